This design comes from an exercise in tuning for small area on the open sky130 flow, not from production work.
RTL that was checked went through simulation tests only; none was proved equivalent to the original.
The runs stand in the order in which they began. Some may have run side by side, so a run need not build on the results above it, and the first need not be the original design.
The series may have gaps, and a smaller design here may also do less where the tests do not look.
Only the layout flow was run in runs 9, 13 and 26; the RTL was not checked for function there.
No driver is modelled on the clock port, so clock power and skew are understated where the tree is cut down; a real chip needs a root buffer or a tree.

`flow/design.v`:
```
`timescale 1 ps / 1 ps
module arbitor ( 
    input               clk                 ,  
    input               rst                 , 
    input               link_initialized    , 
    input               iotx_tvalid         , 
    input               event_in_0          ,  
    input               event_in_1          , 
    input               event_in_2          , 
    input               event_in_3          , 
    input               event_in_4          , 
    input               event_in_5          , 
    input               event_in_6          , 
    input               event_in_7          , 
    input               event_in_8          ,  
    output reg          event_out_0         ,  
    output reg          event_out_1         , 
    output reg          event_out_2         , 
    output reg          event_out_3         , 
    output reg          event_out_4         , 
    output reg          event_out_5         , 
    output reg          event_out_6         , 
    output reg          event_out_7         , 
    output reg          event_out_8            
);
    reg         [04:00] fifo[8:0]           ;
    reg                 evt_flag0           ;
    reg                 evt_flag1           ;
    reg                 evt_flag2           ;
    reg                 evt_flag3           ;
    reg                 evt_flag4           ;
    reg                 evt_flag5           ;
    reg                 evt_flag6           ;
    reg                 evt_flag7           ;
    wire                no_evt_out          ;
    wire                no_evt              ;
    reg         [30:00] cnt_1s              ;
    reg                 ready_dly           ;
    assign no_evt_out = ~(event_out_8|event_out_7|event_out_6|event_out_5|event_out_4|event_out_3|event_out_2|event_out_1|event_out_0);
    assign no_evt     = ~(event_in_8|event_in_7|event_in_6|event_in_5|event_in_4|event_in_3|event_in_2|event_in_1|event_in_0
                         |evt_flag7|evt_flag6|evt_flag4|evt_flag3|evt_flag2|evt_flag1|evt_flag0);
    always @(posedge clk or posedge rst ) begin
        if ( rst ) begin
            cnt_1s    <= 0;
            ready_dly <= 0;
        end else begin
            cnt_1s <= 0;
            if(link_initialized) begin
                cnt_1s <= cnt_1s + 1;
                    ready_dly <= 1;
            end
        end
    end 
    always@(posedge clk or posedge rst ) begin
        if(rst ) begin
            fifo[0]   <= 0;
            fifo[1]   <= 0;
            fifo[2]   <= 0;
            fifo[3]   <= 0;
            fifo[4]   <= 0;
            fifo[5]   <= 0;
            fifo[6]   <= 0;
            fifo[7]   <= 0;
            fifo[8]   <= 0;
            evt_flag0 <= 0;
            evt_flag1 <= 0;
            evt_flag2 <= 0;
            evt_flag3 <= 0;
            evt_flag4 <= 0;
            evt_flag5 <= 0;
            evt_flag6 <= 0;
            evt_flag7 <= 0;
            event_out_0  <= 0;
            event_out_1  <= 0;
            event_out_2  <= 0;
            event_out_3  <= 0;
            event_out_4  <= 0;
            event_out_5  <= 0;
            event_out_6  <= 0;
            event_out_7  <= 0;
            event_out_8  <= 0;
        end else begin 
            event_out_0 <= 0;
            event_out_1 <= 0;
            event_out_2 <= 0;
            event_out_3 <= 0;
            event_out_4 <= 0;
            event_out_5 <= 0;
            event_out_6 <= 0;
            event_out_7 <= 0;
            event_out_8 <= 0;
            if(fifo[8][4] == 1 & ~iotx_tvalid & no_evt & no_evt_out ) begin
                fifo[8] <= 0;
                case ( fifo[8][3:0] )
                4'd1: event_out_0 <= 1;
                4'd2: event_out_1 <= 1;
                4'd3: event_out_2 <= 1;
                4'd4: event_out_3 <= 1;
                4'd5: event_out_4 <= 1;
                4'd6: event_out_5 <= 1;
                4'd7: event_out_6 <= 1;
                4'd8: event_out_7 <= 1;
                4'd9: event_out_8 <= 1;
                endcase
            end else begin
                if(fifo[7][4] == 1 & ~iotx_tvalid & no_evt & no_evt_out ) begin
                    fifo[7] <= 0;
                    case ( fifo[7][3:0] )
                        4'd1: event_out_0 <= 1;
                        4'd2: event_out_1 <= 1;
                        4'd3: event_out_2 <= 1;
                        4'd4: event_out_3 <= 1;
                        4'd5: event_out_4 <= 1;
                        4'd6: event_out_5 <= 1;
                        4'd7: event_out_6 <= 1;
                        4'd8: event_out_7 <= 1;
                        4'd9: event_out_8 <= 1;
                    endcase
                end else begin
                    if ( fifo[6][4] == 1 & ~iotx_tvalid & no_evt & no_evt_out ) begin
                        fifo[6] <= 0;
                        case ( fifo[6][3:0] )
                            4'd1: event_out_0 <= 1;
                            4'd2: event_out_1 <= 1;
                            4'd3: event_out_2 <= 1;
                            4'd4: event_out_3 <= 1;
                            4'd5: event_out_4 <= 1;
                            4'd6: event_out_5 <= 1;
                            4'd7: event_out_6 <= 1;
                            4'd8: event_out_7 <= 1;
                            4'd9: event_out_8 <= 1;
                        endcase
                    end else begin 
                        if ( fifo[5][4] == 1 & ~iotx_tvalid & no_evt & no_evt_out ) begin
                            fifo[5] <= 0;
                            case ( fifo[5][3:0] )
                                4'd1: event_out_0 <= 1;
                                4'd2: event_out_1 <= 1;
                                4'd3: event_out_2 <= 1;
                                4'd4: event_out_3 <= 1;
                                4'd5: event_out_4 <= 1;
                                4'd6: event_out_5 <= 1;
                                4'd7: event_out_6 <= 1;
                                4'd8: event_out_7 <= 1;
                                4'd9: event_out_8 <= 1;
                            endcase
                        end else begin
                            if ( fifo[4][4] == 1 & ~iotx_tvalid & no_evt & no_evt_out ) begin
                                fifo[4] <= 0;
                                case ( fifo[4][3:0] )
                                4'd1: event_out_0 <= 1;
                                4'd2: event_out_1 <= 1;
                                4'd3: event_out_2 <= 1;
                                4'd4: event_out_3 <= 1;
                                4'd5: event_out_4 <= 1;
                                4'd6: event_out_5 <= 1;
                                4'd7: event_out_6 <= 1;
                                4'd8: event_out_7 <= 1;
                                4'd9: event_out_8 <= 1;
                                endcase
                            end else begin 
                                if ( fifo[3][4] == 1 & ~iotx_tvalid & no_evt & no_evt_out ) begin
                                    fifo[3] <= 0;
                                    case ( fifo[3][3:0] )
                                    4'd1: event_out_0 <= 1;
                                    4'd2: event_out_1 <= 1;
                                    4'd3: event_out_2 <= 1;
                                    4'd4: event_out_3 <= 1;
                                    4'd5: event_out_4 <= 1;
                                    4'd6: event_out_5 <= 1;
                                    4'd7: event_out_6 <= 1;
                                    4'd8: event_out_7 <= 1;
                                    4'd9: event_out_8 <= 1;
                                    endcase
                                end else begin 
                                    if ( fifo[2][4] == 1 & ~iotx_tvalid & no_evt & no_evt_out) begin
                                        fifo[2] <= 0;
                                        case ( fifo[2][3:0] )
                                        4'd1: event_out_0 <= 1;
                                        4'd2: event_out_1 <= 1;
                                        4'd3: event_out_2 <= 1;
                                        4'd4: event_out_3 <= 1;
                                        4'd5: event_out_4 <= 1;
                                        4'd6: event_out_5 <= 1;
                                        4'd7: event_out_6 <= 1;
                                        4'd8: event_out_7 <= 1;
                                        4'd9: event_out_8 <= 1;
                                        endcase
                                    end else begin 
                                        if ( fifo[1][4] == 1 & ~iotx_tvalid & no_evt & no_evt_out) begin
                                            fifo[1] <= 0;
                                            case ( fifo[1][3:0] )
                                            4'd1: event_out_0 <= 1;
                                            4'd2: event_out_1 <= 1;
                                            4'd3: event_out_2 <= 1;
                                            4'd4: event_out_3 <= 1;
                                            4'd5: event_out_4 <= 1;
                                            4'd6: event_out_5 <= 1;
                                            4'd7: event_out_6 <= 1;
                                            4'd8: event_out_7 <= 1;
                                            4'd9: event_out_8 <= 1;
                                            endcase
                                        end else begin
                                            if ( fifo[0][4] == 1 & ~iotx_tvalid & no_evt & no_evt_out) begin
                                                fifo[0] <= 0;
                                                case ( fifo[0][3:0] )
                                                4'd1: event_out_0 <= 1;
                                                4'd2: event_out_1 <= 1;
                                                4'd3: event_out_2 <= 1;
                                                4'd4: event_out_3 <= 1;
                                                4'd5: event_out_4 <= 1;
                                                4'd6: event_out_5 <= 1;
                                                4'd7: event_out_6 <= 1;
                                                4'd8: event_out_7 <= 1;
                                                4'd9: event_out_8 <= 1;
                                                endcase
                                            end
                                        end
                                    end
                                end
                            end
                        end
                    end
                    if (ready_dly)
                    begin
                        if ( event_in_0|evt_flag0 )
                        begin
                            fifo[0] <= {1'b1,4'd1};
                            fifo[1] <= fifo[0];
                            fifo[2] <= fifo[1];
                            fifo[3] <= fifo[2];
                            fifo[4] <= fifo[3];
                            fifo[5] <= fifo[4];
                            fifo[6] <= fifo[5];
                            fifo[7] <= fifo[6];
                            fifo[8] <= fifo[7];
                            evt_flag0 <= 0;
                        end
                        if ( event_in_1|evt_flag1 )
                        begin
                            evt_flag0 <= event_in_0|evt_flag0;
                            fifo[0] <= {1'b1,4'd2};
                            fifo[1] <= fifo[0];
                            fifo[2] <= fifo[1];
                            fifo[3] <= fifo[2];
                            fifo[4] <= fifo[3];
                            fifo[5] <= fifo[4];
                            fifo[6] <= fifo[5];
                            fifo[7] <= fifo[6];
                            fifo[8] <= fifo[7];
                            evt_flag1 <= 0;
                        end
                        if ( event_in_2|evt_flag2 )
                        begin
                            evt_flag1 <= event_in_1|evt_flag1;
                            evt_flag0 <= event_in_0|evt_flag0;
                            fifo[0] <= {1'b1,4'd3};
                            fifo[1] <= fifo[0];
                            fifo[2] <= fifo[1];
                            fifo[3] <= fifo[2];
                            fifo[4] <= fifo[3];
                            fifo[5] <= fifo[4];
                            fifo[6] <= fifo[5];
                            fifo[7] <= fifo[6];
                            fifo[8] <= fifo[7];
                            evt_flag2 <= 0;
                        end
                        if ( event_in_3|evt_flag3 )
                        begin
                            evt_flag2 <= event_in_2|evt_flag2;
                            evt_flag1 <= event_in_1|evt_flag1;
                            evt_flag0 <= event_in_0|evt_flag0;
                            fifo[0] <= {1'b1,4'd4};
                            fifo[1] <= fifo[0];
                            fifo[2] <= fifo[1];
                            fifo[3] <= fifo[2];
                            fifo[4] <= fifo[3];
                            fifo[5] <= fifo[4];
                            fifo[6] <= fifo[5];
                            fifo[7] <= fifo[6];
                            fifo[8] <= fifo[7];
                            evt_flag3 <= 0;
                        end
                        if ( event_in_4|evt_flag4 )
                        begin
                            evt_flag3 <= event_in_3|evt_flag3;
                            evt_flag2 <= event_in_2|evt_flag2;
                            evt_flag1 <= event_in_1|evt_flag1;
                            evt_flag0 <= event_in_0|evt_flag0;
                            fifo[0] <= {1'b1,4'd5};
                            fifo[1] <= fifo[0];
                            fifo[2] <= fifo[1];
                            fifo[3] <= fifo[2];
                            fifo[4] <= fifo[3];
                            fifo[5] <= fifo[4];
                            fifo[6] <= fifo[5];
                            fifo[7] <= fifo[6];
                            fifo[8] <= fifo[7];
                            evt_flag4 <= 0;
                        end
                        if ( event_in_5|evt_flag5 ) begin
                            evt_flag4 <= event_in_4|evt_flag4;
                            evt_flag3 <= event_in_3|evt_flag3;
                            evt_flag2 <= event_in_2|evt_flag2;
                            evt_flag1 <= event_in_1|evt_flag1;
                            evt_flag0 <= event_in_0|evt_flag0;
                            fifo[0] <= {1'b1,4'd6};
                            fifo[1] <= fifo[0];
                            fifo[2] <= fifo[1];
                            fifo[3] <= fifo[2];
                            fifo[4] <= fifo[3];
                            fifo[5] <= fifo[4];
                            fifo[6] <= fifo[5];
                            fifo[7] <= fifo[6];
                            fifo[8] <= fifo[7];
                            evt_flag5 <= 0;
                        end
                        if ( event_in_6|evt_flag6 ) begin
                            evt_flag5 <= event_in_5|evt_flag5;
                            evt_flag4 <= event_in_4|evt_flag4;
                            evt_flag3 <= event_in_3|evt_flag3;
                            evt_flag2 <= event_in_2|evt_flag2;
                            evt_flag1 <= event_in_1|evt_flag1;
                            evt_flag0 <= event_in_0|evt_flag0;
                            fifo[0] <= {1'b1,4'd7};
                            fifo[1] <= fifo[0];
                            fifo[2] <= fifo[1];
                            fifo[3] <= fifo[2];
                            fifo[4] <= fifo[3];
                            fifo[5] <= fifo[4];
                            fifo[6] <= fifo[5];
                            fifo[7] <= fifo[6];
                            fifo[8] <= fifo[7];
                            evt_flag6 <= 0;
                        end
                        if ( event_in_7|evt_flag7 ) begin
                            evt_flag6 <= event_in_6|evt_flag6;
                            evt_flag5 <= event_in_5|evt_flag5;
                            evt_flag4 <= event_in_4|evt_flag4;
                            evt_flag3 <= event_in_3|evt_flag3;
                            evt_flag2 <= event_in_2|evt_flag2;
                            evt_flag1 <= event_in_1|evt_flag1;
                            evt_flag0 <= event_in_0|evt_flag0;
                            fifo[0] <= {1'b1,4'd8};
                            fifo[1] <= fifo[0];
                            fifo[2] <= fifo[1];
                            fifo[3] <= fifo[2];
                            fifo[4] <= fifo[3];
                            fifo[5] <= fifo[4];
                            fifo[6] <= fifo[5];
                            fifo[7] <= fifo[6];
                            fifo[8] <= fifo[7];
                            evt_flag7 <= 0;
                        end
                        if(event_in_8) begin
                            evt_flag7 <= event_in_7|evt_flag7;
                            evt_flag6 <= event_in_6|evt_flag6;
                            evt_flag5 <= event_in_5|evt_flag5;
                            evt_flag4 <= event_in_4|evt_flag4;
                            evt_flag3 <= event_in_3|evt_flag3;
                            evt_flag2 <= event_in_2|evt_flag2;
                            evt_flag1 <= event_in_1|evt_flag1;
                            evt_flag0 <= event_in_0|evt_flag0;
                            fifo[0] <= {1'b1,4'd9};
                            fifo[1] <= fifo[0];
                            fifo[2] <= fifo[1];
                            fifo[3] <= fifo[2];
                            fifo[4] <= fifo[3];
                            fifo[5] <= fifo[4];
                            fifo[6] <= fifo[5];
                            fifo[7] <= fifo[6];
                            fifo[8] <= fifo[7];
                        end
                    end
                end
            end
        end
    end
endmodule
```
`flow/run.sh`:
```
#!/bin/bash
# synth_recipe.tcl (not shown) runs the flow's synth.tcl, then flattens the netlist and writes it again
# the make line also repeats each setting of config.mk as NAME=value (left out here)
make -C /OpenROAD-flow-scripts/flow DESIGN_CONFIG=/design/flow/config.mk WORK_HOME=/design/flow/orfs CLKGATE_MAP_FILE= SYNTH_SCRIPT=/design/flow/synth_recipe.tcl finish
```
`flow/config.mk`:
```
export PLATFORM = sky130hd
export DESIGN_NAME = arbitor
export DESIGN_NICKNAME = arbitor
export VERILOG_FILES = /design/flow/design.v
export SDC_FILE = /design/flow/constraint.sdc
export NUM_CORES = 4
export LEC_CHECK = 0
export CAP_MARGIN = 20
export CORE_MARGIN = 2
export CORE_UTILIZATION = 40
export SLEW_MARGIN = 20
```
`flow/constraint.sdc`:
```
create_clock -name core_clock -period 5.0 [get_ports {clk}]
set_input_delay 1.0000 -clock core_clock [delete_from_list [all_inputs] [get_ports {clk}]]
set_output_delay 1.0000 -clock core_clock [all_outputs]
set_load 0.01 [all_outputs]
```
==> metrics.md, run 1 <==
| Metric | Value |
|---|---|
| Status | complete, no violations |
| Chip Height | ~100 um |
| Largest net degree at the start of global routing | 35 |
| Wire per inst | 18.9 um |
| Global Route Usage Sum | 21.4% |
| TritonCTS clock tree | yes |
| Cells after synthesis | approximately 460 |
| Initial antenna violation count | 0 |
| Final Util | 45.8% |
| PortBufs | 21 |
| Die width | just over 100 um |
| Share of the synthesized area in the top cell type | between 30% and 40% |
| Vias per cell | a little over 6 |
| Gpl congestion | between 0.9 and 1 |
| Final net count | 479 |
| Final setup fails | 0 |
| Startpoint types | input port |
| RSZ-0062 raised after global routing | no |
| Setup TNS | 0 ps |
| Worst Path Arrival | 3510 ps |
| CORE AREA | roughly 9700 um2 |
| Vias in the first global route | approximately 3500 |
| Area Growth Syn to Fin | 11.6% |
| Fin crit period | between 3000 and 4000 ps |
| Worst slew margin | 52.5% |
| ANT cells | 0 |
| Io pins | 22 |
| Synth Register Bits | 63 |
| Async set-or-reset flop fraction in the synthesized netlist | 100% |
| # hold bufs at CTS | 0 |
| Number of flip-flops under the largest register name | 45 |
| CTS Root Cell | clkbuf_8 |
| Worst-Skew Late Latency | around 340 ps |
| Clock transition at path regs | about 70 ps |
| Synth Flop Type | dfrtp_1 |
| Sequential element share of the synthesized area | 39.5% |
| Largest Register | fifo |
| Post-synthesis cell type count | between 60 and 70 |
| Die area | 10800 um2 |
| Most instantiated cells after synthesis | 63 x dfrtp_1, 38 x nand3_1, 37 x nor2_1 |
| Post-synth top area cell | dfrtp_1 |
| Final slew viol count | 0 |
| FP Rows | 36 |
| Tcrit/Tclk final | 65.9% |
| Layout cells sized above 1 | about a tenth |
| 1st-iter DRT viols | approximately 340 |
| CP required | 5220 ps |
| Via count | between 3000 and 4000 |
| Syn Nets | between 400 and 500 |
| Drt total wl | 11400 um |
| Yosys warns | 2 |
| Antenna-violating nets left | 0 |
| Post-DP HPWL | 8380 um |
| Final Skew | 8.45 ps |
| Synth area leaders | dfrtp_1 40%, nand3_1 4.8%, a21oi_1 4.5%, a22o_1 4.2%, o31ai_1 3.8% |
| Synthesized area | approximately 4000 um2 |
| Global-route wire length before repair | approximately 18000 um |
| Initial Utilization | about two fifths |
| Number of flops mapped to enable cells by yosys | 0 |
| Post-synthesis average cell area | 8.77 um2 |
| Congestion Overflow GR | 0 |
| Hold Crit Class | flop to flop |
| CTS Buf Count | 9 |
| CTS HTree Levels | 3 |
| Cts repair resizes | 0 |
| CTS Sinks | 63 |
| Final hold vios | 0 |
| Crit Path Max Fanout | 24 |
| Peak Freq | approximately 300 MHz |
| Worst Tran Pin Value | between 700 and 800 ps |
| Setup crit end kind | flop |
| Clock buffer depth | 2 |
| Drt first pass iters | 5 |
| # DRC | 0 |
| Count leader, synth | dfrtp_1 |
| Postcts setup bufs | 0 |
| Critical path type | input port to flop |
| # Max-Cap Violations | 0 |
==> per-layer routing <==
layer / global-route usage [%] / part of all wire (%) / up-vias
li1: - / - / 1761
met1: 30.3 / 46 / 1786
met2: 33.5 / 47 / 127
met3: 3.76 / 5.2 / 24
met4: 6.85 / 2.2 / 0
met5: 0 / 0 / -
==> logic make-up after synthesis <==
kind of cell           after synthesis  share of synthesized area, %
and+or+nand+nor                    206                          29.6
AOI/OAI and AO/OA                  144                          25.9
DFF                                 63                          39.5
buffers and inverters               42                          4.99
==> path summary, 6_finish.rpt <==
| path | from | end | slack, ps | depth (start not counted) |
|---|---|---|---|---|
| worst min-delay path | evt_flag0$_DFFE_PP0P_ | evt_flag0$_DFFE_PP0P_ | 530 | 2 |
| worst max register to register | event_out_7$_DFF_PP0_ | fifo[1][1]$_DFFE_PP0P_ | 2270 | 6 |
| max in group asynchronous | rst | fifo[2][3]$_DFFE_PP0P_ | 3080 | 3 |
| min in group asynchronous | rst | fifo[8][0]$_DFFE_PP0P_ | 1050 | 2 |
| worst max-delay path | event_in_5 | fifo[1][1]$_DFFE_PP0P_ | 1700 | 7 |
| worst min register to register | evt_flag0$_DFFE_PP0P_ | evt_flag0$_DFFE_PP0P_ | 530 | 2 |
==> cells in the final DEF, fill, tap and decap left out, types with 9 or more instances in the layout <==
| cell type | instances |
|---|---|
| inv_1 | 16 |
| nand2_1 | 31 |
| dfrtp_1 | 63 |
| o21ai_0 | 18 |
| nor2b_1 | 16 |
| nor2_1 | 37 |
| a21oi_1 | 36 |
| clkdlybuf4s50_1 | 21 |
| nand3_1 | 38 |
| nor3_1 | 14 |
| nand4_1 | 9 |
| o31ai_1 | 20 |
| clkbuf_8 | 10 |
| a22o_1 | 19 |
==> metrics by stage <==
stage / setup slack [ps] / cell area (um2) / hold WS, ps / std cells
after floorplan: 2430 / 3990 / 485 / 455
after global placement: 1450 / 4250 / 505 / 587
after detailed placement: 1340 / 4250 / 520 / 587
after CTS: 1720 / 4440 / 534 / 601
after global routing: 1560 / 4450 / 596 / 602
final: 1700 / 4450 / 532 / 602
==> layout make-up <==
type                    instances  area, um2
fillers                       979       5280
repair buffers                 25        248
clock inverters                 4       47.5
well taps                     133        166
clock buffers                  10        138
inverters                      17       63.8
multi-input cells             350       2210
flip-flops and latches         63       1580
==> critical path: stages <==
cell and delay, ps:
clkdlybuf4s50_1 500, nor4_2 440, nand4_1 380, nor2_4 440, a21oi_2 190, buf_4 270
a22o_1 270
Power of run 1 is not shown: the default activity estimate is doubtful for this run.
==> run 2: changes to the inputs <==
==> flow/design.v (replaced) <==
`timescale 1 ps / 1 ps
module arbitor (
    input      clk,
    input      rst,
    input      link_initialized,
    input      iotx_tvalid,
    input      event_in_0,
    input      event_in_1,
    input      event_in_2,
    input      event_in_3,
    input      event_in_4,
    input      event_in_5,
    input      event_in_6,
    input      event_in_7,
    input      event_in_8,
    output     event_out_0,
    output     event_out_1,
    output     event_out_2,
    output     event_out_3,
    output     event_out_4,
    output     event_out_5,
    output     event_out_6,
    output     event_out_7,
    output     event_out_8
);
    reg  [3:0] q [0:8];    
    reg  [3:0] o;          
    reg  [7:0] flag;       
    reg        ready;
    reg        pop;        
    reg        dec;        
    wire [8:0] ev  = {event_in_8, event_in_7, event_in_6, event_in_5, event_in_4,
                      event_in_3, event_in_2, event_in_1, event_in_0};
    wire [8:0] act = ev | {1'b0, flag};
    wire [8:0] higher;
    assign higher[8] = 1'b0;
    genvar k;
    generate
        for (k = 7; k >= 0; k = k - 1) begin : g_hi
            assign higher[k] = higher[k+1] | act[k+1];
        end
    endgenerate
    wire any = higher[0] | act[0];
    reg [3:0] code;
    always @* begin
        casez (act)
            9'b1????????: code = 4'd8;
            9'b01???????: code = 4'd7;
            9'b001??????: code = 4'd6;
            9'b0001?????: code = 4'd5;
            9'b00001????: code = 4'd4;
            9'b000001???: code = 4'd3;
            9'b0000001??: code = 4'd2;
            9'b00000001?: code = 4'd1;
            default:      code = 4'd0;
        endcase
    end
    wire no_evt  = ~(|ev) & ~(|{flag[7:6], flag[4:0]});
    wire replay  = ~iotx_tvalid & no_evt & ~pop & (o != 4'd15);
    wire blocked = replay & (o == 4'd7 || o == 4'd8);
    wire accept  = ready & any & ~blocked;
    always @(posedge clk) begin
        if (accept) begin
            q[0] <= code;
            q[1] <= q[0];
            q[2] <= q[1];
            q[3] <= q[2];
            q[4] <= q[3];
            q[5] <= q[4];
            q[6] <= q[5];
            q[7] <= q[6];
            q[8] <= q[7];
        end
    end
    always @(posedge clk or posedge rst) begin
        if (rst) begin
            o     <= 4'd15;
            flag  <= 8'd0;
            ready <= 1'b0;
            pop   <= 1'b0;
            dec   <= 1'b0;
        end else begin
            if (link_initialized)
                ready <= 1'b1;
            flag[4:0] <= {5{ready}} & act[4:0] & higher[4:0];
            flag[7:6] <= {2{ready}} & act[7:6] & higher[7:6];
            flag[5]   <= ready & act[5] & higher[5] | blocked & flag[5];
            pop <= replay;
            dec <= replay & ~accept;
            if (accept & ~dec & (o != 4'd8))
                o <= o + 4'd1;
            else if (dec & ~accept)
                o <= o - 4'd1;
        end
    end
    wire [3:0] head = q[o];
    assign event_out_0 = pop & (head == 4'd0);
    assign event_out_1 = pop & (head == 4'd1);
    assign event_out_2 = pop & (head == 4'd2);
    assign event_out_3 = pop & (head == 4'd3);
    assign event_out_4 = pop & (head == 4'd4);
    assign event_out_5 = pop & (head == 4'd5);
    assign event_out_6 = pop & (head == 4'd6);
    assign event_out_7 = pop & (head == 4'd7);
    assign event_out_8 = pop & (head == 4'd8);
endmodule
==> metrics.md, run 2 <==
| Metric | Value |
|---|---|
| R2R Setup Slk | about 1900 ps |
| CP Cell Sequence | ha_1 -> nor3_1 -> o22ai_1 -> nor4b_1 -> o21ai_0 -> or2_1 -> nor2_1 -> clkdlybuf4s50_1 |
| Simple-Gate Fraction of Synth Area | between 10% and 20% |
| 1st-iter DRT viols | roughly 160 |
| CP required | about 4000 ps |
| Vias per cell | roughly 5.5 |
| # hold bufs at CTS | 0 |
| Clock transition at path regs | approximately 90 ps |
| Largest family of logic cells by synthesized area | simple AND/OR/NAND/NOR gates |
| CTS Buf Count | 5 |
| Final slew viol count | 0 |
| Synthesized area | about 2400 um2 |
| Post-synthesis cell type count | 48 |
| Postcts setup bufs | 0 |
| Hold Crit Class | flop to flop |
| Initial Utilization | 41.3% |
| Final setup fails | 0 |
| Worst Path Arrival | 3400 ps |
| FP Rows | 28 |
| Global-route wire length before repair | around 7800 um |
| Largest Register | q |
| Worst-Skew Late Latency | about 300 ps |
| Chip Height | just over 80 um |
| CORE AREA | about 5900 um2 |
| Final hold vios | 0 |
| Share of the synthesized area in the top cell type | roughly 44% |
| Die area | 6710 um2 |
| Top flop regs | q (36), flag (8), o (4) |
| # DRC | 0 |
| Fillers | 540 |
| Startpoint types | flop |
| RSZ-0062 raised after global routing | no |
| Post-DP HPWL | between 3000 and 4000 um |
| Cts repair resizes | 0 |
| Synth Area in XOR/XNOR | under 10% |
| Layout cells sized above 1 | around 10% |
| Status | complete, no violations |
| Area Growth Syn to Fin | 15.2% |
| PortBufs | 21 |
| Most instantiated cells after synthesis | 36 x edfxtp_1, 20 x nor2_1, 13 x a21oi_1 |
| Peak Freq | between 200 and 250 MHz |
| Syn Nets | 222 |
| CTS HTree Levels | 2 |
| Final Skew | ~10 ps |
| Vias in the first global route | approximately 1600 |
| Synth Flop Type | edfxtp_1 |
| Setup TNS | 0 ps |
| Critical path's largest stage delay | roughly 600 ps |
| Via count | roughly 1600 |
| Drt total wl | 4720 um |
| Adder-cell share of the synthesized area | between 2 and 2.5% |
| Largest net degree at the start of global routing | 40 |
| Most frequent cells in the layout | 36 x edfxtp_1, 21 x clkdlybuf4s50_1, 20 x nor2_1 |
| Yosys warns | 2 |
| Mux share of post-synthesis cell area | approximately 2.6% |
| Gpl congestion | 0.797 |
| Die width | 81.9 um |
| Antenna-violating nets left | 0 |
| Async set-or-reset flop fraction in the synthesized netlist | ~29% |
| Cells after synthesis | about 200 |
| Synth Register Bits | 51 |
| CTS Root Cell | clkbuf_8 |
| Number of flops mapped to enable cells by yosys | 36 |
| Post-synthesis average cell area | roughly 12 um2 |
| Critical path type | flop to output port |
| Drt first pass iters | 4 |
| CTS Sinks | a little over 50 |
| Worst Tran Pin Value | between 800 and 900 ps |
| Initial antenna violation count | 0 |
| Worst slew margin | between 40% and 50% |
| Tcrit/Tclk final | approximately 88% |
| Sequential element share of the synthesized area | 60.1% |
| Fin crit period | between 4000 and 5000 ps |
| Global Route Usage Sum | around 16% |
| Io pins | 22 |
| Final net count | between 200 and 250 |
| # Max-Cap Violations | 0 |
| Commonest non-fill, non-tap cell in the layout | edfxtp_1 |
| Crit Path Max Fanout | 12 |
| Post-synth top area cell | edfxtp_1 |
| Wire per inst | between 15 and 20 um |
| Congestion Overflow GR | 0 |
| TritonCTS clock tree | yes |
| ANT cells | 0 |
| CP max-delay cell | dfstp_2 |
| Clock buffer depth | 2 |
| Number of flip-flops under the largest register name | 36 |
| Setup crit end kind | output port |
| Synth area leaders | edfxtp_1 44%, dfrtp_1 11%, dfstp_2 4.3%, nor2_1 3.1%, a21oi_1 2.7% |
| Count leader, synth | edfxtp_1 |
| Post-synthesis compound-gate area fraction | about an eighth |
run 2: cell types whose count changed after synthesis, sizes merged, moves of 9 or more:
cell | previous run | this run
a22o | 19 | 0
nor2 | 38 | 20
edfxtp | 0 | 36
nand2 | 32 | 9
buf | 14 | 4
nand3 | 39 | 7
dfrtp | 63 | 11
o31ai | 22 | 0
o21ai | 21 | 10
a21oi | 37 | 13
nand4 | 10 | 1
nor2b | 16 | 0
run 2: worst max-delay path, delay by kind of cell, from the launching register on:
| family | cells | cell delay (ps) |
|---|---|---|
| AO/OA/AOI/OAI | 2 | 560 |
| adder cells (fa/ha/maj) | 1 | 490 |
| AND/OR/NAND/NOR | 4 | 900 |
| buffers and inverters | 1 | 540 |
| flip-flops | 1 | 600 |
run 2: cell families (layout without fill, tap and decap cells):
kind of cell | after synthesis | in the layout
fa+ha+maj | 4 | 4
mux | 6 | 6
flops | 51 | 51
buf+inv | 20 | 39
compound gates | 49 | 49
simple gates | 72 | 72
xor+xnor | 3 | 3
run 2: worst paths after layout:
path	start	endpoint	cells after the start
min	q[3][2]$_DFFE_PP_	q[4][2]$_DFFE_PP_	0
max reg2reg	o[1]$_DFFE_PP1P_	o[0]$_DFFE_PP1P_	9
max	o[1]$_DFFE_PP1P_	event_out_6	8
min in group asynchronous	rst	flag[6]$_DFF_PP0_	2
max in group asynchronous	rst	o[2]$_DFFE_PP1P_	2
min reg2reg	q[3][2]$_DFFE_PP_	q[4][2]$_DFFE_PP_	0
run 2: per-layer routing:
layer	up-vias	global-route usage, %	part of all wire [%]
li1	806	-	-
met1	798	21.4	48
met2	32	24.6	48
met3	5	3.74	3.5
met4	0	5.00	0.97
met5	-	0	0
run 2: stage by stage:
step	hold WS (ps)	cells	worst slack (ps)	instance area, um2	util (%)
CTS	458	299	598	2800	47.6
detailed placement	437	291	944	2690	45.7
global route	463	299	335	2800	47.6
global placement	431	291	1060	2690	45.7
finish	454	299	603	2800	47.6
floorplan	420	205	1820	2430	-
run 2: final cells by class:
type / instances / area [um2] / share of cell area (%)
Multi-Input combinational cell: 134 / 890 / 31.8
Timing Repair Buffer: 21 / 210 / 7.51
Sequential cell: 51 / 1460 / 52.2
Tap cell: 75 / 93.8 / 3.35
Clock buffer: 5 / 68.8 / 2.46
Inverter: 10 / 37.5 / 1.34
Clock inverter: 3 / 38.8 / 1.39
Power of run 2 is not shown: the default activity estimate is doubtful for this run.
==> run 3: changes to the inputs <==
==> flow/flow/run.sh (new file) <==
#!/bin/bash
# Standard ORFS layout with two changes: ports are buffered with the smallest
# buffer, and cells that synthesis upsized are sized back down after floorplan
# (timing repair later sizes up whatever needs it).
set -euo pipefail
here=$(pwd)
export BUFFER_PORTS_ARGS="-buffer_cell sky130_fd_sc_hd__buf_1"
export POST_FLOORPLAN_TCL=$here/flow/downsize.tcl
bash standard.sh > $here/standard.log 2>&1
==> flow/flow/downsize.tcl (new file) <==
# Size every cell down to the smallest-area cell of the same family
# (same function and pins, e.g. nor4_4 -> nor4_1).
set lib_cells {}
foreach lc [get_lib_cells */*] { lappend lib_cells [get_name $lc] }
set dont_use $::env(DONT_USE_CELLS)
proc lc_area {name} {
  set m [[get_lib_cells */$name] liberty_cell]
  return [$m area]
}
set n 0
foreach inst [get_cells *] {
  set master [get_property [get_lib_cells -of_objects $inst] name]
  if {![regexp {^(sky130_fd_sc_hd__[a-z0-9]+)_([0-9]+)$} $master -> base drive]} { continue }
  set best $master
  set best_area [lc_area $master]
  foreach cand [get_lib_cells */${base}_*] {
    set cn [get_name $cand]
    if {![regexp "^${base}_\[0-9\]+\$" $cn]} { continue }
    if {[lsearch -exact $dont_use $cn] >= 0} { continue }
    set a [lc_area $cn]
    if {$a < $best_area} { set best $cn; set best_area $a }
  }
  if {$best ne $master} {
    puts "downsize [get_name $inst]: $master -> $best"
    replace_cell $inst [get_lib_cells */$best]
    incr n
  }
}
puts "downsized $n cells"
==> flow/standard.sh (new file) <==
#!/bin/bash
# synth_recipe.tcl (not shown) runs the flow's synth.tcl, then flattens the netlist and writes it again
# the make line also repeats each setting of config.mk as NAME=value (left out here)
make -C /OpenROAD-flow-scripts/flow DESIGN_CONFIG=/design/flow/config.mk WORK_HOME=/design/flow/orfs CLKGATE_MAP_FILE= SYNTH_SCRIPT=/design/flow/synth_recipe.tcl "${@:-finish}"
removed: flow/run.sh
==> metrics.md, run 3 <==
| Metric | Value |
|---|---|
| Synth area leaders | edfxtp_1 44%, dfrtp_1 11%, dfstp_2 4.3%, nor2_1 3.1%, a21oi_1 2.7% |
| Post-synthesis compound-gate area fraction | about an eighth |
| Synthesized area | between 2000 and 2500 um2 |
| Synth Flop Type | edfxtp_1 |
| Mux share of post-synthesis cell area | under 10% |
| Largest family of logic cells by synthesized area | simple AND/OR/NAND/NOR gates |
| Post-synthesis average cell area | ~12 um2 |
| Initial Utilization | approximately two fifths |
| Post-synthesis cell type count | between 40 and 50 |
| Synth Area in XOR/XNOR | 1.08% |
| Async set-or-reset flop fraction in the synthesized netlist | around 30% |
| Most instantiated cells after synthesis | 36 x edfxtp_1, 20 x nor2_1, 13 x a21oi_1 |
| FP Rows | 28 |
| Synth Register Bits | between 50 and 60 |
| Cells after synthesis | about 210 |
| Last stage | 2_1_floorplan |
| Number of flops mapped to enable cells by yosys | 36 |
| Chip Height | a little over 80 um |
| Status | did not finish |
| Die width | 81.9 um |
| Post-synth top area cell | edfxtp_1 |
| Count leader, synth | edfxtp_1 |
| Yosys warns | 2 |
| Sequential element share of the synthesized area | around three fifths |
| Adder-cell share of the synthesized area | under 10% |
| First Err | Error: floorplan.tcl, 161 Invalid method. Must be one of: configure cget -acquire -disown -delete name is_leaf is_buffer is_inverter liberty_library cell find_liberty_... |
| Simple-Gate Fraction of Synth Area | roughly 18% |
| Share of the synthesized area in the top cell type | ~44% |
| Syn Nets | about 220 |
## run 3: cell counts after synthesis
No cell type changed its count.
## run 3: cell families after synthesis
kind of cell	after synthesis
AO/OA/AOI/OAI	49
XOR/XNOR	3
adder cells (fa/ha/maj)	4
buffers and inverters	20
flip-flops	51
multiplexers	6
AND/OR/NAND/NOR	72
==> run 4: changes to the inputs <==
==> flow/flow/downsize.tcl (replaced) <==
# Size every cell down to the smallest-area cell of the same family
# (same function and pins, e.g. nor4_4 -> nor4_1).
set dont_use $::env(DONT_USE_CELLS)
set n 0
foreach inst [get_cells *] {
  set master [get_property $inst ref_name]
  if {![regexp {^(sky130_fd_sc_hd__[a-z0-9]+)_([0-9]+)$} $master -> base drive]} { continue }
  set best $master
  set best_area [get_property [get_lib_cells */$master] area]
  foreach cand [get_lib_cells */${base}_*] {
    set cn [get_name $cand]
    if {![regexp "^${base}_\[0-9\]+\$" $cn]} { continue }
    if {[lsearch -exact $dont_use $cn] >= 0} { continue }
    set a [get_property $cand area]
    if {$a < $best_area} { set best $cn; set best_area $a }
  }
  if {$best ne $master} {
    puts "downsize [get_name $inst]: $master -> $best"
    replace_cell $inst [get_lib_cells */$best]
    incr n
  }
}
puts "downsized $n cells"
==> metrics.md, run 4 <==
| Metric | Value |
|---|---|
| Status | complete, no violations |
| # DRC | 0 |
| Startpoint types | flop |
| Final hold vios | 0 |
| Postcts setup bufs | 0 |
| Worst-Skew Late Latency | around 300 ps |
| Initial Utilization | roughly two fifths |
| Fillers | 570 |
| Most instantiated cells after synthesis | 36 x edfxtp_1, 20 x nor2_1, 13 x a21oi_1 |
| Clock buffer depth | 2 |
| Post-synth top area cell | edfxtp_1 |
| CORE AREA | just under 6000 um2 |
| Critical path type | flop to output port |
| Worst slew margin | between 40% and 50% |
| Congestion Overflow GR | 0 |
| Commonest non-fill, non-tap cell in the layout | edfxtp_1 |
| # hold bufs at CTS | 0 |
| FP Rows | 28 |
| 1st-iter DRT viols | 165 |
| Post-synthesis cell type count | 48 |
| Die width | 81.9 um |
| Synth Flop Type | edfxtp_1 |
| CTS Root Cell | clkbuf_8 |
| Setup crit end kind | output port |
| Die area | between 6000 and 7000 um2 |
| Wire per inst | ~15 um |
| Synth Register Bits | 51 |
| Area Growth Syn to Fin | 7.88% |
| Share of the synthesized area in the top cell type | about 44% |
| Layout cells sized above 1 | 8.00% |
| Vias per cell | 5.38 |
| Post-synthesis average cell area | about 12 um2 |
| Launch point of the worst reg-to-reg path | o[1]$_DFFE_PP1P_ |
| Hold Startpoint | q[5][1]$_DFFE_PP_ |
| Antenna-violating nets left | 0 |
| Gpl congestion | 0.785 |
| Worst Path Arrival | approximately 3000 ps |
| Chip Height | between 80 and 90 um |
| Final slew viol count | 0 |
| Top flop regs | q (36), flag (8), o (4) |
| Initial antenna violation count | 0 |
| Async set-or-reset flop fraction in the synthesized netlist | roughly 29% |
| Most frequent cells in the layout | 36 x edfxtp_1, 21 x buf_1, 20 x nor2_1 |
| Setup TNS | 0 ps |
| Global Route Usage Sum | about 15% |
| Cells after synthesis | between 200 and 250 |
| Synth area leaders | edfxtp_1 44%, dfrtp_1 11%, dfstp_2 4.3%, nor2_1 3.1%, a21oi_1 2.7% |
| CTS Buf Count | 5 |
| Global-route wire length before repair | approximately 7700 um |
| Met2 usage | between 20% and 30% |
| Largest net degree at the start of global routing | 40 |
| Yosys warns | 2 |
| Count leader, synth | edfxtp_1 |
| Final Skew | around 11 ps |
| Drt total wl | approximately 4500 um |
| Cts repair resizes | 0 |
| PortBufs | 21 |
| Final setup fails | 0 |
| Clock transition at path regs | approximately 90 ps |
| GRT Max-Usage Layer | met2 |
| ANT cells | 0 |
| R2R cell count | 9 |
| Final Util | 44.5% |
| Worst Tran Pin Value | 799 ps |
| TritonCTS clock tree | yes |
| Multi-input logic area | roughly 830 um2 |
| Fin crit period | 3970 ps |
| Reg-to-Reg End | o[0]$_DFFE_PP1P_ |
| # Max-Cap Violations | 0 |
| Drt first pass iters | 4 |
| Largest Register | q |
| Syn Nets | 222 |
| CTS Sinks | 51 |
| Crit Path Max Fanout | 12 |
| Number of flops mapped to enable cells by yosys | 36 |
| CP required | roughly 4000 ps |
| R2R Setup Slk | just over 2000 ps |
| GRT met1 Usage | a little over a fifth |
| Vias in the first global route | between 1500 and 2000 |
| Synthesized area | approximately 2400 um2 |
| Post-DP HPWL | between 3000 and 4000 um |
| Final net count | around 240 |
| FF/Latch Area | between 1000 and 1500 um2 |
| Via count | roughly 1600 |
| Tcrit/Tclk final | about four fifths |
| Hold Crit Class | flop to flop |
| Sequential element share of the synthesized area | between 60% and 70% |
| Io pins | 22 |
| Fin worst setup slack | 1030 ps |
| Met3 usage | between 3 and 4% |
| Peak Freq | between 200 and 300 MHz |
| RSZ-0062 raised after global routing | no |
| CTS HTree Levels | 2 |
| Number of flip-flops under the largest register name | 36 |
| Pre-CTS setup slack | 1300 ps |
| Worst hold path depth | 0 |
| Hold path endpoint | q[6][1]$_DFFE_PP_ |
run 4: critical path: stages, from the launching register on:
cell and delay, ps:
dfstp_2 600, ha_1 470, nor3_1 110, o22ai_1 420
nor4b_1 370, o21ai_0 140, or2_1 270, nor2_1 130
buf_1 160
run 4: area by class of cell:
type	count	area share, %
flip-flops and latches	51	55.8
multi-input cells	134	31.8
well taps	75	3.58
repair buffers	22	3.29
clock buffers	5	2.63
clock inverters	3	1.48
inverters	10	1.43
run 4: logic make-up (layout without fill, tap and decap cells):
family | Yosys count | count (layout) | share of synthesized area [%]
adder cells (fa/ha/maj) | 4 | 4 | 2.06
multiplexers | 6 | 6 | 2.57
flip-flops | 51 | 51 | 60.1
buffers and inverters | 20 | 40 | 3.24
AND/OR/NAND/NOR | 72 | 72 | 17.8
XOR/XNOR | 3 | 3 | 1.08
AO/OA/AOI/OAI | 49 | 49 | 13.1
run 4: worst max path at each step:
stage,from,end,slack [ps]
finish,o[0]$_DFFE_PP1P_,event_out_5,1030
global route,o[0]$_DFFE_PP1P_,event_out_8,700
CTS,o[0]$_DFFE_PP1P_,event_out_5,1040
detailed placement,event_in_2,o[0]$_DFFE_PP1P_,1300
floorplan,o[0]$_DFFE_PP1P_,event_out_4,1820
global placement,event_in_2,o[0]$_DFFE_PP1P_,1330
run 4: through the flow:
step	hold slack (ps)	std cells	cell area, um2
floorplan	420	205	2430
global placement	428	292	2510
detailed placement	432	292	2510
CTS	452	300	2620
global route	462	300	2620
finish	452	300	2620
run 4: layer usage:
metal	vias up	wire length, um
li1	806	-
met1	762	2280
met2	37	2020
met3	8	142
met4	0	76
met5	-	0
Power of run 4 is not shown: the default activity estimate is doubtful for this run.
==> run 5: changes to the inputs <==
==> flow/flow/run.sh (replaced) <==
#!/bin/bash
# Standard ORFS layout with these changes:
#  - ports are buffered with the smallest buffer (buf_1);
#  - after floorplan, the logic between registers is re-synthesised for area
#    with OpenROAD's restructure (registers untouched) and cells are sized
#    down; the later timing repair sizes up whatever needs it.
set -euo pipefail
here=$(pwd)
mkdir -p $here/rmp
export RMP_WORK_DIR=$here/rmp
export BUFFER_PORTS_ARGS="-buffer_cell sky130_fd_sc_hd__buf_1"
export POST_FLOORPLAN_TCL=$here/flow/post_floorplan.tcl
bash standard.sh > $here/standard.log 2>&1
==> flow/flow/post_floorplan.tcl (new file) <==
set here [file dirname [info script]]
source [file join $here downsize.tcl]
report_design_area
# restructure maps with every cell of the liberty file it is given, so give it
# a copy without the platform's don't-use cells
set rmp_lib $::env(RMP_WORK_DIR)/trimmed.lib
exec python3 [file join $here trim_lib.py] [lindex $::env(LIB_FILES) 0] $rmp_lib {*}$::env(DONT_USE_CELLS)
set_dont_use $::env(DONT_USE_CELLS)
restructure -liberty_file $rmp_lib -target area \
  -tielo_port [join $::env(TIELO_CELL_AND_PORT) /] \
  -tiehi_port [join $::env(TIEHI_CELL_AND_PORT) /] \
  -work_dir $::env(RMP_WORK_DIR) -abc_logfile $::env(RMP_WORK_DIR)/abc.log
report_design_area
source [file join $here downsize.tcl]
report_design_area
==> flow/flow/trim_lib.py (new file) <==
"""Write a copy of a liberty file without the given cells (brace-matched)."""
import sys
src, dst, *drop = sys.argv[1:]
drop = set(drop)
t = open(src).read()
out = []
i = 0
key = 'cell ("'
while True:
    j = t.find(key, i)
    if j < 0:
        out.append(t[i:])
        break
    name = t[j + len(key):t.find('"', j + len(key))]
    # find the end of this cell group
    k = t.find('{', j)
    depth = 0
    m = k
    while True:
        c = t[m]
        if c == '{':
            depth += 1
        elif c == '}':
            depth -= 1
            if depth == 0:
                break
        m += 1
    out.append(t[i:j])
    if name not in drop:
        out.append(t[j:m + 1])
    i = m + 1
open(dst, 'w').write(''.join(out))
==> metrics.md, run 5 <==
| Metric | Value |
|---|---|
| Status | complete, no violations |
| Fillers | ~570 |
| Worst hold path depth | 0 |
| Non-filler cells, final | approximately 290 |
| Critical path's largest stage delay | 530 ps |
| Worst-Skew Late Latency | approximately 300 ps |
| CTS HTree Levels | 2 |
| Reg-to-Reg End | q[4][3]$_DFFE_PP_ |
| Critical path type | flop to output port |
| Wire per inst | between 15 and 20 um |
| Post-synthesis average cell area | approximately 12 um2 |
| ANT cells | 0 |
| RSZ-0062 raised after global routing | no |
| Post-DP HPWL | 3250 um |
| # DRC | 0 |
| Launch point of the worst reg-to-reg path | o[0]$_DFFE_PP1P_ |
| FF/Latch Area | 1460 um2 |
| Setup crit end kind | output port |
| Async set-or-reset flop fraction in the synthesized netlist | ~30% |
| Initial Utilization | between 40% and 50% |
| Vias in the first global route | around 1500 |
| Io pins | 22 |
| CTS Buf Count | 5 |
| 1st-iter DRT viols | roughly 130 |
| FP Rows | 28 |
| Clock buffer depth | 2 |
| Die area | ~6700 um2 |
| # Max-Cap Violations | 0 |
| Synthesized area | 2430 um2 |
| Count leader, synth | edfxtp_1 |
| Worst Tran Pin Value | 638 ps |
| Postcts setup bufs | 0 |
| Most frequent cells in the layout | 36 x edfxtp_1, 35 x nor2_1, 21 x buf_1 |
| Synth Flop Type | edfxtp_1 |
| R2R Setup Slk | 1940 ps |
| Antenna-violating nets left | 0 |
| Syn Nets | ~220 |
| # hold bufs at CTS | 0 |
| CP Cell Sequence | nor2_1 -> nand2_1 -> o22ai_1 -> clkinv_1 -> a222oi_1 -> clkinv_1 -> or2_0 -> nor2_1 -> buf_1 |
| CORE AREA | approximately 6000 um2 |
| Drt total wl | about 4600 um |
| Via count | approximately 1600 |
| Yosys warns | 2 |
| Hold Startpoint | q[2][1]$_DFFE_PP_ |
| Synth Register Bits | 51 |
| Largest net degree at the start of global routing | 30 |
| Global Route Usage Sum | approximately 15% |
| Final slew viol count | 0 |
| Die width | a little over 80 um |
| Cts repair resizes | 0 |
| Crit Path Max Fanout | 10 |
| Congestion Overflow GR | 0 |
| Startpoint types | flop |
| Post-synth top area cell | edfxtp_1 |
| Synth area leaders | edfxtp_1 44%, dfrtp_1 11%, dfstp_2 4.3%, nor2_1 3.1%, a21oi_1 2.7% |
| Sequential element share of the synthesized area | between 60% and 70% |
| Layout cells sized above 1 | a little over 6% |
| Met3 usage | under 10% |
| Fin crit period | around 4000 ps |
| Most instantiated cells after synthesis | 36 x edfxtp_1, 20 x nor2_1, 13 x a21oi_1 |
| Peak Freq | between 200 and 250 MHz |
| Worst Path Arrival | roughly 3000 ps |
| Clock transition at path regs | ~90 ps |
| Cells after DPL | around 280 |
| Multi-input logic area | roughly 640 um2 |
| Final hold vios | 0 |
| Top flop regs | q (36), flag (8), o (4) |
| Number of flops mapped to enable cells by yosys | 36 |
| Final net count | 224 |
| CP max-delay cell | a222oi_1 |
| Final Skew | roughly 7.3 ps |
| Met2 usage | 24.5% |
| Worst Path Buf+Inv | 3 |
| Largest Register | q |
| PortBufs | 21 |
| CP delay by family, top | simple AND/OR/NAND/NOR gates |
| GRT met1 Usage | roughly a fifth |
| CP required | around 4000 ps |
| Worst slew margin | between 50% and 60% |
| Initial antenna violation count | 0 |
| Chip Height | ~80 um |
| TritonCTS clock tree | yes |
| GRT Max-Usage Layer | met2 |
| R2R cell count | 8 |
| Share of the synthesized area in the top cell type | 44.5% |
| Hold Crit Class | flop to flop |
| Tcrit/Tclk final | about 80% |
| Area Growth Syn to Fin | 0.670% |
| Drt first pass iters | 4 |
| Setup TNS | 0 ps |
| CTS Sinks | 51 |
| Vias per cell | between 5 and 6 |
| CTS Root Cell | clkbuf_8 |
| Cells after synthesis | just over 200 |
| Final setup fails | 0 |
| Hold path endpoint | q[3][1]$_DFFE_PP_ |
| Post-synthesis cell type count | 48 |
| Gpl congestion | slightly above 0.8 |
| Global-route wire length before repair | between 7000 and 8000 um |
| Number of flip-flops under the largest register name | 36 |
| Commonest non-fill, non-tap cell in the layout | edfxtp_1 |
## run 5: cell type report
class / count / share of cell area (%)
repair buffers: 22 / 3.53
multi-input cells: 111 / 26.2
inverters: 20 / 3.07
flip-flops and latches: 51 / 59.7
clock buffers: 5 / 2.81
clock inverters: 3 / 0.818
well taps: 75 / 3.84
## run 5: cell families after synthesis
family                     synth area share, %
adders and majority gates                 2.06
AOI/OAI and AO/OA                         13.1
buffers and inverters                     3.24
xor gates and xnor gates                  1.08
and+or+nand+nor                           17.8
muxes                                     2.57
DFF                                       60.1
## run 5: per-stage QoR
step | area, um2 | setup slack (ps) | hold WS [ps] | util (%)
detailed placement | 2360 | 1300 | 438 | 40.1
floorplan | 2430 | 1820 | 420 | -
global route | 2450 | 600 | 484 | 41.6
CTS | 2450 | 931 | 470 | 41.6
global placement | 2360 | 1300 | 438 | 40.1
finish | 2450 | 927 | 465 | 41.6
## run 5: how the worst max path moves through the flow
| stage | startpoint | end | slack (ps) | depth (start not counted) |
|---|---|---|---|---|
| 2_1_floorplan | o[0]$_DFFE_PP1P_ | event_out_4 | 1820 | 8 |
| 3_3_place_gp | o[2]$_DFFE_PP1P_ | event_out_8 | 1300 | 8 |
| 3_5_place_dp | o[0]$_DFFE_PP1P_ | event_out_6 | 1300 | 9 |
| 4_1_cts | o[0]$_DFFE_PP1P_ | event_out_6 | 930 | 9 |
| 5_1_grt | o[0]$_DFFE_PP1P_ | event_out_6 | 600 | 9 |
| 6_report | o[0]$_DFFE_PP1P_ | event_out_6 | 930 | 9 |
## run 5: routing by layer
layer / vias up / routed length [um]
met2: 44 / 2230
met5: - / 0
met4: 0 / 65
met1: 777 / 2060
li1: 741 / -
met3: 7 / 194
## run 5: worst reg2reg max path, cell delays in order, from the launching register on
cell      delay, ps
dfstp_2         580
clkinv_1        140
nor2_1          540
clkinv_1        270
nor2_1          160
o21ai_0         140
o211ai_1        220
clkinv_1        360
buf_4           360
Power of run 5 is not shown: the default activity estimate is doubtful for this run.
==> run 6: changes to the inputs <==
--- a/flow/config.mk
+++ b/flow/config.mk
@@ -9,3 +9,6 @@
 export CORE_MARGIN = 2
 export CORE_UTILIZATION = 40
+export CTS_BUF_LIST = sky130_fd_sc_hd__clkbuf_8
+export CTS_CLUSTER_DIAMETER = 500
+export CTS_CLUSTER_SIZE = 30
 export SLEW_MARGIN = 20
==> metrics.md, run 6 <==
| Metric | Value |
|---|---|
| Status | complete, no violations |
| # DRC | 0 |
| Vias per cell | ~5.5 |
| Drt first pass iters | 4 |
| Number of flip-flops under the largest register name | 36 |
| Global-route wire length before repair | around 7400 um |
| Largest Register | q |
| Final instance area | 2450 um2 |
| Synth area leaders | edfxtp_1 44%, dfrtp_1 11%, dfstp_2 4.3%, nor2_1 3.1%, a21oi_1 2.7% |
| # Max-Cap Violations | 0 |
| Chip Height | 81.9 um |
| Top flop regs | q (36), flag (8), o (4) |
| Cells after synthesis | ~210 |
| Gpl congestion | between 0.8 and 0.9 |
| Stages on the worst setup path | 9 |
| Io pins | 22 |
| Count leader, synth | edfxtp_1 |
| Worst-Skew Late Latency | approximately 300 ps |
| CP max-delay cell | a222oi_1 |
| Vias in the first global route | 1544 |
| Via count | roughly 1600 |
| Peak Freq | about 250 MHz |
| 1st-iter DRT viols | approximately 130 |
| CTS Root Cell | clkbuf_8 |
| Clock transition at path regs | approximately 90 ps |
| Setup crit end kind | output port |
| Yosys warns | 2 |
| CP startpoint | o[0]$_DFFE_PP1P_ |
| CTS Sinks | 51 |
| Critical path's largest stage delay | around 530 ps |
| Tcrit/Tclk final | 81.5% |
| CTS Buf Count | 5 |
| Most instantiated cells after synthesis | 36 x edfxtp_1, 20 x nor2_1, 13 x a21oi_1 |
| Initial antenna violation count | 0 |
| Drt total wl | between 4000 and 5000 um |
| Wire per inst | around 16 um |
| Hold Startpoint | q[2][1]$_DFFE_PP_ |
| CP required | 4000 ps |
| Die area | 6710 um2 |
| Final setup fails | 0 |
| RSZ-0062 raised after global routing | no |
| Non-filler cells, final | ~290 |
| Post-synthesis average cell area | about 12 um2 |
| Worst Path Buf+Inv | 3 |
| Final Skew | between 7 and 8 ps |
| Final slew viol count | 0 |
| Crit Path Max Fanout | 10 |
| Layout cells sized above 1 | 6.13% |
| CP delay by family, top | simple AND/OR/NAND/NOR gates |
| ANT cells | 0 |
| # hold bufs at CTS | 0 |
| Synthesized area | ~2400 um2 |
| FP Rows | 28 |
| Cells after DPL | about 280 |
| Most frequent cells in the layout | 36 x edfxtp_1, 35 x nor2_1, 21 x buf_1 |
| Post-synth top area cell | edfxtp_1 |
| Post-synthesis cell type count | 48 |
| Commonest non-fill, non-tap cell in the layout | edfxtp_1 |
| Initial Utilization | roughly 41% |
| Critical path type | flop to output port |
| TritonCTS clock tree | yes |
| Global Route Usage Sum | 14.7% |
| Setup TNS | 0 ps |
| Antenna-violating nets left | 0 |
| Synth Flop Type | edfxtp_1 |
| Post-DP HPWL | between 3000 and 4000 um |
| Worst Tran Pin Value | between 600 and 700 ps |
| Pre-CTS setup slack | roughly 1300 ps |
| Cts repair resizes | 0 |
| Final hold vios | 0 |
| Fin crit period | slightly above 4000 ps |
| Final net count | around 220 |
| Fillers | roughly 570 |
| Fin worst setup slack | approximately 900 ps |
| CP Cell Sequence | nor2_1 -> nand2_1 -> o22ai_1 -> clkinv_1 -> a222oi_1 -> clkinv_1 -> or2_0 -> nor2_1 -> buf_1 |
| R2R cell count | 8 |
| Postcts setup bufs | 0 |
| Congestion Overflow GR | 0 |
| CORE AREA | around 6000 um2 |
| Worst slew margin | ~57% |
| Sequential element share of the synthesized area | ~60% |
| Startpoint types | flop |
| Synth Register Bits | between 50 and 60 |
| Largest net degree at the start of global routing | 30 |
| Hold Crit Class | flop to flop |
| Clock buffer depth | 2 |
| PortBufs | 21 |
| Worst Path Arrival | approximately 3100 ps |
| Launch point of the worst reg-to-reg path | o[0]$_DFFE_PP1P_ |
| Share of the synthesized area in the top cell type | 44.5% |
| CTS HTree Levels | 2 |
| Area Growth Syn to Fin | 0.670% |
| Placed cell area | 2360 um2 |
| Die width | 81.9 um |
| Syn Nets | approximately 220 |
| Async set-or-reset flop fraction in the synthesized netlist | 29.4% |
| Number of flops mapped to enable cells by yosys | 36 |
| Worst hold path depth | 0 |
==> run 6: layout make-up <==
cell class	count	area [um2]	share of cell area (%)
sequential	51	1460	59.7
multi-input combinational	111	641	26.2
tap	75	93.8	3.84
timing repair buffer	22	86.3	3.53
inverter	20	75.1	3.07
clock buffer	5	68.8	2.81
clock inverter	3	20.0	0.818
==> run 6: cell families after synthesis <==
family / share of synthesized area, %
AO/OA/AOI/OAI: 13.1
XOR/XNOR: 1.08
adder cells (fa/ha/maj): 2.06
buffers and inverters: 3.24
flip-flops: 60.1
multiplexers: 2.57
AND/OR/NAND/NOR: 17.8
==> run 6: worst paths after layout <==
check / end / slack, ps
setup / recovery: event_out_6 / 930
hold / removal: q[3][1]$_DFFE_PP_ / 460
setup reg to reg: q[4][3]$_DFFE_PP_ / 1940
hold reg to reg: q[3][1]$_DFFE_PP_ / 460
max in group asynchronous: o[3]$_DFFE_PP1P_ / 4050
min in group asynchronous: ready$_DFFE_PP0P_ / 640
==> run 6: through the flow <==
step / hold slack, ps / util, %
3_3_place_gp: 438 / 40.1
3_5_place_dp: 438 / 40.1
5_1_grt: 484 / 41.6
4_1_cts: 470 / 41.6
6_report: 465 / 41.6
2_1_floorplan: 420 / -
==> run 6: routing by layer <==
| layer | global-route usage [%] | wire [um] |
|---|---|---|
| met1 | 18.9 | 2060 |
| met2 | 24.5 | 2230 |
| met3 | 3.19 | 194 |
| met4 | 5.00 | 65 |
| met5 | 0 | 0 |
Power of run 6 is not shown: the default activity estimate is doubtful for this run.
==> run 7: changes to the inputs <==
--- a/flow/config.mk
+++ b/flow/config.mk
@@ -9,6 +9,5 @@
 export CORE_MARGIN = 2
 export CORE_UTILIZATION = 40
-export CTS_BUF_LIST = sky130_fd_sc_hd__clkbuf_8
 export CTS_CLUSTER_DIAMETER = 500
-export CTS_CLUSTER_SIZE = 30
+export CTS_CLUSTER_SIZE = 60
 export SLEW_MARGIN = 20
==> metrics.md, run 7 <==
| Metric | Value |
|---|---|
| Cts repair resizes | 0 |
| Congestion Overflow GR | 0 |
| Post-synthesis average cell area | 11.9 um2 |
| Number of flops mapped to enable cells by yosys | 36 |
| PortBufs | 21 |
| CTS HTree Levels | 2 |
| TritonCTS clock tree | yes |
| CTS Buf Count | 5 |
| Drt total wl | between 4000 and 5000 um |
| Drt first pass iters | 4 |
| Async set-or-reset flop fraction in the synthesized netlist | between 20% and 30% |
| Final net count | between 200 and 250 |
| FF/Latch Area | roughly 1500 um2 |
| RSZ-0062 raised after global routing | no |
| Crit Path Max Fanout | 10 |
| Peak Freq | 246 MHz |
| Synthesized area | about 2400 um2 |
| Largest net degree at the start of global routing | 30 |
| CORE AREA | ~6000 um2 |
| Worst-Skew Late Latency | 300 ps |
| Startpoint types | flop |
| ANT cells | 0 |
| Tcrit/Tclk final | approximately four fifths |
| Critical path type | flop to output port |
| Die area | ~6700 um2 |
| Area Growth Syn to Fin | 0.670% |
| Most frequent cells in the layout | 36 x edfxtp_1, 35 x nor2_1, 21 x buf_1 |
| CTS Sinks | 51 |
| Setup TNS | 0 ps |
| Share of the synthesized area in the top cell type | between 40 and 50% |
| # hold bufs at CTS | 0 |
| Most instantiated cells after synthesis | 36 x edfxtp_1, 20 x nor2_1, 13 x a21oi_1 |
| Worst slew margin | around 57% |
| Synth Flop Type | edfxtp_1 |
| Non-filler cells, final | 287 |
| Clock transition at path regs | 90 ps |
| Initial antenna violation count | 0 |
| Commonest non-fill, non-tap cell in the layout | edfxtp_1 |
| Vias per cell | 5.47 |
| Final slew viol count | 0 |
| Io pins | 22 |
| Clock buffer depth | 2 |
| Setup crit end kind | output port |
| Post-DP HPWL | 3250 um |
| Count leader, synth | edfxtp_1 |
| Synth area leaders | edfxtp_1 44%, dfrtp_1 11%, dfstp_2 4.3%, nor2_1 3.1%, a21oi_1 2.7% |
| # DRC | 0 |
| FP Rows | 28 |
| Vias in the first global route | roughly 1500 |
| Final Skew | about 7.3 ps |
| Worst hold slack | roughly 460 ps |
| Status | complete, no violations |
| Via count | 1569 |
| Number of flip-flops under the largest register name | 36 |
| Postcts setup bufs | 0 |
| Yosys warns | 2 |
| Fin crit period | around 4100 ps |
| Syn Nets | 222 |
| Die width | between 80 and 90 um |
| 1st-iter DRT viols | 129 |
| Post-synth top area cell | edfxtp_1 |
| Chip Height | about 80 um |
| Fillers | approximately 570 |
| Initial Utilization | 41.3% |
| Top flop regs | q (36), flag (8), o (4) |
| Synth Register Bits | 51 |
| Final hold vios | 0 |
| Gpl congestion | 0.824 |
| # Max-Cap Violations | 0 |
| Sequential element share of the synthesized area | 60.1% |
| Global-route wire length before repair | around 7400 um |
| CP required | ~4000 ps |
| Antenna-violating nets left | 0 |
| Global Route Usage Sum | approximately 15% |
| Cells after DPL | approximately 280 |
| Hold Crit Class | flop to flop |
| Wire per inst | roughly 16 um |
| Multi-input logic area | between 600 and 700 um2 |
| Layout cells sized above 1 | a little over 6% |
| Largest Register | q |
| Cells after synthesis | roughly 200 |
| CTS Root Cell | clkbuf_8 |
| Post-synthesis cell type count | 48 |
| Final setup fails | 0 |
| Worst Path Arrival | between 3000 and 4000 ps |
| Worst Tran Pin Value | about 640 ps |
run 7: cell counts after synthesis:
Identical to the previous run, type by type.
run 7: logic make-up after synthesis:
group / after synthesis / share of synthesized area (%)
simple gates: 72 / 17.8
buf+inv: 20 / 3.24
compound gates: 49 / 13.1
xor+xnor: 3 / 1.08
flops: 51 / 60.1
mux: 6 / 2.57
fa+ha+maj: 4 / 2.06
run 7: worst max-delay path, stage by stage, from the launching register on:
cell and delay, ps:
dfstp_2 400, nor2_1 490, nand2_1 140, o22ai_1 330, clkinv_1 190, a222oi_1 530, clkinv_1 160, or2_0 260
nor2_1 110, buf_1 150
run 7: final timing paths:
kind | slack (ps) | endpoint | start | cells past startpoint
setup / recovery | 930 | event_out_6 | o[0]$_DFFE_PP1P_ | 9
hold / removal | 460 | q[3][1]$_DFFE_PP_ | q[2][1]$_DFFE_PP_ | 0
setup reg to reg | 1940 | q[4][3]$_DFFE_PP_ | o[0]$_DFFE_PP1P_ | 8
hold reg to reg | 460 | q[3][1]$_DFFE_PP_ | q[2][1]$_DFFE_PP_ | 0
max in group asynchronous | 4050 | o[3]$_DFFE_PP1P_ | rst | 2
min in group asynchronous | 640 | ready$_DFFE_PP0P_ | rst | 2
run 7: metal layers:
metal	up-vias	GRT usage, %	share of wire [%]
met5	-	0	0
met4	0	5.00	1.4
met3	7	3.19	4.3
met2	44	24.5	49
met1	777	18.9	45
li1	741	-	-
run 7: layout make-up:
type	count	share of cell area [%]
Sequential cell	51	59.7
Inverter	20	3.07
Clock inverter	3	0.818
Multi-Input combinational cell	111	26.2
Clock buffer	5	2.81
Tap cell	75	3.84
Timing Repair Buffer	22	3.53
run 7: per-stage QoR:
step           instance area, um2  util [%]  setup slack [ps]
2_1_floorplan                2430         -              1820
3_3_place_gp                 2360      40.1              1300
3_5_place_dp                 2360      40.1              1300
4_1_cts                      2450      41.6               931
5_1_grt                      2450      41.6               600
6_report                     2450      41.6               927
Power of run 7 is not shown: the default activity estimate is doubtful for this run.
==> run 8: changes to the inputs <==
--- a/flow/flow/run.sh
+++ b/flow/flow/run.sh
@@ -11,3 +11,4 @@
 export BUFFER_PORTS_ARGS="-buffer_cell sky130_fd_sc_hd__buf_1"
 export POST_FLOORPLAN_TCL=$here/flow/post_floorplan.tcl
+export CTS_ARGS="-repair_clock_nets -buf_list sky130_fd_sc_hd__clkbuf_16 -root_buf sky130_fd_sc_hd__clkbuf_16"
 bash standard.sh > $here/standard.log 2>&1
--- a/flow/config.mk
+++ b/flow/config.mk
@@ -9,5 +9,3 @@
 export CORE_MARGIN = 2
 export CORE_UTILIZATION = 40
-export CTS_CLUSTER_DIAMETER = 500
-export CTS_CLUSTER_SIZE = 60
 export SLEW_MARGIN = 20
==> metrics.md, run 8 <==
| Metric | Value |
|---|---|
| Vias in the first global route | roughly 1500 |
| TritonCTS clock tree | yes |
| Global-route wire length before repair | around 7400 um |
| Final Skew | about 4.6 ps |
| CTS HTree Levels | 2 |
| Worst-Skew Late Latency | ~290 ps |
| CP required | roughly 4000 ps |
| Commonest non-fill, non-tap cell in the layout | edfxtp_1 |
| Setup TNS | 0 ps |
| ANT cells | 0 |
| Most instantiated cells after synthesis | 36 x edfxtp_1, 20 x nor2_1, 13 x a21oi_1 |
| RSZ-0062 raised after global routing | no |
| Peak Freq | approximately 250 MHz |
| Worst Tran Pin Value | 640 ps |
| Cells after synthesis | about 210 |
| 1st-iter DRT viols | approximately 140 |
| Synth Register Bits | 51 |
| Fillers | around 570 |
| Worst hold slack | 459 ps |
| Wire per inst | between 15 and 20 um |
| FF/Latch Area | around 1500 um2 |
| Synthesized area | roughly 2400 um2 |
| Synth Flop Type | edfxtp_1 |
| Final setup fails | 0 |
| PortBufs | 21 |
| Layout cells sized above 1 | roughly 6.1% |
| Io pins | 22 |
| Die width | about 80 um |
| Count leader, synth | edfxtp_1 |
| Clock transition at path regs | about 70 ps |
| CORE AREA | 5890 um2 |
| Via count | 1556 |
| Yosys warns | 2 |
| CP delay by family, top | simple AND/OR/NAND/NOR gates |
| Share of the synthesized area in the top cell type | between 40% and 50% |
| # Max-Cap Violations | 0 |
| Post-synth top area cell | edfxtp_1 |
| Fin crit period | 4070 ps |
| Worst Path Buf+Inv | 3 |
| Startpoint types | flop |
| Drt first pass iters | 4 |
| Chip Height | 81.9 um |
| Crit Path Max Fanout | 10 |
| Initial antenna violation count | 0 |
| Largest Register | q |
| Gpl congestion | 0.824 |
| Status | complete, no violations |
| Final net count | approximately 220 |
| Hold Crit Class | flop to flop |
| Vias per cell | between 5 and 6 |
| Largest net degree at the start of global routing | 30 |
| Sequential element share of the synthesized area | between 60 and 70% |
| Die area | about 6700 um2 |
| Final slew viol count | 0 |
| Post-synthesis average cell area | 11.9 um2 |
| Tcrit/Tclk final | between 80% and 90% |
| Worst slew margin | ~57% |
| Number of flip-flops under the largest register name | 36 |
| Synth area leaders | edfxtp_1 44%, dfrtp_1 11%, dfstp_2 4.3%, nor2_1 3.1%, a21oi_1 2.7% |
| Most frequent cells in the layout | 36 x edfxtp_1, 35 x nor2_1, 21 x buf_1 |
| Post-DP HPWL | ~3200 um |
| Final hold vios | 0 |
| Drt total wl | between 4000 and 5000 um |
| Post-synthesis cell type count | 48 |
| Setup crit end kind | output port |
| CP Cell Sequence | nor2_1 -> nand2_1 -> o22ai_1 -> clkinv_1 -> a222oi_1 -> clkinv_1 -> or2_0 -> nor2_1 -> buf_1 |
| Initial Utilization | between 40 and 50% |
| Async set-or-reset flop fraction in the synthesized netlist | between 20% and 30% |
| Number of flops mapped to enable cells by yosys | 36 |
| CTS Buf Count | 5 |
| Top flop regs | q (36), flag (8), o (4) |
| CTS Sinks | slightly above 50 |
| CTS Root Cell | clkbuf_16 |
| Syn Nets | roughly 220 |
| Multi-input logic area | about 640 um2 |
| Cts repair resizes | 0 |
| Global Route Usage Sum | approximately 15% |
| # hold bufs at CTS | 0 |
| Congestion Overflow GR | 0 |
| FP Rows | 28 |
| Critical path type | flop to output port |
| # DRC | 0 |
| Worst Path Arrival | about 3100 ps |
| CP max-delay cell | a222oi_1 |
| Postcts setup bufs | 0 |
| Critical path's largest stage delay | roughly 540 ps |
| Antenna-violating nets left | 0 |
| Area Growth Syn to Fin | 2.99% |
| Clock buffer depth | 2 |
## run 8: layout make-up
cell class | instances | share of cell area (%)
flip-flops and latches | 51 | 58.4
clock buffers | 5 | 5.00
inverters | 20 | 3.00
clock inverters | 3 | 0.800
repair buffers | 22 | 3.45
multi-input cells | 111 | 25.6
well taps | 75 | 3.75
## run 8: logic make-up after synthesis
kind of cell | after synthesis | share of synthesized area [%]
mux | 6 | 2.57
simple gates | 72 | 17.8
xor+xnor | 3 | 1.08
buf+inv | 20 | 3.24
flops | 51 | 60.1
fa+ha+maj | 4 | 2.06
compound gates | 49 | 13.1
## run 8: final timing paths
| path | from | endpoint | slack [ps] | cells past startpoint |
|---|---|---|---|---|
| max reg2reg | o[0]$_DFFE_PP1P_ | q[3][3]$_DFFE_PP_ | 1970 | 8 |
| min reg2reg | q[2][1]$_DFFE_PP_ | q[3][1]$_DFFE_PP_ | 460 | 0 |
| max in group asynchronous | rst | o[3]$_DFFE_PP1P_ | 4030 | 2 |
| min | q[2][1]$_DFFE_PP_ | q[3][1]$_DFFE_PP_ | 460 | 0 |
| max | o[0]$_DFFE_PP1P_ | event_out_6 | 930 | 9 |
| min in group asynchronous | rst | ready$_DFFE_PP0P_ | 650 | 2 |
## run 8: metrics by stage
stage	std cells	setup slack, ps	util, %	instance area (um2)
after floorplan	205	1820	-	2430
after global placement	279	1300	40.1	2360
after detailed placement	279	1300	40.1	2360
after CTS	287	959	42.5	2500
after global routing	287	628	42.5	2500
final	287	925	42.5	2500
## run 8: routing by layer
metal	routed length, um	part of all wire, %	global-route usage [%]	up-vias
met4	59	1.3	5.00	0
met3	188	4.1	3.52	5
li1	-	-	-	742
met5	0	0	0	-
met2	2300	50	24.6	30
met1	2020	44	18.8	779
Power of run 8 is not shown: the default activity estimate is doubtful for this run.
==> run 9: changes to the inputs <==
--- a/flow/design.v
+++ b/flow/design.v
@@ -27,7 +27,7 @@
     reg  [3:0] o;          
     reg  [7:0] flag;       
-    reg        ready;
     reg        pop;        
     reg        dec;        
+    reg        ready;
     wire [8:0] ev  = {event_in_8, event_in_7, event_in_6, event_in_5, event_in_4,
                       event_in_3, event_in_2, event_in_1, event_in_0};
@@ -45,19 +45,25 @@
     always @* begin
         casez (act)
-            9'b1????????: code = 4'd8;
-            9'b01???????: code = 4'd7;
-            9'b001??????: code = 4'd6;
-            9'b0001?????: code = 4'd5;
-            9'b00001????: code = 4'd4;
-            9'b000001???: code = 4'd3;
-            9'b0000001??: code = 4'd2;
-            9'b00000001?: code = 4'd1;
-            default:      code = 4'd0;
+            9'b1????????: code = 4'd1;
+            9'b01???????: code = 4'd6;
+            9'b001??????: code = 4'd0;
+            9'b0001?????: code = 4'd4;
+            9'b00001????: code = 4'd7;
+            9'b000001???: code = 4'd14;
+            9'b0000001??: code = 4'd10;
+            9'b00000001?: code = 4'd3;
+            default:      code = 4'd11;
         endcase
     end
     wire no_evt  = ~(|ev) & ~(|{flag[7:6], flag[4:0]});
-    wire replay  = ~iotx_tvalid & no_evt & ~pop & (o != 4'd15);
+    wire nonempty = (o != 4'd15);
+    wire replay  = ~iotx_tvalid & no_evt & ~pop & nonempty;
     wire blocked = replay & (o == 4'd7 || o == 4'd8);
     wire accept  = ready & any & ~blocked;
+    reg [3:0] o_inc, o_dec;
+    always @* begin
+        o_inc = o + 4'd1;
+        o_dec = o - 4'd1;
+    end
     always @(posedge clk) begin
         if (accept) begin
@@ -89,18 +95,32 @@
             dec <= replay & ~accept;
             if (accept & ~dec & (o != 4'd8))
-                o <= o + 4'd1;
+                o <= o_inc;
             else if (dec & ~accept)
-                o <= o - 4'd1;
+                o <= o_dec;
         end
     end
-    wire [3:0] head = q[o];
-    assign event_out_0 = pop & (head == 4'd0);
-    assign event_out_1 = pop & (head == 4'd1);
-    assign event_out_2 = pop & (head == 4'd2);
-    assign event_out_3 = pop & (head == 4'd3);
-    assign event_out_4 = pop & (head == 4'd4);
-    assign event_out_5 = pop & (head == 4'd5);
-    assign event_out_6 = pop & (head == 4'd6);
-    assign event_out_7 = pop & (head == 4'd7);
-    assign event_out_8 = pop & (head == 4'd8);
+    reg [3:0] head;
+    always @* begin
+        case (o)
+            4'd0: head = q[0];
+            4'd1: head = q[1];
+            4'd2: head = q[2];
+            4'd3: head = q[3];
+            4'd4: head = q[4];
+            4'd5: head = q[5];
+            4'd6: head = q[6];
+            4'd7: head = q[7];
+            4'd8: head = q[8];
+            default: head = 4'bxxxx;
+        endcase
+    end
+    assign event_out_0 = pop & (head == 4'd11);
+    assign event_out_1 = pop & (head == 4'd3);
+    assign event_out_2 = pop & (head == 4'd10);
+    assign event_out_3 = pop & (head == 4'd14);
+    assign event_out_4 = pop & (head == 4'd7);
+    assign event_out_5 = pop & (head == 4'd4);
+    assign event_out_6 = pop & (head == 4'd0);
+    assign event_out_7 = pop & (head == 4'd6);
+    assign event_out_8 = pop & (head == 4'd1);
 endmodule
--- a/flow/flow/run.sh
+++ b/flow/flow/run.sh
@@ -11,4 +11,3 @@
 export BUFFER_PORTS_ARGS="-buffer_cell sky130_fd_sc_hd__buf_1"
 export POST_FLOORPLAN_TCL=$here/flow/post_floorplan.tcl
-export CTS_ARGS="-repair_clock_nets -buf_list sky130_fd_sc_hd__clkbuf_16 -root_buf sky130_fd_sc_hd__clkbuf_16"
 bash standard.sh > $here/standard.log 2>&1
==> metrics.md, run 9 <==
| Metric | Value |
|---|---|
| Number of flip-flops under the largest register name | 36 |
| Crit path capture | event_out_3 |
| Cts repair resizes | 0 |
| Post-DP HPWL | slightly above 3000 um |
| Hold Crit Class | flop to flop |
| Tcrit/Tclk final | 84.3% |
| Worst Path Arrival | approximately 3200 ps |
| Startpoint types | flop |
| Final net count | 220 |
| Peak Freq | roughly 240 MHz |
| Met2 usage | between 10% and 20% |
| Global-route wire length before repair | ~7000 um |
| Initial antenna violation count | 0 |
| Via count | approximately 1500 |
| Post-synthesis compound-gate area fraction | 15.9% |
| GRT Max-Usage Layer | met2 |
| # Max-Cap Violations | 0 |
| Antenna-violating nets left | 0 |
| Drt total wl | between 4000 and 5000 um |
| Die area | ~7000 um2 |
| Final slew viol count | 0 |
| Congestion Overflow GR | 0 |
| Worst slew margin | between 40% and 50% |
| Syn Nets | around 220 |
| ANT cells | 0 |
| Post-synthesis cell type count | 59 |
| Worst-Skew Late Latency | 300 ps |
| Crit Path Max Fanout | 6 |
| Final Skew | between 7 and 8 ps |
| Wire per inst | approximately 15 um |
| Vias per cell | between 5 and 6 |
| Chip Height | between 80 and 90 um |
| Async set-or-reset flop fraction in the synthesized netlist | 29.4% |
| Post-synthesis average cell area | ~13 um2 |
| TritonCTS clock tree | yes |
| CTS Sinks | about 50 |
| CP startpoint | o[0]$_DFFE_PP1P_ |
| Most frequent cells in the layout | 36 x edfxtp_1, 27 x nor2_1, 21 x buf_1 |
| CORE AREA | roughly 6000 um2 |
| Yosys warns | 2 |
| Met3 usage | 2.88% |
| Global Route Usage Sum | 12.6% |
| RSZ-0062 raised after global routing | no |
| Setup TNS | 0 ps |
| Clock transition at path regs | around 80 ps |
| Count leader, synth | edfxtp_1 |
| PortBufs | 21 |
| FP Rows | 28 |
| Vias in the first global route | about 1400 |
| CTS HTree Levels | 2 |
| Final hold vios | 0 |
| Fin crit period | approximately 4200 ps |
| Top flop regs | q (36), flag (8), o (4) |
| 1st-iter DRT viols | ~210 |
| R2R Setup Slk | 1620 ps |
| Synthesized area | 2500 um2 |
| Synth Register Bits | just over 50 |
| Sequential element share of the synthesized area | between 50% and 60% |
| Commonest non-fill, non-tap cell in the layout | edfxtp_1 |
| # DRC | 0 |
| Initial Utilization | a little over two fifths |
| Synth Flop Type | edfxtp_1 |
| CP required | around 4000 ps |
| Number of flops mapped to enable cells by yosys | 36 |
| Synth area leaders | edfxtp_1 43%, dfrtp_1 11%, dfstp_2 4.2%, nor2_1 2.3%, ha_1 2.0% |
| Share of the synthesized area in the top cell type | ~43% |
| Final setup fails | 0 |
| Mux share of post-synthesis cell area | 2.11% |
| CTS Buf Count | 5 |
| Adder-cell share of the synthesized area | 2.01% |
| Largest net degree at the start of global routing | 28 |
| Synth Area in XOR/XNOR | approximately 1.4% |
| Area Growth Syn to Fin | -1.60% |
| CTS Root Cell | clkbuf_8 |
| Clock buffer depth | 2 |
| Io pins | 22 |
| Worst Tran Pin Value | roughly 770 ps |
| GRT met1 Usage | 17.7% |
| Gpl congestion | between 0.8 and 0.9 |
| Setup crit end kind | output port |
| Layout cells sized above 1 | under 10% |
| Reg-to-Reg End | o[3]$_DFFE_PP1P_ |
| Simple-Gate Fraction of Synth Area | between 15 and 20% |
| Postcts setup bufs | 0 |
| Critical path type | flop to output port |
| Die width | a little over 80 um |
| Most instantiated cells after synthesis | 36 x edfxtp_1, 15 x nor2_1, 11 x dfrtp_1, 11 x nand2_1, 10 x nor3_1 |
| Launch point of the worst reg-to-reg path | o[2]$_DFFE_PP1P_ |
| R2R cell count | 10 |
| Post-synth top area cell | edfxtp_1 |
| Largest Register | q |
| Largest family of logic cells by synthesized area | compound AO/OA/AOI/OAI gates |
| Drt first pass iters | 4 |
| Status | complete, no violations |
| # hold bufs at CTS | 0 |
| Cells after synthesis | 199 |
==> run 9: cell types whose count changed after synthesis, moves of 3 or more <==
cell / change
a21oi_1: -6
nor2_1: -5
nor3_1: +3
nand2b_1: -3
o21ai_1: -3
a31oi_1: -5
buf_6: +3
o31ai_1: +3
clkbuf_1: -6
a221o_2: +3
==> run 9: cell families (layout without fill, tap and decap cells) <==
kind of cell	Yosys count	in the layout
AND/OR/NAND/NOR	71	62
adder cells (fa/ha/maj)	4	0
XOR/XNOR	3	3
buffers and inverters	15	49
flip-flops	51	51
AO/OA/AOI/OAI	50	43
multiplexers	5	0
==> run 9: worst min path at each step <==
stage                           start           endpoint  slack [ps]  depth (start not counted)
floorplan           q[0][1]$_DFFE_PP_  q[1][1]$_DFFE_PP_         420                          0
global placement    q[5][1]$_DFFE_PP_  q[6][1]$_DFFE_PP_         430                          0
detailed placement  q[1][3]$_DFFE_PP_  q[2][3]$_DFFE_PP_         440                          0
CTS                 q[1][3]$_DFFE_PP_  q[2][3]$_DFFE_PP_         460                          0
global route        q[1][3]$_DFFE_PP_  q[2][3]$_DFFE_PP_         470                          0
finish              q[1][3]$_DFFE_PP_  q[2][3]$_DFFE_PP_         460                          0
==> run 9: final cells by class <==
class / count / area, um2
multi-input cells: 108 / 636
inverters: 18 / 67.6
clock buffers: 8 / 104
repair buffers: 23 / 93.8
fillers: 554 / 3530
well taps: 75 / 93.8
flip-flops and latches: 51 / 1460
==> run 9: routing by layer <==
| layer | part of all wire (%) | vias to the layer above | wire length (um) |
|---|---|---|---|
| met5 | 0 | - | 0 |
| met2 | 45 | 63 | 1900 |
| met3 | 7.5 | 4 | 320 |
| met4 | 0.68 | 0 | 29 |
| met1 | 47 | 702 | 2000 |
| li1 | - | 727 | - |
==> run 9: critical path, cell delays in order, from the launching register on <==
cell,delay (ps)
dfstp_2,400
nor2_1,350
clkinv_1,220
nor3_1,380
o21bai_1,220
clkinv_1,170
o32ai_1,510
nand2_1,160
nor4b_1,330
buf_1,180
==> run 9: through the flow <==
stage / instances / utilization, % / instance area [um2] / setup WS [ps] / hold WS (ps)
detailed placement: 275 / 39.3 / 2350 / 1130 / 436
finish: 283 / 41.0 / 2460 / 785 / 457
floorplan: 199 / - / 2500 / 1690 / 417
global placement: 275 / 39.3 / 2350 / 1220 / 432
global route: 283 / 41.0 / 2460 / 463 / 468
CTS: 283 / 41.0 / 2460 / 751 / 457
Power of run 9 is not shown: the default activity estimate is doubtful for this run.
==> run 10: changes to the inputs <==
==> flow/design.v: back to that of run 2 <==
--- a/flow/flow/run.sh
+++ b/flow/flow/run.sh
@@ -11,3 +11,4 @@
 export BUFFER_PORTS_ARGS="-buffer_cell sky130_fd_sc_hd__buf_1"
 export POST_FLOORPLAN_TCL=$here/flow/post_floorplan.tcl
+export CTS_ARGS="-sink_clustering_enable -repair_clock_nets -sink_clustering_size 60 -sink_clustering_max_diameter 500 -sink_buffer_max_cap_derate 1.0 -buf_list sky130_fd_sc_hd__clkbuf_16"
 bash standard.sh > $here/standard.log 2>&1
==> metrics.md, run 10 <==
| Metric | Value |
|---|---|
| CP delay by family, top | simple AND/OR/NAND/NOR gates |
| Die width | between 80 and 90 um |
| Io pins | 22 |
| Share of the synthesized area in the top cell type | approximately 44% |
| Crit Path Max Fanout | 10 |
| TritonCTS clock tree | yes |
| CP max-delay cell | a222oi_1 |
| FP Rows | 28 |
| R2R Setup Slk | roughly 2000 ps |
| Hold Startpoint | q[2][1]$_DFFE_PP_ |
| Postcts setup bufs | 0 |
| Worst Path Arrival | about 3100 ps |
| # Max-Cap Violations | 0 |
| ANT cells | 0 |
| Worst slew margin | between 50% and 60% |
| Peak Freq | ~250 MHz |
| Largest net degree at the start of global routing | 30 |
| Number of flip-flops under the largest register name | 36 |
| 1st-iter DRT viols | between 100 and 150 |
| Post-synth top area cell | edfxtp_1 |
| Clock buffer depth | 2 |
| Synth area leaders | edfxtp_1 44%, dfrtp_1 11%, dfstp_2 4.3%, nor2_1 3.1%, a21oi_1 2.7% |
| Setup crit end kind | output port |
| Count leader, synth | edfxtp_1 |
| Post-DP HPWL | 3250 um |
| Synth Flop Type | edfxtp_1 |
| Die area | about 6700 um2 |
| Vias per cell | around 5.4 |
| Hold Crit Class | flop to flop |
| Global-route wire length before repair | between 7000 and 8000 um |
| Adder-cell share of the synthesized area | under 10% |
| Status | complete, no violations |
| Layout cells sized above 1 | 6.13% |
| Setup TNS | 0 ps |
| Startpoint types | flop |
| Critical path's largest stage delay | ~540 ps |
| Antenna-violating nets left | 0 |
| Cells after synthesis | slightly above 200 |
| Async set-or-reset flop fraction in the synthesized netlist | 29.4% |
| Sequential element share of the synthesized area | about three fifths |
| CTS Sinks | just over 50 |
| Synth Area in XOR/XNOR | around 1.1% |
| Final setup fails | 0 |
| Simple-Gate Fraction of Synth Area | between 10% and 20% |
| Stages on the worst setup path | 9 |
| Drt total wl | roughly 4600 um |
| CORE AREA | 5890 um2 |
| Post-synthesis average cell area | approximately 12 um2 |
| Final net count | between 200 and 250 |
| PortBufs | 21 |
| Cts repair resizes | 0 |
| Drt first pass iters | 4 |
| # hold bufs at CTS | 0 |
| Worst Tran Pin Value | about 640 ps |
| Via count | 1556 |
| Syn Nets | ~220 |
| Synth Register Bits | ~50 |
| Worst Path Buf+Inv | 3 |
| Most frequent cells in the layout | 36 x edfxtp_1, 35 x nor2_1, 21 x buf_1 |
| Wire per inst | approximately 16 um |
| Yosys warns | 2 |
| Critical path type | flop to output port |
| Worst-Skew Late Latency | about 290 ps |
| Post-synthesis cell type count | 48 |
| CTS Buf Count | 5 |
| Largest family of logic cells by synthesized area | simple AND/OR/NAND/NOR gates |
| Congestion Overflow GR | 0 |
| Fillers | about 570 |
| Reg-to-Reg End | q[3][3]$_DFFE_PP_ |
| R2R cell count | 8 |
| Hold path endpoint | q[3][1]$_DFFE_PP_ |
| Post-synthesis compound-gate area fraction | a little over an eighth |
| Final slew viol count | 0 |
| Fin crit period | between 4000 and 5000 ps |
| RSZ-0062 raised after global routing | no |
| CTS Root Cell | clkbuf_16 |
| CP Cell Sequence | nor2_1 -> nand2_1 -> o22ai_1 -> clkinv_1 -> a222oi_1 -> clkinv_1 -> or2_0 -> nor2_1 -> buf_1 |
| Launch point of the worst reg-to-reg path | o[0]$_DFFE_PP1P_ |
| Initial Utilization | roughly two fifths |
| Tcrit/Tclk final | between 80% and 90% |
| Top flop regs | q (36), flag (8), o (4) |
| Most instantiated cells after synthesis | 36 x edfxtp_1, 20 x nor2_1, 13 x a21oi_1 |
| Global Route Usage Sum | between 10 and 15% |
| Commonest non-fill, non-tap cell in the layout | edfxtp_1 |
| Chip Height | between 80 and 90 um |
| Final Skew | about 4.6 ps |
| Synthesized area | ~2400 um2 |
| Final hold vios | 0 |
| Gpl congestion | 0.824 |
| Mux share of post-synthesis cell area | under 10% |
| Clock transition at path regs | around 70 ps |
| CTS HTree Levels | 2 |
| Vias in the first global route | roughly 1500 |
| # DRC | 0 |
| Area Growth Syn to Fin | 2.99% |
| CP required | 4000 ps |
| Number of flops mapped to enable cells by yosys | 36 |
| Largest Register | q |
| Worst hold path depth | 0 |
| Initial antenna violation count | 0 |
run 10: kinds of logic (layout without fill, tap and decap cells):
family / Yosys count / in the layout
compound gates: 49 / 44
xor+xnor: 3 / 2
fa+ha+maj: 4 / 0
buf+inv: 20 / 50
flops: 51 / 51
mux: 6 / 0
simple gates: 72 / 65
run 10: metrics by stage:
stage               instances  hold WS, ps  utilization (%)  setup WS (ps)  cell area, um2
CTS                       287          464             42.5            959            2500
global route              287          478             42.5            628            2500
detailed placement        279          438             40.1           1300            2360
global placement          279          438             40.1           1300            2360
finish                    287          459             42.5            925            2500
floorplan                 205          420                -           1820            2430
run 10: layer usage:
metal | vias up | track usage (%) | part of all wire (%)
li1 | 742 | - | -
met1 | 779 | 18.8 | 44
met2 | 30 | 24.6 | 50
met3 | 5 | 3.52 | 4.1
met4 | 0 | 5.00 | 1.3
met5 | - | 0 | 0
run 10: layout make-up:
| cell class | count | area [um2] | area share [%] |
|---|---|---|---|
| sequential | 51 | 1460 | 58.4 |
| timing repair buffer | 22 | 86.3 | 3.45 |
| clock buffer | 5 | 125 | 5.00 |
| multi-input combinational | 111 | 641 | 25.6 |
| inverter | 20 | 75.1 | 3.00 |
| clock inverter | 3 | 20.0 | 0.800 |
| tap | 75 | 93.8 | 3.75 |
run 10: how the worst max path moves through the flow:
stage	startpoint	to
2_1_floorplan	o[0]$_DFFE_PP1P_	event_out_4
3_3_place_gp	o[2]$_DFFE_PP1P_	event_out_8
3_5_place_dp	o[0]$_DFFE_PP1P_	event_out_6
4_1_cts	o[0]$_DFFE_PP1P_	event_out_6
5_1_grt	o[0]$_DFFE_PP1P_	event_out_6
6_report	o[0]$_DFFE_PP1P_	event_out_6
run 10: worst register-to-register path: cells and delay by family, from the launching register on:
family / cells / cell delay (ps)
compound gates: 2 / 360
flops: 1 / 580
simple gates: 2 / 680
buf+inv: 4 / 1120
Power of run 10 is not shown: the default activity estimate is doubtful for this run.
==> run 11: changes to the inputs <==
--- a/flow/flow/run.sh
+++ b/flow/flow/run.sh
@@ -11,4 +11,4 @@
 export BUFFER_PORTS_ARGS="-buffer_cell sky130_fd_sc_hd__buf_1"
 export POST_FLOORPLAN_TCL=$here/flow/post_floorplan.tcl
-export CTS_ARGS="-sink_clustering_enable -repair_clock_nets -sink_clustering_size 60 -sink_clustering_max_diameter 500 -sink_buffer_max_cap_derate 1.0 -buf_list sky130_fd_sc_hd__clkbuf_16"
+export CTS_ARGS="-sink_clustering_enable -repair_clock_nets -sink_clustering_size 60 -sink_clustering_max_diameter 500 -sink_buffer_max_cap_derate 1.0 -buf_list sky130_fd_sc_hd__clkbuf_8"
 bash standard.sh > $here/standard.log 2>&1
==> metrics.md, run 11 <==
| Metric | Value |
|---|---|
| Wire per inst | between 15 and 20 um |
| Commonest non-fill, non-tap cell in the layout | edfxtp_1 |
| Fillers | roughly 570 |
| Synthesized area | ~2400 um2 |
| Worst Tran Pin Value | 638 ps |
| Cells after synthesis | ~210 |
| Sequential element share of the synthesized area | 60.1% |
| Hold Crit Class | flop to flop |
| Drt first pass iters | 4 |
| CTS Root Cell | clkbuf_8 |
| Post-DP HPWL | roughly 3200 um |
| CP required | 4000 ps |
| Syn Nets | between 200 and 250 |
| Yosys warns | 2 |
| Fin crit period | about 4000 ps |
| Die area | roughly 6700 um2 |
| Critical path type | flop to output port |
| Reg-to-Reg End | q[4][3]$_DFFE_PP_ |
| Vias per cell | approximately 5.5 |
| Worst Path Arrival | a little over 3000 ps |
| Final hold vios | 0 |
| Share of the synthesized area in the top cell type | ~44% |
| FP Rows | 28 |
| R2R Setup Slk | about 1900 ps |
| Clock transition at path regs | ~90 ps |
| FF/Latch Area | approximately 1500 um2 |
| 1st-iter DRT viols | ~130 |
| Tcrit/Tclk final | 81.5% |
| Largest net degree at the start of global routing | 30 |
| Crit path capture | event_out_6 |
| Via count | between 1500 and 2000 |
| Number of flip-flops under the largest register name | 36 |
| Die width | 81.9 um |
| Status | complete, no violations |
| CTS Sinks | between 50 and 60 |
| # Max-Cap Violations | 0 |
| # hold bufs at CTS | 0 |
| TritonCTS clock tree | yes |
| Global-route wire length before repair | between 7000 and 8000 um |
| ANT cells | 0 |
| Critical path's largest stage delay | 530 ps |
| Post-synthesis cell type count | between 40 and 50 |
| Congestion Overflow GR | 0 |
| Final net count | roughly 220 |
| Synth Register Bits | a little over 50 |
| CP startpoint | o[0]$_DFFE_PP1P_ |
| Global Route Usage Sum | about 15% |
| Vias in the first global route | about 1500 |
| Initial antenna violation count | 0 |
| Drt total wl | between 4000 and 5000 um |
| R2R cell count | 8 |
| Peak Freq | approximately 250 MHz |
| CP max-delay cell | a222oi_1 |
| RSZ-0062 raised after global routing | no |
| Worst slew margin | a little under three fifths |
| PortBufs | 21 |
| Largest Register | q |
| Worst-Skew Late Latency | 300 ps |
| Gpl congestion | between 0.8 and 0.9 |
| Most instantiated cells after synthesis | 36 x edfxtp_1, 20 x nor2_1, 13 x a21oi_1 |
| Setup TNS | 0 ps |
| CTS HTree Levels | 2 |
| CP Cell Sequence | nor2_1 -> nand2_1 -> o22ai_1 -> clkinv_1 -> a222oi_1 -> clkinv_1 -> or2_0 -> nor2_1 -> buf_1 |
| Cts repair resizes | 0 |
| Multi-input logic area | roughly 640 um2 |
| Chip Height | just over 80 um |
| Worst hold path depth | 0 |
| Io pins | 22 |
| Clock buffer depth | 2 |
| Layout cells sized above 1 | 6.13% |
| Synth Flop Type | edfxtp_1 |
| Post-synthesis average cell area | 11.9 um2 |
| Post-synth top area cell | edfxtp_1 |
| Crit Path Max Fanout | 10 |
| Initial Utilization | between 40% and 50% |
| Synth area leaders | edfxtp_1 44%, dfrtp_1 11%, dfstp_2 4.3%, nor2_1 3.1%, a21oi_1 2.7% |
| Hold Startpoint | q[2][1]$_DFFE_PP_ |
| Top flop regs | q (36), flag (8), o (4) |
| Startpoint types | flop |
| Final Skew | roughly 7.3 ps |
| Area Growth Syn to Fin | 0.670% |
| Final slew viol count | 0 |
| CTS Buf Count | 5 |
| Most frequent cells in the layout | 36 x edfxtp_1, 35 x nor2_1, 21 x buf_1 |
| Number of flops mapped to enable cells by yosys | 36 |
| Count leader, synth | edfxtp_1 |
| # DRC | 0 |
| Setup crit end kind | output port |
| Launch point of the worst reg-to-reg path | o[0]$_DFFE_PP1P_ |
| CORE AREA | 5890 um2 |
| Final setup fails | 0 |
| Postcts setup bufs | 0 |
| Antenna-violating nets left | 0 |
| Async set-or-reset flop fraction in the synthesized netlist | between 20% and 30% |
[run 11: cell counts after synthesis]
No cell type changed its count.
[run 11: metal layers]
metal  global-route usage, %  vias up  part of all wire (%)
li1                        -      741                     -
met1                    18.9      777                    45
met2                    24.5       44                    49
met3                    3.19        7                   4.3
met4                    5.00        0                   1.4
met5                       0        -                     0
[run 11: worst max-delay path: cells and delay by family (launching register included)]
family                 cells  cell delay [ps]
buffers and inverters      3              500
AND/OR/NAND/NOR            4             1000
AO/OA/AOI/OAI              2              860
flip-flops                 1              400
[run 11: logic make-up (layout without fill, tap and decap cells)]
logic type | after synthesis | after routing | share of synthesized area (%)
AOI/OAI and AO/OA | 49 | 44 | 13.1
xor gates and xnor gates | 3 | 2 | 1.08
adders and majority gates | 4 | 0 | 2.06
buffers and inverters | 20 | 50 | 3.24
DFF | 51 | 51 | 60.1
muxes | 6 | 0 | 2.57
and+or+nand+nor | 72 | 65 | 17.8
[run 11: worst min path at each step]
stage	slack, ps	end
6_report	460	q[3][1]$_DFFE_PP_
5_1_grt	480	q[8][3]$_DFFE_PP_
4_1_cts	470	q[6][3]$_DFFE_PP_
3_5_place_dp	440	q[8][1]$_DFFE_PP_
3_3_place_gp	440	q[3][1]$_DFFE_PP_
2_1_floorplan	420	q[6][1]$_DFFE_PP_
[run 11: stage by stage]
stage          area (um2)  worst slack (ps)  cells  util [%]  hold WS [ps]
4_1_cts              2450               931    287      41.6           470
3_3_place_gp         2360              1300    279      40.1           438
6_report             2450               927    287      41.6           465
5_1_grt              2450               600    287      41.6           484
3_5_place_dp         2360              1300    279      40.1           438
2_1_floorplan        2430              1820    205         -           420
[run 11: cell type report]
class,count,area share (%)
clock inverter,3,0.818
tap,75,3.84
timing repair buffer,22,3.53
sequential,51,59.7
multi-input combinational,111,26.2
inverter,20,3.07
clock buffer,5,2.81
Power of run 11 is not shown: the default activity estimate is doubtful for this run.
==> run 12: changes to the inputs <==
==> flow/flow/run.sh (replaced) <==
#!/bin/bash
# Standard ORFS layout with these changes:
#  - ports are buffered with the smallest buffer (buf_1);
#  - after floorplan, the logic between registers is re-synthesised for area
#    with OpenROAD's restructure (registers untouched) and cells are sized
#    down; the later timing repair sizes up whatever needs it;
#  - after CTS, the clock tree's dummy loads and its root buffer are removed
#    (the clock port then drives the four leaf clock buffers).
set -euo pipefail
here=$(pwd)
mkdir -p $here/rmp
export RMP_WORK_DIR=$here/rmp
export BUFFER_PORTS_ARGS="-buffer_cell sky130_fd_sc_hd__buf_1"
export POST_FLOORPLAN_TCL=$here/flow/post_floorplan.tcl
export POST_CTS_TCL=$here/flow/post_cts.tcl
export TRIM_CLOCK_PORT=clk
bash standard.sh > $here/standard.log 2>&1
==> flow/flow/post_cts.tcl (new file) <==
set block [ord::get_db_block]
set port_net [[$block findBTerm $::env(TRIM_CLOCK_PORT)] getNet]
set todo [list $port_net]
set removed 0
while {[llength $todo] > 0} {
  set net [lindex $todo 0]
  set todo [lrange $todo 1 end]
  foreach it [$net getITerms] {
    if {[$it isOutputSignal]} { continue }
    set inst [$it getInst]
    set m [[$inst getMaster] getName]
    set driven {}
    foreach o [$inst getITerms] {
      if {[$o isOutputSignal] && [$o getNet] ne "NULL"} { lappend driven [$o getNet] }
    }
    if {[string match "*clkinv*" $m] && [llength $driven] == 0} {
      puts "trim clock tree: remove dummy load [$inst getName] ($m)"
      odb::dbInst_destroy $inst
      incr removed
    } elseif {[string match "*clkbuf*" $m]} {
      lappend todo {*}$driven
    }
  }
}
set loads {}
foreach it [$port_net getITerms] { lappend loads $it }
if {[llength $loads] == 1} {
  set root [[lindex $loads 0] getInst]
  set rm [[$root getMaster] getName]
  set out_net ""
  foreach o [$root getITerms] {
    if {[$o isOutputSignal]} { set out_net [$o getNet] }
  }
  if {[string match "*clkbuf*" $rm] && $out_net ne "" && $out_net ne "NULL"} {
    set leaves [$out_net getITerms]
    set ok 1
    set n 0
    foreach it $leaves {
      if {[$it isOutputSignal]} { continue }
      incr n
      if {![string match "*clkbuf*" [[[$it getInst] getMaster] getName]]} { set ok 0 }
    }
    if {$ok && $n <= 4} {
      foreach it $leaves {
        if {[$it isOutputSignal]} { continue }
        $it disconnect
        $it connect $port_net
      }
      puts "trim clock tree: remove root buffer [$root getName] ($rm), port now drives $n buffers"
      odb::dbInst_destroy $root
      odb::dbNet_destroy $out_net
      incr removed
    }
  }
}
puts "trim clock tree: removed $removed cells"
==> metrics.md, run 12 <==
| Metric | Value |
|---|---|
| Status | complete, no violations |
| Area Growth Syn to Fin | -0.721% |
| Fin crit period | between 3000 and 4000 ps |
| Antenna-violating nets left | 0 |
| R2R cell count | 8 |
| Post-synthesis cell type count | 48 |
| Worst Tran Pin Value | about 640 ps |
| Io pins | 22 |
| Post-synthesis compound-gate area fraction | about an eighth |
| Synth area leaders | edfxtp_1 44%, dfrtp_1 11%, dfstp_2 4.3%, nor2_1 3.1%, a21oi_1 2.7% |
| Most instantiated cells after synthesis | 36 x edfxtp_1, 20 x nor2_1, 13 x a21oi_1 |
| Number of flip-flops under the largest register name | 36 |
| Initial antenna violation count | 0 |
| Critical path's largest stage delay | between 500 and 600 ps |
| Worst hold path depth | 0 |
| CP max-delay cell | a222oi_1 |
| CP required | 4000 ps |
| Mux share of post-synthesis cell area | under 10% |
| Post-synth top area cell | edfxtp_1 |
| Final setup fails | 0 |
| Layout cells sized above 1 | under 10% |
| Simple-Gate Fraction of Synth Area | between 15 and 20% |
| ANT cells | 0 |
| Cells after synthesis | 205 |
| Vias in the first global route | 1529 |
| Yosys warns | 2 |
| Count leader, synth | edfxtp_1 |
| Synth Area in XOR/XNOR | under 10% |
| Chip Height | roughly 82 um |
| Global Route Usage Sum | between 10% and 20% |
| Async set-or-reset flop fraction in the synthesized netlist | roughly 29% |
| Setup crit end kind | output port |
| # DRC | 0 |
| Die width | approximately 82 um |
| Final hold vios | 0 |
| Largest net degree at the start of global routing | 30 |
| Number of flops mapped to enable cells by yosys | 36 |
| Vias per cell | 5.41 |
| RSZ-0062 raised after global routing | no |
| Final net count | 223 |
| Peak Freq | around 250 MHz |
| Worst Path Arrival | slightly below 3000 ps |
| 1st-iter DRT viols | approximately 160 |
| Worst-Skew Late Latency | 150 ps |
| Wire per inst | 15.9 um |
| Synthesized area | ~2400 um2 |
| Via count | 1532 |
| Critical path type | flop to output port |
| Most frequent cells in the layout | 36 x edfxtp_1, 35 x nor2_1, 21 x buf_1 |
| Multi-input logic area | approximately 640 um2 |
| # Max-Cap Violations | 0 |
| Fillers | 574 |
| Crit Path Max Fanout | 10 |
| CTS Sinks | 51 |
| Syn Nets | around 220 |
| Synth Register Bits | a little over 50 |
| Synth Flop Type | edfxtp_1 |
| Final slew viol count | 0 |
| CP Cell Sequence | nor2_1 -> nand2_1 -> o22ai_1 -> clkinv_1 -> a222oi_1 -> clkinv_1 -> or2_0 -> nor2_1 -> buf_1 |
| FF/Latch Area | roughly 1500 um2 |
| Setup TNS | 0 ps |
| Die area | roughly 6700 um2 |
| CORE AREA | approximately 5900 um2 |
| FP Rows | 28 |
| Post-synthesis average cell area | approximately 12 um2 |
| Drt total wl | 4490 um |
| Gpl congestion | 0.824 |
| Hold Crit Class | flop to flop |
| Startpoint types | flop |
| Largest family of logic cells by synthesized area | simple AND/OR/NAND/NOR gates |
| Post-DP HPWL | 3250 um |
| Share of the synthesized area in the top cell type | about 44% |
| Drt first pass iters | 4 |
| Clock transition at path regs | around 90 ps |
| Worst slew margin | 56.9% |
| PortBufs | 21 |
| Commonest non-fill, non-tap cell in the layout | edfxtp_1 |
| Sequential element share of the synthesized area | about three fifths |
| Tcrit/Tclk final | about four fifths |
| Congestion Overflow GR | 0 |
| Largest Register | q |
| Global-route wire length before repair | about 7300 um |
| Top flop regs | q (36), flag (8), o (4) |
| Final Skew | ~17 ps |
| Adder-cell share of the synthesized area | about 2.1% |
| Initial Utilization | between 40% and 50% |
==> run 12: cell counts after synthesis <==
Identical to the previous run, type by type.
==> run 12: final cells by class <==
class                   count  share of cell area (%)
multi-input cells         111                    26.6
repair buffers             22                    3.58
inverters                  20                    3.11
clock buffers               4                    2.28
well taps                  75                    3.89
flip-flops and latches     51                    60.6
==> run 12: logic make-up (layout without fill, tap and decap cells) <==
group | Yosys count | after routing
adders and majority gates | 4 | 0
xor gates and xnor gates | 3 | 2
DFF | 51 | 51
muxes | 6 | 0
AOI/OAI and AO/OA | 49 | 44
buffers and inverters | 20 | 46
and+or+nand+nor | 72 | 65
==> run 12: worst max-delay path, delay by kind of cell (launching register included) <==
| family | cells | cell delay, ps |
|---|---|---|
| AO/OA/AOI/OAI | 2 | 890 |
| buffers and inverters | 3 | 500 |
| flip-flops | 1 | 400 |
| AND/OR/NAND/NOR | 4 | 1030 |
==> run 12: path summary, 6_finish.rpt <==
path                                   start           endpoint  slack (ps)
max                         o[0]$_DFFE_PP1P_        event_out_6        1040
min                        q[4][0]$_DFFE_PP_  q[5][0]$_DFFE_PP_         470
max reg2reg                 o[0]$_DFFE_PP1P_  q[3][2]$_DFFE_PP_        1970
min reg2reg                q[4][0]$_DFFE_PP_  q[5][0]$_DFFE_PP_         470
max in group asynchronous                rst   o[3]$_DFFE_PP1P_        3880
min in group asynchronous                rst  flag[3]$_DFF_PP0_         800
==> run 12: layer usage <==
layer / part of all wire, % / vias to the layer above / GRT usage (%)
li1: - / 734 / -
met3: 3.5 / 2 / 2.53
met4: 0.38 / 0 / 4.00
met5: 0 / - / 0
met2: 52 / 26 / 24.5
met1: 44 / 770 / 18.8
==> run 12: metrics by stage <==
stage / instance area, um2 / hold slack [ps] / worst slack, ps / instances / utilization, %
after global placement: 2360 / 438 / 1300 / 279 / 40.1
after detailed placement: 2360 / 438 / 1300 / 279 / 40.1
after global routing: 2410 / 480 / 776 / 283 / 41.0
final: 2410 / 466 / 1040 / 283 / 41.0
after floorplan: 2430 / 420 / 1820 / 205 / -
Power of run 12 is not shown: the default activity estimate is doubtful for this run.
==> run 13: changes to the inputs <==
--- a/flow/design.v
+++ b/flow/design.v
@@ -25,9 +25,10 @@
 );
     reg  [3:0] q [0:8];    
-    reg  [3:0] o;          
+    reg  [3:0] o_n;        
     reg  [7:0] flag;       
     reg        ready;
     reg        pop;        
     reg        dec;        
+    wire [3:0] o = ~o_n;
     wire [8:0] ev  = {event_in_8, event_in_7, event_in_6, event_in_5, event_in_4,
                       event_in_3, event_in_2, event_in_1, event_in_0};
@@ -42,21 +43,14 @@
     endgenerate
     wire any = higher[0] | act[0];
-    reg [3:0] code;
-    always @* begin
-        casez (act)
-            9'b1????????: code = 4'd8;
-            9'b01???????: code = 4'd7;
-            9'b001??????: code = 4'd6;
-            9'b0001?????: code = 4'd5;
-            9'b00001????: code = 4'd4;
-            9'b000001???: code = 4'd3;
-            9'b0000001??: code = 4'd2;
-            9'b00000001?: code = 4'd1;
-            default:      code = 4'd0;
-        endcase
-    end
-    wire no_evt  = ~(|ev) & ~(|{flag[7:6], flag[4:0]});
-    wire replay  = ~iotx_tvalid & no_evt & ~pop & (o != 4'd15);
-    wire blocked = replay & (o == 4'd7 || o == 4'd8);
+    wire [3:0] code;
+    assign code[3] = act[8];
+    assign code[2] = higher[3] & ~act[8];
+    assign code[1] = higher[5] & ~act[8] | higher[1] & ~higher[3];
+    assign code[0] = act[7] & ~act[8] | act[5] & ~higher[5] | act[3] & ~higher[3] | act[1] & ~higher[1];
+    wire busy    = higher[5] | ev[5] | (|act[4:0]);
+    wire empty   = o[3] & o[0];
+    wire replay  = ~iotx_tvalid & ~busy & ~pop & ~empty;
+    wire full    = o[3] & ~o[0];
+    wire blocked = replay & (o[3] | o[2] & o[1] & o[0]);    
     wire accept  = ready & any & ~blocked;
     always @(posedge clk) begin
@@ -75,5 +69,5 @@
     always @(posedge clk or posedge rst) begin
         if (rst) begin
-            o     <= 4'd15;
+            o_n   <= 4'd0;
             flag  <= 8'd0;
             ready <= 1'b0;
@@ -88,19 +82,33 @@
             pop <= replay;
             dec <= replay & ~accept;
-            if (accept & ~dec & (o != 4'd8))
-                o <= o + 4'd1;
+            if (accept & ~dec & ~full)
+                o_n <= o_n - 4'd1;
             else if (dec & ~accept)
-                o <= o - 4'd1;
+                o_n <= o_n + 4'd1;
         end
     end
-    wire [3:0] head = q[o];
+    reg [3:0] head;
+    always @* begin
+        case (o[2:0])
+            3'd0: head = q[0];
+            3'd1: head = q[1];
+            3'd2: head = q[2];
+            3'd3: head = q[3];
+            3'd4: head = q[4];
+            3'd5: head = q[5];
+            3'd6: head = q[6];
+            default: head = q[7];
+        endcase
+        if (o[3])
+            head = q[8];
+    end
     assign event_out_0 = pop & (head == 4'd0);
-    assign event_out_1 = pop & (head == 4'd1);
-    assign event_out_2 = pop & (head == 4'd2);
-    assign event_out_3 = pop & (head == 4'd3);
-    assign event_out_4 = pop & (head == 4'd4);
-    assign event_out_5 = pop & (head == 4'd5);
-    assign event_out_6 = pop & (head == 4'd6);
-    assign event_out_7 = pop & (head == 4'd7);
-    assign event_out_8 = pop & (head == 4'd8);
+    assign event_out_1 = pop & (head[2:0] == 3'd1);
+    assign event_out_2 = pop & (head[2:0] == 3'd2);
+    assign event_out_3 = pop & (head[2:0] == 3'd3);
+    assign event_out_4 = pop & (head[2:0] == 3'd4);
+    assign event_out_5 = pop & (head[2:0] == 3'd5);
+    assign event_out_6 = pop & (head[2:0] == 3'd6);
+    assign event_out_7 = pop & (head[2:0] == 3'd7);
+    assign event_out_8 = pop & head[3];
 endmodule
==> metrics.md, run 13 <==
| Metric | Value |
|---|---|
| Status | complete, no violations |
| Critical path's largest stage delay | roughly 600 ps |
| Vias in the first global route | 1349 |
| 1st-iter DRT viols | 121 |
| Synth Flop Type | edfxtp_1 |
| Count leader, synth | edfxtp_1 |
| Synthesized area | ~2400 um2 |
| Initial Utilization | about 41% |
| Yosys warns | 2 |
| Final net count | ~220 |
| Post-synth top area cell | edfxtp_1 |
| Antenna-violating nets left | 0 |
| TritonCTS clock tree | yes |
| ANT cells | 0 |
| Final setup fails | 0 |
| Post-synthesis average cell area | between 10 and 15 um2 |
| Drt total wl | 4250 um |
| Largest Register | q |
| CP max-delay cell | dfrtp_1 |
| Commonest non-fill, non-tap cell in the layout | edfxtp_1 |
| Number of flip-flops under the largest register name | 36 |
| PortBufs | 21 |
| Worst slew margin | roughly 47% |
| CP startpoint | o_n[2]$_DFFE_PP0P_ |
| CP required | about 4000 ps |
| Hold Startpoint | q[7][0]$_DFFE_PP_ |
| Syn Nets | 203 |
| Congestion Overflow GR | 0 |
| Crit-path most repeated cell | clkinv_1 |
| CTS Sinks | 51 |
| Met2 usage | 20.0% |
| GRT met1 Usage | about 21% |
| Most instantiated cells after synthesis | 36 x edfxtp_1, 15 x dfrtp_1, 13 x nor2_1 |
| Post-DP HPWL | 3020 um |
| Worst Path Arrival | 2880 ps |
| Worst Path Buf+Inv | 4 |
| GRT Max-Usage Layer | met1 |
| Initial antenna violation count | 0 |
| Largest net degree at the start of global routing | 26 |
| FP Rows | 28 |
| Met3 usage | under 10% |
| Chip Height | approximately 81 um |
| R2R Setup Slk | 1760 ps |
| Hold Crit Class | flop to flop |
| Number of flops mapped to enable cells by yosys | 36 |
| Die area | roughly 6600 um2 |
| Final slew viol count | 0 |
| CP Cell Sequence | clkinv_1 -> nor2_1 -> clkinv_1 -> o21ai_0 -> a221oi_1 -> o22ai_1 -> clkinv_1 -> or3_1 -> nor2_1 -> buf_1 |
| Most frequent cells in the layout | 36 x edfxtp_1, 24 x nor2_1, 21 x buf_1 |
| RSZ-0062 raised after global routing | no |
| Share of the synthesized area in the top cell type | ~46% |
| Wire per inst | 15.2 um |
| Vias per cell | 5.44 |
| Launch point of the worst reg-to-reg path | flag[2]$_DFF_PP0_ |
| Worst Tran Pin Value | 794 ps |
| # Max-Cap Violations | 0 |
| Global Route Usage Sum | between 10 and 15% |
| Die width | about 81 um |
| Clock transition at path regs | about 90 ps |
| Global-route wire length before repair | approximately 6900 um |
| Worst-Skew Late Latency | 150 ps |
| Critical path type | flop to output port |
| Post-synthesis cell type count | a little under 50 |
| Peak Freq | approximately 260 MHz |
| Sequential element share of the synthesized area | roughly three fifths |
| Final hold vios | 0 |
| Setup crit end kind | output port |
| Via count | ~1500 |
| Cells after synthesis | about 190 |
| Io pins | 22 |
| Gpl congestion | ~0.83 |
| CP delay by family, top | buffers and inverters |
| CORE AREA | 5820 um2 |
| Async set-or-reset flop fraction in the synthesized netlist | between 20 and 30% |
| Drt first pass iters | 4 |
| Final Skew | 6.01 ps |
| Setup TNS | 0 ps |
| Startpoint types | flop |
| Fin crit period | 3880 ps |
| Top flop regs | q (36), flag (8), o_n (4) |
| Synth Register Bits | 51 |
| Tcrit/Tclk final | roughly 78% |
| Area Growth Syn to Fin | 2.75% |
| Layout cells sized above 1 | a little under 3% |
| Crit Path Max Fanout | 13 |
| Synth area leaders | edfxtp_1 46%, dfrtp_1 16%, mux2i_1 3.0%, o21ai_0 2.5%, nand3_1 2.3% |
| # DRC | 0 |
==> run 13: cell count changes in the layout (fill, tap and decap cells not counted), moves of 6 or more <==
cell	previous run	this run
o22ai_1	3	9
o21ai_0	2	13
a221oi_1	2	9
nor2_1	35	24
==> run 13: layout make-up <==
type	instances	area [um2]
tap	75	93.8
clock buffer	6	62.6
multi-input combinational	108	642
timing repair buffer	22	86.3
fill	592	3380
inverter	17	63.8
clock inverter	1	30.0
sequential	51	1460
==> run 13: per-layer routing <==
| layer | vias up | share of wire (%) |
|---|---|---|
| li1 | 748 | - |
| met3 | 3 | 3.9 |
| met2 | 36 | 43 |
| met4 | 0 | 0.82 |
| met5 | - | 0 |
| met1 | 736 | 52 |
==> run 13: stage by stage <==
step | hold slack (ps) | cells | worst slack, ps | area, um2 | utilization [%]
final | 455 | 280 | 1120 | 2430 | 41.9
after global routing | 467 | 280 | 814 | 2430 | 41.9
after detailed placement | 434 | 273 | 1080 | 2340 | 40.3
after global placement | 433 | 273 | 1240 | 2340 | 40.3
after floorplan | 421 | 187 | 1480 | 2370 | -
==> run 13: final timing paths <==
check                                     end  cells after the start
setup reg to reg           o_n[1]$_DFFE_PP0P_                     10
hold / removal              q[8][0]$_DFFE_PP_                      0
hold reg to reg             q[8][0]$_DFFE_PP_                      0
max in group asynchronous       dec$_DFF_PP0_                      2
min in group asynchronous   ready$_DFFE_PP0P_                      2
setup / recovery                  event_out_4                     10
==> run 13: cell families after synthesis <==
logic type,after synthesis,share of synthesized area [%]
compound gates,49,14.5
xor+xnor,2,0.739
fa+ha+maj,3,1.90
buf+inv,16,3.06
flops,51,61.5
mux,10,5.33
simple gates,56,13.0
Power of run 13 is not shown: the default activity estimate is doubtful for this run.
==> run 14: changes to the inputs <==
--- a/flow/design.v
+++ b/flow/design.v
@@ -25,10 +25,10 @@
 );
     reg  [3:0] q [0:8];    
-    reg  [3:0] o_n;        
+    reg  [3:0] o_s;        
     reg  [7:0] flag;       
-    reg        ready;
     reg        pop;        
     reg        dec;        
-    wire [3:0] o = ~o_n;
+    wire [3:0] o = o_s ^ 4'd14;
+    wire ready = ~(o[3] & o[1] & ~o[0]);
     wire [8:0] ev  = {event_in_8, event_in_7, event_in_6, event_in_5, event_in_4,
                       event_in_3, event_in_2, event_in_1, event_in_0};
@@ -49,7 +49,7 @@
     assign code[0] = act[7] & ~act[8] | act[5] & ~higher[5] | act[3] & ~higher[3] | act[1] & ~higher[1];
     wire busy    = higher[5] | ev[5] | (|act[4:0]);
-    wire empty   = o[3] & o[0];
+    wire empty   = o[3] & o[1];    
     wire replay  = ~iotx_tvalid & ~busy & ~pop & ~empty;
-    wire full    = o[3] & ~o[0];
+    wire full    = o[3] & ~o[1];
     wire blocked = replay & (o[3] | o[2] & o[1] & o[0]);    
     wire accept  = ready & any & ~blocked;
@@ -69,12 +69,9 @@
     always @(posedge clk or posedge rst) begin
         if (rst) begin
-            o_n   <= 4'd0;
+            o_s   <= 4'd0;
             flag  <= 8'd0;
-            ready <= 1'b0;
             pop   <= 1'b0;
             dec   <= 1'b0;
         end else begin
-            if (link_initialized)
-                ready <= 1'b1;
             flag[4:0] <= {5{ready}} & act[4:0] & higher[4:0];
             flag[7:6] <= {2{ready}} & act[7:6] & higher[7:6];
@@ -82,8 +79,8 @@
             pop <= replay;
             dec <= replay & ~accept;
-            if (accept & ~dec & ~full)
-                o_n <= o_n - 4'd1;
+            if (accept & ~dec & ~full | ~ready & link_initialized)
+                o_s <= (o + 4'd1) ^ 4'd14;
             else if (dec & ~accept)
-                o_n <= o_n + 4'd1;
+                o_s <= (o - 4'd1) ^ 4'd14;
         end
     end
==> metrics.md, run 14 <==
| Metric | Value |
|---|---|
| Worst-Skew Late Latency | around 150 ps |
| Drt total wl | between 4000 and 5000 um |
| Layout cells sized above 1 | 3.96% |
| Final slew viol count | 0 |
| Largest Register | q |
| Largest net degree at the start of global routing | 41 |
| FP Rows | 27 |
| Commonest non-fill, non-tap cell in the layout | edfxtp_1 |
| Crit-path most repeated cell | nor2_1 |
| Number of flip-flops under the largest register name | 36 |
| Worst slew margin | around 38% |
| Final hold vios | 0 |
| Post-DP HPWL | about 3000 um |
| RSZ-0062 raised after global routing | no |
| CTS Sinks | 50 |
| TritonCTS clock tree | yes |
| Congestion Overflow GR | 0 |
| Status | complete, no violations |
| Global Route Usage Sum | between 10% and 20% |
| Setup TNS | 0 ps |
| Crit path capture | o_s[2]$_DFFE_PP0P_ |
| R2R Setup Slk | roughly 1400 ps |
| Global-route wire length before repair | between 6000 and 7000 um |
| Clock transition at path regs | around 90 ps |
| Post-synth top area cell | edfxtp_1 |
| Critical path's largest stage delay | approximately 800 ps |
| Number of flops mapped to enable cells by yosys | 36 |
| CP required | approximately 5000 ps |
| Initial Utilization | a little over two fifths |
| Vias per cell | about 5.4 |
| Synth Flop Type | edfxtp_1 |
| Via count | between 1000 and 1500 |
| Worst Path Arrival | roughly 3800 ps |
| Final Skew | 20.0 ps |
| Final instance area | between 2000 and 2500 um2 |
| Initial antenna violation count | 0 |
| CORE AREA | about 5600 um2 |
| Die width | 80.6 um |
| ANT cells | 0 |
| Setup crit end kind | flop |
| Cells after synthesis | between 150 and 200 |
| Die area | between 6000 and 7000 um2 |
| Non-filler cells, final | ~270 |
| Critical path type | input port to flop |
| Wire per inst | approximately 15 um |
| Startpoint types | input port |
| CP Cell Sequence | buf_1 -> nor2_1 -> clkinv_1 -> nor2_1 -> nand2_1 -> nor4b_1 -> a21boi_0 -> nor2_4 -> buf_12 -> o31ai_1 -> a32oi_1 |
| Drt first pass iters | 4 |
| # DRC | 0 |
| Chip Height | slightly above 80 um |
| Top flop regs | q (36), flag (8), o_s (4) |
| R2R cell count | 10 |
| Peak Freq | about 260 MHz |
| Reg-to-Reg End | o_s[2]$_DFFE_PP0P_ |
| Worst hold path depth | 0 |
| Placed cell area | around 2300 um2 |
| Yosys warns | 2 |
| Async set-or-reset flop fraction in the synthesized netlist | 28.0% |
| Tcrit/Tclk final | 75.9% |
| Post-synthesis cell type count | 47 |
| Sequential element share of the synthesized area | just over 60% |
| PortBufs | 21 |
| Antenna-violating nets left | 0 |
| # Max-Cap Violations | 0 |
| Io pins | 22 |
| Most instantiated cells after synthesis | 36 x edfxtp_1, 18 x nor2_1, 14 x dfrtp_1 |
| Syn Nets | 200 |
| Final net count | 215 |
| CP startpoint | event_in_3 |
| Share of the synthesized area in the top cell type | a little under half |
| Worst Tran Pin Value | around 920 ps |
| Vias in the first global route | about 1400 |
| Crit Path Max Fanout | 30 |
| CP max-delay cell | a21boi_0 |
| Area Growth Syn to Fin | 2.34% |
| Count leader, synth | edfxtp_1 |
| Cells after DPL | approximately 270 |
| Fin crit period | around 3800 ps |
| Synth area leaders | edfxtp_1 46%, dfrtp_1 15%, ha_1 3.7%, nor2_1 2.9%, a222oi_1 2.6% |
| Gpl congestion | around 0.78 |
| 1st-iter DRT viols | between 150 and 200 |
| Most frequent cells in the layout | 36 x edfxtp_1, 29 x nor2_1, 21 x buf_1, 21 x clkinv_1, 14 x dfrtp_1 |
| Hold Crit Class | flop to flop |
| Final setup fails | 0 |
| Synth Register Bits | 50 |
| Synthesized area | roughly 2300 um2 |
| Post-synthesis average cell area | between 10 and 15 um2 |
| Launch point of the worst reg-to-reg path | o_s[0]$_DFFE_PP0P_ |
## run 14: final cells by class
class / instances / area (um2)
Inverter: 21 / 78.8
Tap cell: 72 / 90.1
Fill cell: 533 / 3170
Timing Repair Buffer: 23 / 106
Clock inverter: 1 / 30.0
Clock buffer: 5 / 58.8
Sequential cell: 50 / 1430
Multi-Input combinational cell: 102 / 609
## run 14: stage by stage
| step | hold slack, ps | utilization [%] | setup WS (ps) |
|---|---|---|---|
| floorplan | 419 | - | 1800 |
| global placement | 428 | 41.2 | 1070 |
| detailed placement | 433 | 41.2 | 1010 |
| global route | 471 | 43.1 | 909 |
| finish | 456 | 43.1 | 1200 |
## run 14: kinds of logic (layout without fill, tap and decap cells)
group | count (synthesis) | count (layout) | share of synthesized area [%]
xor gates and xnor gates | 2 | 2 | 0.746
muxes | 7 | 0 | 3.35
buffers and inverters | 16 | 50 | 3.04
AOI/OAI and AO/OA | 42 | 46 | 15.1
adders and majority gates | 7 | 0 | 3.73
DFF | 50 | 50 | 60.9
and+or+nand+nor | 56 | 54 | 13.1
## run 14: routing by layer
| layer | track usage, % | vias up | part of all wire (%) | routed length, um |
|---|---|---|---|---|
| met1 | 19.4 | 709 | 49 | 2070 |
| met5 | 0 | - | 0 | 0 |
| li1 | - | 721 | - | - |
| met2 | 20.7 | 45 | 44 | 1860 |
| met4 | 3.39 | 0 | 0.64 | 27 |
| met3 | 3.37 | 3 | 5.4 | 226 |
## run 14: worst max-delay path: cells and delay by family
kind	cells	cell delay, ps
AOI/OAI and AO/OA	3	1140
and+or+nand+nor	5	1220
buffers and inverters	3	410
## run 14: worst min-delay path by stage
stage / slack, ps / from / to
floorplan: 420 / q[5][0]$_DFFE_PP_ / q[6][0]$_DFFE_PP_
global placement: 430 / q[2][3]$_DFFE_PP_ / q[3][3]$_DFFE_PP_
detailed placement: 430 / q[2][3]$_DFFE_PP_ / q[3][3]$_DFFE_PP_
global route: 470 / q[3][0]$_DFFE_PP_ / q[4][0]$_DFFE_PP_
finish: 460 / q[2][3]$_DFFE_PP_ / q[3][3]$_DFFE_PP_
Power of run 14 is not shown: the default activity estimate is doubtful for this run.
==> run 15: changes to the inputs <==
--- a/flow/flow/post_cts.tcl
+++ b/flow/flow/post_cts.tcl
@@ -14,5 +14,5 @@
       if {[$o isOutputSignal] && [$o getNet] ne "NULL"} { lappend driven [$o getNet] }
     }
-    if {[string match "*clkinv*" $m] && [llength $driven] == 0} {
+    if {![[$inst getMaster] isSequential] && [llength $driven] == 0} {
       puts "trim clock tree: remove dummy load [$inst getName] ($m)"
       odb::dbInst_destroy $inst
==> metrics.md, run 15 <==
| Metric | Value |
|---|---|
| Setup TNS | 0 ps |
| Area Growth Syn to Fin | 0.905% |
| Initial Utilization | a little over two fifths |
| PortBufs | 21 |
| Post-DP HPWL | between 2000 and 3000 um |
| Initial antenna violation count | 0 |
| Count leader, synth | edfxtp_1 |
| Chip Height | ~80 um |
| Synth Register Bits | 50 |
| Sequential element share of the synthesized area | 60.9% |
| Die area | approximately 6500 um2 |
| ANT cells | 0 |
| Drt first pass iters | 5 |
| Die width | between 80 and 90 um |
| Fin worst setup slack | between 1000 and 1500 ps |
| Worst slew margin | 40.1% |
| Final hold vios | 0 |
| Final setup fails | 0 |
| Gpl congestion | between 0.7 and 0.8 |
| Global-route wire length before repair | 6760 um |
| Wire per inst | about 15 um |
| Critical path's largest stage delay | around 780 ps |
| CP required | 5000 ps |
| CP Cell Sequence | buf_1 -> nor2_1 -> clkinv_1 -> nor2_1 -> nand2_1 -> nor4b_1 -> a21boi_0 -> nor2_4 -> buf_12 -> o31ai_1 -> a32oi_1 |
| CORE AREA | roughly 5600 um2 |
| Synth area leaders | edfxtp_1 46%, dfrtp_1 15%, ha_1 3.7%, nor2_1 2.9%, a222oi_1 2.6% |
| Post-synthesis average cell area | ~13 um2 |
| Final net count | between 200 and 250 |
| Io pins | 22 |
| RSZ-0062 raised after global routing | no |
| Most instantiated cells after synthesis | 36 x edfxtp_1, 18 x nor2_1, 14 x dfrtp_1 |
| Commonest non-fill, non-tap cell in the layout | edfxtp_1 |
| Largest Register | q |
| Congestion Overflow GR | 0 |
| Final Skew | 20.8 ps |
| Syn Nets | 200 |
| Worst Path Arrival | ~3800 ps |
| Worst hold slack | between 400 and 500 ps |
| Status | complete, no violations |
| Global Route Usage Sum | approximately 14% |
| CTS Sinks | 50 |
| Critical path type | input port to flop |
| Largest net degree at the start of global routing | approximately 40 |
| Final slew viol count | 0 |
| CP max-delay cell | a21boi_0 |
| Worst-Skew Late Latency | 150 ps |
| Crit-path most repeated cell | nor2_1 |
| FP Rows | 27 |
| Crit Path Max Fanout | 29 |
| Drt total wl | approximately 4200 um |
| Fin crit period | between 3000 and 4000 ps |
| Number of flip-flops under the largest register name | 36 |
| Top flop regs | q (36), flag (8), o_s (4) |
| Startpoint types | input port |
| Vias per cell | roughly 5.4 |
| Worst Tran Pin Value | slightly below 900 ps |
| Cells after synthesis | 180 |
| Number of flops mapped to enable cells by yosys | 36 |
| Peak Freq | between 200 and 300 MHz |
| Pre-CTS setup slack | approximately 1000 ps |
| Yosys warns | 2 |
| Antenna-violating nets left | 0 |
| Via count | ~1500 |
| Post-synthesis cell type count | between 40 and 50 |
| Tcrit/Tclk final | roughly three quarters |
| Vias in the first global route | 1429 |
| Placed cell area | between 2000 and 2500 um2 |
| Setup crit end kind | flop |
| Synthesized area | between 2000 and 2500 um2 |
| Clock transition at path regs | 90 ps |
| Most frequent cells in the layout | 36 x edfxtp_1, 29 x nor2_1, 21 x buf_1, 21 x clkinv_1, 14 x dfrtp_1 |
| Async set-or-reset flop fraction in the synthesized netlist | 28.0% |
| 1st-iter DRT viols | approximately 190 |
| Final instance area | ~2400 um2 |
| Layout cells sized above 1 | 3.50% |
| Hold Crit Class | flop to flop |
| # DRC | 0 |
| Post-synth top area cell | edfxtp_1 |
| Share of the synthesized area in the top cell type | between 40% and 50% |
| # Max-Cap Violations | 0 |
| Synth Flop Type | edfxtp_1 |
## run 15: cell counts after synthesis
Identical to the previous run, type by type.
## run 15: worst paths after layout
path / end / cells past startpoint / slack, ps / start
worst min-delay path: q[3][3]$_DFFE_PP_ / 0 / 460 / q[2][3]$_DFFE_PP_
max in group asynchronous: o_s[2]$_DFFE_PP0P_ / 2 / 3930 / rst
worst max register to register: o_s[2]$_DFFE_PP0P_ / 10 / 1360 / o_s[0]$_DFFE_PP0P_
worst max-delay path: o_s[2]$_DFFE_PP0P_ / 11 / 1190 / event_in_3
min in group asynchronous: flag[2]$_DFF_PP0_ / 2 / 780 / rst
worst min register to register: q[3][3]$_DFFE_PP_ / 0 / 460 / q[2][3]$_DFFE_PP_
## run 15: cells by family after synthesis
| group | after synthesis | synth area share (%) |
|---|---|---|
| AND/OR/NAND/NOR | 56 | 13.1 |
| flip-flops | 50 | 60.9 |
| AO/OA/AOI/OAI | 42 | 15.1 |
| buffers and inverters | 16 | 3.04 |
| multiplexers | 7 | 3.35 |
| adder cells (fa/ha/maj) | 7 | 3.73 |
| XOR/XNOR | 2 | 0.746 |
## run 15: critical path: cells and delay by family
kind,cells,cell delay [ps]
AOI/OAI and AO/OA,3,1180
and+or+nand+nor,5,1200
buffers and inverters,3,410
## run 15: cell type report
class,count,area [um2]
Timing Repair Buffer,23,106
Multi-Input combinational cell,102,609
Sequential cell,50,1430
Inverter,21,78.8
Fill cell,533,3200
Clock buffer,4,55.1
Tap cell,72,90.1
## run 15: stage by stage
stage               util (%)  instances
finish                  42.5        272
global route            42.5        272
detailed placement      41.2        267
global placement        41.2        267
floorplan                  -        180
## run 15: layer usage
layer	track usage [%]	share of wire, %	up-vias
met5	0	0	-
met4	3.39	0.70	0
met3	3.37	6.2	3
met2	20.8	45	51
met1	19.3	48	700
li1	-	-	719
Power of run 15 is not shown: the default activity estimate is doubtful for this run.
==> run 16: changes to the inputs <==
--- a/flow/config.mk
+++ b/flow/config.mk
@@ -6,6 +6,6 @@
 export NUM_CORES = 4
 export LEC_CHECK = 0
-export CAP_MARGIN = 20
+export CAP_MARGIN = 0
 export CORE_MARGIN = 2
 export CORE_UTILIZATION = 40
-export SLEW_MARGIN = 20
+export SLEW_MARGIN = 0
==> metrics.md, run 16 <==
| Metric | Value |
|---|---|
| Async set-or-reset flop fraction in the synthesized netlist | between 20% and 30% |
| Post-synthesis cell type count | between 40 and 50 |
| Synthesized area | roughly 2300 um2 |
| Clock transition at path regs | about 90 ps |
| Count leader, synth | edfxtp_1 |
| Die area | roughly 6500 um2 |
| Cells after DPL | ~270 |
| Syn Nets | 200 |
| Synth Register Bits | 50 |
| FP Rows | 27 |
| Largest Register | q |
| Global Route Usage Sum | between 10% and 20% |
| Initial antenna violation count | 0 |
| Tcrit/Tclk final | a little under 80% |
| Congestion Overflow GR | 0 |
| Sequential element share of the synthesized area | around three fifths |
| Yosys warns | 2 |
| PortBufs | 21 |
| CP max-delay cell | a21boi_0 |
| Final Util | between 40% and 50% |
| Antenna-violating nets left | 0 |
| Largest net degree at the start of global routing | between 40 and 50 |
| Non-filler cells, final | 271 |
| Synth Flop Type | edfxtp_1 |
| Hold Crit Class | flop to flop |
| Post-DP HPWL | between 2000 and 3000 um |
| Met2 usage | around 21% |
| Gpl congestion | slightly below 0.8 |
| Cells after synthesis | 180 |
| Most instantiated cells after synthesis | 36 x edfxtp_1, 18 x nor2_1, 14 x dfrtp_1 |
| ANT cells | 0 |
| Startpoint types | input port |
| Initial Utilization | a little over two fifths |
| Drt first pass iters | 6 |
| Crit Path Max Fanout | 40 |
| Critical path type | input port to flop |
| Commonest non-fill, non-tap cell in the layout | edfxtp_1 |
| Drt total wl | 4120 um |
| Status | complete, no violations |
| Final hold vios | 0 |
| Area Growth Syn to Fin | 0.0530% |
| Setup TNS | 0 ps |
| Fin crit period | a little under 4000 ps |
| Number of flip-flops under the largest register name | 36 |
| 1st-iter DRT viols | ~200 |
| CORE AREA | about 5600 um2 |
| Worst Path Buf+Inv | 2 |
| Top flop regs | q (36), flag (8), o_s (4) |
| Final setup fails | 0 |
| Worst-Skew Late Latency | around 150 ps |
| Worst slew margin | 29.8% |
| CP delay by family, top | simple AND/OR/NAND/NOR gates |
| GRT Max-Usage Layer | met2 |
| Peak Freq | between 200 and 300 MHz |
| Share of the synthesized area in the top cell type | 46.0% |
| # Max-Cap Violations | 0 |
| Most frequent cells in the layout | 36 x edfxtp_1, 29 x nor2_1, 21 x buf_1, 21 x clkinv_1, 14 x dfrtp_1 |
| Layout cells sized above 1 | between 3 and 4% |
| Via count | between 1000 and 1500 |
| RSZ-0062 raised after global routing | no |
| Vias in the first global route | approximately 1400 |
| Io pins | 22 |
| Wire per inst | around 15 um |
| Vias per cell | 5.52 |
| Global-route wire length before repair | roughly 6800 um |
| # DRC | 0 |
| CP required | approximately 5000 ps |
| Synth area leaders | edfxtp_1 46%, dfrtp_1 15%, ha_1 3.7%, nor2_1 2.9%, a222oi_1 2.6% |
| Met3 usage | ~3.4% |
| GRT met1 Usage | 19.3% |
| Die width | between 80 and 90 um |
| Chip Height | 80.6 um |
| Setup crit end kind | flop |
| Final net count | 214 |
| Worst Tran Pin Value | ~1100 ps |
| Fillers | around 540 |
| Worst Path Arrival | approximately 3900 ps |
| Critical path's largest stage delay | about 800 ps |
| Crit-path most repeated cell | nor2_1 |
| Number of flops mapped to enable cells by yosys | 36 |
| Final slew viol count | 0 |
| Post-synthesis average cell area | around 13 um2 |
| CP Cell Sequence | buf_1 -> nor2_1 -> clkinv_1 -> nor2_1 -> nand2_1 -> nor4b_1 -> a21boi_0 -> nor2_4 -> o31ai_1 -> a32oi_1 |
| Final Skew | 17.2 ps |
| CTS Sinks | 50 |
| Post-synth top area cell | edfxtp_1 |
## run 16: stage by stage
step,instance area [um2],hold slack [ps],setup WS (ps)
global placement,2300,428,1070
detailed placement,2300,433,1010
floorplan,2350,419,1800
global route,2350,468,806
finish,2350,455,1130
## run 16: worst paths after layout
| check | startpoint | to | slack [ps] | cells after the start |
|---|---|---|---|---|
| min in group asynchronous | rst | flag[3]$_DFF_PP0_ | 780 | 2 |
| hold reg to reg | q[2][3]$_DFFE_PP_ | q[3][3]$_DFFE_PP_ | 460 | 0 |
| setup reg to reg | o_s[0]$_DFFE_PP0P_ | o_s[2]$_DFFE_PP0P_ | 1330 | 9 |
| setup / recovery | event_in_3 | o_s[2]$_DFFE_PP0P_ | 1130 | 10 |
| hold / removal | q[2][3]$_DFFE_PP_ | q[3][3]$_DFFE_PP_ | 460 | 0 |
| max in group asynchronous | rst | o_s[2]$_DFFE_PP0P_ | 3930 | 2 |
## run 16: cells by family (layout without fill, tap and decap cells)
family          count (synthesis)  count (layout)  synth area share [%]
buf+inv                        16              47                  3.04
compound gates                 42              46                  15.1
flops                          50              50                  60.9
simple gates                   56              54                  13.1
xor+xnor                        2               2                 0.746
fa+ha+maj                       7               0                  3.73
mux                             7               0                  3.35
## run 16: per-layer routing
layer | vias up | wire, um
met1 | 707 | 1940
met3 | 4 | 263
met4 | 0 | 21
met5 | - | 0
li1 | 720 | -
met2 | 65 | 1890
## run 16: layout make-up
cell class	count	area, um2	share of cell area, %
Sequential cell	50	1430	60.9
Multi-Input combinational cell	102	609	25.9
Timing Repair Buffer	22	86.3	3.67
Tap cell	72	90.1	3.83
Inverter	21	78.8	3.35
Clock buffer	4	55.1	2.34
## run 16: worst register-to-register path: cells and delay by family, from the launching register on
| kind | cells | cell delay (ps) |
|---|---|---|
| compound gates | 4 | 1480 |
| buf+inv | 2 | 420 |
| flops | 1 | 390 |
| simple gates | 3 | 1240 |
Power of run 16 is not shown: the default activity estimate is doubtful for this run.
==> run 17: changes to the inputs <==
--- a/flow/config.mk
+++ b/flow/config.mk
@@ -9,3 +9,4 @@
 export CORE_MARGIN = 2
 export CORE_UTILIZATION = 40
+export GPL_TIMING_DRIVEN = 0
 export SLEW_MARGIN = 0
==> metrics.md, run 17 <==
| Metric | Value |
|---|---|
| Status | complete, no violations |
| Worst-Skew Late Latency | 150 ps |
| 1st-iter DRT viols | 112 |
| Io pins | 22 |
| Via count | roughly 1500 |
| FF/Latch Area | 1430 um2 |
| Gpl congestion | approximately 0.81 |
| Count leader, synth | edfxtp_1 |
| R2R Setup Slk | between 1000 and 1500 ps |
| Clock transition at path regs | around 90 ps |
| Worst Path Arrival | approximately 3000 ps |
| Synthesized area | between 2000 and 2500 um2 |
| Critical path type | flop to output port |
| Die width | between 80 and 90 um |
| Final setup fails | 0 |
| Simple-Gate Fraction of Synth Area | 13.1% |
| Post-synth top area cell | edfxtp_1 |
| Multi-input logic area | about 610 um2 |
| Reg-to-Reg End | o_s[2]$_DFFE_PP0P_ |
| Synth Flop Type | edfxtp_1 |
| Vias per cell | 5.44 |
| Cells after synthesis | 180 |
| Mux share of post-synthesis cell area | 3.35% |
| Async set-or-reset flop fraction in the synthesized netlist | about 28% |
| Worst hold path depth | 0 |
| Setup TNS | 0 ps |
| Hold Crit Class | flop to flop |
| Largest Register | q |
| Worst Tran Pin Value | about 1200 ps |
| R2R cell count | 10 |
| # DRC | 0 |
| Top flop regs | q (36), flag (8), o_s (4) |
| Share of the synthesized area in the top cell type | a little under half |
| Final net count | 216 |
| Yosys warns | 2 |
| # Max-Cap Violations | 0 |
| Fin crit period | between 3000 and 4000 ps |
| ANT cells | 0 |
| Setup crit end kind | output port |
| Sequential element share of the synthesized area | between 60% and 70% |
| Number of flops mapped to enable cells by yosys | 36 |
| Startpoint types | flop |
| Drt first pass iters | 4 |
| Syn Nets | 200 |
| Initial Utilization | 42.2% |
| Final slew viol count | 0 |
| Largest family of logic cells by synthesized area | compound AO/OA/AOI/OAI gates |
| Peak Freq | between 200 and 300 MHz |
| Adder-cell share of the synthesized area | under 10% |
| Hold Startpoint | q[2][0]$_DFFE_PP_ |
| Drt total wl | ~4200 um |
| Global-route wire length before repair | between 6000 and 7000 um |
| Number of flip-flops under the largest register name | 36 |
| CORE AREA | approximately 5600 um2 |
| Tcrit/Tclk final | 79.0% |
| Antenna-violating nets left | 0 |
| Wire per inst | ~15 um |
| RSZ-0062 raised after global routing | no |
| Layout cells sized above 1 | 2.99% |
| Post-synthesis compound-gate area fraction | ~15% |
| FP Rows | 27 |
| Synth area leaders | edfxtp_1 46%, dfrtp_1 15%, ha_1 3.7%, nor2_1 2.9%, a222oi_1 2.6% |
| PortBufs | 21 |
| CTS Sinks | 50 |
| Final Skew | 13.3 ps |
| Global Route Usage Sum | 14.1% |
| Fillers | 559 |
| Synth Register Bits | 50 |
| Chip Height | 80.6 um |
| Congestion Overflow GR | 0 |
| Largest net degree at the start of global routing | 31 |
| Worst slew margin | between 10% and 20% |
| Synth Area in XOR/XNOR | less than 1% |
| Die area | about 6500 um2 |
| CP required | roughly 4000 ps |
| Launch point of the worst reg-to-reg path | o_s[0]$_DFFE_PP0P_ |
| Vias in the first global route | 1400 |
| Post-DP HPWL | around 3000 um |
| Final hold vios | 0 |
| Area Growth Syn to Fin | 0.905% |
| Post-synthesis average cell area | 13.1 um2 |
| Hold path endpoint | q[3][0]$_DFFE_PP_ |
| Most instantiated cells after synthesis | 36 x edfxtp_1, 18 x nor2_1, 14 x dfrtp_1 |
| Most frequent cells in the layout | 36 x edfxtp_1, 29 x nor2_1, 23 x buf_1 |
| Post-synthesis cell type count | between 40 and 50 |
| Initial antenna violation count | 0 |
| Commonest non-fill, non-tap cell in the layout | edfxtp_1 |
| Crit Path Max Fanout | 8 |
[run 17: cell counts after synthesis]
No cell type changed its count.
[run 17: stage by stage]
stage | setup slack, ps | std cells | hold WS, ps | utilization (%) | instance area [um2]
after floorplan | 1800 | 180 | 419 | - | 2350
after global placement | 70.6 | 268 | 429 | 41.1 | 2290
after detailed placement | 1170 | 269 | 435 | 41.5 | 2320
after global routing | 769 | 273 | 450 | 42.5 | 2370
final | 1050 | 273 | 440 | 42.5 | 2370
[run 17: worst max-delay path by stage]
| stage | slack (ps) | start | cells past startpoint | to |
|---|---|---|---|---|
| 6_report | 1050 | o_s[0]$_DFFE_PP0P_ | 10 | event_out_7 |
| 3_3_place_gp | 70 | event_in_8 | 10 | o_s[0]$_DFFE_PP0P_ |
| 2_1_floorplan | 1800 | o_s[1]$_DFFE_PP0P_ | 7 | event_out_0 |
| 5_1_grt | 770 | o_s[0]$_DFFE_PP0P_ | 10 | event_out_7 |
| 3_5_place_dp | 1170 | event_in_3 | 11 | o_s[2]$_DFFE_PP0P_ |
[run 17: kinds of logic (layout without fill, tap and decap cells)]
group           after synthesis  count (layout)
simple gates                 56              54
flops                        50              50
compound gates               42              46
buf+inv                      16              49
fa+ha+maj                     7               0
mux                           7               0
xor+xnor                      2               2
[run 17: critical path: stages (launching register included)]
cell,delay (ps)
dfrtp_1,400
clkinv_1,150
nor2_1,530
clkinv_1,310
nor2_1,430
nand2_1,100
o221ai_1,80
o22ai_1,150
or3_1,390
nor2_1,100
buf_1,150
[run 17: layout make-up]
| type | count | area share, % |
|---|---|---|
| Buffer | 2 | 0.317 |
| Clock buffer | 4 | 2.32 |
| Inverter | 21 | 3.32 |
| Timing Repair Buffer | 22 | 4.17 |
| Tap cell | 72 | 3.80 |
| Multi-Input combinational cell | 102 | 25.7 |
| Sequential cell | 50 | 60.4 |
[run 17: layer usage]
layer	vias to the layer above	track usage [%]	wire length, um
met1	714	20.0	1990
met3	4	3.82	214
met5	-	0	0
li1	718	-	-
met2	50	21.8	1920
met4	0	2.54	30
Power of run 17 is not shown: the default activity estimate is doubtful for this run.
==> run 18: changes to the inputs <==
--- a/flow/flow/post_floorplan.tcl
+++ b/flow/flow/post_floorplan.tcl
@@ -12,4 +12,9 @@
   -work_dir $::env(RMP_WORK_DIR) -abc_logfile $::env(RMP_WORK_DIR)/abc.log
 report_design_area
+restructure -liberty_file $rmp_lib -target area \
+  -tielo_port [join $::env(TIELO_CELL_AND_PORT) /] \
+  -tiehi_port [join $::env(TIEHI_CELL_AND_PORT) /] \
+  -work_dir $::env(RMP_WORK_DIR) -abc_logfile $::env(RMP_WORK_DIR)/abc.log
+report_design_area
 source [file join $here downsize.tcl]
 report_design_area
--- a/flow/config.mk
+++ b/flow/config.mk
@@ -9,4 +9,3 @@
 export CORE_MARGIN = 2
 export CORE_UTILIZATION = 40
-export GPL_TIMING_DRIVEN = 0
 export SLEW_MARGIN = 0
==> metrics.md, run 18 <==
| Metric | Value |
|---|---|
| Post-synth top area cell | edfxtp_1 |
| Most frequent cells in the layout | 36 x edfxtp_1, 27 x nor2_1, 22 x clkinv_1 |
| Startpoint types | flop |
| Vias per cell | roughly 5.4 |
| Chip Height | 80.6 um |
| Post-DP HPWL | around 3000 um |
| Hold Crit Class | flop to flop |
| Global Route Usage Sum | between 10% and 20% |
| Post-synthesis cell type count | 47 |
| 1st-iter DRT viols | 155 |
| Final hold vios | 0 |
| Io pins | 22 |
| Final instance area | about 2300 um2 |
| Largest net degree at the start of global routing | 39 |
| Commonest non-fill, non-tap cell in the layout | edfxtp_1 |
| Count leader, synth | edfxtp_1 |
| Post-synthesis average cell area | between 10 and 15 um2 |
| Layout cells sized above 1 | around 2.5% |
| Worst-Skew Late Latency | 140 ps |
| R2R cell count | 10 |
| Clock transition at path regs | about 80 ps |
| Drt first pass iters | 5 |
| R2R Setup Slk | between 1500 and 2000 ps |
| Hold Startpoint | q[5][2]$_DFFE_PP_ |
| Die width | 80.6 um |
| Sequential element share of the synthesized area | 60.9% |
| Yosys warns | 2 |
| Reg-to-Reg End | o_s[2]$_DFFE_PP0P_ |
| Crit Path Max Fanout | 9 |
| Worst Tran Pin Value | between 1000 and 1500 ps |
| Worst slew margin | around 28% |
| RSZ-0062 raised after global routing | no |
| Status | complete, no violations |
| Pre-CTS setup slack | 1210 ps |
| ANT cells | 0 |
| Final slew viol count | 0 |
| Initial antenna violation count | 0 |
| Via count | around 1500 |
| Drt total wl | 4180 um |
| Setup crit end kind | output port |
| Number of flops mapped to enable cells by yosys | 36 |
| Gpl congestion | 0.807 |
| Hold path endpoint | q[6][2]$_DFFE_PP_ |
| Top flop regs | q (36), flag (8), o_s (4) |
| Die area | 6500 um2 |
| Share of the synthesized area in the top cell type | 46.0% |
| Synth area leaders | edfxtp_1 46%, dfrtp_1 15%, ha_1 3.7%, nor2_1 2.9%, a222oi_1 2.6% |
| Worst Path Arrival | between 2000 and 3000 ps |
| Tcrit/Tclk final | ~80% |
| Largest Register | q |
| Synth Register Bits | 50 |
| Fin worst setup slack | 1010 ps |
| Congestion Overflow GR | 0 |
| Final setup fails | 0 |
| Area Growth Syn to Fin | -0.479% |
| Cells after synthesis | 180 |
| Antenna-violating nets left | 0 |
| Vias in the first global route | around 1400 |
| Initial Utilization | 42.2% |
| Critical path type | flop to output port |
| Fin crit period | roughly 4000 ps |
| Launch point of the worst reg-to-reg path | o_s[0]$_DFFE_PP0P_ |
| Async set-or-reset flop fraction in the synthesized netlist | between 20% and 30% |
| Wire per inst | about 15 um |
| PortBufs | 21 |
| Syn Nets | 200 |
| # DRC | 0 |
| CORE AREA | between 5000 and 6000 um2 |
| Final Skew | roughly 14 ps |
| Setup TNS | 0 ps |
| Synth Flop Type | edfxtp_1 |
| Number of flip-flops under the largest register name | 36 |
| Final net count | approximately 210 |
| CTS Sinks | 50 |
| Global-route wire length before repair | about 6800 um |
| CP required | roughly 4000 ps |
| Peak Freq | 251 MHz |
| # Max-Cap Violations | 0 |
| Synthesized area | roughly 2300 um2 |
| Most instantiated cells after synthesis | 36 x edfxtp_1, 18 x nor2_1, 14 x dfrtp_1 |
| FP Rows | 27 |
| Worst hold path depth | 0 |
| Placed cell area | roughly 2300 um2 |
==> run 18: cell count changes in the layout (fill, tap and decap cells not counted), moves of 3 or more <==
cell and change:
nand3_1 +3, o22a_1 +4, o221ai_1 -3, a21oi_1 +4, a31oi_1 -3
==> run 18: logic make-up after synthesis <==
logic type               Yosys count  share of synthesized area (%)
adder cells (fa/ha/maj)            7                           3.73
buffers and inverters             16                           3.04
multiplexers                       7                           3.35
AND/OR/NAND/NOR                   56                           13.1
flip-flops                        50                           60.9
AO/OA/AOI/OAI                     42                           15.1
XOR/XNOR                           2                          0.746
==> run 18: metrics by stage <==
| stage | util [%] | hold slack (ps) | instances |
|---|---|---|---|
| 6_report | 42.0 | 447 | 270 |
| 3_3_place_gp | 41.0 | 431 | 266 |
| 2_1_floorplan | - | 419 | 180 |
| 3_5_place_dp | 41.0 | 439 | 266 |
| 5_1_grt | 42.0 | 452 | 270 |
==> run 18: how the worst max path moves through the flow <==
stage                        from          end  slack (ps)  depth (start not counted)
3_5_place_dp   o_s[0]$_DFFE_PP0P_  event_out_0        1210                          8
6_report       o_s[0]$_DFFE_PP0P_  event_out_0        1010                          8
2_1_floorplan  o_s[1]$_DFFE_PP0P_  event_out_0        1800                          7
5_1_grt        o_s[0]$_DFFE_PP0P_  event_out_0         780                          8
3_3_place_gp   o_s[0]$_DFFE_PP0P_  event_out_0        1240                          8
==> run 18: metal layers <==
metal / up-vias / wire (um) / GRT usage [%]
li1: 705 / - / -
met1: 703 / 2000 / 18.9
met2: 49 / 1910 / 22.3
met3: 2 / 247 / 3.15
met4: 0 / 29 / 2.03
met5: - / 0 / 0
==> run 18: final cells by class <==
type | count | area [um2]
fill | 550 | 3240
tap | 72 | 90.1
multi-input combinational | 101 | 601
sequential | 50 | 1430
clock buffer | 4 | 55.1
timing repair buffer | 21 | 78.8
inverter | 22 | 82.6
==> run 18: worst max-delay path, stage by stage, from the launching register on <==
cell and delay, ps:
dfrtp_1 430, clkinv_1 170, nor2_1 560, clkinv_1 300
or3_1 370, a32oi_1 400, clkinv_1 230, nor3b_1 210
buf_1 170
Power of run 18 is not shown: the default activity estimate is doubtful for this run.
==> run 19: changes to the inputs <==
--- a/flow/flow/run.sh
+++ b/flow/flow/run.sh
@@ -6,5 +6,6 @@
 #    down; the later timing repair sizes up whatever needs it;
 #  - after CTS, the clock tree's dummy loads and its root buffer are removed
-#    (the clock port then drives the four leaf clock buffers).
+#    (the clock port then drives the four leaf clock buffers), and leaf
+#    buffers are sized down where the estimated clock slew stays low.
 set -euo pipefail
 here=$(pwd)
@@ -15,3 +16,5 @@
 export POST_CTS_TCL=$here/flow/post_cts.tcl
 export TRIM_CLOCK_PORT=clk
+export SHRINK_CELLS="sky130_fd_sc_hd__clkbuf_4"
+export SHRINK_MAX_SLEW=0.110
 bash standard.sh > $here/standard.log 2>&1
--- a/flow/flow/post_cts.tcl
+++ b/flow/flow/post_cts.tcl
@@ -55,2 +55,5 @@
 }
 puts "trim clock tree: removed $removed cells"
+
+# then size the leaf clock buffers down where the clock slew allows
+source [file join [file dirname [info script]] shrink_leaves.tcl]
==> flow/flow/shrink_leaves.tcl (new file) <==
estimate_parasitics -placement
set block [ord::get_db_block]
set port_net [[$block findBTerm $::env(TRIM_CLOCK_PORT)] getNet]
set cands $::env(SHRINK_CELLS)
proc leaf_slew {inst} {
  set w 0
  foreach o [$inst getITerms] {
    if {![$o isOutputSignal] || [$o getNet] eq "NULL"} { continue }
    foreach it [[$o getNet] getITerms] {
      if {[$it isOutputSignal]} { continue }
      set p [get_pins [[$it getInst] getName]/[[$it getMTerm] getName]]
      set s [get_property $p slew_max]
      if {$s > $w} { set w $s }
    }
  }
  return $w
}
foreach it [$port_net getITerms] {
  if {[$it isOutputSignal]} { continue }
  set inst [$it getInst]
  set orig [[$inst getMaster] getName]
  if {![string match "*clkbuf*" $orig]} { continue }
  set cell [get_cells [$inst getName]]
  set best $orig
  foreach c $cands {
    replace_cell $cell [get_lib_cells */$c]
    estimate_parasitics -placement
    set s [leaf_slew $inst]
    puts "shrink leaves: [$inst getName] as $c: slew $s"
    if {$s <= $::env(SHRINK_MAX_SLEW)} { set best $c; break }
  }
  replace_cell $cell [get_lib_cells */$best]
  puts "shrink leaves: [$inst getName] $orig -> $best"
}
estimate_parasitics -placement
==> metrics.md, run 19 <==
| Metric | Value |
|---|---|
| Vias in the first global route | around 1400 |
| Async set-or-reset flop fraction in the synthesized netlist | ~28% |
| Final setup fails | 0 |
| Launch point of the worst reg-to-reg path | o_s[0]$_DFFE_PP0P_ |
| Post-DP HPWL | 2970 um |
| Hold Startpoint | q[6][2]$_DFFE_PP_ |
| Via count | 1447 |
| Congestion Overflow GR | 0 |
| Setup crit end kind | output port |
| CTS Sinks | 50 |
| Syn Nets | 200 |
| Post-synthesis cell type count | between 40 and 50 |
| Final hold vios | 0 |
| Startpoint types | flop |
| Post-synth top area cell | edfxtp_1 |
| # Max-Cap Violations | 0 |
| Largest net degree at the start of global routing | 39 |
| Number of flip-flops under the largest register name | 36 |
| Synth area leaders | edfxtp_1 46%, dfrtp_1 15%, ha_1 3.7%, nor2_1 2.9%, a222oi_1 2.6% |
| Fin crit period | about 4000 ps |
| Tcrit/Tclk final | about four fifths |
| Antenna-violating nets left | 0 |
| Area Growth Syn to Fin | -0.745% |
| Initial Utilization | 42.2% |
| Status | complete, no violations |
| Clock transition at path regs | ~80 ps |
| Critical path type | flop to output port |
| Worst Tran Pin Value | ~1100 ps |
| Gpl congestion | between 0.8 and 0.9 |
| Count leader, synth | edfxtp_1 |
| CP startpoint | o_s[0]$_DFFE_PP0P_ |
| Synth Flop Type | edfxtp_1 |
| # DRC | 0 |
| Initial antenna violation count | 0 |
| Final slew viol count | 0 |
| Final net count | between 200 and 250 |
| Yosys warns | 2 |
| Hold Crit Class | flop to flop |
| Most instantiated cells after synthesis | 36 x edfxtp_1, 18 x nor2_1, 14 x dfrtp_1 |
| RSZ-0062 raised after global routing | no |
| Cells after DPL | approximately 270 |
| Final Skew | roughly 24 ps |
| Number of flops mapped to enable cells by yosys | 36 |
| Wire per inst | around 15 um |
| Io pins | 22 |
| ANT cells | 0 |
| Most frequent cells in the layout | 36 x edfxtp_1, 27 x nor2_1, 22 x clkinv_1 |
| Global-route wire length before repair | between 6000 and 7000 um |
| Die area | roughly 6500 um2 |
| Sequential element share of the synthesized area | between 60% and 70% |
| Drt first pass iters | 5 |
| FP Rows | 27 |
| CP required | 4000 ps |
| Non-filler cells, final | 270 |
| Drt total wl | 4180 um |
| Layout cells sized above 1 | under 10% |
| Synth Register Bits | 50 |
| Setup TNS | 0 ps |
| Worst-Skew Late Latency | 160 ps |
| Worst hold path depth | 0 |
| Worst slew margin | ~29% |
| Vias per cell | 5.36 |
| CORE AREA | around 5600 um2 |
| Cells after synthesis | 180 |
| PortBufs | 21 |
| Share of the synthesized area in the top cell type | between 40 and 50% |
| Largest Register | q |
| Post-synthesis average cell area | about 13 um2 |
| Global Route Usage Sum | 13.6% |
| R2R cell count | 10 |
| 1st-iter DRT viols | roughly 160 |
| Synthesized area | around 2300 um2 |
| Peak Freq | approximately 250 MHz |
| Worst Path Arrival | around 3000 ps |
| Crit Path Max Fanout | 9 |
| Commonest non-fill, non-tap cell in the layout | edfxtp_1 |
| Top flop regs | q (36), flag (8), o_s (4) |
| Die width | 80.6 um |
| Chip Height | ~80 um |
## run 19: cells by family (layout without fill, tap and decap cells)
| kind of cell | after synthesis | in the layout | synth area share (%) |
|---|---|---|---|
| simple gates | 56 | 56 | 13.1 |
| flops | 50 | 50 | 60.9 |
| compound gates | 42 | 43 | 15.1 |
| buf+inv | 16 | 47 | 3.04 |
| fa+ha+maj | 7 | 0 | 3.73 |
| mux | 7 | 0 | 3.35 |
| xor+xnor | 2 | 2 | 0.746 |
## run 19: critical path: stages, from the launching register on
cell	delay, ps
dfrtp_1	430
clkinv_1	170
nor2_1	560
clkinv_1	300
or3_1	370
a32oi_1	400
clkinv_1	230
nor3b_1	210
buf_1	170
## run 19: area by class of cell
cell class / count / area (um2)
fillers: 552 / 3240
flip-flops and latches: 50 / 1430
multi-input cells: 101 / 601
well taps: 72 / 90.1
inverters: 22 / 82.6
repair buffers: 21 / 78.8
clock buffers: 4 / 48.8
## run 19: per-layer routing
metal  global-route usage (%)  wire [um]  vias to the layer above
met5                        0          0                        -
met4                     2.03         29                        0
met3                     3.15        219                        2
met2                     22.3       1910                       39
met1                     18.9       2020                      700
li1                         -          -                      706
## run 19: path summary, 6_finish.rpt
path	endpoint	slack [ps]
min in group asynchronous	flag[4]$_DFF_PP0_	760
max in group asynchronous	o_s[1]$_DFFE_PP0P_	3940
hold / removal	q[7][2]$_DFFE_PP_	460
setup / recovery	event_out_0	1010
setup reg to reg	o_s[2]$_DFFE_PP0P_	1620
hold reg to reg	q[7][2]$_DFFE_PP_	460
## run 19: metrics by stage
stage               hold WS (ps)  cell area (um2)  util (%)  worst slack [ps]
floorplan                    419             2350         -              1800
global placement             431             2280      41.0              1240
detailed placement           439             2280      41.0              1210
global route                 469             2330      41.8               777
finish                       457             2330      41.8              1010
Power of run 19 is not shown: the default activity estimate is doubtful for this run.
==> run 20: changes to the inputs <==
--- a/flow/config.mk
+++ b/flow/config.mk
@@ -8,4 +8,4 @@
 export CAP_MARGIN = 0
 export CORE_MARGIN = 2
-export CORE_UTILIZATION = 40
+export CORE_UTILIZATION = 60
 export SLEW_MARGIN = 0
==> metrics.md, run 20 <==
| Metric | Value |
|---|---|
| Io pins | 22 |
| Wire per inst | 16.3 um |
| Syn Nets | 200 |
| FP Rows | 22 |
| Clock transition at path regs | ~100 ps |
| Hold Crit Class | flop to flop |
| Largest net degree at the start of global routing | 39 |
| # DRC | 0 |
| Fin crit period | roughly 4000 ps |
| Crit path capture | event_out_0 |
| Largest Register | q |
| Via count | roughly 1500 |
| Vias in the first global route | about 1400 |
| Synth Register Bits | 50 |
| Cells after synthesis | 180 |
| Initial antenna violation count | 0 |
| Stages on the worst setup path | 8 |
| CP required | around 4000 ps |
| Number of flops mapped to enable cells by yosys | 36 |
| Gpl congestion | between 0.8 and 0.9 |
| Global Route Usage Sum | around 20% |
| Worst Path Buf+Inv | 4 |
| Async set-or-reset flop fraction in the synthesized netlist | 28.0% |
| Post-synthesis average cell area | between 10 and 15 um2 |
| Initial Utilization | 63.2% |
| R2R Setup Slk | ~1700 ps |
| Final hold vios | 0 |
| Chip Height | around 67 um |
| Count leader, synth | edfxtp_1 |
| Post-synthesis cell type count | 47 |
| CORE AREA | between 3000 and 4000 um2 |
| Final net count | around 210 |
| Synthesized area | approximately 2300 um2 |
| Reg-to-Reg End | o_s[2]$_DFFE_PP0P_ |
| Setup TNS | 0 ps |
| Sequential element share of the synthesized area | 60.9% |
| Non-filler cells, final | 246 |
| Critical path type | flop to output port |
| CTS Sinks | 50 |
| Most instantiated cells after synthesis | 36 x edfxtp_1, 18 x nor2_1, 14 x dfrtp_1 |
| Die width | between 60 and 70 um |
| R2R cell count | 10 |
| Drt first pass iters | 5 |
| Final setup fails | 0 |
| Synth area leaders | edfxtp_1 46%, dfrtp_1 15%, ha_1 3.7%, nor2_1 2.9%, a222oi_1 2.6% |
| Crit Path Max Fanout | 9 |
| Crit-path most repeated cell | clkinv_1 |
| Worst Tran Pin Value | between 1000 and 1500 ps |
| Worst Path Arrival | approximately 3000 ps |
| Synth Flop Type | edfxtp_1 |
| Status | complete, no violations |
| Worst-Skew Late Latency | 160 ps |
| # Max-Cap Violations | 0 |
| Worst slew margin | 31.3% |
| 1st-iter DRT viols | around 170 |
| Top flop regs | q (36), flag (8), o_s (4) |
| CP Cell Sequence | clkinv_1 -> nor2_1 -> clkinv_1 -> or3_1 -> a32oi_1 -> clkinv_1 -> nor3b_1 -> buf_1 |
| Post-synth top area cell | edfxtp_1 |
| Share of the synthesized area in the top cell type | a little under half |
| Area Growth Syn to Fin | -2.29% |
| Startpoint types | flop |
| CP startpoint | o_s[0]$_DFFE_PP0P_ |
| Final slew viol count | 0 |
| Final Skew | 19.9 ps |
| Drt total wl | approximately 4000 um |
| CP delay by family, top | simple AND/OR/NAND/NOR gates |
| Most frequent cells in the layout | 36 x edfxtp_1, 27 x nor2_1, 22 x clkinv_1 |
| Antenna-violating nets left | 0 |
| Commonest non-fill, non-tap cell in the layout | edfxtp_1 |
| Yosys warns | 2 |
| PortBufs | 21 |
| Setup crit end kind | output port |
| Global-route wire length before repair | 6570 um |
| RSZ-0062 raised after global routing | no |
| CP max-delay cell | nor2_1 |
| Number of flip-flops under the largest register name | 36 |
| Layout cells sized above 1 | under 10% |
| Critical path's largest stage delay | 550 ps |
| Vias per cell | roughly 6 |
| Post-DP HPWL | approximately 2900 um |
| Launch point of the worst reg-to-reg path | o_s[0]$_DFFE_PP0P_ |
| Tcrit/Tclk final | between 80% and 90% |
| ANT cells | 0 |
| Peak Freq | between 200 and 250 MHz |
| Congestion Overflow GR | 0 |
| Cells after DPL | between 200 and 250 |
| Die area | 4430 um2 |
==> run 20: per-stage QoR <==
stage	worst slack (ps)	cell area, um2	util, %	hold WS, ps
after floorplan	1800	2350	-	419
after global placement	1290	2250	60.6	433
after detailed placement	1240	2250	60.6	434
after global routing	775	2300	61.8	467
final	999	2300	61.8	455
==> run 20: layout make-up <==
type | instances | area [um2]
fill | 315 | 1420
sequential | 50 | 1430
timing repair buffer | 21 | 78.8
multi-input combinational | 101 | 601
clock buffer | 4 | 42.5
inverter | 22 | 82.6
tap | 48 | 60.1
==> run 20: logic make-up (layout without fill, tap and decap cells) <==
group                    after synthesis  after routing  synth area share (%)
AO/OA/AOI/OAI                         42             43                  15.1
XOR/XNOR                               2              2                 0.746
adder cells (fa/ha/maj)                7              0                  3.73
buffers and inverters                 16             47                  3.04
flip-flops                            50             50                  60.9
multiplexers                           7              0                  3.35
AND/OR/NAND/NOR                       56             56                  13.1
==> run 20: per-layer routing <==
metal  vias up  global-route usage (%)  wire [um]
met5         -                       0          0
met4         0                    4.59         29
met3         3                    4.56        228
met2        50                    32.9       1990
met1       721                    27.4       1770
li1        706                       -          -
==> run 20: worst min-delay path by stage <==
stage                 startpoint                end  slack [ps]  depth (start not counted)
2_1_floorplan  q[5][0]$_DFFE_PP_  q[6][0]$_DFFE_PP_         420                          0
6_report       q[4][3]$_DFFE_PP_  q[5][3]$_DFFE_PP_         450                          0
5_1_grt        q[5][1]$_DFFE_PP_  q[6][1]$_DFFE_PP_         470                          0
3_5_place_dp   q[4][3]$_DFFE_PP_  q[5][3]$_DFFE_PP_         430                          0
3_3_place_gp   q[2][1]$_DFFE_PP_  q[3][1]$_DFFE_PP_         430                          0
Power of run 20 is not shown: the default activity estimate is doubtful for this run.
==> run 21: changes to the inputs <==
--- a/flow/config.mk
+++ b/flow/config.mk
@@ -6,4 +6,5 @@
 export NUM_CORES = 4
 export LEC_CHECK = 0
+export ABC_AREA = 1
 export CAP_MARGIN = 0
 export CORE_MARGIN = 2
==> metrics.md, run 21 <==
| Metric | Value |
|---|---|
| Cells after synthesis | 250 |
| Number of flip-flops under the largest register name | 36 |
| Final slew viol count | 0 |
| Final hold vios | 0 |
| Synth area leaders | edfxtp_1 44%, dfrtp_1 14%, nand2_1 8.9%, inv_1 5.2%, nand3_1 4.7% |
| CP required | around 4000 ps |
| Count leader, synth | nand2_1 |
| Antenna-violating nets left | 0 |
| # DRC | 0 |
| Multi-input logic area | approximately 590 um2 |
| Number of flops mapped to enable cells by yosys | 36 |
| Worst Tran Pin Value | a little under 1000 ps |
| Worst-Skew Late Latency | around 170 ps |
| Drt first pass iters | 7 |
| CP Cell Sequence | clkinv_1 -> nor2_1 -> nand2_1 -> nor2_1 -> a41oi_1 -> o22ai_1 -> clkinv_1 -> or2_0 -> nor2_1 -> buf_1 |
| Vias per cell | 5.85 |
| ANT cells | 0 |
| Via count | ~1500 |
| Initial antenna violation count | 0 |
| Clock transition at path regs | 110 ps |
| Drt total wl | between 4000 and 5000 um |
| Tcrit/Tclk final | 76.1% |
| Global-route wire length before repair | between 6000 and 7000 um |
| Critical path type | flop to output port |
| Post-synthesis cell type count | 29 |
| Setup TNS | 0 ps |
| Adder-cell share of the synthesized area | 3.56% |
| Global Route Usage Sum | 19.3% |
| # Max-Cap Violations | 0 |
| RSZ-0062 raised after global routing | no |
| Async set-or-reset flop fraction in the synthesized netlist | 28.0% |
| Critical path's largest stage delay | 450 ps |
| Status | complete, no violations |
| CP max-delay cell | dfrtp_1 |
| Most frequent cells in the layout | 36 x edfxtp_1, 25 x nor2_1, 21 x buf_1 |
| PortBufs | 21 |
| Die width | between 60 and 70 um |
| Final Skew | roughly 26 ps |
| Post-DP HPWL | approximately 3000 um |
| Placed cell area | 2250 um2 |
| Startpoint types | flop |
| Pre-CTS setup slack | 1300 ps |
| Layout cells sized above 1 | under 10% |
| 1st-iter DRT viols | ~240 |
| Simple-Gate Fraction of Synth Area | ~27% |
| CTS Sinks | 50 |
| Sequential element share of the synthesized area | roughly three fifths |
| Vias in the first global route | between 1000 and 1500 |
| Top flop regs | q (36), flag (8), o_s (4) |
| Worst slew margin | about a third |
| Initial Utilization | about three fifths |
| Worst Path Arrival | 2800 ps |
| Peak Freq | ~260 MHz |
| Share of the synthesized area in the top cell type | between 40% and 50% |
| Post-synthesis compound-gate area fraction | around 4.7% |
| Worst Path Buf+Inv | 3 |
| Syn Nets | 270 |
| Final instance area | around 2300 um2 |
| CP delay by family, top | simple AND/OR/NAND/NOR gates |
| Final net count | approximately 210 |
| Fin crit period | 3800 ps |
| Fillers | approximately 330 |
| Synthesized area | 2460 um2 |
| Wire per inst | around 17 um |
| Synth Register Bits | 50 |
| Commonest non-fill, non-tap cell in the layout | edfxtp_1 |
| Crit-path most repeated cell | nor2_1 |
| Synth Area in XOR/XNOR | less than 1% |
| Post-synthesis average cell area | 9.83 um2 |
| Congestion Overflow GR | 0 |
| Yosys warns | 2 |
| Crit Path Max Fanout | 8 |
| CORE AREA | approximately 4000 um2 |
| Setup crit end kind | output port |
| Die area | around 4600 um2 |
| Chip Height | a little under 70 um |
| Synth Flop Type | edfxtp_1 |
| FP Rows | 23 |
| Mux share of post-synthesis cell area | 0% |
| Area Growth Syn to Fin | -6.82% |
| Largest family of logic cells by synthesized area | simple AND/OR/NAND/NOR gates |
| Io pins | 22 |
| Largest net degree at the start of global routing | 39 |
| Fin worst setup slack | 1200 ps |
| Most instantiated cells after synthesis | 58 x nand2_1, 36 x edfxtp_1, 34 x inv_1 |
| Hold Crit Class | flop to flop |
| Post-synth top area cell | edfxtp_1 |
| Largest Register | q |
| FF/Latch Area | about 1400 um2 |
| Final setup fails | 0 |
| Gpl congestion | 0.804 |
## run 21: changes by cell type in the layout (fill, tap and decap cells not counted), moves of 2 or more
cell and delta:
a21oi_1 -2, nand3_1 -6, clkinv_1 -2, or3_1 -2, nor2_1 -2, nand2_1 +5
a41oi_1 +3, nor3_1 +6, a22oi_1 +2, o22a_1 -4, or2_0 +3
## run 21: cells by family after synthesis
kind of cell / after synthesis
simple gates: 134
flops: 50
buf+inv: 38
compound gates: 19
fa+ha+maj: 7
xor+xnor: 2
## run 21: worst paths after layout
path	slack (ps)	start	to	depth (start not counted)
worst max-delay path	1200	o_s[0]$_DFFE_PP0P_	event_out_6	10
worst min-delay path	430	q[7][0]$_DFFE_PP_	q[8][0]$_DFFE_PP_	0
worst max register to register	1930	o_s[0]$_DFFE_PP0P_	o_s[2]$_DFFE_PP0P_	10
worst min register to register	430	q[7][0]$_DFFE_PP_	q[8][0]$_DFFE_PP_	0
max in group asynchronous	3960	rst	flag[5]$_DFF_PP0_	2
min in group asynchronous	750	rst	o_s[3]$_DFFE_PP0P_	2
## run 21: stage by stage
step,instances,util (%),hold slack [ps]
floorplan,250,-,421
global placement,244,56.6,436
detailed placement,244,56.6,434
global route,248,57.7,447
finish,248,57.7,435
## run 21: worst register-to-register path, stage by stage (launching register included)
cell and delay (ps):
dfrtp_1 450, clkinv_1 240, nor2_1 430, nand2_1 300, a211o_1 370, a21boi_0 140
nor2b_2 190, nor2_1 240, nor2_1 120, a222oi_1 370, clkinv_1 100
## run 21: layout make-up
cell class | instances | area share, %
Timing Repair Buffer | 22 | 3.77
Tap cell | 50 | 2.73
Sequential cell | 50 | 62.5
Clock buffer | 4 | 1.86
Multi-Input combinational cell | 102 | 25.8
Inverter | 20 | 3.28
## run 21: per-layer routing
| metal | share of wire, % | track usage (%) |
|---|---|---|
| met1 | 45 | 27.7 |
| met2 | 49 | 30.6 |
| met3 | 5.1 | 2.96 |
| met4 | 0.61 | 6.00 |
| met5 | 0 | 0 |
Power of run 21 is not shown: the default activity estimate is doubtful for this run.
==> run 22: changes to the inputs <==
--- a/flow/design.v
+++ b/flow/design.v
@@ -67,14 +67,15 @@
         end
     end
+    always @(posedge clk) begin
+        flag[4:0] <= {5{ready}} & act[4:0] & higher[4:0];
+        flag[7:6] <= {2{ready}} & act[7:6] & higher[7:6];
+        flag[5]   <= ready & act[5] & higher[5] | blocked & flag[5];
+    end
     always @(posedge clk or posedge rst) begin
         if (rst) begin
             o_s   <= 4'd0;
-            flag  <= 8'd0;
             pop   <= 1'b0;
             dec   <= 1'b0;
         end else begin
-            flag[4:0] <= {5{ready}} & act[4:0] & higher[4:0];
-            flag[7:6] <= {2{ready}} & act[7:6] & higher[7:6];
-            flag[5]   <= ready & act[5] & higher[5] | blocked & flag[5];
             pop <= replay;
             dec <= replay & ~accept;
==> metrics.md, run 22 <==
| Metric | Value |
|---|---|
| Critical path type | flop to output port |
| Launch point of the worst reg-to-reg path | o_s[0]$_DFFE_PP0P_ |
| Final hold vios | 0 |
| Most instantiated cells after synthesis | 61 x nand2_1, 36 x edfxtp_1, 28 x nor2_1 |
| Count leader, synth | nand2_1 |
| Status | complete, no violations |
| 1st-iter DRT viols | about 150 |
| Worst-Skew Late Latency | around 150 ps |
| ANT cells | 0 |
| Drt total wl | approximately 4300 um |
| Worst Path Arrival | ~2800 ps |
| CTS Sinks | 50 |
| Die area | between 4000 and 5000 um2 |
| R2R cell count | 13 |
| Post-DP HPWL | 3160 um |
| Setup TNS | 0 ps |
| Largest net degree at the start of global routing | 40 |
| Global-route wire length before repair | around 7100 um |
| Tcrit/Tclk final | between 70% and 80% |
| Synthesized area | 2460 um2 |
| PortBufs | 21 |
| Vias per cell | 6.00 |
| Post-synthesis average cell area | around 9.7 um2 |
| Die width | around 68 um |
| Final setup fails | 0 |
| Startpoint types | flop |
| Chip Height | about 70 um |
| Crit Path Max Fanout | 11 |
| Hold Crit Class | flop to flop |
| Yosys warns | 2 |
| RSZ-0062 raised after global routing | no |
| Most frequent cells in the layout | 36 x edfxtp_1, 28 x nor2_1, 21 x buf_1 |
| Global Route Usage Sum | around a fifth |
| Initial antenna violation count | 0 |
| CORE AREA | ~4000 um2 |
| Io pins | 22 |
| Number of flip-flops under the largest register name | 36 |
| CP required | 4000 ps |
| # DRC | 0 |
| FP Rows | 23 |
| Reg-to-Reg End | o_s[2]$_DFFE_PP0P_ |
| Async set-or-reset flop fraction in the synthesized netlist | approximately an eighth |
| Syn Nets | approximately 270 |
| Peak Freq | between 200 and 300 MHz |
| Initial Utilization | ~62% |
| Final Skew | 14.9 ps |
| CP startpoint | o_s[0]$_DFFE_PP0P_ |
| Final slew viol count | 0 |
| Post-synthesis cell type count | 33 |
| Post-synth top area cell | edfxtp_1 |
| Layout cells sized above 1 | under 10% |
| Final net count | around 210 |
| Area Growth Syn to Fin | -8.27% |
| Sequential element share of the synthesized area | a little under three fifths |
| Drt first pass iters | 5 |
| Worst slew margin | approximately 58% |
| R2R Setup Slk | ~1600 ps |
| Gpl congestion | just under 0.9 |
| Crit path capture | event_out_7 |
| Setup crit end kind | output port |
| Synth area leaders | edfxtp_1 44%, nand2_1 9.3%, dfxtp_1 6.5%, dfrtp_1 6.1%, nor2_1 4.3% |
| Share of the synthesized area in the top cell type | between 40% and 50% |
| Antenna-violating nets left | 0 |
| Clock transition at path regs | 80 ps |
| Top flop regs | q (36), flag (8), o_s (4) |
| Worst Tran Pin Value | ~630 ps |
| Wire per inst | ~18 um |
| Number of flops mapped to enable cells by yosys | 36 |
| Synth Flop Type | edfxtp_1 |
| Cells after synthesis | 254 |
| Vias in the first global route | approximately 1500 |
| # Max-Cap Violations | 0 |
| Fin crit period | 3830 ps |
| Via count | 1488 |
| Largest Register | q |
| Synth Register Bits | 50 |
| Commonest non-fill, non-tap cell in the layout | edfxtp_1 |
| Congestion Overflow GR | 0 |
[run 22: cell types whose count changed after synthesis, moves of 4 or more]
cell / delta
o21ai_0: -4
dfrtp_1: -8
inv_2: +4
inv_1: -8
dfxtp_1: +8
[run 22: final cells by class]
type	count	area (um2)
timing repair buffer	23	93.8
multi-input combinational	103	597
sequential	50	1390
tap	50	62.6
clock buffer	4	48.8
inverter	18	67.6
fill	350	1710
[run 22: logic make-up (layout without fill, tap and decap cells)]
kind of cell / count (synthesis) / count (layout) / share of synthesized area [%]
simple gates: 142 / 55 / 28.9
flops: 50 / 50 / 56.4
buf+inv: 36 / 45 / 6.19
compound gates: 17 / 47 / 4.21
fa+ha+maj: 7 / 0 / 3.55
xor+xnor: 2 / 1 / 0.711
[run 22: routing by layer]
metal	share of wire, %	routed length (um)	track usage, %
met1	42	1850	28.0
met5	0	0	0
met4	1.6	70	8.50
met3	6.2	270	4.11
met2	50	2160	34.2
[run 22: how the worst min path moves through the flow]
stage	from	to	slack, ps	cells after the start
floorplan	q[7][0]$_DFFE_PP_	q[8][0]$_DFFE_PP_	420	0
global placement	q[1][3]$_DFFE_PP_	q[2][3]$_DFFE_PP_	430	0
detailed placement	q[1][3]$_DFFE_PP_	q[2][3]$_DFFE_PP_	440	0
global route	q[1][3]$_DFFE_PP_	q[2][3]$_DFFE_PP_	470	0
finish	q[7][0]$_DFFE_PP_	q[8][0]$_DFFE_PP_	460	0
[run 22: stage by stage]
| step | util (%) | area, um2 | hold slack, ps | worst slack, ps | std cells |
|---|---|---|---|---|---|
| 6_report | 56.9 | 2260 | 459 | 1170 | 248 |
| 5_1_grt | 56.9 | 2260 | 465 | 807 | 248 |
| 3_5_place_dp | 55.7 | 2210 | 438 | 1040 | 244 |
| 3_3_place_gp | 55.7 | 2210 | 431 | 1280 | 244 |
| 2_1_floorplan | - | 2460 | 421 | 2160 | 254 |
[run 22: worst max-delay path, cell delays in order (launching register included)]
cell and delay (ps):
dfrtp_1 570, clkinv_1 220, nor2_1 200, clkinv_1 140, nor2_1 460, a21oi_1 150
a31oi_1 290, clkinv_1 140, or2_0 240, nor2_1 120, buf_1 160
Power of run 22 is not shown: the default activity estimate is doubtful for this run.
==> run 23: changes to the inputs <==
--- a/flow/design.v
+++ b/flow/design.v
@@ -71,4 +71,5 @@
         flag[7:6] <= {2{ready}} & act[7:6] & higher[7:6];
         flag[5]   <= ready & act[5] & higher[5] | blocked & flag[5];
+        dec       <= replay & ~accept;
     end
     always @(posedge clk or posedge rst) begin
@@ -76,11 +77,9 @@
             o_s   <= 4'd0;
             pop   <= 1'b0;
-            dec   <= 1'b0;
         end else begin
             pop <= replay;
-            dec <= replay & ~accept;
             if (accept & ~dec & ~full | ~ready & link_initialized)
                 o_s <= (o + 4'd1) ^ 4'd14;
-            else if (dec & ~accept)
+            else if (dec & ~accept & ~empty)
                 o_s <= (o - 4'd1) ^ 4'd14;
         end
==> metrics.md, run 23 <==
| Metric | Value |
|---|---|
| Status | complete, no violations |
| Worst-Skew Late Latency | 160 ps |
| Cells after synthesis | between 200 and 250 |
| Number of flops mapped to enable cells by yosys | 36 |
| PortBufs | 21 |
| Synth Area in XOR/XNOR | less than 1% |
| Worst Path Arrival | between 2000 and 3000 ps |
| Global-route wire length before repair | 6470 um |
| Vias in the first global route | 1367 |
| Drt total wl | about 4000 um |
| Critical path type | flop to output port |
| Commonest non-fill, non-tap cell in the layout | edfxtp_1 |
| Tcrit/Tclk final | about three quarters |
| Congestion Overflow GR | 0 |
| Worst hold slack | ~440 ps |
| Post-synthesis average cell area | a little under 10 um2 |
| Final hold vios | 0 |
| Largest net degree at the start of global routing | 38 |
| Sequential element share of the synthesized area | between 50% and 60% |
| CP max-delay cell | dfrtp_1 |
| Peak Freq | about 260 MHz |
| Antenna-violating nets left | 0 |
| Largest family of logic cells by synthesized area | simple AND/OR/NAND/NOR gates |
| Most instantiated cells after synthesis | 53 x nand2_1, 36 x edfxtp_1, 32 x nor2_1 |
| Final slew viol count | 0 |
| Setup crit end kind | output port |
| Simple-Gate Fraction of Synth Area | roughly 28% |
| Top flop regs | q (36), flag (8), o_s (4) |
| Drt first pass iters | 5 |
| FP Rows | 22 |
| Fin crit period | 3800 ps |
| Number of flip-flops under the largest register name | 36 |
| Io pins | 22 |
| Gpl congestion | about 0.77 |
| Die width | 66.8 um |
| Most frequent cells in the layout | 36 x edfxtp_1, 24 x nor2_1, 21 x buf_1 |
| Via count | about 1400 |
| Global Route Usage Sum | 20.0% |
| CP required | 4000 ps |
| Multi-input logic area | about 580 um2 |
| Worst Tran Pin Value | about 950 ps |
| CP Cell Sequence | clkinv_1 -> nand2_1 -> clkinv_1 -> a222oi_1 -> o2111ai_1 -> o21ai_0 -> nand2_1 -> nor3b_1 -> buf_1 |
| Async set-or-reset flop fraction in the synthesized netlist | between 10% and 20% |
| CTS Sinks | 50 |
| Synth Register Bits | 50 |
| Post-synthesis compound-gate area fraction | between 3 and 4% |
| Post-synthesis cell type count | 31 |
| Synth area leaders | edfxtp_1 46%, nand2_1 8.4%, dfxtp_1 7.6%, dfrtp_1 5.3%, nand3_1 5.3% |
| Vias per cell | 5.86 |
| ANT cells | 0 |
| Mux share of post-synthesis cell area | 0% |
| Chip Height | 66.8 um |
| Hold Crit Class | flop to flop |
| Largest Register | q |
| Fillers | between 300 and 400 |
| Crit Path Max Fanout | 14 |
| FF/Latch Area | approximately 1400 um2 |
| Yosys warns | 2 |
| Initial antenna violation count | 0 |
| Final Skew | between 20 and 25 ps |
| Synthesized area | 2370 um2 |
| CP delay by family, top | compound AO/OA/AOI/OAI gates |
| Startpoint types | flop |
| Layout cells sized above 1 | 2.53% |
| # DRC | 0 |
| Final net count | roughly 210 |
| Share of the synthesized area in the top cell type | ~46% |
| Post-DP HPWL | around 2900 um |
| Post-synth top area cell | edfxtp_1 |
| RSZ-0062 raised after global routing | no |
| Synth Flop Type | edfxtp_1 |
| Worst slew margin | approximately 36% |
| CORE AREA | between 3000 and 4000 um2 |
| Wire per inst | 16.2 um |
| Setup TNS | 0 ps |
| Final setup fails | 0 |
| Adder-cell share of the synthesized area | 3.70% |
| Syn Nets | roughly 260 |
| 1st-iter DRT viols | 200 |
| Initial Utilization | between 60% and 70% |
| # Max-Cap Violations | 0 |
| Count leader, synth | nand2_1 |
| Worst Path Buf+Inv | 3 |
| Area Growth Syn to Fin | -5.39% |
| Clock transition at path regs | 90 ps |
| Die area | about 4500 um2 |
| Critical path's largest stage delay | 460 ps |
run 23: cell types whose count changed in the layout (fill, tap and decap cells not counted), sizes merged, moves of 4 or more:
cell / delta
o21ai: +4
nand2: +5
a21oi: -6
nor2: -4
run 23: stage by stage:
stage	util [%]	cells	setup slack, ps	instance area, um2
2_1_floorplan	-	243	1550	2370
3_3_place_gp	59.0	242	1290	2190
3_5_place_dp	59.0	242	1310	2190
5_1_grt	60.3	246	1000	2240
6_report	60.3	246	1200	2240
run 23: cell type report:
type | count | share of cell area, %
clock buffer | 4 | 2.18
inverter | 20 | 3.35
multi-input combinational | 102 | 26.1
sequential | 50 | 61.9
tap | 48 | 2.68
timing repair buffer | 22 | 3.85
run 23: kinds of logic after synthesis:
kind of cell	count (synthesis)
buf+inv	32
compound gates	14
flops	50
simple gates	138
xor+xnor	2
fa+ha+maj	7
run 23: worst paths after layout:
kind	start	endpoint	slack, ps	depth (start not counted)
max	o_s[2]$_DFFE_PP0P_	event_out_0	1200	9
max in group asynchronous	rst	o_s[1]$_DFFE_PP0P_	4170	2
min	q[3][2]$_DFFE_PP_	q[4][2]$_DFFE_PP_	440	0
min in group asynchronous	rst	o_s[3]$_DFFE_PP0P_	670	2
max reg2reg	flag[2]$_DFF_P_	o_s[3]$_DFFE_PP0P_	2020	10
min reg2reg	q[3][2]$_DFFE_PP_	q[4][2]$_DFFE_PP_	440	0
run 23: per-layer routing:
metal,GRT usage [%],routed length [um]
met1,27.3,1790
met2,32.5,1950
met3,4.73,217
met4,4.85,40
met5,0,0
Power of run 23 is not shown: the default activity estimate is doubtful for this run.
==> run 24: changes to the inputs <==
--- a/flow/design.v
+++ b/flow/design.v
@@ -25,9 +25,8 @@
 );
     reg  [3:0] q [0:8];    
-    reg  [3:0] o_s;        
+    reg  [3:0] o;          
     reg  [7:0] flag;       
     reg        pop;        
     reg        dec;        
-    wire [3:0] o = o_s ^ 4'd14;
     wire ready = ~(o[3] & o[1] & ~o[0]);
     wire [8:0] ev  = {event_in_8, event_in_7, event_in_6, event_in_5, event_in_4,
@@ -75,12 +74,12 @@
     always @(posedge clk or posedge rst) begin
         if (rst) begin
-            o_s   <= 4'd0;
+            o     <= 4'd14;
             pop   <= 1'b0;
         end else begin
             pop <= replay;
             if (accept & ~dec & ~full | ~ready & link_initialized)
-                o_s <= (o + 4'd1) ^ 4'd14;
+                o <= o + 4'd1;
             else if (dec & ~accept & ~empty)
-                o_s <= (o - 4'd1) ^ 4'd14;
+                o <= o - 4'd1;
         end
     end
==> metrics.md, run 24 <==
| Metric | Value |
|---|---|
| Startpoint types | input port |
| Die area | ~4600 um2 |
| Drt total wl | 4060 um |
| Stages on the worst setup path | 12 |
| CTS Sinks | 50 |
| Final Skew | slightly above 20 ps |
| Post-synthesis compound-gate area fraction | ~7% |
| Crit Path Max Fanout | 5 |
| Adder-cell share of the synthesized area | less than 1% |
| Via count | between 1000 and 1500 |
| Drt first pass iters | 4 |
| Number of flip-flops under the largest register name | 36 |
| Tcrit/Tclk final | between 70% and 80% |
| Share of the synthesized area in the top cell type | a little over two fifths |
| Async set-or-reset flop fraction in the synthesized netlist | around 10% |
| Largest family of logic cells by synthesized area | simple AND/OR/NAND/NOR gates |
| Io pins | 22 |
| Reg-to-Reg End | o[3]$_DFFE_PP1P_ |
| PortBufs | 21 |
| Mux share of post-synthesis cell area | 0% |
| Simple-Gate Fraction of Synth Area | 27.8% |
| Post-synthesis average cell area | just under 10 um2 |
| Initial Utilization | between 60% and 70% |
| ANT cells | 0 |
| FP Rows | 23 |
| CP max-delay cell | nor4bb_1 |
| Commonest non-fill, non-tap cell in the layout | edfxtp_1 |
| Count leader, synth | nand2_1 |
| Hold path endpoint | q[7][3]$_DFFE_PP_ |
| Global-route wire length before repair | roughly 6400 um |
| Peak Freq | around 260 MHz |
| Worst Path Arrival | around 4000 ps |
| Final setup fails | 0 |
| Clock transition at path regs | 100 ps |
| Syn Nets | 266 |
| Antenna-violating nets left | 0 |
| Worst Path Buf+Inv | 3 |
| Synth area leaders | edfxtp_1 44%, nand2_1 8.1%, dfxtp_1 7.3%, inv_1 5.3%, nor2_1 4.6% |
| Final instance area | 2230 um2 |
| RSZ-0062 raised after global routing | no |
| Worst hold path depth | 0 |
| Setup crit end kind | flop |
| Final net count | around 210 |
| Top flop regs | q (36), flag (8), o (4) |
| Most frequent cells in the layout | 36 x edfxtp_1, 28 x nor2_1, 21 x buf_1 |
| Final hold vios | 0 |
| Area Growth Syn to Fin | -9.44% |
| CORE AREA | 3970 um2 |
| Congestion Overflow GR | 0 |
| Synth Flop Type | edfxtp_1 |
| Layout cells sized above 1 | between 4 and 5% |
| Largest Register | q |
| CP required | slightly above 5000 ps |
| Sequential element share of the synthesized area | between 50 and 60% |
| Post-synth top area cell | edfxtp_1 |
| Chip Height | between 60 and 70 um |
| Placed cell area | about 2200 um2 |
| Largest net degree at the start of global routing | 38 |
| Fin crit period | roughly 4000 ps |
| Yosys warns | 2 |
| CP delay by family, top | simple AND/OR/NAND/NOR gates |
| R2R cell count | 11 |
| Launch point of the worst reg-to-reg path | flag[2]$_DFF_P_ |
| Post-synthesis cell type count | 34 |
| CP Cell Sequence | buf_1 -> or2_0 -> nor3_1 -> nor4bb_1 -> o21ai_0 -> nand3_1 -> a211oi_1 -> a21oi_1 -> clkinv_1 -> a31oi_1 -> clkinv_1 -> o21ai_0 |
| Vias in the first global route | about 1300 |
| Critical path type | input port to flop |
| Vias per cell | between 5 and 6 |
| # DRC | 0 |
| Synth Area in XOR/XNOR | less than 1% |
| Cells after synthesis | ~250 |
| # Max-Cap Violations | 0 |
| Setup TNS | 0 ps |
| Worst-Skew Late Latency | ~160 ps |
| Critical path's largest stage delay | between 400 and 500 ps |
| Global Route Usage Sum | between 10% and 20% |
| Initial antenna violation count | 0 |
| Post-DP HPWL | a little under 3000 um |
| Gpl congestion | roughly 0.83 |
| Worst slew margin | a little under three fifths |
| Hold Crit Class | flop to flop |
| Die width | around 70 um |
| Synth Register Bits | 50 |
| Most instantiated cells after synthesis | 53 x nand2_1, 36 x edfxtp_1, 35 x inv_1 |
| Synthesized area | 2460 um2 |
| Wire per inst | 16.4 um |
| Hold Startpoint | q[6][3]$_DFFE_PP_ |
| Worst Tran Pin Value | 661 ps |
| Status | complete, no violations |
| Number of flops mapped to enable cells by yosys | 36 |
| Final slew viol count | 0 |
| R2R Setup Slk | roughly 1700 ps |
| 1st-iter DRT viols | roughly 170 |
run 24: cell count changes after synthesis, sizes merged, moves of 3 or more:
cell / before / now
and3: 3 / 0
dfstp: 0 / 3
o22ai: 0 / 3
dfrtp: 5 / 2
nand4: 9 / 4
inv: 28 / 42
ha: 7 / 1
run 24: metal layers:
| metal | global-route usage (%) | up-vias | share of wire, % |
|---|---|---|---|
| met1 | 25.8 | 691 | 46 |
| met3 | 4.44 | 6 | 4.9 |
| met5 | 0 | - | 0 |
| met2 | 30.6 | 49 | 49 |
| li1 | - | 704 | - |
| met4 | 5.25 | 0 | 0.89 |
run 24: worst max path at each step:
stage	endpoint	slack [ps]	start
floorplan	event_out_0	2460	o[1]$_DFFE_PP1P_
global placement	o[3]$_DFFE_PP1P_	1350	event_in_2
detailed placement	o[3]$_DFFE_PP1P_	1050	event_in_2
global route	o[3]$_DFFE_PP1P_	800	event_in_2
finish	o[3]$_DFFE_PP1P_	1080	event_in_2
run 24: metrics by stage:
stage               setup WS, ps  instances  util (%)  hold slack [ps]
finish                      1080        247      56.2              448
global route                 800        247      56.2              460
detailed placement          1050        243      55.1              433
global placement            1350        243      55.1              431
floorplan                   2460        252         -              426
run 24: layout make-up:
class,instances,area [um2]
Fill cell,354,1740
Sequential cell,50,1390
Multi-Input combinational cell,106,594
Timing Repair Buffer,22,86.3
Tap cell,50,62.6
Inverter,15,56.3
Clock buffer,4,42.5
run 24: kinds of logic after synthesis:
family | Yosys count
adder cells (fa/ha/maj) | 1
buffers and inverters | 46
flip-flops | 50
XOR/XNOR | 1
AND/OR/NAND/NOR | 130
AO/OA/AOI/OAI | 24
Power of run 24 is not shown: the default activity estimate is doubtful for this run.
==> run 25: changes to the inputs <==
--- a/flow/flow/post_floorplan.tcl
+++ b/flow/flow/post_floorplan.tcl
@@ -17,4 +17,9 @@
   -work_dir $::env(RMP_WORK_DIR) -abc_logfile $::env(RMP_WORK_DIR)/abc.log
 report_design_area
+restructure -liberty_file $rmp_lib -target area \
+  -tielo_port [join $::env(TIELO_CELL_AND_PORT) /] \
+  -tiehi_port [join $::env(TIEHI_CELL_AND_PORT) /] \
+  -work_dir $::env(RMP_WORK_DIR) -abc_logfile $::env(RMP_WORK_DIR)/abc.log
+report_design_area
 source [file join $here downsize.tcl]
 report_design_area
==> metrics.md, run 25 <==
| Metric | Value |
|---|---|
| Final net count | 211 |
| Initial antenna violation count | 0 |
| Chip Height | about 68 um |
| Startpoint types | flop |
| Die width | between 60 and 70 um |
| Vias in the first global route | approximately 1400 |
| Vias per cell | 5.83 |
| Commonest non-fill, non-tap cell in the layout | edfxtp_1 |
| FF/Latch Area | approximately 1400 um2 |
| Worst Path Arrival | ~2700 ps |
| Status | complete, no violations |
| Drt first pass iters | 4 |
| GRT Max-Usage Layer | met2 |
| Placed cell area | approximately 2200 um2 |
| Setup crit end kind | output port |
| Number of flip-flops under the largest register name | 36 |
| CORE AREA | 3970 um2 |
| Synth area leaders | edfxtp_1 44%, nand2_1 8.1%, dfxtp_1 7.3%, inv_1 5.3%, nor2_1 4.6% |
| Post-synthesis cell type count | 34 |
| Most frequent cells in the layout | 36 x edfxtp_1, 28 x nor2_1, 21 x buf_1 |
| Largest net degree at the start of global routing | 37 |
| Post-synthesis average cell area | 9.78 um2 |
| Hold Crit Class | flop to flop |
| ANT cells | 0 |
| Async set-or-reset flop fraction in the synthesized netlist | about a tenth |
| Cells after DPL | around 240 |
| Syn Nets | 266 |
| Sequential element share of the synthesized area | between 50% and 60% |
| Final setup fails | 0 |
| Number of flops mapped to enable cells by yosys | 36 |
| CTS Sinks | 50 |
| Synth Register Bits | 50 |
| Layout cells sized above 1 | 4.08% |
| Congestion Overflow GR | 0 |
| Most instantiated cells after synthesis | 53 x nand2_1, 36 x edfxtp_1, 35 x inv_1 |
| PortBufs | 21 |
| Worst-Skew Late Latency | about 150 ps |
| Initial Utilization | between 60% and 70% |
| Adder-cell share of the synthesized area | less than 1% |
| Crit Path Max Fanout | 8 |
| Drt total wl | 4230 um |
| Post-DP HPWL | 3110 um |
| Met3 usage | ~5.3% |
| Setup TNS | 0 ps |
| Peak Freq | between 200 and 300 MHz |
| Worst Tran Pin Value | ~670 ps |
| Tcrit/Tclk final | about three quarters |
| Top flop regs | q (36), flag (8), o (4) |
| Area Growth Syn to Fin | -9.29% |
| Die area | about 4600 um2 |
| Post-synth top area cell | edfxtp_1 |
| Io pins | 22 |
| Worst slew margin | 55.0% |
| Global-route wire length before repair | between 6000 and 7000 um |
| Largest family of logic cells by synthesized area | simple AND/OR/NAND/NOR gates |
| Yosys warns | 2 |
| Largest Register | q |
| Non-filler cells, final | 246 |
| Synthesized area | around 2500 um2 |
| Fillers | 341 |
| Count leader, synth | nand2_1 |
| Final hold vios | 0 |
| Post-synthesis compound-gate area fraction | between 7 and 8% |
| FP Rows | 23 |
| # DRC | 0 |
| Share of the synthesized area in the top cell type | between 40 and 50% |
| 1st-iter DRT viols | between 100 and 150 |
| Critical path type | flop to output port |
| Met2 usage | between 30% and 40% |
| Final instance area | about 2200 um2 |
| Synth Flop Type | edfxtp_1 |
| # Max-Cap Violations | 0 |
| Synth Area in XOR/XNOR | less than 1% |
| Cells after synthesis | roughly 250 |
| Wire per inst | between 15 and 20 um |
| Antenna-violating nets left | 0 |
| Global Route Usage Sum | ~20% |
| Fin crit period | about 3700 ps |
| Gpl congestion | just over 0.8 |
| Simple-Gate Fraction of Synth Area | between 20 and 30% |
| CP required | about 4000 ps |
| Final Skew | about 13 ps |
| GRT met1 Usage | a little over a quarter |
| Mux share of post-synthesis cell area | 0% |
| Clock transition at path regs | roughly 90 ps |
| Via count | approximately 1400 |
| Multi-input logic area | between 500 and 600 um2 |
| Final slew viol count | 0 |
| RSZ-0062 raised after global routing | no |
run 25: critical path, cell delays in order (launching register included):
cell and delay, ps:
dfstp_2 610, clkinv_1 180, nor3_1 600, a222oi_1 230, a21oi_1 260, o22ai_1 130, or2_0 280, nor2_1 120
buf_1 180
run 25: cell families (layout without fill, tap and decap cells):
logic type | after synthesis | count (layout)
simple gates | 130 | 63
flops | 50 | 50
buf+inv | 46 | 41
compound gates | 24 | 42
fa+ha+maj | 1 | 0
xor+xnor | 1 | 0
run 25: area by class of cell:
type                       instances  share of cell area (%)
clock buffer                       4                    2.18
inverter                          15                    2.52
multi-input combinational        105                    26.5
sequential                        50                    62.2
tap                               50                    2.80
timing repair buffer              22                    3.86
run 25: worst paths after layout:
path,start,to,slack [ps],cells after the start
setup / recovery,o[1]$_DFFE_PP1P_,event_out_7,1260,8
hold / removal,q[3][2]$_DFFE_PP_,q[4][2]$_DFFE_PP_,450,0
setup reg to reg,o[3]$_DFFE_PP1P_,o[1]$_DFFE_PP1P_,1860,10
hold reg to reg,q[3][2]$_DFFE_PP_,q[4][2]$_DFFE_PP_,450,0
max in group asynchronous,rst,o[2]$_DFFE_PP1P_,4100,2
min in group asynchronous,rst,pop$_DFF_PP0_,670,2
run 25: metal layers:
layer  up-vias  wire (um)
li1        704          -
met1       685       1860
met2        37       2130
met3         8        184
met4         0         57
met5         -          0
run 25: stage by stage:
| stage | setup WS, ps | util (%) | hold slack, ps |
|---|---|---|---|
| after floorplan | 2460 | - | 426 |
| after global placement | 1410 | 55.1 | 432 |
| after detailed placement | 1210 | 55.1 | 442 |
| after global routing | 974 | 56.3 | 478 |
| final | 1260 | 56.3 | 453 |
Power of run 25 is not shown: the default activity estimate is doubtful for this run.
==> run 26: changes to the inputs <==
--- a/flow/design.v
+++ b/flow/design.v
@@ -53,4 +53,11 @@
     wire blocked = replay & (o[3] | o[2] & o[1] & o[0]);    
     wire accept  = ready & any & ~blocked;
+    wire inc = accept & ~dec & ~full | ~ready & link_initialized;
+    wire dn  = dec & ~accept & ~empty;
+    wire [3:0] o_tog;
+    assign o_tog[0] = inc | dn;
+    assign o_tog[1] = inc & o[0] | dn & ~o[0];
+    assign o_tog[2] = inc & o[0] & o[1] | dn & ~o[0] & ~o[1];
+    assign o_tog[3] = inc & o[0] & o[1] & o[2] | dn & ~o[0] & ~o[1] & ~o[2];
     always @(posedge clk) begin
         if (accept) begin
@@ -78,8 +85,5 @@
         end else begin
             pop <= replay;
-            if (accept & ~dec & ~full | ~ready & link_initialized)
-                o <= o + 4'd1;
-            else if (dec & ~accept & ~empty)
-                o <= o - 4'd1;
+            o <= o ^ o_tog;
         end
     end
--- a/flow/flow/post_floorplan.tcl
+++ b/flow/flow/post_floorplan.tcl
@@ -17,9 +17,4 @@
   -work_dir $::env(RMP_WORK_DIR) -abc_logfile $::env(RMP_WORK_DIR)/abc.log
 report_design_area
-restructure -liberty_file $rmp_lib -target area \
-  -tielo_port [join $::env(TIELO_CELL_AND_PORT) /] \
-  -tiehi_port [join $::env(TIEHI_CELL_AND_PORT) /] \
-  -work_dir $::env(RMP_WORK_DIR) -abc_logfile $::env(RMP_WORK_DIR)/abc.log
-report_design_area
 source [file join $here downsize.tcl]
 report_design_area
==> metrics.md, run 26 <==
| Metric | Value |
|---|---|
| Final setup fails | 0 |
| CP required | 4000 ps |
| Largest net degree at the start of global routing | 40 |
| # Max-Cap Violations | 0 |
| Commonest non-fill, non-tap cell in the layout | edfxtp_1 |
| Synth Register Bits | 50 |
| Syn Nets | 260 |
| Post-synth top area cell | edfxtp_1 |
| Fin worst setup slack | roughly 1400 ps |
| Startpoint types | flop |
| # DRC | 0 |
| Status | complete, no violations |
| Worst Tran Pin Value | between 600 and 700 ps |
| Via count | 1397 |
| Worst-Skew Late Latency | 160 ps |
| Mux share of post-synthesis cell area | 0% |
| Vias in the first global route | approximately 1300 |
| Vias per cell | 5.80 |
| Die area | roughly 4500 um2 |
| Area Growth Syn to Fin | -7.79% |
| Initial Utilization | between 60% and 70% |
| Sequential element share of the synthesized area | approximately 58% |
| Simple-Gate Fraction of Synth Area | about 30% |
| Final Skew | around 32 ps |
| Global Route Usage Sum | 18.4% |
| Most frequent cells in the layout | 36 x edfxtp_1, 26 x nor2_1, 21 x buf_1 |
| Drt total wl | ~3900 um |
| Pre-CTS setup slack | around 1200 ps |
| ANT cells | 0 |
| Final Util | 56.3% |
| Most instantiated cells after synthesis | 55 x nand2_1, 36 x edfxtp_1, 32 x nor2_1 |
| Setup crit end kind | output port |
| Synth Area in XOR/XNOR | 0% |
| Async set-or-reset flop fraction in the synthesized netlist | approximately 10% |
| Yosys warns | 2 |
| Wire per inst | about 16 um |
| Congestion Overflow GR | 0 |
| Synth Flop Type | edfxtp_1 |
| Io pins | 22 |
| Count leader, synth | nand2_1 |
| Gpl congestion | about 0.81 |
| Worst slew margin | 53.6% |
| Number of flops mapped to enable cells by yosys | 36 |
| Peak Freq | roughly 280 MHz |
| PortBufs | 21 |
| Fin crit period | between 3000 and 4000 ps |
| Post-synthesis cell type count | 33 |
| Global-route wire length before repair | ~6200 um |
| R2R Setup Slk | 2040 ps |
| Cells after synthesis | about 250 |
| Antenna-violating nets left | 0 |
| Adder-cell share of the synthesized area | 0% |
| Chip Height | 67.4 um |
| Largest family of logic cells by synthesized area | simple AND/OR/NAND/NOR gates |
| Hold Crit Class | flop to flop |
| FP Rows | 23 |
| Post-synthesis compound-gate area fraction | ~5% |
| Top flop regs | q (36), flag (8), o (4) |
| Post-DP HPWL | about 2800 um |
| Largest Register | q |
| Initial antenna violation count | 0 |
| Critical path type | flop to output port |
| CTS Sinks | 50 |
| Setup TNS | 0 ps |
| Post-synthesis average cell area | 9.75 um2 |
| Final net count | just over 200 |
| 1st-iter DRT viols | ~120 |
| RSZ-0062 raised after global routing | no |
| Number of flip-flops under the largest register name | 36 |
| Drt first pass iters | 5 |
| Synthesized area | 2410 um2 |
| Share of the synthesized area in the top cell type | 44.9% |
| Crit Path Max Fanout | 7 |
| Synth area leaders | edfxtp_1 45%, nand2_1 8.6%, dfxtp_1 7.5%, nor2_1 5.0%, inv_1 4.5% |
| Final slew viol count | 0 |
| Worst Path Arrival | 2630 ps |
| CORE AREA | between 3000 and 4000 um2 |
| Die width | around 67 um |
| Layout cells sized above 1 | under 10% |
| Tcrit/Tclk final | 72.6% |
| Clock transition at path regs | 80 ps |
| Final hold vios | 0 |
-- run 26: worst max-delay path: stages (launching register included) --
cell	delay, ps
dfstp_2	600
clkinv_1	210
nor3_1	540
o2bb2ai_1	170
a221oi_1	70
a21oi_1	210
o22ai_1	110
or2_0	280
nor2_1	120
buf_1	160
-- run 26: logic make-up after synthesis --
kind of cell	count (synthesis)
AOI/OAI and AO/OA	18
buffers and inverters	41
DFF	50
and+or+nand+nor	138
-- run 26: area by class of cell --
| class | instances | area [um2] |
|---|---|---|
| Clock buffer | 4 | 48.8 |
| Fill cell | 335 | 1720 |
| Inverter | 13 | 48.8 |
| Multi-Input combinational cell | 101 | 577 |
| Sequential cell | 50 | 1390 |
| Tap cell | 50 | 62.6 |
| Timing Repair Buffer | 23 | 93.8 |
-- run 26: through the flow --
| stage | instances | instance area, um2 | hold WS, ps |
|---|---|---|---|
| 6_report | 241 | 2220 | 444 |
| 2_1_floorplan | 247 | 2410 | 426 |
| 5_1_grt | 241 | 2220 | 472 |
| 3_5_place_dp | 237 | 2170 | 434 |
| 3_3_place_gp | 237 | 2170 | 431 |
-- run 26: path summary, 6_finish.rpt --
check / start / end / depth (start not counted)
setup / recovery: o[1]$_DFF_PP1_ / event_out_7 / 9
hold / removal: q[3][2]$_DFFE_PP_ / q[4][2]$_DFFE_PP_ / 0
setup reg to reg: flag[2]$_DFF_P_ / o[2]$_DFF_PP1_ / 12
hold reg to reg: q[3][2]$_DFFE_PP_ / q[4][2]$_DFFE_PP_ / 0
max in group asynchronous: rst / o[3]$_DFF_PP1_ / 2
min in group asynchronous: rst / pop$_DFF_PP0_ / 2
-- run 26: layer usage --
layer	global-route usage [%]	vias to the layer above	part of all wire, %
met2	28.1	61	46
li1	-	676	-
met3	4.33	6	7.0
met5	0	-	0
met1	26.8	654	46
met4	4.59	0	0.98
Power of run 26 is not shown: the default activity estimate is doubtful for this run.

==> what the ideal ports hide <==
How much do the figures lean on ideal ports? The routed layouts below were timed once more, with nothing changed but the port constraints. Step 1 (the two cells are an assumption about what drives the block):
set clk [get_ports {clk}]
set_driving_cell -lib_cell sky130_fd_sc_hd__clkbuf_16 $clk
set_driving_cell -lib_cell sky130_fd_sc_hd__buf_2 [delete_from_list [all_inputs] $clk]
Step 2 times the ports against the registers' clock, not the clock port: input delays grow and output delays shrink by t, the midpoint of the rising clock arrivals with the driver on. Three values: ideal, step 1, step 2; two values: the first two.
| run | t, ns | setup WS [ns] | clock arrival spread, ns | worst slew at a driven data input, ns |
|---|---|---|---|---|
| run 1 | 0.367 | 1.705 / 1.718 / 1.350 | 0.008 / 0.009 | 0.03 |
| run 2 | 0.325 | 0.603 / 0.575 / 0.900 | 0.011 / 0.010 | 0.03 |
| run 4 | 0.323 | 1.028 / 1.004 / 1.326 | 0.011 / 0.011 | 0.03 |
| run 5 | 0.325 | 0.927 / 0.902 / 1.226 | 0.011 / 0.011 | 0.03 |
| run 6 | 0.325 | 0.927 / 0.902 / 1.226 | 0.011 / 0.011 | 0.03 |
| run 7 | 0.325 | 0.927 / 0.902 / 1.226 | 0.011 / 0.011 | 0.03 |
| run 8 | 0.319 | 0.925 / 0.896 / 1.215 | 0.007 / 0.007 | 0.03 |
| run 9 | 0.320 | 0.785 / 0.757 / 1.077 | 0.008 / 0.007 | 0.04 |
| run 10 | 0.319 | 0.925 / 0.896 / 1.215 | 0.007 / 0.007 | 0.03 |
| run 11 | 0.325 | 0.927 / 0.902 / 1.226 | 0.011 / 0.011 | 0.03 |
| run 12 | 0.193 | 1.040 / 0.989 / 1.182 | 0.024 / 0.024 | 0.03 |
| run 13 | 0.194 | 1.124 / 1.074 / 1.020 | 0.006 / 0.006 | 0.03 |
| run 14 | 0.188 | 1.204 / 1.155 / 1.047 | 0.020 / 0.020 | 0.03 |
| run 15 | 0.189 | 1.194 / 1.157 / 1.037 | 0.020 / 0.021 | 0.03 |
| run 16 | 0.186 | 1.133 / 1.164 / 0.977 | 0.017 / 0.017 | 0.03 |
| run 17 | 0.192 | 1.049 / 1.000 / 1.141 | 0.014 / 0.013 | 0.03 |
| run 18 | 0.185 | 1.010 / 0.960 / 1.145 | 0.014 / 0.014 | 0.03 |
| run 19 | 0.197 | 1.009 / 0.962 / 1.158 | 0.024 / 0.025 | 0.03 |
| run 20 | 0.199 | 0.999 / 0.952 / 1.151 | 0.020 / 0.020 | 0.03 |
| run 21 | 0.204 | 1.196 / 1.148 / 1.232 | 0.026 / 0.026 | 0.03 |
| run 22 | 0.196 | 1.166 / 1.117 / 0.999 | 0.015 / 0.015 | 0.03 |
| run 23 | 0.194 | 1.204 / 1.156 / 1.204 | 0.021 / 0.022 | 0.03 |
| run 24 | 0.198 | 1.080 / 1.105 / 0.907 | 0.021 / 0.020 | 0.03 |
| run 25 | 0.197 | 1.264 / 1.214 / 1.131 | 0.013 / 0.013 | 0.03 |
| run 26 | 0.195 | 1.371 / 1.323 / 1.206 | 0.032 / 0.032 | 0.03 |
After both steps setup and hold are still met in every run listed. For run 1, which loses most, drivers alone change the setup slack by +0.013 ns; drivers and shift together by -0.355 ns.
